This is an optimization exercise on Yosys and OpenROAD, whose aim is small area, not a production implementation.
At most, simulation tests tie the RTL to the original design; equivalence was not proved.
The runs stand in the order in which they began. Some may have run side by side, so a run need not build on the results above it, and the first need not be the original design.
The series may have gaps, and a smaller design here may also do less where the tests do not look.
For runs 2 and 3, only the layout was checked, not whether the RTL still works.
No activity file was given, so power comes from the tool's default toggle rates.

**flow/run.sh**
```bash
#!/bin/bash
# synth_recipe.tcl (not shown) runs the flow's synth.tcl, then flattens the netlist and writes it again
# the make line also repeats each setting of config.mk as NAME=value (left out here)
make -C /OpenROAD-flow-scripts/flow DESIGN_CONFIG=/design/flow/config.mk WORK_HOME=/design/flow/orfs CLKGATE_MAP_FILE= SYNTH_SCRIPT=/design/flow/synth_recipe.tcl finish
```
**flow/config.mk**
```make
export PLATFORM = sky130hd
export DESIGN_NAME = rally_de1
export DESIGN_NICKNAME = rally_de1
export VERILOG_FILES = /design/flow/design.v
export SDC_FILE = /design/flow/constraint.sdc
export NUM_CORES = 4
export LEC_CHECK = 0
export CAP_MARGIN = 20
export CORE_MARGIN = 2
export CORE_UTILIZATION = 40
export SLEW_MARGIN = 20
```
**flow/constraint.sdc**
```tcl
create_clock -name core_clock -period 20.0 [get_ports {CLOCK_50}]
set_input_delay 4.0000 -clock core_clock [delete_from_list [all_inputs] [get_ports {CLOCK_50}]]
set_output_delay 4.0000 -clock core_clock [all_outputs]
set_load 0.01 [all_outputs]
```
**flow/design.v**
```verilog
module map (
    input [9:0] xPixel,
    input [9:0] yPixel,
    input [1:0] level_id,
    output reg is_wall
);
    wire [4:0] gx = xPixel[9:5];  
    wire [4:0] gy = yPixel[9:5];  
    always @(*) begin
        is_wall = 0;
        if (gx == 5'd0 || gx == 5'd19 || gy == 5'd0 || gy == 5'd14) 
            is_wall = 1'b1;
		  if ((gy == 5'd13 || gy == 5'd12) && (gx == 5'd18 || gx == 5'd17 || gx == 5'd16 || gx == 5'd15))
				is_wall = 1'b1;
        else begin
            case (level_id)
                2'd1: begin
							if (gx == 5'd10 && gy > 5'd2 && gy < 5'd12)
								is_wall = 1'b1;
                end
                2'd2: begin
							if (gy == 5'd5 && gx > 5'd7 && gx < 5'd16)
								is_wall = 1'b1;
							if (gx == 5'd7 && gy > 5'd4 && gy < 5'd12)
								is_wall = 1'b1;
							if (gy == 5'd9 && gx > 5'd0 && gx < 5'd7)
								is_wall = 1'b1;
                end
					 2'd3: begin
							if (gy == 5'd2 && gx >= 5'd2 && gx <= 5'd3)
								is_wall = 1'b1;
							if (gy >= 5'd1 && gy <= 5'd2 && gx >= 5'd5 && gx <= 5'd7)
								is_wall = 1'b1;
							if ((gy == 5'd4 || gy == 5'd6 || gy == 5'd8) && gx >= 5'd3 && gx <= 5'd7)
								is_wall = 1'b1;
							if (gx == 5'd3 && gy >= 5'd9 && gy <= 5'd10)
								is_wall = 1'b1;
							if (gx == 5'd1 && gy >= 5'd10 && gy <= 5'd13)
								is_wall = 1'b1;
							if (gy == 5'd12 && gx >= 5'd3 && gx <= 5'd6)
								is_wall = 1'b1;
							if (gx == 5'd6 && gy >= 5'd10 && gy <= 5'd11)
								is_wall = 1'b1;
							if (gx == 5'd7 && gy == 5'd10)
								is_wall = 1'b1;
							if (gy == 5'd12 && gx >= 5'd8 && gx <= 5'd11)
								is_wall = 1'b1;
							if (gx == 5'd10 && gy >= 5'd3 && gy <= 5'd9)
								is_wall = 1'b1;
							if (gy == 5'd9 && gx >= 5'd11 && gx <= 5'd16)
								is_wall = 1'b1;
							if (gx == 5'd13 && gy >= 5'd10 && gy <= 5'd12)
								is_wall = 1'b1;
							if (gy == 5'd1 && gx >= 5'd12 && gx <= 5'd18)
								is_wall = 1'b1;
							if (gy == 5'd3 && gx >= 5'd12 && gx <= 5'd16)
								is_wall = 1'b1;
							if (gx == 5'd12 && gy >= 5'd4 && gy <= 5'd7)
								is_wall = 1'b1;
							if (gy == 5'd7 && gx >= 5'd13 && gx <= 5'd16)
								is_wall = 1'b1;
							if (gy == 5'd5 && gx >= 5'd14 && gx <= 5'd16)
								is_wall = 1'b1;
                end
                default: ;  
            endcase
        end
    end
endmodule
module collision (
    input [9:0] x,
    input [9:0] y,
    input [1:0] level_id,
    output reg is_wall  
);
    parameter P_SIZE = 10'd31; 
    wire w_tl, w_tr, w_bl, w_br;
    map check_tl (
        .xPixel(x),
		  .yPixel(y), 
        .level_id(level_id),
		  .is_wall(w_tl)
    );
    map check_tr (
        .xPixel(x + P_SIZE), 
		  .yPixel(y), 
        .level_id(level_id), 
		  .is_wall(w_tr)
    );
    map check_bl (
        .xPixel(x), 
		  .yPixel(y + P_SIZE), 
        .level_id(level_id), 
		  .is_wall(w_bl)
    );
    map check_br (
        .xPixel(x + P_SIZE), 
		  .yPixel(y + P_SIZE), 
        .level_id(level_id), 
		  .is_wall(w_br)
    );
	 always @(*) begin
		is_wall = w_tl | w_tr | w_bl | w_br;
	 end
endmodule
module controller (
    input clk,
    input rst, 
    input [1:0] level_id,
    input btn_u, btn_d, btn_l, btn_r,
    output reg [9:0] player_x,
    output reg [9:0] player_y
);
    parameter STOP  = 3'd0;
    parameter UP    = 3'd1;
    parameter DOWN  = 3'd2;
    parameter LEFT  = 3'd3;
    parameter RIGHT = 3'd4;
    reg [2:0] cur_dir;  
    reg [2:0] req_dir;  
    reg [8:0] move_counter;  
    wire aligned = (player_x[4:0] == 5'd0) && (player_y[4:0] == 5'd0);
    always @(posedge clk) begin
        if (rst) 
            req_dir <= STOP;
        else begin
            if (btn_u) req_dir <= UP;
            else if (btn_d) req_dir <= DOWN;
            else if (btn_l) req_dir <= LEFT;
            else if (btn_r) req_dir <= RIGHT;
        end
    end
    reg [9:0] check_x_req, check_y_req;
    reg [9:0] check_x_cur, check_y_cur;
    always @(*) begin
        check_x_req = player_x;
        check_y_req = player_y;
        case (req_dir)
            UP:    check_y_req = player_y - 10'd1;
            DOWN:  check_y_req = player_y + 10'd1;
            LEFT:  check_x_req = player_x - 10'd1;
            RIGHT: check_x_req = player_x + 10'd1;
            default: ;  
        endcase
    end
    always @(*) begin
        check_x_cur = player_x;
        check_y_cur = player_y;
        case (cur_dir)
            UP:    check_y_cur = player_y - 10'd1;
            DOWN:  check_y_cur = player_y + 10'd1;
            LEFT:  check_x_cur = player_x - 10'd1;
            RIGHT: check_x_cur = player_x + 10'd1;
            default: ;  
        endcase
    end
    wire wall_req, wall_cur;
    collision col_checker_req (
        .x(check_x_req),
		  .y(check_y_req), 
		  .level_id(level_id),
        .is_wall(wall_req)
    );
    collision col_checker_cur (
        .x(check_x_cur), 
		  .y(check_y_cur), 
		  .level_id(level_id),
        .is_wall(wall_cur)
    );
    always @(posedge clk) begin
        if (rst) begin
            player_x <= 10'd160; 
            player_y <= 10'd224;
            move_counter <= 9'd0;
            cur_dir <= STOP;
        end 
        else begin
            move_counter <= move_counter + 1;
            if (move_counter >= 9'd500) begin
                move_counter <= 0;
                if (aligned) begin
                    if (!wall_req && req_dir != STOP) begin
                        cur_dir <= req_dir;
                        player_x <= check_x_req;
                        player_y <= check_y_req;
                    end
                    else if (!wall_cur && cur_dir != STOP) begin
                        player_x <= check_x_cur;
                        player_y <= check_y_cur;
                    end
                    else begin
                        cur_dir <= STOP;
                    end
                end 
                else begin
                    player_x <= check_x_cur;
                    player_y <= check_y_cur;
                end
            end
        end
    end
endmodule
module flag (
    input clk,
    input rst,
    input [1:0] level_id,
    input [9:0] player_x, 
	 input [9:0] player_y,
    input [9:0] vga_x,    
	 input [9:0] vga_y,
    output reg flag_pixel,
    output reg all_collected
);
    wire [4:0] p_gx = player_x[9:5];
    wire [4:0] p_gy = player_y[9:5];
    wire [4:0] v_gx = vga_x[9:5];
    wire [4:0] v_gy = vga_y[9:5];
	 wire [4:0] local_x = vga_x[4:0];
    wire [4:0] local_y = vga_y[4:0];
    reg [3:0] collected; 
    reg [3:0] active_flag;
	 reg grid_has_flag;
    wire is_pole_shape = (local_x >= 5'd5 && local_x <= 5'd7) && (local_y >= 5'd4 && local_y <= 5'd28);
    wire is_cloth_shape = (local_x > 5'd7) && 
                          (local_y >= 5'd4 && local_y <= 5'd16) && 
                          (local_x <= (5'd26 - (local_y - 5'd4))); 
    wire is_flag_shape = is_pole_shape | is_cloth_shape;
    always @(posedge clk) begin
        if (rst)
				collected <= 4'b0000;
        else begin
            case(level_id)
                2'd1: begin
                    if (p_gx == 5'd18 && p_gy == 5'd11)
								collected[0] <= 1'b1;
						  if (p_gx == 5'd7 && p_gy == 5'd2)
								collected[1] <= 1'b1;
                end
                2'd2: begin
                    if (p_gx == 5'd18 && p_gy == 5'd1)
								collected[0] <= 1'b1;
                    if (p_gx == 5'd2  && p_gy == 5'd11)
								collected[1] <= 1'b1;
						  if (p_gx == 5'd9 && p_gy == 5'd8)
								collected[2] <= 1'b1;
                end
					 2'd3: begin
                    if (p_gx == 5'd2 && p_gy == 5'd1)
								collected[0] <= 1'b1;
                    if (p_gx == 5'd5  && p_gy == 5'd11)
								collected[1] <= 1'b1;
						  if (p_gx == 5'd18 && p_gy == 5'd11)
								collected[2] <= 1'b1;
						  if (p_gx == 5'd13 && p_gy == 5'd6)
								collected[3] <= 1'b1;
                end
            endcase
        end
    end
    always @(*) begin
        flag_pixel = 1'b0;
        all_collected = 1'b0;
        active_flag = 1'b0;
		  grid_has_flag = 1'b0;
        case(level_id)
            2'd1: begin
                active_flag = 4'b0011;
                if (v_gx == 5'd18 && v_gy == 5'd11 && !collected[0])
							grid_has_flag = 1'b1;
					 if (v_gx == 5'd7 && v_gy == 5'd2 && !collected[1])
							grid_has_flag = 1'b1;
            end
            2'd2: begin
                active_flag = 4'b0111;
                if (v_gx == 5'd18 && v_gy == 5'd1 && !collected[0])
							grid_has_flag = 1'b1;
                if (v_gx == 5'd2  && v_gy == 5'd11 && !collected[1]) 
							grid_has_flag = 1'b1;
                if (v_gx == 5'd9  && v_gy == 5'd8 && !collected[2]) 
							grid_has_flag = 1'b1;
            end
            2'd3: begin
                active_flag = 4'b1111;
                if (v_gx == 5'd2 && v_gy == 5'd1 && !collected[0])
							grid_has_flag = 1'b1;
                if (v_gx == 5'd5  && v_gy == 5'd11 && !collected[1]) 
							grid_has_flag = 1'b1;
                if (v_gx == 5'd18  && v_gy == 5'd11 && !collected[2]) 
							grid_has_flag = 1'b1;
                if (v_gx == 5'd13  && v_gy == 5'd6 && !collected[3]) 
							grid_has_flag = 1'b1;
            end
        endcase
		  if (grid_has_flag && is_flag_shape) begin
            flag_pixel = 1'b1;
        end
        if ((active_flag != 4'd0) && (collected & active_flag) == active_flag)
            all_collected = 1'b1;
    end
endmodule
module fuel (
    input clk,
    input rst,
    output reg time_out,    
    output reg [6:0] fuel_width  
);
    reg [13:0] tick_count;
    always @(posedge clk) begin
        if (rst) begin
            fuel_width <= 7'd96;  
            tick_count <= 14'd0;
            time_out <= 1'b0;
        end 
        else if (fuel_width > 0) begin
            tick_count <= tick_count + 1;
            if (tick_count >= 14'd9999) begin
                tick_count <= 14'd0;
                fuel_width <= fuel_width - 1;
            end
        end 
        else begin
            time_out <= 1'b1;
        end
    end
endmodule
module game_state (
    input clk,
    input rst,
    input [2:0] level_sw,
    input all_flags,
    input time_out, 
    output reg game_active,
    output reg [1:0] level_id, 
    output reg [1:0] state_out
);
    parameter S_IDLE = 2'b00;
    parameter S_PLAY = 2'b01;
    parameter S_WIN  = 2'b10;
    parameter S_LOSE = 2'b11;
    reg [1:0] S; 
    reg [1:0] NS;
    always @(posedge clk) begin
        if (rst)
            S <= S_IDLE;
        else
            S <= NS;
    end
    always @(*) begin
        NS = S;
        level_id = 2'b00; 
        state_out = S;
        game_active = 1'b0; 
        case (S)
            S_IDLE: begin
                game_active = 1'b0;
                if (level_sw[0]) begin
                    NS = S_PLAY;
                    level_id = 2'd1;
                end
                else if (level_sw[1]) begin
                    NS = S_PLAY;
                    level_id = 2'd2;
                end
                else if (level_sw[2]) begin
                    NS = S_PLAY;
                    level_id = 2'd3;
                end
            end
            S_PLAY: begin
                game_active = 1'b1;
                if (level_sw[0])
						  level_id = 2'd1;
                else if (level_sw[1])
						  level_id = 2'd2;
					 else if (level_sw[2])
						  level_id = 2'd3;
                if (level_sw == 2'b00)
						  NS = S_IDLE;
                else if (all_flags)
						  NS = S_WIN;
                else if (time_out)
						  NS = S_LOSE;
					 else
						  NS = S_PLAY;
            end
            S_WIN: begin
                game_active = 1'b0;
                if (level_sw == 2'b00)
						  NS = S_IDLE;
					else
						  NS = S_WIN;
            end
            S_LOSE: begin
                game_active = 1'b0;
                if (level_sw == 2'b00)
						  NS = S_IDLE;
					 else
						  NS = S_LOSE;
            end
            default: begin
                game_active = 1'b0;
                NS = S_IDLE;
            end
        endcase
    end
endmodule
module vga_driver(
input clk,
input rst,
output reg vga_clk,
output reg hsync,  
output reg vsync,  
output reg active_pixels,  
output reg [9:0]xPixel,  
output reg [9:0]yPixel,  
output reg VGA_BLANK_N,	 
output reg VGA_SYNC_N		 
);
parameter HA_END = 10'd639;            
parameter HS_STA = HA_END + 16;    
parameter HS_END = HS_STA + 96;    
parameter WIDTH   = 10'd799;            
parameter VA_END = 10'd479;            
parameter VS_STA = VA_END + 10;    
parameter VS_END = VS_STA + 2;     
parameter HEIGHT = 10'd524;            
always @(*)
begin 
	hsync = ~((xPixel >= HS_STA) && (xPixel < HS_END));
	vsync = ~((yPixel >= VS_STA) && (yPixel < VS_END));
	active_pixels = (xPixel <= HA_END && yPixel <= VA_END); 
	VGA_BLANK_N = active_pixels;
	VGA_SYNC_N = 1'b1;
end
always @(posedge clk)
begin
	if (rst == 1'b0)
	begin
		vga_clk <= 1'b0;
		xPixel <= 10'd0;
		yPixel <= 10'd0;
	end
	else
	begin
		vga_clk = ~vga_clk;  
		if (vga_clk == 1'b1)
			if(xPixel == WIDTH)
			begin
				xPixel <= 10'd0;
				if(yPixel == HEIGHT)
				begin
					yPixel<=10'd0;
				end
				else
				begin
					yPixel <= yPixel+1'b1;
				end
			end
			else
			begin
				xPixel <= xPixel+1'b1;
			end		
		end
end
endmodule
module rally_de1 (
    input CLOCK_50,
    input reset,  
    input [3:0] KEY,  
    input [9:0] SW,  
    output VGA_CLK,
    output VGA_HS,
    output VGA_VS,
    output VGA_BLANK_N,
    output VGA_SYNC_N,
    output reg [7:0] VGA_R,
    output reg [7:0] VGA_G,
    output reg [7:0] VGA_B
);
    wire clk = CLOCK_50;
    wire [1:0] current_level;
    wire game_active;
    wire [1:0] game_state;
    wire pixel_wall;
	 wire pixel_flag;
	 wire all_collected;
	 wire time_out;
    wire [6:0] fuel_width;
    wire [9:0] xPixel, yPixel;
    wire active_pixels;
    wire [9:0] p_x, p_y;
    wire [4:0] gx = xPixel[9:5];  
    wire [4:0] gy = yPixel[9:5];  
    game_state fsm (
        .clk(clk),
        .rst(reset),
        .level_sw(SW[2:0]),
        .all_flags(all_collected),
        .time_out(time_out),
        .game_active(game_active),
        .level_id(current_level),
        .state_out(game_state)
    );
    controller control (
        .clk(clk),
        .rst(~game_active),
		  .level_id(current_level),
        .btn_u(~KEY[3]),
        .btn_d(~KEY[2]),
        .btn_l(~KEY[1]),
        .btn_r(~KEY[0]),
        .player_x(p_x),
        .player_y(p_y)
    );
    map maps (
        .xPixel(xPixel),
        .yPixel(yPixel),
        .level_id(current_level),
        .is_wall(pixel_wall)
    );
	 flag flags (
        .clk(clk),
        .rst(~game_active),
        .level_id(current_level),
        .player_x(p_x),
        .player_y(p_y),
        .vga_x(xPixel),
        .vga_y(yPixel),
        .flag_pixel(pixel_flag),
        .all_collected(all_collected)
    );
	 fuel fuel_timer (
		  .clk(clk),
		  .rst(~game_active),
		  .time_out(time_out),
		  .fuel_width(fuel_width)
	 );
    vga_driver vga (
        .clk(clk),
        .rst(~reset),  
        .vga_clk(VGA_CLK),
        .hsync(VGA_HS),
        .vsync(VGA_VS),
        .active_pixels(active_pixels),
        .xPixel(xPixel),
        .yPixel(yPixel),
        .VGA_BLANK_N(VGA_BLANK_N),
        .VGA_SYNC_N(VGA_SYNC_N)
    );
    always @(*) begin
        if (!active_pixels) begin
            {VGA_R, VGA_G, VGA_B} = 24'h000000;
        end else begin
            case (game_state)
                2'b00: begin
						{VGA_R, VGA_G, VGA_B} = 24'h7F00FE;
						if (yPixel >= 10'd215 && yPixel <= 10'd265) begin
							if ((xPixel >= 145 && xPixel <= 150) ||  
								 (xPixel >= 145 && xPixel <= 175 && yPixel <= 220) ||  
								 (xPixel >= 145 && xPixel <= 175 && yPixel >= 235 && yPixel <= 240) ||  
								 (xPixel >= 170 && xPixel <= 175 && yPixel <= 240) ||  
								 (xPixel >= 165 && xPixel <= 170 && yPixel >= 240 && xPixel >= 160))  
								 {VGA_R, VGA_G, VGA_B} = 24'hFFFFFF;
							else if ((xPixel >= 185 && xPixel <= 190) ||  
										(xPixel >= 210 && xPixel <= 215) ||  
										(xPixel >= 185 && xPixel <= 215 && yPixel <= 220) ||  
										(xPixel >= 185 && xPixel <= 215 && yPixel >= 235 && yPixel <= 240))  
								 {VGA_R, VGA_G, VGA_B} = 24'hFFFFFF;
							else if ((xPixel >= 225 && xPixel <= 230) ||  
										(xPixel >= 225 && xPixel <= 255 && yPixel >= 260))  
								 {VGA_R, VGA_G, VGA_B} = 24'hFFFFFF;
							else if ((xPixel >= 265 && xPixel <= 270) ||  
										(xPixel >= 265 && xPixel <= 295 && yPixel >= 260))  
								 {VGA_R, VGA_G, VGA_B} = 24'hFFFFFF;
							else if ((xPixel >= 305 && xPixel <= 310 && yPixel <= 240) ||  
										(xPixel >= 330 && xPixel <= 335 && yPixel <= 240) ||  
										(xPixel >= 305 && xPixel <= 335 && yPixel >= 235 && yPixel <= 240) ||  
										(xPixel >= 317 && xPixel <= 322 && yPixel >= 240))  
								 {VGA_R, VGA_G, VGA_B} = 24'hFFFFFF;
							else if (xPixel >= 345 && xPixel <= 375 && yPixel >= 260)  
								 {VGA_R, VGA_G, VGA_B} = 24'hFFFFFF;
							else if ((xPixel >= 385 && xPixel <= 390) ||  
										(xPixel >= 410 && xPixel <= 415 && yPixel >= 220 && yPixel <= 260) ||  
										(xPixel >= 385 && xPixel <= 410 && yPixel <= 220) ||  
										(xPixel >= 385 && xPixel <= 410 && yPixel >= 260))  
								 {VGA_R, VGA_G, VGA_B} = 24'hFFFFFF;
							else if ((xPixel >= 425 && xPixel <= 430) ||  
										(xPixel >= 425 && xPixel <= 455 && yPixel <= 220) ||  
										(xPixel >= 425 && xPixel <= 450 && yPixel >= 235 && yPixel <= 240) ||  
										(xPixel >= 425 && xPixel <= 455 && yPixel >= 260))  
								 {VGA_R, VGA_G, VGA_B} = 24'hFFFFFF;
							else if ((xPixel >= 477 && xPixel <= 482) ||  
										(xPixel >= 470 && xPixel <= 482 && yPixel <= 220) ||  
										(xPixel >= 465 && xPixel <= 495 && yPixel >= 260))  
								 {VGA_R, VGA_G, VGA_B} = 24'hFFFFFF;
						end
					 end
                2'b01: begin
						  if (xPixel >= 10'd512 && yPixel >= 10'd416) begin
								{VGA_R, VGA_G, VGA_B} = 24'h000000;
								if (yPixel >= 10'd448 && yPixel <= 10'd468 && xPixel >= 528 && xPixel < (528 + fuel_width))
                             {VGA_R, VGA_G, VGA_B} = 24'hFFFF00;
								else if (yPixel >= 10'd442 && yPixel <= 10'd446 && (xPixel >= 10'd528 && xPixel <= 10'd530
												| xPixel >= 10'd575 && xPixel <= 10'd577 | xPixel >= 10'd622 && xPixel <= 10'd624))
									  {VGA_R, VGA_G, VGA_B} = 24'hFF0000;
								else if (yPixel >= 10'd444 && yPixel <= 10'd446 && (xPixel >= 10'd540 && xPixel <= 10'd542
												| xPixel >= 10'd552 && xPixel <= 10'd554 | xPixel >= 10'd564 && xPixel <= 10'd566
												| xPixel >= 10'd588 && xPixel <= 10'd590 | xPixel >= 10'd600 && xPixel <= 10'd602
												| xPixel >= 10'd612 && xPixel <= 10'd614))
									  {VGA_R, VGA_G, VGA_B} = 24'hFFFF00;
                        else if (yPixel >= 10'd420 && yPixel <= 10'd435) begin
                             if ((xPixel >= 547 && xPixel <= 549) ||  
                                 (xPixel >= 547 && xPixel <= 557 && yPixel <= 422) ||  
                                 (xPixel >= 547 && xPixel <= 555 && yPixel >= 426 && yPixel <= 428))  
                                 {VGA_R, VGA_G, VGA_B} = 24'h40FF40;
                             else if ((xPixel >= 562 && xPixel <= 564) ||  
                                      (xPixel >= 570 && xPixel <= 572) ||  
                                      (xPixel >= 562 && xPixel <= 572 && yPixel >= 433))  
                                 {VGA_R, VGA_G, VGA_B} = 24'h40FF40;
                             else if ((xPixel >= 580 && xPixel <= 582) ||  
                                      (xPixel >= 580 && xPixel <= 590 && (yPixel <= 422 || yPixel >= 433)) ||  
                                      (xPixel >= 580 && xPixel <= 588 && yPixel >= 426 && yPixel <= 428))  
                                 {VGA_R, VGA_G, VGA_B} = 24'h40FF40;
                             else if ((xPixel >= 595 && xPixel <= 597) ||  
                                      (xPixel >= 595 && xPixel <= 605 && yPixel >= 433))  
                                 {VGA_R, VGA_G, VGA_B} = 24'h40FF40;
                        end
						  end
                    else if ((xPixel >= p_x && xPixel < p_x + 32) && 
                        (yPixel >= p_y && yPixel < p_y + 32)) 
                        {VGA_R, VGA_G, VGA_B} = 24'h7F00FE;
                    else if (pixel_wall) begin
								if ((gx % 2 == 1 && gy % 2 == 1) || (gx % 2 == 0 && gy % 2 == 0))
									  {VGA_R, VGA_G, VGA_B} = 24'hFF0000;
								else
									  {VGA_R, VGA_G, VGA_B} = 24'hFFFFFF;
						  end
                    else if (pixel_flag) 
                        {VGA_R, VGA_G, VGA_B} = 24'hFFFF00;
                    else 
                        {VGA_R, VGA_G, VGA_B} = 24'h404040;
                end
                2'b10: {VGA_R, VGA_G, VGA_B} = 24'h00FF00;
                2'b11: {VGA_R, VGA_G, VGA_B} = 24'hFF0000;
                default: {VGA_R, VGA_G, VGA_B} = 24'h00FFFF;
            endcase
        end
    end
endmodule
```
==> key figures, run 1 <==
Routing
  • Post-detailed-route count of antenna-violating nets: 0
  • Vias after detailed routing: 15,597
  • Pre-antenna DRT Iters: 8
  • # DRC: 0
  • Detailed Route WL: 52,100 microns
  • Routed vias/inst: 6.91
  • DRT iter0 DRCs: 2,277
  • WL/cell: 23.1 microns

Synth
  • Xor/xnor cell area share of the yosys netlist: 5.41%
  • EDFF count, synth: 0
  • Post-Synthesis Cells: 1,924
  • Synth Area in Compound Gates: 31.1%
  • Post-synth top flop: dfxtp_1
  • Synth async-reset ratio: 0%
  • Cell variety after synth: 102
  • Largest family of logic cells by synthesized area: simple AND/OR/NAND/NOR gates
  • Post-synth top area cell: dfxtp_1
  • Synth Area in Simple Gates: 33.8%
  • Top cell type's share of synthesized area: 13.0%
  • Largest cells by area after synthesis: dfxtp_1 (13%), ha_1 (7.1%), nor2_1 (5.7%)
  • Mux cell area share after synthesis: 2.29%
  • Mapped Avg Cell Area: 6.73 sq um
  • Mapped cell area: 0.0129 sq mm
  • Register area share after synthesis: 13.0%
  • Synthesis Warnings: 8
  • Area share of fa/ha/maj cells after synthesis: 7.05%
  • Synthesized Nets: 2,013
  • #FFs+latches synth: 84

Final layout
  • Reg area: 0.00168 sq mm
  • Nets: 1,939
  • Fill cells: 3,320
  • Commonest non-fill, non-tap cell in the layout: nor2_1
  • Layout cells sized above 1: 5.61%
  • Area Growth Syn to Fin: 5.81%
  • Area of the multi-input gates: 0.0104 sq mm
  • Most frequent cells in the layout: nor2_1 (198), nand2_1 (173), a21oi_1 (132), o21ai_0 (129), nor3_1 (87)
  • Final Non-Filler Cells: 2,257
  • Diode count: 0

Clock network
  • Worst-path clk slew: 70 ps
  • Clock sinks: 84
  • Worst-Skew Late Latency: 360 ps
  • Gates resized, CTS repair: 0
  • Clock Path Buffers: 2
  • CTS tree: done
  • CTS H-Tree Depth: 3
  • Post-CTS Hold Fix Bufs: 0
  • Root Buffer: clkbuf_16
  • Cts bufs inserted: 9
  • Post-CTS Setup Repair Bufs: 0

Timing
  • RSZ-0062 raised after global routing: no
  • Final hold vios: 0
  • Final setup vio count: 0
  • Slew Limit Fails: 0
  • TNS Setup: 0 ps
  • Clock Skews: 14.3 ps
  • Worst-Margin Slew: 993 ps
  • Highest clock rate: 82.6 MHz
  • Max-slew headroom: 33.4%
  • Post-layout min period: 12,110 ps
  • Final period util: 60.6%

GRT
  • Global-route wire length before repair: 82,000 microns
  • Vias in the first global route: 14,560
  • Initial antenna violation count: 0
  • Largest net degree at the start of global routing: 41
  • Total congestion overflow: 0
  • GRT Total Usage: 30.2%

Run
  • MaxCap Viol Count: 0

Critical path
  • WS Path Type: in2out
  • Critical path data required time: 16,000 ps
  • Worst Setup End Kind: primary output
  • Worst setup SP type: primary input
  • Crit path max fanout: 13
  • Crit path arrival time: 8110 ps

Place
  • DP Cell Count: 2,241
  • Placer Congestion: 1.01
  • Port-buffer cells: 36
  • Post-DP HPWL: 37,800 microns

Die
  • Io pins: 45
  • Standard-cell rows: 65
  • Die Wd: 184 microns
  • Core area: 0.0317 sq mm
  • Die ar.: 0.0338 sq mm
  • DIE HEIGHT: 184 microns
  • Starting Density: 40.8%

Status
  • Outcome: no timing/DRC/antenna violations

Worst hold path
  • Hold crit path type: reg2reg

Pwr
  • Power density cells: 31.3 mW/mm^2
  • Pleak: 4.87 nW
  • Max VDD drop: 0.0347 mV
## cells in the mapped netlist (22+ instances only)
master,instances
dfxtp_1,84
inv_1,55
a31oi_1,32
nand3_1,82
ha_1,73
nand2_1,173
and3_1,26
o22ai_1,22
nor2_1,198
o211ai_1,27
mux2i_1,27
clkbuf_1,108
o21ai_0,129
xnor2_1,55
nor4_1,32
nand4_1,55
nor3_1,87
a21oi_1,132
a211oi_1,29
or3_1,36
## final timing paths
kind / startpoint / to / slack, ps / cells past startpoint
max: SW[0] / VGA_B[5] / 7890 / 12
min: control.move_counter[0]$_SDFF_PP0_ / control.move_counter[0]$_SDFF_PP0_ / 480 / 1
max reg2reg: control.player_y[5]$_SDFFE_PP1P_ / control.player_x[2]$_SDFFE_PP0P_ / 13470 / 17
min reg2reg: control.move_counter[0]$_SDFF_PP0_ / control.move_counter[0]$_SDFF_PP0_ / 480 / 1
## per-stage QoR
step	utilization, %	area (sq um)	power, mW	setup WS (ps)	hold WS [ps]
floorplan	-	12900	0.233	9530	422
global placement	42.3	13400	0.260	8060	461
detailed placement	42.3	13400	0.260	7960	472
CTS	43.2	13700	0.430	7960	488
global route	43.2	13700	0.446	7680	492
finish	43.2	13700	0.428	7890	483
## sequential cells by signal (all words and copies together), names as in the netlist
| register | cells |
|---|---|
| fuel_timer.fuel_width | 7 |
| fuel_timer.tick_count | 14 |
| control.cur_dir | 3 |
| vga.vga_clk | 1 |
| control.player_y | 10 |
| fuel_timer.time_out | 1 |
| fsm.S | 2 |
| flags.collected | 4 |
| vga.yPixel | 10 |
| control.move_counter | 9 |
| control.req_dir | 3 |
| vga.xPixel | 10 |
| control.player_x | 10 |
## critical path: stages
cell             delay [ps]
clkdlybuf4s50_1         890
nor2_1                  110
and2_1                  340
nor3_1                  290
a21oi_1                 140
a2bb2oi_1               150
nor2_1                   50
o21ai_0                 350
and2_1                  210
o21ai_0                 100
a211oi_1                780
clkdlybuf4s50_1         690
## power by group
| group | switching [mW] | internal [mW] | leakage [nW] | total [mW] |
|---|---|---|---|---|
| Sequential | 0.00468 | 0.169 | 0.679 | 0.174 |
| Combinational | 0.0562 | 0.0296 | 4.06 | 0.0858 |
| Clock | 0.0798 | 0.0886 | 0.135 | 0.168 |
## metal layers
layer	part of all wire (%)	wire, microns	track usage (%)	vias up
met5	0	0	0	-
met4	4.6	2400	14.7	0
met3	11	5510	6.34	191
met2	43	22600	46.4	1018
met1	41	21600	40.1	7274
li1	-	-	-	7114
## cells by family after synthesis
family,Yosys count
AO/OA/AOI/OAI,597
XOR/XNOR,77
adder cells (fa/ha/maj),73
buffers and inverters,218
flip-flops,84
multiplexers,29
other,1
AND/OR/NAND/NOR,845
## area by class of cell
type	instances	area share (%)
multi-input cells	1622	75.6
flip-flops and latches	84	12.3
repair buffers	76	4.82
well taps	402	3.67
clock buffers	10	1.74
inverters	57	1.56
clock inverters	6	0.338
==> run 2: changes to the inputs <==
==> flow/design.v (replaced) <==
module map (
    input [1:0] L,
    input [4:0] gx,
    input [3:0] gy,
    output is_wall
);
    assign is_wall = (~gx[4] & ~gx[3] & ~gx[2] & ~gx[1] & ~gx[0]) | (~gy[3] & ~gy[2] & ~gy[1] & ~gy[0]) | (L[1] & ~L[0] & ~gx[4] & ~gx[3] & gy[3] & ~gy[2] & ~gy[1] & gy[0]) | (gx[4] & gx[1] & gx[0]) | (L[1] & L[0] & ~gx[4] & ~gx[3] & ~gx[2] & ~gx[1] & gy[3] & gy[1]) | (L[1] & L[0] & ~gx[3] & ~gx[2] & ~gx[1] & gy[3] & gy[2]) | (gy[3] & gy[2] & gy[1]) | (L[1] & L[0] & gx[2] & gx[0] & ~gy[3] & ~gy[2] & ~gy[1]) | (L[1] & L[0] & ~gx[3] & gx[2] & gx[0] & ~gy[3] & ~gy[0]) | (L[1] & L[0] & gx[2] & gx[1] & ~gy[3] & ~gy[2] & ~gy[1]) | (L[1] & L[0] & ~gx[3] & gx[2] & gx[1] & ~gx[0] & gy[3] & gy[1]) | (L[1] & ~L[0] & gx[3] & ~gy[3] & gy[2] & ~gy[1] & gy[0]) | (L[0] & gx[3] & ~gx[2] & gx[1] & ~gx[0] & ~gy[3] & gy[2]) | (L[1] & L[0] & gx[3] & gx[2] & ~gy[2] & ~gy[1] & gy[0]) | (L[1] & L[0] & gx[3] & gx[2] & ~gx[1] & gx[0] & gy[3] & gy[1]) | (gx[3] & gx[2] & gx[1] & gx[0] & gy[3] & gy[2]) | (L[1] & L[0] & gx[4] & ~gy[3] & ~gy[2] & ~gy[1]) | (gx[4] & gy[3] & gy[2]) | (L[1] & L[0] & gx[3] & gx[2] & ~gy[3] & gy[1] & gy[0]) | (L[1] & L[0] & ~gx[3] & gx[2] & ~gx[0] & gy[2] & ~gy[0]) | (L[1] & L[0] & ~gx[3] & ~gx[2] & gx[1] & gx[0] & ~gy[0]) | (L[1] & L[0] & ~gx[3] & gx[2] & ~gy[2] & ~gy[1] & ~gy[0]) | (L[1] & L[0] & gx[3] & ~gx[2] & gy[3] & gy[2] & ~gy[0]) | (~L[1] & L[0] & gx[3] & ~gx[2] & gx[1] & ~gx[0] & gy[3] & ~gy[2]) | (L[1] & L[0] & gx[4] & ~gx[1] & ~gx[0] & ~gy[3] & gy[0]) | (L[1] & ~gx[3] & gx[2] & gx[1] & gx[0] & gy[3] & ~gy[2] & ~gy[0]) | (L[1] & L[0] & gx[3] & gx[2] & ~gx[1] & ~gx[0] & ~gy[3] & gy[2]) | (L[1] & L[0] & ~gx[1] & gx[0] & gy[3] & gy[2] & ~gy[0]) | (L[1] & L[0] & gx[3] & gx[2] & gx[1] & ~gy[3] & gy[0]) | (L[0] & gx[3] & ~gx[2] & gx[1] & ~gx[0] & ~gy[3] & gy[1] & gy[0]) | (L[1] & L[0] & ~gx[4] & ~gx[3] & gx[1] & ~gy[3] & ~gy[2] & ~gy[0]) | (L[1] & L[0] & gx[3] & gx[1] & gy[3] & ~gy[2] & ~gy[1] & gy[0]) | (L[1] & ~L[0] & ~gx[3] & gx[2] & gx[1] & gx[0] & gy[2] & gy[1]) | (L[1] & L[0] & gx[4] & ~gx[1] & ~gx[0] & ~gy[1] & gy[0]) | (L[0] & gx[3] & ~gx[2] & gx[1] & ~gx[0] & ~gy[2] & ~gy[1] & ~gy[0]) | (L[1] & ~L[0] & ~gx[3] & gx[2] & gx[1] & gx[0] & gy[3] & gy[1]) | (L[1] & L[0] & ~gx[3] & ~gx[2] & gx[1] & gx[0] & gy[3] & ~gy[2] & ~gy[1]) | (L[1] & ~L[0] & gx[2] & gx[1] & gx[0] & ~gy[3] & gy[2] & ~gy[1] & gy[0]);
endmodule
module rally_de1 (
    input CLOCK_50,
    input reset,
    input [3:0] KEY,
    input [9:0] SW,
    output VGA_CLK,
    output VGA_HS,
    output VGA_VS,
    output VGA_BLANK_N,
    output VGA_SYNC_N,
    output [7:0] VGA_R,
    output [7:0] VGA_G,
    output [7:0] VGA_B
);
    wire clk = CLOCK_50;
    reg vga_clk;
    reg [9:0] xPixel, yPixel;
    always @(posedge clk) begin
        if (reset) begin
            vga_clk <= 1'b0;
            xPixel <= 10'd0;
            yPixel <= 10'd0;
        end else begin
            vga_clk <= ~vga_clk;
            if (!vga_clk) begin
                if (xPixel == 10'd799) begin
                    xPixel <= 10'd0;
                    yPixel <= (yPixel == 10'd524) ? 10'd0 : yPixel + 10'd1;
                end else
                    xPixel <= xPixel + 10'd1;
            end
        end
    end
    wire active = (xPixel <= 10'd639) && (yPixel <= 10'd479);
    assign VGA_CLK = vga_clk;
    assign VGA_HS = ~((xPixel >= 10'd655) && (xPixel < 10'd751));
    assign VGA_VS = ~((yPixel >= 10'd489) && (yPixel < 10'd491));
    assign VGA_BLANK_N = active;
    assign VGA_SYNC_N = 1'b1;
    localparam S_IDLE = 2'b00, S_PLAY = 2'b01, S_WIN = 2'b10, S_LOSE = 2'b11;
    reg [1:0] S;
    wire any_sw = SW[0] | SW[1] | SW[2];
    wire [1:0] L = {~SW[0] & (SW[1] | SW[2]), SW[0] | (~SW[1] & SW[2])};
    wire play = (S == S_PLAY);
    wire all_flags;
    wire time_out;
    always @(posedge clk) begin
        if (reset) S <= S_IDLE;
        else if (!any_sw) S <= S_IDLE;
        else if (S == S_IDLE) S <= S_PLAY;
        else if (play) begin
            if (all_flags) S <= S_WIN;
            else if (time_out) S <= S_LOSE;
        end
    end
    reg [2:0] req_dir, cur_dir;
    reg [8:0] move_lfsr;      
    reg [9:0] px;             
    reg [8:0] pq;             
    always @(posedge clk) begin
        if (!play) req_dir <= 3'b000;
        else if (!KEY[3]) req_dir <= 3'b111;
        else if (!KEY[2]) req_dir <= 3'b110;
        else if (!KEY[1]) req_dir <= 3'b101;
        else if (!KEY[0]) req_dir <= 3'b100;
    end
    wire move_tick = move_lfsr == 9'h043;
    wire aligned = (px[4:0] == 5'd0) && (pq[4:0] == 5'd0);
    reg [3:0] blk1, blk2, blk3;
    wire [3:0] blk = L[1] ? (L[0] ? blk3 : blk2) : blk1;
    wire go_req = req_dir[2] & ~blk[req_dir[1:0]];
    wire go_cur = cur_dir[2] & ~blk[cur_dir[1:0]];
    wire [2:0] sd = (aligned & go_req) ? req_dir : cur_dir;
    wire step = move_tick & (~aligned | go_req | go_cur);
    always @(posedge clk) begin
        if (!play) begin
            move_lfsr <= 9'd0;
            cur_dir <= 3'b000;
            px <= 10'd160;
            pq <= 9'd192;
        end else begin
            move_lfsr <= move_tick ? 9'd0 : {move_lfsr[7:0], ~(move_lfsr[8] ^ move_lfsr[4])};
            if (move_tick & aligned) begin
                if (go_req) cur_dir <= req_dir;
                else if (!go_cur) cur_dir[2] <= 1'b0;
            end
            if (step & ~sd[1]) px <= sd[0] ? px - 10'd1 : px + 10'd1;
            if (step & sd[1]) pq <= sd[0] ? pq - 9'd1 : pq + 9'd1;
        end
    end
    reg [3:0] collected;
    wire [4:0] pgx = px[9:5];
    wire [3:0] pgq = pq[8:5];    
    always @(posedge clk) begin
        if (!play) collected <= 4'b0000;
        else case (L)
            2'd1: begin
                if (pgx == 5'd18 && pgq == 4'd10) collected[0] <= 1'b1;
                if (pgx == 5'd7  && pgq == 4'd1)  collected[1] <= 1'b1;
            end
            2'd2: begin
                if (pgx == 5'd18 && pgq == 4'd0)  collected[0] <= 1'b1;
                if (pgx == 5'd2  && pgq == 4'd10) collected[1] <= 1'b1;
                if (pgx == 5'd9  && pgq == 4'd7)  collected[2] <= 1'b1;
            end
            2'd3: begin
                if (pgx == 5'd2  && pgq == 4'd0)  collected[0] <= 1'b1;
                if (pgx == 5'd5  && pgq == 4'd10) collected[1] <= 1'b1;
                if (pgx == 5'd18 && pgq == 4'd10) collected[2] <= 1'b1;
                if (pgx == 5'd13 && pgq == 4'd5)  collected[3] <= 1'b1;
            end
            default: ;
        endcase
    end
    assign all_flags = (L == 2'd1) ? (collected[0] & collected[1]) :
                       (L == 2'd2) ? (collected[0] & collected[1] & collected[2]) :
                       (L == 2'd3) ? (&collected) : 1'b0;
    reg [13:0] tick_lfsr;     
    reg [6:0] fuel16;         
    wire fuel_tick = tick_lfsr == 14'h3ff3;
    wire fuel_empty = fuel16 == 7'd16;
    always @(posedge clk) begin
        if (!play) begin
            tick_lfsr <= 14'd0;
            fuel16 <= 7'd112;
        end else begin
            tick_lfsr <= fuel_tick ? 14'd0 :
                {tick_lfsr[12:0], ~(tick_lfsr[13] ^ tick_lfsr[4] ^ tick_lfsr[2] ^ tick_lfsr[0])};
            if (fuel_tick) fuel16 <= fuel16 - 7'd1;
        end
    end
    assign time_out = fuel_empty & tick_lfsr[0];
    wire [9:0] x = xPixel, y = yPixel;
    wire [4:0] gx = x[9:5];
    wire [3:0] gy = y[8:5];
    wire [4:0] lx = x[4:0], ly = y[4:0];
    reg title;
    always @(*) begin
        title = 1'b0;
        if (y >= 215 && y <= 265) begin
            if ((x >= 145 && x <= 150) || (x >= 145 && x <= 175 && y <= 220) ||
                (x >= 145 && x <= 175 && y >= 235 && y <= 240) || (x >= 170 && x <= 175 && y <= 240) ||
                (x >= 165 && x <= 170 && y >= 240 && x >= 160)) title = 1'b1;
            if ((x >= 185 && x <= 190) || (x >= 210 && x <= 215) ||
                (x >= 185 && x <= 215 && y <= 220) || (x >= 185 && x <= 215 && y >= 235 && y <= 240)) title = 1'b1;
            if ((x >= 225 && x <= 230) || (x >= 225 && x <= 255 && y >= 260)) title = 1'b1;
            if ((x >= 265 && x <= 270) || (x >= 265 && x <= 295 && y >= 260)) title = 1'b1;
            if ((x >= 305 && x <= 310 && y <= 240) || (x >= 330 && x <= 335 && y <= 240) ||
                (x >= 305 && x <= 335 && y >= 235 && y <= 240) || (x >= 317 && x <= 322 && y >= 240)) title = 1'b1;
            if (x >= 345 && x <= 375 && y >= 260) title = 1'b1;
            if ((x >= 385 && x <= 390) || (x >= 410 && x <= 415 && y >= 220 && y <= 260) ||
                (x >= 385 && x <= 410 && y <= 220) || (x >= 385 && x <= 410 && y >= 260)) title = 1'b1;
            if ((x >= 425 && x <= 430) || (x >= 425 && x <= 455 && y <= 220) ||
                (x >= 425 && x <= 450 && y >= 235 && y <= 240) || (x >= 425 && x <= 455 && y >= 260)) title = 1'b1;
            if ((x >= 477 && x <= 482) || (x >= 470 && x <= 482 && y <= 220) ||
                (x >= 465 && x <= 495 && y >= 260)) title = 1'b1;
        end
    end
    wire gauge = x[9] & (y >= 10'd416);
    wire [6:0] fx = x[6:0];    
    wire bar = (y >= 448 && y <= 468) && fx >= 7'd16 && fx < fuel16;
    wire red_tick = (y >= 442 && y <= 446) &&
        ((fx >= 16 && fx <= 18) || (fx >= 63 && fx <= 65) || (fx >= 110 && fx <= 112));
    wire yel_tick = (y >= 444 && y <= 446) &&
        ((fx >= 28 && fx <= 30) || (fx >= 40 && fx <= 42) || (fx >= 52 && fx <= 54) ||
         (fx >= 76 && fx <= 78) || (fx >= 88 && fx <= 90) || (fx >= 100 && fx <= 102));
    reg fuel_txt;
    always @(*) begin
        fuel_txt = 1'b0;
        if (y >= 420 && y <= 435) begin
            if ((x >= 547 && x <= 549) || (x >= 547 && x <= 557 && y <= 422) ||
                (x >= 547 && x <= 555 && y >= 426 && y <= 428)) fuel_txt = 1'b1;
            if ((x >= 562 && x <= 564) || (x >= 570 && x <= 572) ||
                (x >= 562 && x <= 572 && y >= 433)) fuel_txt = 1'b1;
            if ((x >= 580 && x <= 582) || (x >= 580 && x <= 590 && (y <= 422 || y >= 433)) ||
                (x >= 580 && x <= 588 && y >= 426 && y <= 428)) fuel_txt = 1'b1;
            if ((x >= 595 && x <= 597) || (x >= 595 && x <= 605 && y >= 433)) fuel_txt = 1'b1;
        end
    end
    wire [9:0] dx = x - px;
    wire [9:0] dy = y - {1'b0, pq};
    wire player = (dx[9:5] == 5'd0) && (dy[9:5] == 5'd1);
    wire blank = ~active;
    wire [4:0] k = x[4:0];
    wire incx = ~cur_dir[1] & ~cur_dir[0] & (|px[4:0]);    
    wire incy =  cur_dir[1] & ~cur_dir[0] & (|pq[4:0]);    
    reg [4:0] tgx;
    reg [3:0] tgy;
    always @(*) begin
        tgx = px[9:5] + {4'd0, incx};
        tgy = pq[8:5] + 4'd1 + {3'd0, incy};
        if (k[2])
            case (k[1:0])
                2'b11: tgy = tgy - 4'd1;
                2'b10: tgy = tgy + 4'd1;
                2'b01: tgx = tgx - 5'd1;
                2'b00: tgx = tgx + 5'd1;
            endcase
    end
    wire pix_wall;
    map mp (.L(blank ? k[4:3] : L), .gx(blank ? tgx : gx), .gy(blank ? tgy : gy), .is_wall(pix_wall));
    reg wself;
    always @(posedge clk) begin
        if (blank && k[2:0] == 3'b000) wself <= pix_wall;
        if (!play) begin
            blk1 <= 4'b0000;
            blk2 <= 4'b0000;
            blk3 <= 4'b1100;
        end else if (blank && k[2]) begin
            case (k[4:3])
                2'd1: blk1[k[1:0]] <= wself | pix_wall;
                2'd2: blk2[k[1:0]] <= wself | pix_wall;
                2'd3: blk3[k[1:0]] <= wself | pix_wall;
                default: ;
            endcase
        end
    end
    wire vc_1_18_11 = gx == 5'd18 && gy == 4'd11;
    wire vc_7_2     = gx == 5'd7  && gy == 4'd2;
    wire vc_18_1    = gx == 5'd18 && gy == 4'd1;
    wire vc_2_11    = gx == 5'd2  && gy == 4'd11;
    wire vc_9_8     = gx == 5'd9  && gy == 4'd8;
    wire vc_2_1     = gx == 5'd2  && gy == 4'd1;
    wire vc_5_11    = gx == 5'd5  && gy == 4'd11;
    wire vc_13_6    = gx == 5'd13 && gy == 4'd6;
    reg flag_cell;
    always @(*) begin
        case (L)
            2'd1: flag_cell = (vc_1_18_11 & ~collected[0]) | (vc_7_2 & ~collected[1]);
            2'd2: flag_cell = (vc_18_1 & ~collected[0]) | (vc_2_11 & ~collected[1]) | (vc_9_8 & ~collected[2]);
            2'd3: flag_cell = (vc_2_1 & ~collected[0]) | (vc_5_11 & ~collected[1]) |
                              (vc_1_18_11 & ~collected[2]) | (vc_13_6 & ~collected[3]);
            default: flag_cell = 1'b0;
        endcase
    end
    wire flag_shape = ((lx >= 5 && lx <= 7) && (ly >= 4 && ly <= 28)) ||
                      (lx > 7 && ly >= 4 && ly <= 16 && ({1'b0, lx} + {1'b0, ly} <= 6'd30));
    wire flag_pix = flag_cell & flag_shape;
    localparam C_BLACK = 3'd0, C_PURPLE = 3'd1, C_WHITE = 3'd2, C_RED = 3'd3,
               C_YELLOW = 3'd4, C_GRAY = 3'd5, C_LGREEN = 3'd6, C_GREEN = 3'd7;
    reg [2:0] c;
    always @(*) begin
        if (!active) c = C_BLACK;
        else case (S)
            S_IDLE: c = title ? C_WHITE : C_PURPLE;
            S_PLAY: begin
                if (gauge) begin
                    if (bar) c = C_YELLOW;
                    else if (red_tick) c = C_RED;
                    else if (yel_tick) c = C_YELLOW;
                    else if (fuel_txt) c = C_LGREEN;
                    else c = C_BLACK;
                end
                else if (player) c = C_PURPLE;
                else if (pix_wall) c = (gx[0] ^ gy[0]) ? C_WHITE : C_RED;
                else if (flag_pix) c = C_YELLOW;
                else c = C_GRAY;
            end
            S_WIN: c = C_GREEN;
            default: c = C_RED;
        endcase
    end
    reg [23:0] rgb;
    always @(*) begin
        case (c)
            C_BLACK:  rgb = 24'h000000;
            C_PURPLE: rgb = 24'h7F00FE;
            C_WHITE:  rgb = 24'hFFFFFF;
            C_RED:    rgb = 24'hFF0000;
            C_YELLOW: rgb = 24'hFFFF00;
            C_GRAY:   rgb = 24'h404040;
            C_LGREEN: rgb = 24'h40FF40;
            default:  rgb = 24'h00FF00;
        endcase
    end
    assign {VGA_R, VGA_G, VGA_B} = rgb;
endmodule
==> flow/flow/run.sh (new file) <==
#!/bin/bash
# Layout flow: the standard synthesis, then its combinational logic re-mapped
# for area (flow/reopt.sh; the registers stay the cells and names the standard
# synthesis gave them), then the standard flow from floorplan to finish.
# Each tool writes its full output to a log of its own here.
set -euo pipefail
R=orfs/results/$FLOW_PLATFORM/rally_de1/base
bash standard.sh synth > 1_standard_synth.log 2>&1
cp $R/1_2_yosys.v std_synth.v
if bash flow/reopt.sh std_synth.v reopt.v > 1_reopt.log 2>&1; then
  cp reopt.v $R/1_2_yosys.v
  rm -f $R/1_synth.odb $R/1_synth.sdc
else
  echo "re-mapping failed or not proven equivalent: keeping the standard netlist" >> 1_reopt.log
fi
bash standard.sh finish > 2_standard_finish.log 2>&1
==> flow/flow/area.abc (new file) <==
strash
dch -f
balance; rewrite; refactor; balance; rewrite; rewrite -z; balance; refactor -z; rewrite -z; balance
&get -n; &dch -f; &if -K 6; &st; &syn2; &dch -f; &if -K 4; &st; &put
strash; dch -f; balance; rewrite; refactor; balance; rewrite; rewrite -z; balance; refactor -z; rewrite -z; balance; dc2
dch -f
amap
&get -n; &st; &dch -f; &nf -R 1000; &put
topo; dnsize
==> flow/flow/cut.py (new file) <==
# cut.py IN OUT: turn every flip-flop instance into cut points: Q from an input
# port ffq_<n>, D (and DE) to output ports ffd_<n>/ffe_<n>; n from the instance name.
import re, sys
s = open(sys.argv[1]).read()
pat = re.compile(r'\s*sky130_fd_sc_hd__(e?dfxtp_\d)\s+(\S+)\s*\((.*?)\);', re.S)
ports = []; assigns = []
def key(n):
    return re.sub(r'[^A-Za-z0-9]', '_', n)
def rep(m):
    name = key(m.group(2)); pins = dict(re.findall(r'\.(\w+)\(\s*(.*?)\s*\)', m.group(3), re.S))
    ports.append(('input', 'ffq_' + name)); assigns.append('assign %s = ffq_%s ;' % (pins['Q'], name))
    ports.append(('output', 'ffd_' + name)); assigns.append('assign ffd_%s = %s ;' % (name, pins['D']))
    if 'DE' in pins:
        ports.append(('output', 'ffe_' + name)); assigns.append('assign ffe_%s = %s ;' % (name, pins['DE']))
    return '\n'
s = pat.sub(rep, s)
m = re.search(r'module\s+(\w+)\s*\((.*?)\);', s, re.S)
plist = m.group(2) + ''.join(', ' + p for _, p in ports)
decl = ''.join('  %s %s;\n' % (d, p) for d, p in ports)
s = s[:m.start()] + 'module %s(%s);\n' % (m.group(1), plist) + decl + s[m.end():]
s = s.replace('endmodule', '\n'.join(assigns) + '\nendmodule', 1)
open(sys.argv[2], 'w').write(s)
==> flow/flow/dont_use.txt (new file) <==
buf_12
buf_16
buf_4
buf_6
buf_8
bufbuf_16
bufbuf_8
bufinv_16
bufinv_8
clkbuf_1
clkbuf_16
clkbuf_2
clkbuf_4
clkbuf_8
clkdlybuf4s15_1
clkdlybuf4s15_2
clkdlybuf4s18_1
clkdlybuf4s18_2
clkdlybuf4s25_1
clkdlybuf4s25_2
clkdlybuf4s50_1
clkdlybuf4s50_2
clkinv_16
conb_1
decap_12
decap_3
decap_4
decap_6
decap_8
dfbbn_1
dfbbn_2
dfbbp_1
dfrbp_1
dfrbp_2
dfrtn_1
dfrtp_1
dfrtp_2
dfrtp_4
dfsbp_1
dfsbp_2
dfstp_1
dfstp_2
dfstp_4
dfxbp_1
dfxbp_2
dfxtp_1
dfxtp_2
dfxtp_4
diode_2
dlclkp_1
dlclkp_2
dlclkp_4
dlrbn_1
dlrbn_2
dlrbp_1
dlrbp_2
dlrtn_1
dlrtn_2
dlrtn_4
dlrtp_1
dlrtp_2
dlrtp_4
dlxbn_1
dlxbn_2
dlxbp_1
dlxtn_1
dlxtn_2
dlxtn_4
dlxtp_1
dlygate4sd1_1
dlygate4sd2_1
dlygate4sd3_1
dlymetal6s2s_1
dlymetal6s4s_1
dlymetal6s6s_1
ebufn_1
ebufn_2
ebufn_4
ebufn_8
edfxbp_1
edfxtp_1
einvn_0
einvn_1
einvn_2
einvn_4
einvn_8
einvp_1
einvp_2
einvp_4
einvp_8
inv_12
inv_16
lpflow_bleeder_1
lpflow_clkbufkapwr_1
lpflow_clkbufkapwr_16
lpflow_clkbufkapwr_2
lpflow_clkbufkapwr_4
lpflow_clkbufkapwr_8
lpflow_clkinvkapwr_1
lpflow_clkinvkapwr_16
lpflow_clkinvkapwr_2
lpflow_clkinvkapwr_4
lpflow_clkinvkapwr_8
lpflow_decapkapwr_12
lpflow_decapkapwr_3
lpflow_decapkapwr_4
lpflow_decapkapwr_6
lpflow_decapkapwr_8
lpflow_inputiso0n_1
lpflow_inputiso0p_1
lpflow_inputiso1n_1
lpflow_inputiso1p_1
lpflow_inputisolatch_1
lpflow_isobufsrc_1
lpflow_isobufsrc_16
lpflow_isobufsrc_2
lpflow_isobufsrc_4
lpflow_isobufsrc_8
lpflow_isobufsrckapwr_16
lpflow_lsbuf_lh_hl_isowell_tap_1
lpflow_lsbuf_lh_hl_isowell_tap_2
lpflow_lsbuf_lh_hl_isowell_tap_4
lpflow_lsbuf_lh_isowell_4
lpflow_lsbuf_lh_isowell_tap_1
lpflow_lsbuf_lh_isowell_tap_2
lpflow_lsbuf_lh_isowell_tap_4
macro_sparecell
probe_p_8
probec_p_8
sdfbbn_1
sdfbbn_2
sdfbbp_1
sdfrbp_1
sdfrbp_2
sdfrtn_1
sdfrtp_1
sdfrtp_2
sdfrtp_4
sdfsbp_1
sdfsbp_2
sdfstp_1
sdfstp_2
sdfstp_4
sdfxbp_1
sdfxbp_2
sdfxtp_1
sdfxtp_2
sdfxtp_4
sdlclkp_1
sdlclkp_2
sdlclkp_4
sedfxbp_1
sedfxbp_2
sedfxtp_1
sedfxtp_2
sedfxtp_4
==> flow/flow/reopt.sh (new file) <==
#!/bin/bash
# reopt.sh IN.v OUT.v: re-map the combinational cells of the netlist IN.v with
# ABC (flow/area.abc), keeping every flip-flop instance as it is, then prove
# the new netlist's logic between the flip-flops equal to IN.v's with a SAT
# miter (flip-flops cut into ports by flow/cut.py). Exits non-zero on failure.
set -euo pipefail
IN=$1; OUT=$2
LIB=$FLOW_HOME/platforms/sky130hd/lib/sky130_fd_sc_hd__tt_025C_1v80.lib
D=$(dirname "$0")
FFS=$(grep -o 'sky130_fd_sc_hd__e\?dfxtp_[0-9]' "$IN" | sort -u | tr '\n' ' ')
DONT=$(sed 's/^/-dont_use sky130_fd_sc_hd__/' "$D/dont_use.txt" | tr '\n' ' ')
cat > reopt.ys <<EOS
read_liberty -ignore_miss_func $LIB
read_verilog $IN
hierarchy -top rally_de1
blackbox $FFS
flatten -noscopeinfo
opt -full
abc -liberty $LIB -script $D/area.abc $DONT
opt_clean -purge
hilomap -singleton -hicell sky130_fd_sc_hd__conb_1 HI -locell sky130_fd_sc_hd__conb_1 LO
stat -liberty $LIB
write_verilog -noattr -noexpr $OUT
EOS
yosys -l reopt_yosys.log -q reopt.ys
python3 "$D/cut.py" "$IN" reopt_gold_cut.v
python3 "$D/cut.py" "$OUT" reopt_gate_cut.v
cat > reopt_eq.ys <<EOS
read_liberty -ignore_miss_func $LIB
read_verilog reopt_gold_cut.v
rename rally_de1 gold
read_verilog reopt_gate_cut.v
rename rally_de1 gate
flatten
miter -equiv -flatten -make_assert gold gate miter
hierarchy -top miter
sat -verify -prove-asserts
EOS
yosys -l reopt_eq_yosys.log -q reopt_eq.ys
grep -q "SUCCESS" reopt_eq_yosys.log
# same flip-flop instances, same cell types
diff <(grep -o 'sky130_fd_sc_hd__e\?dfxtp_[0-9] *[^ ]*' "$IN" | sort) <(grep -o 'sky130_fd_sc_hd__e\?dfxtp_[0-9] *[^ ]*' "$OUT" | sort)
==> flow/standard.sh (new file) <==
#!/bin/bash
# synth_recipe.tcl (not shown) runs the flow's synth.tcl, then flattens the netlist and writes it again
# the make line also repeats each setting of config.mk as NAME=value (left out here)
make -C /OpenROAD-flow-scripts/flow DESIGN_CONFIG=/design/flow/config.mk WORK_HOME=/design/flow/orfs CLKGATE_MAP_FILE= SYNTH_SCRIPT=/design/flow/synth_recipe.tcl "${@:-finish}"
removed: flow/run.sh
==> key figures, run 2 <==
Final layout
  • Largest Register: tick_lfsr
  • Max reg flops: 14 (unchanged)
  • Diode count: 0 (unchanged)
  • Layout cells sized above 1: 3.64% (-2.0 points)
  • Most frequent cells in the layout: nor2_1 (127), a21oi_1 (95), dfxtp_1 (94), nand2_1 (90), o21ai_0 (83)
  • Commonest non-fill, non-tap cell in the layout: nor2_1
  • Area Growth Syn to Fin: 16.3%
  • Post-route cell area: 0.00779 sq mm (-43%)
  • Nets: 1,028 (-47%)

Clock network
  • CTS H-Tree Depth: 3 (unchanged)
  • Worst-path clk slew: 70 ps (about the same)
  • Clock Path Buffers: 2 (unchanged)
  • Post-CTS Hold Fix Bufs: 0 (unchanged)
  • CTS tree: done
  • Cts bufs inserted: 9 (unchanged)
  • Post-CTS Setup Repair Bufs: 0 (unchanged)
  • Root Buffer: clkbuf_16
  • Worst-Skew Late Latency: 360 ps (about the same)
  • Gates resized, CTS repair: 0 (unchanged)
  • Clock sinks: 95 (+13%)

Routing
  • DRT iter0 DRCs: 1,014 (-55%)
  • Post-detailed-route count of antenna-violating nets: 0 (unchanged)
  • Detailed Route WL: 23,400 microns (-55%)
  • Vias after detailed routing: 7,802 (-50%)
  • Pre-antenna DRT Iters: 7 (-1)
  • Routed vias/inst: 6.31 (-8.7%)
  • # DRC: 0 (unchanged)
  • WL/cell: 18.9 microns (-18%)

Timing
  • Slew Limit Fails: 0 (unchanged)
  • Highest clock rate: 81.0 MHz (-1.9%)
  • TNS Setup: 0 ps (unchanged)
  • Final setup vio count: 0 (unchanged)
  • Final hold vios: 0 (unchanged)
  • Final period util: 61.7% (+1.1 points)
  • WHS: 462 ps (-20.8 ps)
  • Clock Skews: 15.4 ps (+1.02 ps)
  • Post-layout min period: 12,340 ps (+230 ps)
  • Worst-Margin Slew: 932 ps (-60.8 ps)
  • RSZ-0062 raised after global routing: no
  • Max-slew headroom: 37.9% (+4.5 points)

Pwr
  • Max VDD drop: 0.0397 mV (+14%)
  • Power density cells: 53.4 mW/mm^2 (+71%)
  • Pleak: 2.66 nW (-46%)

Place
  • Placed Area: 0.00748 sq mm (-44%)
  • Placer Congestion: 0.947 (-6.2%)
  • Post-DP HPWL: 16,200 microns (-57%)
  • Port-buffer cells: 36 (unchanged)

Synth
  • Post-Synthesis Cells: 946 (-51%)
  • Synthesis Warnings: 1 (-7)
  • Synthesized Nets: 962 (-52%)
  • Mapped Avg Cell Area: 7.08 sq um (+5.2%)
  • Mapped cell area: 0.00670 sq mm (-48%)

Worst hold path
  • Hold crit path type: reg2reg

Die
  • Starting Density: 40.7% (-0.16 points)
  • DIE HEIGHT: 133 microns (-27%)
  • Die Wd: 133 microns (-27%)
  • Io pins: 45 (unchanged)
  • Core area: 0.0165 sq mm (-48%)
  • Standard-cell rows: 47 (-28%)
  • Die ar.: 0.0178 sq mm (-47%)

GRT
  • Initial antenna violation count: 0 (unchanged)
  • Vias in the first global route: 7,117 (-51%)
  • GRT Total Usage: 26.3% (-3.9 points)
  • Global-route wire length before repair: 37,800 microns (-54%)
  • Total congestion overflow: 0 (unchanged)
  • Largest net degree at the start of global routing: 38 (-7.3%)

Critical path
  • Worst Setup End Kind: primary output
  • Crit path arrival time: 8340 ps (+230 ps)
  • Crit path max fanout: 7 (-6)
  • Worst setup SP type: primary input
  • WS Path Type: in2out
  • Critical path data required time: 16,000 ps (about the same)

Run
  • MaxCap Viol Count: 0 (unchanged)

Status
  • Outcome: no timing/DRC/antenna violations
-- run 2: routing by layer --
| metal | global-route usage [%] | routed length, microns | share of wire (%) | up-vias |
|---|---|---|---|---|
| li1 | - | - | - | 3732 |
| met1 | 36.3 | 10400 | 44 | 3572 |
| met2 | 39.8 | 10100 | 43 | 409 |
| met3 | 5.33 | 2070 | 8.8 | 89 |
| met4 | 11.8 | 906 | 3.9 | 0 |
| met5 | 0 | 0 | 0 | - |
-- run 2: path summary, 6_finish.rpt --
kind | slack (ps) | endpoint | startpoint | cells after the start
worst max register to register | 13820 | blk3[2]$_SDFFE_PN1P_ | xPixel[1]$_SDFFE_PP0N_ | 19
worst min-delay path | 460 | move_lfsr[8]$_SDFF_PP0_ | move_lfsr[7]$_SDFF_PP0_ | 1
worst min register to register | 460 | move_lfsr[8]$_SDFF_PP0_ | move_lfsr[7]$_SDFF_PP0_ | 1
worst max-delay path | 7660 | VGA_G[2] | SW[2] | 22
-- run 2: through the flow --
step | total power [mW] | setup slack (ps) | util (%) | cells
final | 0.416 | 7660 | 47.3 | 1237
after global routing | 0.430 | 7130 | 47.3 | 1237
after CTS | 0.419 | 7720 | 47.3 | 1237
after detailed placement | 0.236 | 7730 | 45.4 | 1221
after global placement | 0.236 | 7740 | 45.4 | 1221
after floorplan | 0.219 | 8760 | - | 946
-- run 2: final cells by class --
type	instances	area, sq um
Fill cell	1704	8680
Multi-Input combinational cell	824	4690
Sequential cell	95	1910
Timing Repair Buffer	55	503
Tap cell	220	275
Clock buffer	12	256
Inverter	27	101
Clock inverter	4	52.6
-- run 2: critical path, stage by stage --
cell             delay [ps]
clkdlybuf4s50_1         590
clkinv_1                150
nor2_1                  180
nor2_1                   90
nor2_1                  120
a21oi_1                  40
or4_1                   490
clkinv_1                 90
and3_1                  160
a31o_1                   90
o21ai_0                  80
nand4_1                 130
nor3_1                   70
o211ai_1                230
clkinv_1                110
o21ai_0                 190
a311oi_1                170
nor3_1                  220
clkinv_1                120
o21ai_0                 100
and2_0                  310
clkdlybuf4s50_1         600
-- run 2: power by group --
group	leakage [nW]	switching (mW)	internal (mW)	total [mW]
sequential	0.773	0.00311	0.192	0.195
combinational	1.73	0.0249	0.0130	0.0379
clock	0.153	0.0787	0.104	0.183
==> run 3: changes to the inputs <==
==> flow/flow/run.sh (replaced) <==
#!/bin/bash
# Layout flow: the standard synthesis; then its combinational logic re-mapped
# for area by ABC in four runs with different seeds (flow/reopt.sh; the
# flip-flops stay the cells and names the standard synthesis gave them, and
# each result is proven equal to the standard netlist); the smallest proven
# netlist replaces the standard one; then the standard flow from floorplan
# to finish. Each tool writes its full output to a log of its own here.
set -uo pipefail
R=orfs/results/$FLOW_PLATFORM/rally_de1/base
bash standard.sh synth > 1_standard_synth.log 2>&1 || exit 1
cp $R/1_2_yosys.v std_synth.v
for s in 1 2 3 4; do
  mkdir -p reopt_$s
  sed "s/@T@/${REOPT_SECONDS:-400}/; s/@S@/$s/" flow/area.abc.in > reopt_$s/area.abc
  ( cd reopt_$s && bash ../flow/reopt.sh ../std_synth.v reopt.v area.abc > reopt.log 2>&1 ) &
done
wait
best=""; best_area=""
for s in 1 2 3 4; do
  a=$(tail -1 reopt_$s/reopt.log)
  if grep -q SUCCESS reopt_$s/reopt_eq_yosys.log 2>/dev/null && [[ $a =~ ^[0-9.]+$ ]]; then
    if [[ -z $best ]] || awk "BEGIN{exit !($a < $best_area)}"; then best=$s; best_area=$a; fi
  fi
done
echo "best re-mapping: ${best:-none} ${best_area}" > 1_reopt_choice.log
if [[ -n $best ]]; then
  cp reopt_$best/reopt.v $R/1_2_yosys.v
  rm -f $R/1_synth.odb $R/1_synth.sdc
fi
bash standard.sh finish > 2_standard_finish.log 2>&1
==> flow/flow/area.abc.in (new file) <==
strash
&get -n; &st; &deepsyn -T @T@ -S @S@; &put
strash; dch -f
&get -n; &st; &dch -f; &nf -R 1000 -a; &put
topo; dnsize
--- a/flow/flow/cut.py
+++ b/flow/flow/cut.py
@@ -2,5 +2,5 @@
 # port ffq_<n>, D (and DE) to output ports ffd_<n>/ffe_<n>; n from the instance name.
 import re, sys
-s = open(sys.argv[1]).read()
+s = re.sub(r'\(\*.*?\*\)', '', open(sys.argv[1]).read())
 pat = re.compile(r'\s*sky130_fd_sc_hd__(e?dfxtp_\d)\s+(\S+)\s*\((.*?)\);', re.S)
 ports = []; assigns = []
==> flow/flow/reopt.sh (replaced) <==
#!/bin/bash
# reopt.sh IN.v OUT.v SCRIPT.abc: re-map the combinational cells of the netlist
# IN.v with the ABC script SCRIPT.abc, keeping every flip-flop instance as it is,
# then prove the new netlist's logic between the flip-flops equal to IN.v's with
# a SAT miter (flip-flops cut into ports by cut.py) and check that the
# flip-flop instances and cell types are unchanged. Exits non-zero on failure.
# Runs in the current folder; prints the new netlist's cell area last.
set -euo pipefail
IN=$1; OUT=$2; SCRIPT=$3
LIB=$FLOW_HOME/platforms/sky130hd/lib/sky130_fd_sc_hd__tt_025C_1v80.lib
D=$(cd "$(dirname "$0")" && pwd)
FFS=$(grep -o 'sky130_fd_sc_hd__[a-z]*df[a-z]*_[0-9]*' "$IN" | sort -u | tr '\n' ' ')
DONT=$(sed 's/^/-dont_use sky130_fd_sc_hd__/' "$D/dont_use.txt" | tr '\n' ' ')
cat > reopt.ys <<EOS
read_liberty -ignore_miss_func $LIB
read_verilog $IN
hierarchy -top rally_de1
blackbox $FFS
flatten -noscopeinfo
opt -full
abc -liberty $LIB -script $SCRIPT $DONT
opt_clean -purge
hilomap -singleton -hicell sky130_fd_sc_hd__conb_1 HI -locell sky130_fd_sc_hd__conb_1 LO
stat -liberty $LIB
write_verilog -noattr -noexpr $OUT
EOS
yosys -l reopt_yosys.log -q reopt.ys > /dev/null
python3 "$D/cut.py" "$IN" reopt_gold_cut.v
python3 "$D/cut.py" "$OUT" reopt_gate_cut.v
cat > reopt_eq.ys <<EOS
read_liberty -ignore_miss_func $LIB
read_verilog reopt_gold_cut.v
rename rally_de1 gold
read_verilog reopt_gate_cut.v
rename rally_de1 gate
flatten
miter -equiv -flatten -make_assert gold gate miter
hierarchy -top miter
sat -verify -prove-asserts
EOS
yosys -l reopt_eq_yosys.log -q reopt_eq.ys > /dev/null
grep -q "SUCCESS" reopt_eq_yosys.log
diff <(grep -o 'sky130_fd_sc_hd__[a-z]*df[a-z]*_[0-9]* *[^ ]*' "$IN" | sort) \
     <(grep -o 'sky130_fd_sc_hd__[a-z]*df[a-z]*_[0-9]* *[^ ]*' "$OUT" | sort)
grep 'Chip area' reopt_yosys.log | awk '{print $NF}'
--- a/flow/config.mk
+++ b/flow/config.mk
@@ -9,3 +9,5 @@
 export CORE_MARGIN = 2
 export CORE_UTILIZATION = 40
+export CTS_BUF_LIST = sky130_fd_sc_hd__clkbuf_4 sky130_fd_sc_hd__clkbuf_8
+export GPL_TIMING_DRIVEN = 0
 export SLEW_MARGIN = 20
removed: flow/flow/area.abc
==> key figures, run 3 <==
GRT
  • Largest net degree at the start of global routing: 40 (+5.3%)
  • Total congestion overflow: 0 (unchanged)
  • Global-route wire length before repair: 30,200 microns (-20%)
  • GRT Total Usage: 23.4% (-2.9 points)
  • Vias in the first global route: 5,888 (-17%)
  • Initial antenna violation count: 0 (unchanged)

Routing
  • WL/cell: 17.5 microns (-7.4%)
  • Post-detailed-route count of antenna-violating nets: 0 (unchanged)
  • Routed vias/inst: 6.02 (-4.6%)
  • Vias after detailed routing: 6,369 (-18%)
  • DRT iter0 DRCs: 604 (-40%)
  • Detailed Route WL: 18,500 microns (-21%)
  • # DRC: 0 (unchanged)
  • Pre-antenna DRT Iters: 7 (unchanged)

Final layout
  • Layout cells sized above 1: 2.06% (-1.6 points)
  • Commonest non-fill, non-tap cell in the layout: nor2_1
  • Most frequent cells in the layout: nor2_1 (111), dfxtp_1 (94), a21oi_1 (90), nand2_1 (83), o21ai_0 (71)
  • Diode count: 0 (unchanged)
  • Post-route cell area: 0.00675 sq mm (-13%)
  • Largest Register: tick_lfsr
  • Final core utilization: 46.6% (-0.64 points)
  • Nets: 886 (-14%)
  • Area Growth Syn to Fin: 14.2%
  • Max reg flops: 14 (unchanged)
  • Fill cells: 1,487 (-13%)
  • Final Non-Filler Cells: 1,058 (-14%)

Timing
  • Max-slew headroom: 29.6% (-8.3 points)
  • Final hold vios: 0 (unchanged)
  • Highest clock rate: 71.5 MHz (-12%)
  • WHS: 463 ps (+1.21 ps)
  • Worst setup margin: 6010 ps (-1650 ps)
  • Post-layout min period: 13,990 ps (+1650 ps)
  • Slew Limit Fails: 0 (unchanged)
  • TNS Setup: 0 ps (unchanged)
  • Clock Skews: 17.5 ps (+2.13 ps)
  • Final setup vio count: 0 (unchanged)
  • RSZ-0062 raised after global routing: no
  • Worst-Margin Slew: 1050 ps (+113 ps)
  • Final period util: 70.0% (+8.3 points)

Die
  • DIE HEIGHT: 126 microns (-5.8%)
  • Standard-cell rows: 44 (-6.4%)
  • Die Wd: 126 microns (-5.8%)
  • Die ar.: 0.0158 sq mm (-11%)
  • Core area: 0.0145 sq mm (-12%)
  • Starting Density: 40.9% (+0.19 points)
  • Io pins: 45 (unchanged)

Critical path
  • WS Path Type: in2out
  • Critical path data required time: 16,000 ps (about the same)
  • Cell mode on critical path: o21ai_0
  • Crit path max-delay family: compound AO/OA/AOI/OAI gates
  • Worst Setup End Kind: primary output
  • Worst path cell trace: clkdlybuf4s50_1 -> nor2b_1 -> nand2b_1 -> o21ai_0 -> nand2_1 -> a2bb2oi_1 -> nand3_1 -> a21oi_1 -> nand2b_1 -> o2111ai_1 -> o21ai_0 -> o21ai_0 -> o2111a_1 -> o21ai_0 -> a311oi_1 -> or2_0 -> or2_0 -> a21boi_0 -> a31oi_1 -> a21oi_1 -> nand2b_1 -> clkdlybuf4s50_1
  • Worst setup SP type: primary input
  • Crit path arrival time: 9990 ps (+1650 ps)
  • CP bufs+invs: 2 (-4)
  • Crit path max fanout: 10 (+3)
  • Cell with the largest stage delay on the worst path: o21ai_0
  • CP max stage delay: 850 ps (+250 ps)

Clock network
  • Gates resized, CTS repair: 0 (unchanged)
  • Clock Path Buffers: 2 (unchanged)
  • CTS tree: done
  • Root Buffer: clkbuf_8
  • Post-CTS Setup Repair Bufs: 0 (unchanged)
  • Worst-Skew Late Latency: 390 ps (+30 ps)
  • Cts bufs inserted: 9 (unchanged)
  • CTS H-Tree Depth: 3 (unchanged)
  • Post-CTS Hold Fix Bufs: 0 (unchanged)
  • Worst-path clk slew: 80 ps (about the same)
  • Clock sinks: 95 (unchanged)

Synth
  • Mapped cell area: 0.00592 sq mm (-12%)
  • Synthesized Nets: 838 (-13%)
  • Synthesis Warnings: 1 (unchanged)
  • Mapped Avg Cell Area: 7.20 sq um (+1.7%)
  • Post-Synthesis Cells: 822 (-13%)

Place
  • Placer Congestion: 0.937 (-1.0%)
  • Post-DP HPWL: 13,300 microns (-18%)
  • DP Cell Count: 1,043 (-15%)
  • Placed Area: 0.00653 sq mm (-13%)
  • Port-buffer cells: 36 (unchanged)
  • Post-Place Setup Slack: 6150 ps (-1590 ps)

Pwr
  • Pleak: 2.35 nW (-12%)
  • Power density cells: 54.0 mW/mm^2 (+1.1%)
  • Share of total power in the clock network: 39.2% (-4.8 points)
  • Comb power frac: 7.4% (-1.7 points)
  • Pwr Total: 0.365 mW (-12%)
  • P_sw: 0.0862 mW (-19%)
  • Max VDD drop: 0.0432 mV (+9.0%)
  • Internal power: 0.279 mW (-9.9%)
  • Seq pwr share: 53.5% (+6.7 points)
  • Switch share: 23.6% (-2.0 points)

Run
  • MaxCap Viol Count: 0 (unchanged)

Worst hold path
  • Hold crit path type: reg2reg

Status
  • Outcome: no timing/DRC/antenna violations
run 3: per-layer routing:
layer	up-vias	routed length [microns]	global-route usage, %
met1	2959	8680	32.8
met3	41	1350	5.44
li1	3137	-	-
met5	-	0	0
met2	232	8010	34.7
met4	0	501	9.28
run 3: worst paths after layout:
kind                            from                      end  slack (ps)  cells past startpoint
max                            SW[1]                 VGA_R[3]        6010                     22
min          move_lfsr[5]$_SDFF_PP0_  move_lfsr[6]$_SDFF_PP0_         460                      1
max reg2reg   xPixel[7]$_SDFFE_PP0N_     blk3[2]$_SDFFE_PN1P_       13870                     16
min reg2reg  move_lfsr[5]$_SDFF_PP0_  move_lfsr[6]$_SDFF_PP0_         460                      1
run 3: final cells by class:
cell class              count  area, sq um  share of cell area [%]
multi-input cells         692         3880                    57.4
flip-flops and latches     95         1910                    28.3
repair buffers             37          380                    5.63
well taps                 184          230                    3.41
clock buffers              12          153                    2.26
inverters                  35          131                    1.95
clock inverters             3         67.6                    1.00
run 3: power by group through the flow:
stage	registers, mW	logic [mW]	clock network, mW
detailed placement	0.199	0.0266	0
finish	0.195	0.0269	0.143
global route	0.195	0.0294	0.152
CTS	0.195	0.0268	0.147
floorplan	0.198	0.0142	0
global placement	0.199	0.0261	0
==> run 4: changes to the inputs <==
--- a/flow/design.v
+++ b/flow/design.v
@@ -6,4 +6,15 @@
 );
     assign is_wall = (~gx[4] & ~gx[3] & ~gx[2] & ~gx[1] & ~gx[0]) | (~gy[3] & ~gy[2] & ~gy[1] & ~gy[0]) | (L[1] & ~L[0] & ~gx[4] & ~gx[3] & gy[3] & ~gy[2] & ~gy[1] & gy[0]) | (gx[4] & gx[1] & gx[0]) | (L[1] & L[0] & ~gx[4] & ~gx[3] & ~gx[2] & ~gx[1] & gy[3] & gy[1]) | (L[1] & L[0] & ~gx[3] & ~gx[2] & ~gx[1] & gy[3] & gy[2]) | (gy[3] & gy[2] & gy[1]) | (L[1] & L[0] & gx[2] & gx[0] & ~gy[3] & ~gy[2] & ~gy[1]) | (L[1] & L[0] & ~gx[3] & gx[2] & gx[0] & ~gy[3] & ~gy[0]) | (L[1] & L[0] & gx[2] & gx[1] & ~gy[3] & ~gy[2] & ~gy[1]) | (L[1] & L[0] & ~gx[3] & gx[2] & gx[1] & ~gx[0] & gy[3] & gy[1]) | (L[1] & ~L[0] & gx[3] & ~gy[3] & gy[2] & ~gy[1] & gy[0]) | (L[0] & gx[3] & ~gx[2] & gx[1] & ~gx[0] & ~gy[3] & gy[2]) | (L[1] & L[0] & gx[3] & gx[2] & ~gy[2] & ~gy[1] & gy[0]) | (L[1] & L[0] & gx[3] & gx[2] & ~gx[1] & gx[0] & gy[3] & gy[1]) | (gx[3] & gx[2] & gx[1] & gx[0] & gy[3] & gy[2]) | (L[1] & L[0] & gx[4] & ~gy[3] & ~gy[2] & ~gy[1]) | (gx[4] & gy[3] & gy[2]) | (L[1] & L[0] & gx[3] & gx[2] & ~gy[3] & gy[1] & gy[0]) | (L[1] & L[0] & ~gx[3] & gx[2] & ~gx[0] & gy[2] & ~gy[0]) | (L[1] & L[0] & ~gx[3] & ~gx[2] & gx[1] & gx[0] & ~gy[0]) | (L[1] & L[0] & ~gx[3] & gx[2] & ~gy[2] & ~gy[1] & ~gy[0]) | (L[1] & L[0] & gx[3] & ~gx[2] & gy[3] & gy[2] & ~gy[0]) | (~L[1] & L[0] & gx[3] & ~gx[2] & gx[1] & ~gx[0] & gy[3] & ~gy[2]) | (L[1] & L[0] & gx[4] & ~gx[1] & ~gx[0] & ~gy[3] & gy[0]) | (L[1] & ~gx[3] & gx[2] & gx[1] & gx[0] & gy[3] & ~gy[2] & ~gy[0]) | (L[1] & L[0] & gx[3] & gx[2] & ~gx[1] & ~gx[0] & ~gy[3] & gy[2]) | (L[1] & L[0] & ~gx[1] & gx[0] & gy[3] & gy[2] & ~gy[0]) | (L[1] & L[0] & gx[3] & gx[2] & gx[1] & ~gy[3] & gy[0]) | (L[0] & gx[3] & ~gx[2] & gx[1] & ~gx[0] & ~gy[3] & gy[1] & gy[0]) | (L[1] & L[0] & ~gx[4] & ~gx[3] & gx[1] & ~gy[3] & ~gy[2] & ~gy[0]) | (L[1] & L[0] & gx[3] & gx[1] & gy[3] & ~gy[2] & ~gy[1] & gy[0]) | (L[1] & ~L[0] & ~gx[3] & gx[2] & gx[1] & gx[0] & gy[2] & gy[1]) | (L[1] & L[0] & gx[4] & ~gx[1] & ~gx[0] & ~gy[1] & gy[0]) | (L[0] & gx[3] & ~gx[2] & gx[1] & ~gx[0] & ~gy[2] & ~gy[1] & ~gy[0]) | (L[1] & ~L[0] & ~gx[3] & gx[2] & gx[1] & gx[0] & gy[3] & gy[1]) | (L[1] & L[0] & ~gx[3] & ~gx[2] & gx[1] & gx[0] & gy[3] & ~gy[2] & ~gy[1]) | (L[1] & ~L[0] & gx[2] & gx[1] & gx[0] & ~gy[3] & gy[2] & ~gy[1] & gy[0]);
+endmodule
+module collision (
+    input [1:0] L,
+    input [4:0] gx,
+    input [3:0] gq,
+    output bu, bd, bl, br
+);
+    assign bu = (~gq[3] & ~gq[2] & ~gq[1] & ~gq[0]) | (gx[3] & gx[2] & gx[1] & gx[0] & gq[3] & gq[1] & gq[0]) | (gx[3] & gx[2] & gx[1] & gx[0] & gq[3] & gq[2]) | (L[1] & L[0] & gx[4] & ~gq[3] & ~gq[2] & ~gq[1]) | (gx[4] & gq[3] & gq[1] & gq[0]) | (gx[4] & gq[3] & gq[2]) | (L[1] & L[0] & gx[2] & gx[1] & ~gq[3]) | (~L[0] & gx[3] & ~gq[3] & gq[2] & ~gq[1]) | (~L[0] & ~gx[4] & ~gx[3] & gq[3] & ~gq[2] & ~gq[1]) | (L[1] & L[0] & ~gx[3] & ~gx[2] & gx[1] & gx[0]) | (L[1] & L[0] & gx[3] & gx[2] & ~gq[2] & ~gq[1]) | (L[1] & L[0] & ~gx[3] & gx[2] & ~gx[1] & gq[2]) | (L[1] & L[0] & gx[3] & gx[2] & ~gq[3] & gq[1]) | (L[0] & gx[3] & ~gx[2] & gx[1] & ~gx[0] & ~gq[3] & gq[1]) | (L[1] & L[0] & gx[4] & ~gx[1] & ~gx[0] & ~gq[3]) | (L[1] & L[0] & gx[3] & ~gx[2] & gx[1] & gq[3] & ~gq[1]) | (L[1] & L[0] & ~gx[3] & gx[2] & gx[1] & ~gx[0]) | (L[1] & ~gx[3] & gx[2] & gx[1] & gx[0] & ~gq[3] & gq[2]) | (L[1] & L[0] & ~gx[1] & gx[0] & gq[3] & gq[1] & gq[0]) | (gx[3] & ~gx[2] & gx[1] & ~gx[0] & ~gq[3] & gq[2] & ~gq[1]) | (~L[1] & gx[3] & ~gx[2] & gx[1] & ~gx[0] & gq[3] & ~gq[2]) | (L[1] & ~gx[3] & gx[2] & ~gq[2] & ~gq[1] & ~gq[0]) | (L[1] & L[0] & ~gx[1] & gx[0] & gq[3] & gq[2]) | (L[1] & L[0] & gx[2] & gx[0] & ~gq[3] & ~gq[2]) | (L[1] & L[0] & gx[3] & ~gx[2] & gq[3] & gq[1] & gq[0]) | (L[1] & L[0] & gx[2] & ~gx[0] & ~gq[3] & gq[2]) | (L[1] & L[0] & gx[4] & ~gx[1] & ~gx[0] & ~gq[1]) | (~L[0] & ~gx[3] & gx[2] & gx[1] & gx[0] & gq[3] & ~gq[2]) | (L[1] & L[0] & ~gx[3] & ~gx[1] & ~gx[0] & gq[1] & gq[0]) | (L[1] & L[0] & gx[2] & gx[1] & ~gq[2] & ~gq[1]) | (L[1] & L[0] & ~gx[2] & ~gx[1] & gq[3] & gq[2]) | (L[1] & L[0] & gx[3] & gx[2] & ~gx[1] & gx[0] & ~gq[2]) | (L[1] & L[0] & ~gx[3] & gx[1] & gx[0] & ~gq[2] & ~gq[0]) | (L[1] & L[0] & ~gx[3] & gx[1] & ~gq[3] & ~gq[2] & ~gq[1]) | (L[1] & L[0] & ~gx[4] & ~gx[3] & gx[1] & ~gq[3] & ~gq[2] & ~gq[0]) | (L[1] & ~gx[4] & ~gx[3] & ~gx[2] & gx[0] & gq[3] & ~gq[1] & gq[0]) | (L[1] & L[0] & ~gx[4] & ~gx[3] & ~gx[2] & gx[0] & gq[3] & gq[1]);
+    assign bd = (~L[0] & ~gx[4] & ~gx[3] & gq[2] & gq[1] & gq[0]) | (gq[3] & gq[2]) | (~L[0] & ~gx[4] & ~gx[3] & gq[3] & ~gq[1] & ~gq[0]) | (~L[0] & gx[3] & ~gq[3] & ~gq[2] & gq[1] & gq[0]) | (~L[0] & gx[3] & gq[2] & ~gq[1] & ~gq[0]) | (gx[3] & gx[2] & gx[1] & gx[0] & gq[3] & gq[1]) | (L[1] & L[0] & gx[4] & ~gq[3] & ~gq[2] & ~gq[1] & ~gq[0]) | (gx[4] & gq[3] & gq[1]) | (L[1] & L[0] & gx[2] & gx[1] & ~gq[3]) | (L[1] & L[0] & ~gx[3] & ~gx[2] & gx[1] & gx[0]) | (L[1] & L[0] & ~gx[3] & gx[2] & ~gx[1] & gq[1]) | (L[1] & L[0] & gx[3] & gx[2] & ~gx[0] & ~gq[3]) | (L[0] & gx[3] & ~gx[2] & gx[1] & ~gx[0] & gq[2]) | (L[1] & L[0] & gx[3] & ~gx[2] & gq[3] & gq[1]) | (L[1] & L[0] & gx[4] & ~gx[1] & ~gx[0] & ~gq[3]) | (L[1] & L[0] & gx[3] & gx[2] & gx[0] & ~gq[2] & ~gq[0]) | (L[1] & L[0] & gx[2] & gq[2] & gq[0]) | (L[1] & L[0] & ~gx[3] & gx[2] & gx[1] & ~gq[1]) | (L[0] & gx[3] & ~gx[2] & gx[1] & ~gx[0] & ~gq[3] & gq[1]) | (L[1] & L[0] & ~gx[4] & ~gx[3] & ~gx[2] & gx[0] & gq[3]) | (L[1] & ~gx[3] & gx[2] & gx[1] & gx[0] & gq[2]) | (L[1] & L[0] & ~gx[3] & gx[2] & gx[0] & ~gq[3]) | (L[1] & L[0] & gx[3] & gx[1] & gq[3] & ~gq[1] & ~gq[0]) | (L[1] & L[0] & ~gx[3] & gx[2] & ~gx[0] & gq[1]) | (L[1] & L[0] & gx[3] & gx[2] & ~gx[1] & gx[0] & gq[3]) | (~L[1] & gx[3] & ~gx[2] & gx[1] & ~gx[0] & gq[3] & ~gq[1]) | (L[0] & gx[3] & ~gx[2] & gx[1] & ~gx[0] & ~gq[3] & gq[0]) | (L[1] & L[0] & ~gx[4] & ~gx[3] & gx[1] & ~gq[3] & ~gq[2] & ~gq[1]) | (L[1] & L[0] & gx[2] & ~gx[0] & gq[2]) | (L[1] & L[0] & gx[2] & gq[2] & gq[1]) | (L[1] & L[0] & gx[4] & ~gx[1] & ~gx[0] & ~gq[0]) | (L[0] & gx[3] & ~gx[2] & gx[1] & ~gx[0] & gq[1] & ~gq[0]) | (L[1] & L[0] & gx[3] & gx[2] & gq[3] & ~gq[1] & ~gq[0]) | (~L[0] & gx[2] & gx[1] & gx[0] & gq[3] & gq[1] & ~gq[0]) | (L[1] & L[0] & gx[1] & gx[0] & gq[2] & gq[1] & gq[0]) | (~L[0] & ~gx[3] & gx[2] & gx[1] & gx[0] & gq[3] & ~gq[1]) | (L[1] & L[0] & gx[3] & gx[2] & ~gq[3] & ~gq[1] & gq[0]) | (~L[0] & gx[2] & gx[1] & gx[0] & ~gq[3] & ~gq[2] & gq[1] & gq[0]);
+    assign bl = (~gx[4] & ~gx[3] & ~gx[2] & ~gx[1]) | (~L[0] & ~gx[4] & ~gx[3] & gq[3] & ~gq[2] & ~gq[1] & ~gq[0]) | (L[1] & L[0] & ~gx[3] & ~gx[2] & ~gx[0] & gq[3] & gq[2]) | (L[1] & L[0] & gq[3] & gq[1] & gq[0]) | (gx[3] & gx[2] & gx[1] & gx[0] & gq[3] & gq[1] & gq[0]) | (gx[3] & gx[2] & gx[1] & gx[0] & gq[3] & gq[2]) | (L[1] & L[0] & gx[4] & ~gq[3] & ~gq[2] & ~gq[1] & ~gq[0]) | (gx[4] & gq[3] & gq[1] & gq[0]) | (gx[4] & gq[3] & gq[2]) | (L[1] & L[0] & ~gx[3] & gx[2] & ~gq[3] & gq[0]) | (L[0] & gx[3] & ~gx[2] & gx[1] & ~gq[3] & gq[2]) | (L[1] & L[0] & gx[3] & gx[2] & ~gq[3] & ~gq[0]) | (~L[0] & gx[3] & ~gq[3] & gq[2] & ~gq[1] & ~gq[0]) | (L[0] & gx[3] & ~gx[2] & gx[1] & ~gq[3] & gq[1]) | (L[1] & L[0] & ~gx[3] & gx[1] & gx[0] & gq[0]) | (L[1] & L[0] & gx[4] & ~gx[1] & ~gq[3] & ~gq[0]) | (L[1] & L[0] & gx[3] & ~gx[2] & ~gx[1] & ~gx[0] & gq[0]) | (~L[1] & gx[3] & ~gx[2] & gx[1] & gq[3] & ~gq[2] & ~gq[0]) | (~L[0] & ~gx[3] & gx[2] & gx[1] & gx[0] & ~gq[3] & gq[2]) | (L[1] & L[0] & gx[3] & gx[2] & ~gq[2] & ~gq[1] & ~gq[0]) | (L[1] & L[0] & ~gx[4] & ~gx[3] & ~gx[0] & ~gq[2] & ~gq[1] & gq[0]) | (~L[0] & gx[3] & ~gx[2] & ~gx[1] & ~gx[0] & ~gq[3] & gq[2]) | (L[1] & L[0] & gx[4] & ~gx[1] & ~gq[1] & ~gq[0]) | (L[1] & L[0] & gx[2] & ~gx[1] & ~gq[2] & gq[1] & gq[0]) | (~L[1] & gx[3] & ~gx[2] & gx[1] & gq[3] & ~gq[2] & ~gq[1]) | (L[1] & L[0] & ~gx[3] & gx[2] & gx[1] & gq[3] & gq[1]) | (L[1] & L[0] & gx[2] & ~gx[1] & gq[2] & ~gq[1] & gq[0]) | (L[0] & gx[3] & ~gx[2] & gx[1] & gq[3] & ~gq[2] & ~gq[1] & ~gq[0]) | (L[1] & L[0] & gx[2] & gx[0] & ~gq[3] & ~gq[2] & ~gq[1] & ~gq[0]) | (~L[0] & gx[3] & ~gx[2] & ~gx[1] & ~gx[0] & gq[3] & ~gq[2] & ~gq[0]) | (L[1] & L[0] & gx[3] & gx[2] & ~gx[1] & gx[0] & gq[3] & ~gq[2]) | (L[1] & L[0] & gx[3] & gx[2] & gx[1] & ~gx[0] & gq[3] & ~gq[2]) | (L[1] & gx[4] & ~gx[1] & ~gx[0] & gq[2] & ~gq[1] & ~gq[0]) | (L[1] & ~gx[3] & gx[2] & gx[1] & gx[0] & gq[3] & gq[1] & ~gq[0]) | (~L[0] & ~gx[3] & gx[2] & gx[1] & gx[0] & gq[3] & ~gq[2] & ~gq[1]) | (L[1] & gx[3] & ~gx[2] & ~gx[1] & ~gx[0] & gq[3] & ~gq[1] & gq[0]) | (L[1] & L[0] & ~gx[4] & ~gx[3] & ~gx[2] & ~gx[0] & gq[3] & gq[1]) | (L[1] & L[0] & gx[2] & gx[1] & ~gq[3] & ~gq[2] & ~gq[1] & ~gq[0]) | (L[1] & L[0] & ~gx[3] & ~gx[2] & gx[1] & gx[0] & gq[3] & ~gq[2] & ~gq[1]) | (L[1] & L[0] & gx[2] & ~gx[1] & ~gx[0] & gq[3] & ~gq[2] & ~gq[1] & ~gq[0]) | (L[1] & L[0] & gx[3] & ~gx[1] & ~gx[0] & ~gq[3] & ~gq[2] & ~gq[1] & ~gq[0]);
+    assign br = (gx[4] & gx[1]) | (~L[0] & ~gx[4] & ~gx[3] & gq[3] & ~gq[2] & ~gq[1] & ~gq[0]) | (L[1] & L[0] & ~gx[3] & ~gx[2] & ~gx[1] & gq[3] & gq[2]) | (L[1] & L[0] & ~gx[3] & gx[1] & gq[0]) | (L[1] & L[0] & gq[3] & gq[1] & gq[0]) | (gx[3] & gx[2] & gx[1] & gq[3] & gq[1] & gq[0]) | (gx[3] & gx[2] & gx[1] & gq[3] & gq[2]) | (L[1] & L[0] & gx[4] & ~gq[3] & ~gq[2] & ~gq[1] & ~gq[0]) | (gx[4] & gq[3] & gq[1] & gq[0]) | (gx[4] & gq[3] & gq[2]) | (L[1] & L[0] & gx[3] & gx[2] & ~gq[3] & ~gq[0]) | (~L[0] & gx[3] & ~gq[3] & gq[2] & ~gq[1] & ~gq[0]) | (L[1] & L[0] & ~gx[3] & gx[2] & ~gq[3] & gq[0]) | (~L[0] & ~gx[3] & gx[2] & gx[1] & ~gq[3] & gq[2]) | (L[0] & gx[3] & ~gx[2] & gx[1] & ~gx[0] & ~gq[3] & gq[1]) | (L[0] & gx[3] & ~gx[2] & ~gx[1] & gx[0] & ~gq[3] & gq[2]) | (L[1] & L[0] & gx[3] & gx[2] & ~gx[1] & gq[3] & ~gq[2]) | (L[1] & L[0] & gx[3] & gx[1] & gx[0] & ~gq[3] & ~gq[0]) | (L[1] & L[0] & gx[2] & ~gq[3] & ~gq[2] & ~gq[1] & ~gq[0]) | (L[0] & gx[3] & ~gx[2] & ~gx[1] & gx[0] & ~gq[3] & gq[1]) | (L[0] & gx[3] & ~gx[2] & gx[1] & ~gx[0] & ~gq[3] & gq[2]) | (L[1] & L[0] & ~gx[2] & gx[1] & gq[3] & ~gq[2] & ~gq[1] & ~gq[0]) | (L[1] & L[0] & gx[4] & ~gx[0] & ~gq[3] & ~gq[0]) | (L[1] & L[0] & ~gx[4] & ~gx[3] & gx[0] & ~gq[2] & ~gq[1] & gq[0]) | (~L[0] & ~gx[3] & gx[2] & gx[1] & gq[3] & ~gq[2] & ~gq[1]) | (~L[0] & ~gx[3] & gx[2] & gx[1] & gq[3] & gq[1] & ~gq[0]) | (L[1] & L[0] & gx[3] & gx[2] & gx[1] & ~gq[1] & ~gq[0]) | (~L[1] & gx[3] & ~gx[2] & ~gx[1] & gx[0] & gq[3] & ~gq[2] & ~gq[0]) | (~L[1] & gx[3] & ~gx[2] & gx[1] & ~gx[0] & gq[3] & ~gq[2] & ~gq[1]) | (L[1] & L[0] & ~gx[4] & ~gx[3] & ~gx[1] & gx[0] & gq[3] & gq[1]) | (L[1] & L[0] & gx[4] & ~gx[0] & ~gq[1] & ~gq[0]) | (L[1] & L[0] & ~gx[2] & gx[1] & ~gq[2] & gq[1] & gq[0]) | (L[1] & L[0] & ~gx[2] & gx[1] & gq[2] & ~gq[1] & gq[0]) | (~L[1] & gx[3] & ~gx[2] & gx[1] & ~gx[0] & gq[1] & ~gq[0]) | (L[1] & L[0] & gx[2] & ~gx[1] & ~gx[0] & gq[2] & ~gq[1] & gq[0]) | (L[1] & ~gx[3] & gx[2] & gx[1] & ~gx[0] & gq[3] & gq[1] & ~gq[0]) | (L[1] & L[0] & gx[3] & gx[0] & gq[3] & ~gq[2] & ~gq[1] & ~gq[0]) | (~L[1] & gx[3] & ~gx[2] & ~gx[1] & gx[0] & gq[3] & ~gq[2] & ~gq[1]) | (L[1] & L[0] & gx[2] & ~gx[1] & ~gx[0] & ~gq[2] & gq[1] & gq[0]);
 endmodule
 module rally_de1 (
@@ -64,6 +75,9 @@
     reg [2:0] req_dir, cur_dir;
     reg [8:0] move_lfsr;      
-    reg [9:0] px;             
-    reg [8:0] pq;             
+    reg [4:0] pgx;
+    reg [3:0] pgq;
+    reg [4:0] off;
+    wire [9:0] px = {pgx, cur_dir[1] ? 5'd0 : off};    
+    wire [8:0] pq = {pgq, cur_dir[1] ? off : 5'd0};    
     always @(posedge clk) begin
         if (!play) req_dir <= 3'b000;
@@ -74,17 +88,22 @@
     end
     wire move_tick = move_lfsr == 9'h043;
-    wire aligned = (px[4:0] == 5'd0) && (pq[4:0] == 5'd0);
-    reg [3:0] blk1, blk2, blk3;
-    wire [3:0] blk = L[1] ? (L[0] ? blk3 : blk2) : blk1;
-    wire go_req = req_dir[2] & ~blk[req_dir[1:0]];
-    wire go_cur = cur_dir[2] & ~blk[cur_dir[1:0]];
+    wire aligned = off == 5'd0;
+    wire bu, bd, bl, br;
+    collision col (.L(L), .gx(pgx), .gq(pgq), .bu(bu), .bd(bd), .bl(bl), .br(br));
+    function blocked(input [2:0] d, input u, input dn, input l, input r);
+        blocked = d[1] ? (d[0] ? u : dn) : (d[0] ? l : r);
+    endfunction
+    wire go_req = req_dir[2] & ~blocked(req_dir, bu, bd, bl, br);
+    wire go_cur = cur_dir[2] & ~blocked(cur_dir, bu, bd, bl, br);
     wire [2:0] sd = (aligned & go_req) ? req_dir : cur_dir;
     wire step = move_tick & (~aligned | go_req | go_cur);
+    wire wrap = sd[0] ? (off == 5'd0) : (off == 5'd31);
     always @(posedge clk) begin
         if (!play) begin
             move_lfsr <= 9'd0;
             cur_dir <= 3'b000;
-            px <= 10'd160;
-            pq <= 9'd192;
+            pgx <= 5'd5;
+            pgq <= 4'd6;
+            off <= 5'd0;
         end else begin
             move_lfsr <= move_tick ? 9'd0 : {move_lfsr[7:0], ~(move_lfsr[8] ^ move_lfsr[4])};
@@ -93,11 +112,12 @@
                 else if (!go_cur) cur_dir[2] <= 1'b0;
             end
-            if (step & ~sd[1]) px <= sd[0] ? px - 10'd1 : px + 10'd1;
-            if (step & sd[1]) pq <= sd[0] ? pq - 9'd1 : pq + 9'd1;
+            if (step) begin
+                off <= sd[0] ? off - 5'd1 : off + 5'd1;
+                if (wrap & ~sd[1]) pgx <= sd[0] ? pgx - 5'd1 : pgx + 5'd1;
+                if (wrap & sd[1]) pgq <= sd[0] ? pgq - 4'd1 : pgq + 4'd1;
+            end
         end
     end
     reg [3:0] collected;
-    wire [4:0] pgx = px[9:5];
-    wire [3:0] pgq = pq[8:5];    
     always @(posedge clk) begin
         if (!play) collected <= 4'b0000;
@@ -189,39 +209,6 @@
     wire [9:0] dy = y - {1'b0, pq};
     wire player = (dx[9:5] == 5'd0) && (dy[9:5] == 5'd1);
-    wire blank = ~active;
-    wire [4:0] k = x[4:0];
-    wire incx = ~cur_dir[1] & ~cur_dir[0] & (|px[4:0]);    
-    wire incy =  cur_dir[1] & ~cur_dir[0] & (|pq[4:0]);    
-    reg [4:0] tgx;
-    reg [3:0] tgy;
-    always @(*) begin
-        tgx = px[9:5] + {4'd0, incx};
-        tgy = pq[8:5] + 4'd1 + {3'd0, incy};
-        if (k[2])
-            case (k[1:0])
-                2'b11: tgy = tgy - 4'd1;
-                2'b10: tgy = tgy + 4'd1;
-                2'b01: tgx = tgx - 5'd1;
-                2'b00: tgx = tgx + 5'd1;
-            endcase
-    end
     wire pix_wall;
-    map mp (.L(blank ? k[4:3] : L), .gx(blank ? tgx : gx), .gy(blank ? tgy : gy), .is_wall(pix_wall));
-    reg wself;
-    always @(posedge clk) begin
-        if (blank && k[2:0] == 3'b000) wself <= pix_wall;
-        if (!play) begin
-            blk1 <= 4'b0000;
-            blk2 <= 4'b0000;
-            blk3 <= 4'b1100;
-        end else if (blank && k[2]) begin
-            case (k[4:3])
-                2'd1: blk1[k[1:0]] <= wself | pix_wall;
-                2'd2: blk2[k[1:0]] <= wself | pix_wall;
-                2'd3: blk3[k[1:0]] <= wself | pix_wall;
-                default: ;
-            endcase
-        end
-    end
+    map mp (.L(L), .gx(gx), .gy(gy), .is_wall(pix_wall));
     wire vc_1_18_11 = gx == 5'd18 && gy == 4'd11;
     wire vc_7_2     = gx == 5'd7  && gy == 4'd2;
--- a/flow/flow/run.sh
+++ b/flow/flow/run.sh
@@ -5,5 +5,5 @@
 # each result is proven equal to the standard netlist); the smallest proven
 # netlist replaces the standard one; then the standard flow from floorplan
-# to finish. Each tool writes its full output to a log of its own here.
+# to finish, with a leaner clock tree. Each tool writes its full output to a log of its own here.
 set -uo pipefail
 R=orfs/results/$FLOW_PLATFORM/rally_de1/base
@@ -28,3 +28,4 @@
   rm -f $R/1_synth.odb $R/1_synth.sdc
 fi
-bash standard.sh finish > 2_standard_finish.log 2>&1
+# Clock tree: no dummy loads, clkbuf_8 buffers.
+bash standard.sh CTS_ARGS="-sink_clustering_enable -repair_clock_nets -dont_use_dummy_load -buf_list sky130_fd_sc_hd__clkbuf_8" finish > 2_standard_finish.log 2>&1
==> flow/flow/area.abc.in (replaced) <==
strash
&get -n; &st; &deepsyn -T @T@ -S @S@; &put
strash; dch -f
amap -F 20 -A 20 -C 5000
topo; dnsize
--- a/flow/config.mk
+++ b/flow/config.mk
@@ -9,5 +9,4 @@
 export CORE_MARGIN = 2
 export CORE_UTILIZATION = 40
-export CTS_BUF_LIST = sky130_fd_sc_hd__clkbuf_4 sky130_fd_sc_hd__clkbuf_8
 export GPL_TIMING_DRIVEN = 0
 export SLEW_MARGIN = 20
==> key figures, run 4 <==
Critical path
  • R2r setup slk: 13,400 ps (-470 ps)
  • Cell mode on critical path: o21ai_0
  • Cell with the largest stage delay on the worst path: a311oi_1
  • Crit path arrival time: 9040 ps (-950 ps)
  • WS Path Type: in2out
  • Worst path cell trace: clkdlybuf4s50_1 -> nor2_1 -> clkinv_1 -> o21ai_0 -> a222oi_1 -> a311oi_1 -> o21ai_0 -> o21a_1 -> o21ai_0 -> nor2_1 -> o21a_1 -> o21ai_0 -> nor2_1 -> or2_0 -> clkdlybuf4s50_1
  • CP max stage delay: 660 ps (-190 ps)
  • Critical path data required time: 16,000 ps (about the same)
  • Worst setup SP type: primary input
  • Worst Setup End Kind: primary output
  • Crit path max fanout: 10 (unchanged)

Final layout
  • Top Registers: tick_lfsr x14, xPixel x10, yPixel x10
  • Max reg flops: 14 (unchanged)
  • Nets: 883 (-0.34%)
  • Area of the multi-input gates: 0.00342 sq mm (-12%)
  • Area Growth Syn to Fin: 13.2%
  • Reg area: 0.00154 sq mm (-19%)
  • Commonest non-fill, non-tap cell in the layout: nor2_1
  • Final Non-Filler Cells: 1,041 (-1.6%)
  • Diode count: 0 (unchanged)
  • Most frequent cells in the layout: nor2_1 (181), clkinv_1 (114), dfxtp_1 (77), o21ai_0 (62), a21oi_1 (54)
  • Layout cells sized above 1: 1.27% (-0.79 points)
  • Fill cells: 1,420 (-4.5%)
  • Largest Register: tick_lfsr

Clock network
  • Clock sinks: 77 (-19%)
  • Worst-path clk slew: 90 ps (about the same)
  • CTS H-Tree Depth: 3 (unchanged)
  • Post-CTS Hold Fix Bufs: 0 (unchanged)
  • Clock Path Buffers: 2 (unchanged)
  • Post-CTS Setup Repair Bufs: 0 (unchanged)
  • Gates resized, CTS repair: 0 (unchanged)
  • CTS tree: done
  • Root Buffer: clkbuf_8
  • Cts bufs inserted: 9 (unchanged)
  • Worst-Skew Late Latency: 390 ps (about the same)

Status
  • Outcome: no timing/DRC/antenna violations

GRT
  • Vias in the first global route: 6,264 (+6.4%)
  • Largest net degree at the start of global routing: 28 (-30%)
  • Initial antenna violation count: 0 (unchanged)
  • Total congestion overflow: 0 (unchanged)
  • GRT Total Usage: 29.5% (+6.1 points)
  • Global-route wire length before repair: 33,400 microns (+10%)

Timing
  • Max-slew headroom: 37.0% (+7.4 points)
  • Final setup vio count: 0 (unchanged)
  • Slew Limit Fails: 0 (unchanged)
  • TNS Setup: 0 ps (unchanged)
  • Final period util: 65.2% (-4.8 points)
  • Worst setup margin: 6960 ps (+950 ps)
  • Clock Skews: 18.7 ps (+1.16 ps)
  • WHS: 427 ps (-36.6 ps)
  • RSZ-0062 raised after global routing: no
  • Highest clock rate: 76.7 MHz (+7.3%)
  • Worst-Margin Slew: 922 ps (-124 ps)
  • Final hold vios: 0 (unchanged)
  • Post-layout min period: 13,040 ps (-950 ps)

Die
  • Die Wd: 120 microns (-4.5%)
  • Core area: 0.0132 sq mm (-8.9%)
  • DIE HEIGHT: 120 microns (-4.5%)
  • Die ar.: 0.0144 sq mm (-8.7%)
  • Standard-cell rows: 42 (-4.5%)
  • Starting Density: 40.8% (about the same)
  • Io pins: 45 (unchanged)

Place
  • Post-Place Setup Slack: 7090 ps (+949 ps)
  • Port-buffer cells: 36 (unchanged)
  • Placer Congestion: 1.00 (+6.8%)
  • Post-DP HPWL: 15,200 microns (+15%)
  • DP Cell Count: 1,032 (-1.1%)

Pwr
  • Max VDD drop: 0.0556 mV (+29%)
  • Pleak: 1.90 nW (-19%)
  • Power density cells: 46.9 mW/mm^2 (-13%)

Routing
  • Post-detailed-route count of antenna-violating nets: 0 (unchanged)
  • # DRC: 0 (unchanged)
  • WL/cell: 20.3 microns (+16%)
  • Pre-antenna DRT Iters: 9 (+2)
  • Vias after detailed routing: 6,753 (+6.0%)
  • Detailed Route WL: 21,100 microns (+14%)
  • DRT iter0 DRCs: 873 (+45%)
  • Routed vias/inst: 6.49 (+7.8%)

Run
  • MaxCap Viol Count: 0 (unchanged)

Synth
  • Post-Synthesis Cells: 819 (-0.36%)
  • Mapped Avg Cell Area: 6.57 sq um (-8.7%)
  • Mapped cell area: 0.00538 sq mm (-9.0%)
  • Synthesis Warnings: 1 (unchanged)
  • Synthesized Nets: 835 (-0.36%)

Worst hold path
  • Hold crit path type: reg2reg
==> run 4: through the flow <==
| step | instance area, sq um | util (%) | power (mW) |
|---|---|---|---|
| floorplan | 5380 | - | 0.176 |
| global placement | 5960 | 45.2 | 0.191 |
| detailed placement | 5970 | 45.3 | 0.191 |
| CTS | 6100 | 46.2 | 0.289 |
| global route | 6100 | 46.2 | 0.298 |
| finish | 6100 | 46.2 | 0.286 |
==> run 4: critical path, delay by kind of cell <==
| kind | cells | cell delay [ps] |
|---|---|---|
| AND/OR/NAND/NOR | 4 | 1300 |
| buffers and inverters | 3 | 1610 |
| AO/OA/AOI/OAI | 8 | 2130 |
==> run 4: power by group <==
group          switching, mW  internal (mW)
Sequential           0.00253          0.155
Combinational         0.0180         0.0121
Clock                 0.0579         0.0403
Total                 0.0784          0.208
==> run 4: cell type report <==
cell class,instances,share of cell area [%]
clock buffer,9,2.03
inverter,114,7.02
multi-input combinational,628,56.1
sequential,77,25.3
tap,176,3.61
timing repair buffer,37,5.99
==> run 4: per-layer routing <==
metal | vias up | track usage (%) | routed length, microns
met2 | 412 | 44.3 | 8960
met1 | 3102 | 40.7 | 9420
met3 | 70 | 7.27 | 2120
met4 | 0 | 11.1 | 608
li1 | 3169 | - | -
met5 | - | 0 | 0
==> run 4: worst paths after layout <==
check | end | cells past startpoint | from
setup / recovery | VGA_R[2] | 15 | SW[0]
hold / removal | move_lfsr[3]$_SDFF_PP0_ | 2 | move_lfsr[2]$_SDFF_PP0_
setup reg to reg | pgx[4]$_SDFFE_PP0P_ | 26 | pgq[0]$_SDFFE_PP0P_
hold reg to reg | move_lfsr[3]$_SDFF_PP0_ | 2 | move_lfsr[2]$_SDFF_PP0_
==> run 5: changes to the inputs <==
--- a/flow/design.v
+++ b/flow/design.v
@@ -13,8 +13,8 @@
     output bu, bd, bl, br
 );
-    assign bu = (~gq[3] & ~gq[2] & ~gq[1] & ~gq[0]) | (gx[3] & gx[2] & gx[1] & gx[0] & gq[3] & gq[1] & gq[0]) | (gx[3] & gx[2] & gx[1] & gx[0] & gq[3] & gq[2]) | (L[1] & L[0] & gx[4] & ~gq[3] & ~gq[2] & ~gq[1]) | (gx[4] & gq[3] & gq[1] & gq[0]) | (gx[4] & gq[3] & gq[2]) | (L[1] & L[0] & gx[2] & gx[1] & ~gq[3]) | (~L[0] & gx[3] & ~gq[3] & gq[2] & ~gq[1]) | (~L[0] & ~gx[4] & ~gx[3] & gq[3] & ~gq[2] & ~gq[1]) | (L[1] & L[0] & ~gx[3] & ~gx[2] & gx[1] & gx[0]) | (L[1] & L[0] & gx[3] & gx[2] & ~gq[2] & ~gq[1]) | (L[1] & L[0] & ~gx[3] & gx[2] & ~gx[1] & gq[2]) | (L[1] & L[0] & gx[3] & gx[2] & ~gq[3] & gq[1]) | (L[0] & gx[3] & ~gx[2] & gx[1] & ~gx[0] & ~gq[3] & gq[1]) | (L[1] & L[0] & gx[4] & ~gx[1] & ~gx[0] & ~gq[3]) | (L[1] & L[0] & gx[3] & ~gx[2] & gx[1] & gq[3] & ~gq[1]) | (L[1] & L[0] & ~gx[3] & gx[2] & gx[1] & ~gx[0]) | (L[1] & ~gx[3] & gx[2] & gx[1] & gx[0] & ~gq[3] & gq[2]) | (L[1] & L[0] & ~gx[1] & gx[0] & gq[3] & gq[1] & gq[0]) | (gx[3] & ~gx[2] & gx[1] & ~gx[0] & ~gq[3] & gq[2] & ~gq[1]) | (~L[1] & gx[3] & ~gx[2] & gx[1] & ~gx[0] & gq[3] & ~gq[2]) | (L[1] & ~gx[3] & gx[2] & ~gq[2] & ~gq[1] & ~gq[0]) | (L[1] & L[0] & ~gx[1] & gx[0] & gq[3] & gq[2]) | (L[1] & L[0] & gx[2] & gx[0] & ~gq[3] & ~gq[2]) | (L[1] & L[0] & gx[3] & ~gx[2] & gq[3] & gq[1] & gq[0]) | (L[1] & L[0] & gx[2] & ~gx[0] & ~gq[3] & gq[2]) | (L[1] & L[0] & gx[4] & ~gx[1] & ~gx[0] & ~gq[1]) | (~L[0] & ~gx[3] & gx[2] & gx[1] & gx[0] & gq[3] & ~gq[2]) | (L[1] & L[0] & ~gx[3] & ~gx[1] & ~gx[0] & gq[1] & gq[0]) | (L[1] & L[0] & gx[2] & gx[1] & ~gq[2] & ~gq[1]) | (L[1] & L[0] & ~gx[2] & ~gx[1] & gq[3] & gq[2]) | (L[1] & L[0] & gx[3] & gx[2] & ~gx[1] & gx[0] & ~gq[2]) | (L[1] & L[0] & ~gx[3] & gx[1] & gx[0] & ~gq[2] & ~gq[0]) | (L[1] & L[0] & ~gx[3] & gx[1] & ~gq[3] & ~gq[2] & ~gq[1]) | (L[1] & L[0] & ~gx[4] & ~gx[3] & gx[1] & ~gq[3] & ~gq[2] & ~gq[0]) | (L[1] & ~gx[4] & ~gx[3] & ~gx[2] & gx[0] & gq[3] & ~gq[1] & gq[0]) | (L[1] & L[0] & ~gx[4] & ~gx[3] & ~gx[2] & gx[0] & gq[3] & gq[1]);
-    assign bd = (~L[0] & ~gx[4] & ~gx[3] & gq[2] & gq[1] & gq[0]) | (gq[3] & gq[2]) | (~L[0] & ~gx[4] & ~gx[3] & gq[3] & ~gq[1] & ~gq[0]) | (~L[0] & gx[3] & ~gq[3] & ~gq[2] & gq[1] & gq[0]) | (~L[0] & gx[3] & gq[2] & ~gq[1] & ~gq[0]) | (gx[3] & gx[2] & gx[1] & gx[0] & gq[3] & gq[1]) | (L[1] & L[0] & gx[4] & ~gq[3] & ~gq[2] & ~gq[1] & ~gq[0]) | (gx[4] & gq[3] & gq[1]) | (L[1] & L[0] & gx[2] & gx[1] & ~gq[3]) | (L[1] & L[0] & ~gx[3] & ~gx[2] & gx[1] & gx[0]) | (L[1] & L[0] & ~gx[3] & gx[2] & ~gx[1] & gq[1]) | (L[1] & L[0] & gx[3] & gx[2] & ~gx[0] & ~gq[3]) | (L[0] & gx[3] & ~gx[2] & gx[1] & ~gx[0] & gq[2]) | (L[1] & L[0] & gx[3] & ~gx[2] & gq[3] & gq[1]) | (L[1] & L[0] & gx[4] & ~gx[1] & ~gx[0] & ~gq[3]) | (L[1] & L[0] & gx[3] & gx[2] & gx[0] & ~gq[2] & ~gq[0]) | (L[1] & L[0] & gx[2] & gq[2] & gq[0]) | (L[1] & L[0] & ~gx[3] & gx[2] & gx[1] & ~gq[1]) | (L[0] & gx[3] & ~gx[2] & gx[1] & ~gx[0] & ~gq[3] & gq[1]) | (L[1] & L[0] & ~gx[4] & ~gx[3] & ~gx[2] & gx[0] & gq[3]) | (L[1] & ~gx[3] & gx[2] & gx[1] & gx[0] & gq[2]) | (L[1] & L[0] & ~gx[3] & gx[2] & gx[0] & ~gq[3]) | (L[1] & L[0] & gx[3] & gx[1] & gq[3] & ~gq[1] & ~gq[0]) | (L[1] & L[0] & ~gx[3] & gx[2] & ~gx[0] & gq[1]) | (L[1] & L[0] & gx[3] & gx[2] & ~gx[1] & gx[0] & gq[3]) | (~L[1] & gx[3] & ~gx[2] & gx[1] & ~gx[0] & gq[3] & ~gq[1]) | (L[0] & gx[3] & ~gx[2] & gx[1] & ~gx[0] & ~gq[3] & gq[0]) | (L[1] & L[0] & ~gx[4] & ~gx[3] & gx[1] & ~gq[3] & ~gq[2] & ~gq[1]) | (L[1] & L[0] & gx[2] & ~gx[0] & gq[2]) | (L[1] & L[0] & gx[2] & gq[2] & gq[1]) | (L[1] & L[0] & gx[4] & ~gx[1] & ~gx[0] & ~gq[0]) | (L[0] & gx[3] & ~gx[2] & gx[1] & ~gx[0] & gq[1] & ~gq[0]) | (L[1] & L[0] & gx[3] & gx[2] & gq[3] & ~gq[1] & ~gq[0]) | (~L[0] & gx[2] & gx[1] & gx[0] & gq[3] & gq[1] & ~gq[0]) | (L[1] & L[0] & gx[1] & gx[0] & gq[2] & gq[1] & gq[0]) | (~L[0] & ~gx[3] & gx[2] & gx[1] & gx[0] & gq[3] & ~gq[1]) | (L[1] & L[0] & gx[3] & gx[2] & ~gq[3] & ~gq[1] & gq[0]) | (~L[0] & gx[2] & gx[1] & gx[0] & ~gq[3] & ~gq[2] & gq[1] & gq[0]);
-    assign bl = (~gx[4] & ~gx[3] & ~gx[2] & ~gx[1]) | (~L[0] & ~gx[4] & ~gx[3] & gq[3] & ~gq[2] & ~gq[1] & ~gq[0]) | (L[1] & L[0] & ~gx[3] & ~gx[2] & ~gx[0] & gq[3] & gq[2]) | (L[1] & L[0] & gq[3] & gq[1] & gq[0]) | (gx[3] & gx[2] & gx[1] & gx[0] & gq[3] & gq[1] & gq[0]) | (gx[3] & gx[2] & gx[1] & gx[0] & gq[3] & gq[2]) | (L[1] & L[0] & gx[4] & ~gq[3] & ~gq[2] & ~gq[1] & ~gq[0]) | (gx[4] & gq[3] & gq[1] & gq[0]) | (gx[4] & gq[3] & gq[2]) | (L[1] & L[0] & ~gx[3] & gx[2] & ~gq[3] & gq[0]) | (L[0] & gx[3] & ~gx[2] & gx[1] & ~gq[3] & gq[2]) | (L[1] & L[0] & gx[3] & gx[2] & ~gq[3] & ~gq[0]) | (~L[0] & gx[3] & ~gq[3] & gq[2] & ~gq[1] & ~gq[0]) | (L[0] & gx[3] & ~gx[2] & gx[1] & ~gq[3] & gq[1]) | (L[1] & L[0] & ~gx[3] & gx[1] & gx[0] & gq[0]) | (L[1] & L[0] & gx[4] & ~gx[1] & ~gq[3] & ~gq[0]) | (L[1] & L[0] & gx[3] & ~gx[2] & ~gx[1] & ~gx[0] & gq[0]) | (~L[1] & gx[3] & ~gx[2] & gx[1] & gq[3] & ~gq[2] & ~gq[0]) | (~L[0] & ~gx[3] & gx[2] & gx[1] & gx[0] & ~gq[3] & gq[2]) | (L[1] & L[0] & gx[3] & gx[2] & ~gq[2] & ~gq[1] & ~gq[0]) | (L[1] & L[0] & ~gx[4] & ~gx[3] & ~gx[0] & ~gq[2] & ~gq[1] & gq[0]) | (~L[0] & gx[3] & ~gx[2] & ~gx[1] & ~gx[0] & ~gq[3] & gq[2]) | (L[1] & L[0] & gx[4] & ~gx[1] & ~gq[1] & ~gq[0]) | (L[1] & L[0] & gx[2] & ~gx[1] & ~gq[2] & gq[1] & gq[0]) | (~L[1] & gx[3] & ~gx[2] & gx[1] & gq[3] & ~gq[2] & ~gq[1]) | (L[1] & L[0] & ~gx[3] & gx[2] & gx[1] & gq[3] & gq[1]) | (L[1] & L[0] & gx[2] & ~gx[1] & gq[2] & ~gq[1] & gq[0]) | (L[0] & gx[3] & ~gx[2] & gx[1] & gq[3] & ~gq[2] & ~gq[1] & ~gq[0]) | (L[1] & L[0] & gx[2] & gx[0] & ~gq[3] & ~gq[2] & ~gq[1] & ~gq[0]) | (~L[0] & gx[3] & ~gx[2] & ~gx[1] & ~gx[0] & gq[3] & ~gq[2] & ~gq[0]) | (L[1] & L[0] & gx[3] & gx[2] & ~gx[1] & gx[0] & gq[3] & ~gq[2]) | (L[1] & L[0] & gx[3] & gx[2] & gx[1] & ~gx[0] & gq[3] & ~gq[2]) | (L[1] & gx[4] & ~gx[1] & ~gx[0] & gq[2] & ~gq[1] & ~gq[0]) | (L[1] & ~gx[3] & gx[2] & gx[1] & gx[0] & gq[3] & gq[1] & ~gq[0]) | (~L[0] & ~gx[3] & gx[2] & gx[1] & gx[0] & gq[3] & ~gq[2] & ~gq[1]) | (L[1] & gx[3] & ~gx[2] & ~gx[1] & ~gx[0] & gq[3] & ~gq[1] & gq[0]) | (L[1] & L[0] & ~gx[4] & ~gx[3] & ~gx[2] & ~gx[0] & gq[3] & gq[1]) | (L[1] & L[0] & gx[2] & gx[1] & ~gq[3] & ~gq[2] & ~gq[1] & ~gq[0]) | (L[1] & L[0] & ~gx[3] & ~gx[2] & gx[1] & gx[0] & gq[3] & ~gq[2] & ~gq[1]) | (L[1] & L[0] & gx[2] & ~gx[1] & ~gx[0] & gq[3] & ~gq[2] & ~gq[1] & ~gq[0]) | (L[1] & L[0] & gx[3] & ~gx[1] & ~gx[0] & ~gq[3] & ~gq[2] & ~gq[1] & ~gq[0]);
-    assign br = (gx[4] & gx[1]) | (~L[0] & ~gx[4] & ~gx[3] & gq[3] & ~gq[2] & ~gq[1] & ~gq[0]) | (L[1] & L[0] & ~gx[3] & ~gx[2] & ~gx[1] & gq[3] & gq[2]) | (L[1] & L[0] & ~gx[3] & gx[1] & gq[0]) | (L[1] & L[0] & gq[3] & gq[1] & gq[0]) | (gx[3] & gx[2] & gx[1] & gq[3] & gq[1] & gq[0]) | (gx[3] & gx[2] & gx[1] & gq[3] & gq[2]) | (L[1] & L[0] & gx[4] & ~gq[3] & ~gq[2] & ~gq[1] & ~gq[0]) | (gx[4] & gq[3] & gq[1] & gq[0]) | (gx[4] & gq[3] & gq[2]) | (L[1] & L[0] & gx[3] & gx[2] & ~gq[3] & ~gq[0]) | (~L[0] & gx[3] & ~gq[3] & gq[2] & ~gq[1] & ~gq[0]) | (L[1] & L[0] & ~gx[3] & gx[2] & ~gq[3] & gq[0]) | (~L[0] & ~gx[3] & gx[2] & gx[1] & ~gq[3] & gq[2]) | (L[0] & gx[3] & ~gx[2] & gx[1] & ~gx[0] & ~gq[3] & gq[1]) | (L[0] & gx[3] & ~gx[2] & ~gx[1] & gx[0] & ~gq[3] & gq[2]) | (L[1] & L[0] & gx[3] & gx[2] & ~gx[1] & gq[3] & ~gq[2]) | (L[1] & L[0] & gx[3] & gx[1] & gx[0] & ~gq[3] & ~gq[0]) | (L[1] & L[0] & gx[2] & ~gq[3] & ~gq[2] & ~gq[1] & ~gq[0]) | (L[0] & gx[3] & ~gx[2] & ~gx[1] & gx[0] & ~gq[3] & gq[1]) | (L[0] & gx[3] & ~gx[2] & gx[1] & ~gx[0] & ~gq[3] & gq[2]) | (L[1] & L[0] & ~gx[2] & gx[1] & gq[3] & ~gq[2] & ~gq[1] & ~gq[0]) | (L[1] & L[0] & gx[4] & ~gx[0] & ~gq[3] & ~gq[0]) | (L[1] & L[0] & ~gx[4] & ~gx[3] & gx[0] & ~gq[2] & ~gq[1] & gq[0]) | (~L[0] & ~gx[3] & gx[2] & gx[1] & gq[3] & ~gq[2] & ~gq[1]) | (~L[0] & ~gx[3] & gx[2] & gx[1] & gq[3] & gq[1] & ~gq[0]) | (L[1] & L[0] & gx[3] & gx[2] & gx[1] & ~gq[1] & ~gq[0]) | (~L[1] & gx[3] & ~gx[2] & ~gx[1] & gx[0] & gq[3] & ~gq[2] & ~gq[0]) | (~L[1] & gx[3] & ~gx[2] & gx[1] & ~gx[0] & gq[3] & ~gq[2] & ~gq[1]) | (L[1] & L[0] & ~gx[4] & ~gx[3] & ~gx[1] & gx[0] & gq[3] & gq[1]) | (L[1] & L[0] & gx[4] & ~gx[0] & ~gq[1] & ~gq[0]) | (L[1] & L[0] & ~gx[2] & gx[1] & ~gq[2] & gq[1] & gq[0]) | (L[1] & L[0] & ~gx[2] & gx[1] & gq[2] & ~gq[1] & gq[0]) | (~L[1] & gx[3] & ~gx[2] & gx[1] & ~gx[0] & gq[1] & ~gq[0]) | (L[1] & L[0] & gx[2] & ~gx[1] & ~gx[0] & gq[2] & ~gq[1] & gq[0]) | (L[1] & ~gx[3] & gx[2] & gx[1] & ~gx[0] & gq[3] & gq[1] & ~gq[0]) | (L[1] & L[0] & gx[3] & gx[0] & gq[3] & ~gq[2] & ~gq[1] & ~gq[0]) | (~L[1] & gx[3] & ~gx[2] & ~gx[1] & gx[0] & gq[3] & ~gq[2] & ~gq[1]) | (L[1] & L[0] & gx[2] & ~gx[1] & ~gx[0] & ~gq[2] & gq[1] & gq[0]);
+    assign bu = (~gq[3] & ~gq[2] & ~gq[1] & ~gq[0]) | (L[1] & L[0] & gx[4] & ~gq[3] & ~gq[2] & ~gq[1]) | (L[1] & L[0] & gx[2] & gx[1] & ~gq[3]) | (~L[0] & gx[3] & ~gq[3] & gq[2] & ~gq[1]) | (~L[0] & ~gx[4] & ~gx[3] & gq[3] & ~gq[2] & ~gq[1]) | (L[1] & L[0] & ~gx[3] & ~gx[2] & gx[1] & gx[0]) | (L[1] & L[0] & gx[3] & gx[2] & ~gq[2] & ~gq[1]) | (L[1] & L[0] & ~gx[3] & gx[2] & ~gx[1] & gq[2]) | (L[1] & L[0] & gx[3] & gx[2] & ~gq[3] & gq[1]) | (L[0] & gx[3] & ~gx[2] & gx[1] & ~gx[0] & ~gq[3] & gq[1]) | (L[1] & L[0] & gx[4] & ~gx[1] & ~gx[0] & ~gq[3]) | (L[1] & L[0] & gx[3] & ~gx[2] & gx[1] & gq[3] & ~gq[1]) | (L[1] & L[0] & ~gx[3] & gx[2] & gx[1] & ~gx[0]) | (L[1] & ~gx[3] & gx[2] & gx[1] & gx[0] & ~gq[3] & gq[2]) | (L[1] & L[0] & ~gx[1] & gx[0] & gq[3] & gq[1] & gq[0]) | (~L[1] & gx[3] & ~gx[2] & gx[1] & ~gx[0] & gq[3] & ~gq[2]) | (L[1] & ~gx[3] & gx[2] & ~gq[2] & ~gq[1] & ~gq[0]) | (L[1] & L[0] & ~gx[1] & gx[0] & gq[3] & gq[2]) | (L[1] & L[0] & gx[2] & gx[0] & ~gq[3] & ~gq[2]) | (L[1] & L[0] & gx[3] & ~gx[2] & gq[3] & gq[1] & gq[0]) | (L[1] & L[0] & gx[2] & ~gx[0] & ~gq[3] & gq[2]) | (L[1] & L[0] & gx[4] & ~gx[1] & ~gx[0] & ~gq[1]) | (L[0] & gx[3] & ~gx[2] & gx[1] & ~gx[0] & gq[2] & gq[0]) | (~L[0] & ~gx[3] & gx[2] & gx[1] & gx[0] & gq[3] & ~gq[2]) | (L[1] & L[0] & ~gx[3] & ~gx[1] & ~gx[0] & gq[1] & gq[0]) | (L[1] & L[0] & gx[2] & gx[1] & ~gq[2] & ~gq[1]) | (L[1] & L[0] & ~gx[2] & ~gx[1] & gq[3] & gq[2]) | (L[1] & L[0] & gx[3] & gx[2] & ~gx[1] & gx[0] & ~gq[2]) | (L[1] & L[0] & ~gx[3] & gx[1] & gx[0] & ~gq[2] & ~gq[0]) | (L[1] & L[0] & ~gx[3] & gx[1] & ~gq[3] & ~gq[2] & ~gq[1]) | (L[1] & L[0] & ~gx[4] & ~gx[3] & gx[1] & ~gq[3] & ~gq[2] & ~gq[0]) | (L[1] & ~gx[4] & ~gx[3] & ~gx[2] & gx[0] & gq[3] & ~gq[1] & gq[0]) | (L[1] & L[0] & ~gx[4] & ~gx[3] & ~gx[2] & gx[0] & gq[3] & gq[1]);
+    assign bd = (~L[0] & ~gx[4] & ~gx[3] & gq[2] & gq[1] & gq[0]) | (gq[3] & gq[2]) | (~L[0] & ~gx[4] & ~gx[3] & gq[3] & ~gq[1] & ~gq[0]) | (~L[0] & gx[3] & ~gq[3] & ~gq[2] & gq[1] & gq[0]) | (~L[0] & gx[3] & gq[2] & ~gq[1] & ~gq[0]) | (gx[3] & gx[2] & gx[1] & gx[0] & gq[3] & gq[1]) | (L[1] & L[0] & gx[4] & ~gq[3] & ~gq[2] & ~gq[1] & ~gq[0]) | (gx[4] & gq[3] & gq[1]) | (L[1] & L[0] & gx[2] & gx[1] & ~gq[3]) | (L[1] & L[0] & ~gx[3] & ~gx[2] & gx[1] & gx[0]) | (L[1] & L[0] & ~gx[3] & gx[2] & ~gx[1] & gq[1]) | (L[1] & L[0] & gx[3] & gx[2] & ~gx[0] & ~gq[3]) | (L[1] & L[0] & gx[3] & ~gx[2] & gq[3] & gq[1]) | (L[0] & gx[3] & ~gx[2] & gx[1] & ~gx[0] & ~gq[3] & gq[1]) | (L[1] & L[0] & gx[4] & ~gx[1] & ~gx[0] & ~gq[3]) | (L[1] & L[0] & gx[3] & gx[2] & gx[0] & ~gq[2] & ~gq[0]) | (L[1] & L[0] & gx[2] & gq[2] & gq[0]) | (L[1] & L[0] & ~gx[3] & gx[2] & gx[1] & ~gq[1]) | (L[1] & L[0] & ~gx[4] & ~gx[3] & ~gx[2] & gx[0] & gq[3]) | (L[0] & gx[3] & ~gx[2] & gx[1] & ~gx[0] & ~gq[3] & gq[0]) | (L[1] & ~gx[3] & gx[2] & gx[1] & gx[0] & gq[2]) | (L[1] & L[0] & ~gx[3] & gx[2] & gx[0] & ~gq[3]) | (L[1] & L[0] & gx[3] & gx[1] & gq[3] & ~gq[1] & ~gq[0]) | (L[1] & L[0] & ~gx[3] & gx[2] & ~gx[0] & gq[1]) | (L[1] & L[0] & gx[3] & gx[2] & ~gx[1] & gx[0] & gq[3]) | (~L[1] & gx[3] & ~gx[2] & gx[1] & ~gx[0] & gq[3] & ~gq[1]) | (L[1] & L[0] & ~gx[4] & ~gx[3] & gx[1] & ~gq[3] & ~gq[2] & ~gq[1]) | (L[1] & L[0] & gx[2] & ~gx[0] & gq[2]) | (L[1] & L[0] & gx[2] & gq[2] & gq[1]) | (L[1] & L[0] & gx[4] & ~gx[1] & ~gx[0] & ~gq[0]) | (L[0] & gx[3] & ~gx[2] & gx[1] & ~gx[0] & gq[1] & ~gq[0]) | (L[1] & L[0] & gx[3] & gx[2] & gq[3] & ~gq[1] & ~gq[0]) | (~L[0] & gx[2] & gx[1] & gx[0] & gq[3] & gq[1] & ~gq[0]) | (L[1] & L[0] & gx[1] & gx[0] & gq[2] & gq[1] & gq[0]) | (~L[0] & ~gx[3] & gx[2] & gx[1] & gx[0] & gq[3] & ~gq[1]) | (L[1] & L[0] & gx[3] & gx[2] & ~gq[3] & ~gq[1] & gq[0]) | (~L[0] & gx[2] & gx[1] & gx[0] & ~gq[3] & ~gq[2] & gq[1] & gq[0]);
+    assign bl = (~gx[4] & ~gx[3] & ~gx[2] & ~gx[1]) | (~L[0] & ~gx[4] & ~gx[3] & gq[3] & ~gq[2] & ~gq[1] & ~gq[0]) | (L[1] & L[0] & ~gx[3] & ~gx[2] & ~gx[0] & gq[3] & gq[2]) | (L[1] & L[0] & gq[3] & gq[1] & gq[0]) | (L[1] & L[0] & gx[4] & ~gq[3] & ~gq[2] & ~gq[1] & ~gq[0]) | (L[1] & L[0] & ~gx[3] & gx[2] & ~gq[3] & gq[0]) | (L[1] & L[0] & gx[3] & gx[2] & ~gq[3] & ~gq[0]) | (L[0] & gx[3] & ~gx[2] & gx[1] & ~gq[3] & gq[1]) | (~L[0] & gx[3] & ~gq[3] & gq[2] & ~gq[1] & ~gq[0]) | (L[1] & L[0] & ~gx[3] & gx[1] & gx[0] & gq[0]) | (L[1] & L[0] & gx[4] & ~gx[1] & ~gq[3] & ~gq[0]) | (L[0] & gx[3] & ~gx[2] & gx[1] & ~gq[3] & gq[2]) | (L[1] & L[0] & gx[3] & ~gx[2] & ~gx[1] & ~gx[0] & gq[0]) | (~L[1] & gx[3] & ~gx[2] & gx[1] & gq[3] & ~gq[2] & ~gq[0]) | (~L[0] & ~gx[3] & gx[2] & gx[1] & gx[0] & ~gq[3] & gq[2]) | (L[1] & L[0] & gx[3] & gx[2] & ~gq[2] & ~gq[1] & ~gq[0]) | (L[1] & L[0] & ~gx[4] & ~gx[3] & ~gx[0] & ~gq[2] & ~gq[1] & gq[0]) | (~L[0] & gx[3] & ~gx[2] & ~gx[1] & ~gx[0] & ~gq[3] & gq[2]) | (L[1] & L[0] & gx[4] & ~gx[1] & ~gq[1] & ~gq[0]) | (L[1] & L[0] & gx[2] & ~gx[1] & ~gq[2] & gq[1] & gq[0]) | (~L[1] & gx[3] & ~gx[2] & gx[1] & gq[3] & ~gq[2] & ~gq[1]) | (L[1] & L[0] & ~gx[3] & gx[2] & gx[1] & gq[3] & gq[1]) | (L[1] & L[0] & gx[2] & ~gx[1] & gq[2] & ~gq[1] & gq[0]) | (L[0] & gx[3] & ~gx[2] & gx[1] & gq[3] & ~gq[2] & ~gq[1] & ~gq[0]) | (L[1] & L[0] & gx[2] & gx[0] & ~gq[3] & ~gq[2] & ~gq[1] & ~gq[0]) | (~L[0] & gx[3] & ~gx[2] & ~gx[1] & ~gx[0] & gq[3] & ~gq[2] & ~gq[0]) | (L[1] & L[0] & gx[3] & gx[2] & ~gx[1] & gx[0] & gq[3] & ~gq[2]) | (L[1] & L[0] & gx[3] & gx[2] & gx[1] & ~gx[0] & gq[3] & ~gq[2]) | (L[1] & gx[4] & ~gx[1] & ~gx[0] & gq[2] & ~gq[1] & ~gq[0]) | (L[1] & ~gx[3] & gx[2] & gx[1] & gx[0] & gq[3] & gq[1] & ~gq[0]) | (~L[0] & ~gx[3] & gx[2] & gx[1] & gx[0] & gq[3] & ~gq[2] & ~gq[1]) | (L[1] & gx[3] & ~gx[2] & ~gx[1] & ~gx[0] & gq[3] & ~gq[1] & gq[0]) | (L[1] & L[0] & ~gx[4] & ~gx[3] & ~gx[2] & ~gx[0] & gq[3] & gq[1]) | (L[1] & L[0] & gx[2] & gx[1] & ~gq[3] & ~gq[2] & ~gq[1] & ~gq[0]) | (L[1] & L[0] & ~gx[3] & ~gx[2] & gx[1] & gx[0] & gq[3] & ~gq[2] & ~gq[1]) | (L[1] & L[0] & gx[2] & ~gx[1] & ~gx[0] & gq[3] & ~gq[2] & ~gq[1] & ~gq[0]) | (L[1] & L[0] & gx[3] & ~gx[1] & ~gx[0] & ~gq[3] & ~gq[2] & ~gq[1] & ~gq[0]);
+    assign br = (~L[0] & ~gx[4] & ~gx[3] & gq[3] & ~gq[2] & ~gq[1] & ~gq[0]) | (L[1] & L[0] & ~gx[3] & ~gx[2] & ~gx[1] & gq[3] & gq[2]) | (L[1] & L[0] & ~gx[3] & gx[1] & gq[0]) | (L[1] & L[0] & gq[3] & gq[1] & gq[0]) | (gx[3] & gx[2] & gx[1] & gq[3] & gq[1] & gq[0]) | (gx[3] & gx[2] & gx[1] & gq[3] & gq[2]) | (L[1] & L[0] & gx[4] & ~gq[3] & ~gq[2] & ~gq[1] & ~gq[0]) | (gx[4] & gx[1]) | (L[1] & L[0] & gx[3] & gx[2] & ~gq[3] & ~gq[0]) | (L[1] & L[0] & ~gx[3] & gx[2] & ~gq[3] & gq[0]) | (~L[0] & ~gx[3] & gx[2] & gx[1] & ~gq[3] & gq[2]) | (L[0] & gx[3] & ~gx[2] & gx[1] & ~gx[0] & ~gq[3] & gq[1]) | (L[0] & gx[3] & ~gx[2] & ~gx[1] & gx[0] & ~gq[3] & gq[2]) | (~L[0] & gx[3] & ~gq[3] & gq[2] & ~gq[1] & ~gq[0]) | (L[1] & L[0] & gx[3] & gx[2] & ~gx[1] & gq[3] & ~gq[2]) | (L[1] & L[0] & gx[3] & gx[1] & gx[0] & ~gq[3] & ~gq[0]) | (L[1] & L[0] & gx[2] & ~gq[3] & ~gq[2] & ~gq[1] & ~gq[0]) | (L[0] & gx[3] & ~gx[2] & ~gx[1] & gx[0] & ~gq[3] & gq[1]) | (L[1] & L[0] & ~gx[2] & gx[1] & gq[3] & ~gq[2] & ~gq[1] & ~gq[0]) | (L[1] & L[0] & gx[4] & ~gx[0] & ~gq[3] & ~gq[0]) | (L[1] & L[0] & ~gx[4] & ~gx[3] & gx[0] & ~gq[2] & ~gq[1] & gq[0]) | (L[1] & L[0] & ~gx[2] & gx[1] & gq[2] & ~gq[1] & gq[0]) | (~L[0] & ~gx[3] & gx[2] & gx[1] & gq[3] & ~gq[2] & ~gq[1]) | (~L[0] & ~gx[3] & gx[2] & gx[1] & gq[3] & gq[1] & ~gq[0]) | (L[1] & L[0] & gx[3] & gx[2] & gx[1] & ~gq[1] & ~gq[0]) | (~L[1] & gx[3] & ~gx[2] & ~gx[1] & gx[0] & gq[3] & ~gq[2] & ~gq[0]) | (~L[1] & gx[3] & ~gx[2] & gx[1] & ~gx[0] & gq[3] & ~gq[2] & ~gq[1]) | (L[1] & L[0] & ~gx[4] & ~gx[3] & ~gx[1] & gx[0] & gq[3] & gq[1]) | (L[1] & L[0] & gx[4] & ~gx[0] & ~gq[1] & ~gq[0]) | (L[1] & L[0] & ~gx[2] & gx[1] & ~gq[2] & gq[1] & gq[0]) | (L[0] & gx[3] & ~gx[2] & gx[1] & ~gx[0] & gq[2] & gq[0]) | (~L[1] & gx[3] & ~gx[2] & gx[1] & ~gx[0] & gq[1] & ~gq[0]) | (L[1] & L[0] & gx[2] & ~gx[1] & ~gx[0] & gq[2] & ~gq[1] & gq[0]) | (L[1] & ~gx[3] & gx[2] & gx[1] & ~gx[0] & gq[3] & gq[1] & ~gq[0]) | (L[1] & L[0] & gx[3] & gx[0] & gq[3] & ~gq[2] & ~gq[1] & ~gq[0]) | (~L[1] & gx[3] & ~gx[2] & ~gx[1] & gx[0] & gq[3] & ~gq[2] & ~gq[1]) | (L[1] & L[0] & gx[2] & ~gx[1] & ~gx[0] & ~gq[2] & gq[1] & gq[0]);
 endmodule
 module rally_de1 (
@@ -43,7 +43,7 @@
             vga_clk <= ~vga_clk;
             if (!vga_clk) begin
-                if (xPixel == 10'd799) begin
+                if (xPixel[9] & xPixel[8] & (&xPixel[4:0])) begin
                     xPixel <= 10'd0;
-                    yPixel <= (yPixel == 10'd524) ? 10'd0 : yPixel + 10'd1;
+                    yPixel <= (yPixel[9] & yPixel[3] & yPixel[2]) ? 10'd0 : yPixel + 10'd1;
                 end else
                     xPixel <= xPixel + 10'd1;
--- a/flow/flow/run.sh
+++ b/flow/flow/run.sh
@@ -12,5 +12,5 @@
 for s in 1 2 3 4; do
   mkdir -p reopt_$s
-  sed "s/@T@/${REOPT_SECONDS:-400}/; s/@S@/$s/" flow/area.abc.in > reopt_$s/area.abc
+  sed "s/@T@/${REOPT_SECONDS:-1200}/; s/@S@/$s/" flow/area.abc.in > reopt_$s/area.abc
   ( cd reopt_$s && bash ../flow/reopt.sh ../std_synth.v reopt.v area.abc > reopt.log 2>&1 ) &
 done
@@ -28,4 +28,4 @@
   rm -f $R/1_synth.odb $R/1_synth.sdc
 fi
-# Clock tree: no dummy loads, clkbuf_8 buffers.
-bash standard.sh CTS_ARGS="-sink_clustering_enable -repair_clock_nets -dont_use_dummy_load -buf_list sky130_fd_sc_hd__clkbuf_8" finish > 2_standard_finish.log 2>&1
+# Clock tree: no dummy loads, clkbuf_8 buffers. Port buffers: buf_1.
+bash standard.sh CTS_ARGS="-sink_clustering_enable -repair_clock_nets -dont_use_dummy_load -buf_list sky130_fd_sc_hd__clkbuf_8" BUFFER_PORTS_ARGS="-buffer_cell sky130_fd_sc_hd__buf_1" finish > 2_standard_finish.log 2>&1
==> key figures, run 5 <==
Clock network
  • CTS tree: done
  • Clock sinks: 77 (unchanged)
  • Cts bufs inserted: 9 (unchanged)
  • Root Buffer: clkbuf_8
  • Worst-path clk slew: 90 ps (about the same)
  • Post-CTS Setup Repair Bufs: 0 (unchanged)
  • Worst-Skew Late Latency: 380 ps (about the same)
  • Gates resized, CTS repair: 0 (unchanged)
  • Post-CTS Hold Fix Bufs: 0 (unchanged)
  • CTS H-Tree Depth: 3 (unchanged)
  • Clock Path Buffers: 2 (unchanged)

Routing
  • # DRC: 0 (unchanged)
  • WL/cell: 20.5 microns (+1.1%)
  • Detailed Route WL: 20,800 microns (-1.3%)
  • Routed vias/inst: 6.60 (+1.7%)
  • Vias after detailed routing: 6,706 (-0.70%)
  • DRT iter0 DRCs: 745 (-15%)
  • Post-detailed-route count of antenna-violating nets: 0 (unchanged)
  • Pre-antenna DRT Iters: 6 (-3)

Timing
  • Clock Skews: 21.4 ps (+2.75 ps)
  • RSZ-0062 raised after global routing: no
  • Slew Limit Fails: 0 (unchanged)
  • Post-layout min period: 11,480 ps (-1560 ps)
  • Highest clock rate: 87.1 MHz (+14%)
  • Final hold vios: 0 (unchanged)
  • Final period util: 57.4% (-7.8 points)
  • Final setup vio count: 0 (unchanged)
  • Worst-Margin Slew: 852 ps (-69.9 ps)
  • TNS Setup: 0 ps (unchanged)
  • Max-slew headroom: 43.1% (+6.2 points)

Synth
  • Mapped Avg Cell Area: 6.82 sq um (+3.8%)
  • Synthesized Nets: 811 (-2.9%)
  • Post-Synthesis Cells: 795 (-2.9%)
  • Mapped cell area: 0.00542 sq mm (+0.74%)
  • Synthesis Warnings: 1 (unchanged)

Die
  • Standard-cell rows: 42 (unchanged)
  • DIE HEIGHT: 120 microns (+0.36%)
  • Die ar.: 0.0145 sq mm (+0.72%)
  • Core area: 0.0132 sq mm (+0.40%)
  • Starting Density: 41.0% (+0.14 points)
  • Io pins: 45 (unchanged)
  • Die Wd: 120 microns (+0.36%)

Worst hold path
  • Hold crit path type: reg2reg
  • Hold depth: 2 (unchanged)

Final layout
  • Most frequent cells in the layout: nor2_1 (154), clkinv_1 (126), dfxtp_1 (77), o21ai_0 (60), a21oi_1 (43)
  • Final core utilization: 44.6% (-1.6 points)
  • Area Growth Syn to Fin: 8.88%
  • Diode count: 0 (unchanged)
  • Largest Register: tick_lfsr
  • Layout cells sized above 1: 1.19% (-0.081 points)
  • Top Registers: tick_lfsr x14, xPixel x10, yPixel x10
  • Commonest non-fill, non-tap cell in the layout: nor2_1
  • Nets: 858 (-2.8%)
  • Max reg flops: 14 (unchanged)

Critical path
  • Cell with the largest stage delay on the worst path: o21ai_0
  • Worst Setup End Kind: primary output
  • Worst setup SP type: primary input
  • Levels on crit path: 14 (-1)
  • WS Path Type: in2out
  • R2R cell count: 31 (+19%)
  • Worst path cell trace: buf_1 -> clkinv_1 -> o21ai_0 -> clkinv_1 -> o2111ai_1 -> a31oi_1 -> o2111a_1 -> a222oi_1 -> o22ai_1 -> nor3_1 -> nor2_1 -> nor2_1 -> or2_0 -> buf_1
  • Critical path data required time: 16,000 ps (about the same)
  • CP max stage delay: 360 ps (-300 ps)
  • Crit path max-delay family: compound AO/OA/AOI/OAI gates
  • Crit path max fanout: 9 (-1)
  • CP bufs+invs: 4 (+1)
  • Crit path arrival time: 7480 ps (-1560 ps)

Status
  • Outcome: no timing/DRC/antenna violations

GRT
  • Initial antenna violation count: 0 (unchanged)
  • GRT Total Usage: 28.5% (-0.96 points)
  • Largest net degree at the start of global routing: 34 (+21%)
  • Total congestion overflow: 0 (unchanged)
  • Global-route wire length before repair: 32,600 microns (-2.4%)
  • Vias in the first global route: 6,179 (-1.4%)

Run
  • MaxCap Viol Count: 0 (unchanged)

Pwr
  • Max VDD drop: 0.0403 mV (-28%)
  • Power density cells: 47.0 mW/mm^2 (+0.14%)
  • Pleak: 1.77 nW (-6.7%)

Place
  • Port-buffer cells: 36 (unchanged)
  • Post-DP HPWL: 15,000 microns (-1.6%)
  • Placer Congestion: 0.998 (-0.26%)
run 5: changes by cell type in the layout (fill, tap and decap cells not counted), moves of 9 or more:
| cell | change |
|---|---|
| nor3_1 | -16 |
| clkdlybuf4s50_1 | -36 |
| nor2b_1 | +10 |
| and3_1 | -9 |
| nor2_1 | -27 |
| clkinv_1 | +12 |
| buf_1 | +36 |
| o32ai_1 | +10 |
| a21oi_1 | -11 |
run 5: worst paths after layout:
check                          start                       to  slack, ps
max reg2reg      pgx[0]$_SDFFE_PN1P_      pgx[4]$_SDFFE_PN0P_      12750
min          move_lfsr[7]$_SDFF_PP0_  move_lfsr[8]$_SDFF_PP0_        430
max                            SW[0]                 VGA_R[0]       8520
min reg2reg  move_lfsr[7]$_SDFF_PP0_  move_lfsr[8]$_SDFF_PP0_        430
run 5: per-stage QoR:
| stage | power, mW | cell area (sq um) | instances | setup slack (ps) | hold WS, ps |
|---|---|---|---|---|---|
| final | 0.278 | 5910 | 1016 | 8520 | 430 |
| after global routing | 0.289 | 5910 | 1016 | 8250 | 451 |
| after CTS | 0.279 | 5910 | 1016 | 8610 | 434 |
| after detailed placement | 0.185 | 5780 | 1007 | 8620 | 419 |
| after global placement | 0.184 | 5780 | 1007 | 8730 | 411 |
| after floorplan | 0.176 | 5420 | 795 | 8530 | 403 |
run 5: report_power, final:
part | internal [mW] | leakage, nW | switching [mW]
registers | 0.155 | 0.624 | 0.00278
clock network | 0.0403 | 0.0647 | 0.0558
logic | 0.00657 | 1.08 | 0.0168
total | 0.202 | 1.77 | 0.0754
run 5: layout make-up:
| class | count | area (sq um) |
|---|---|---|
| Fill cell | 1419 | 7340 |
| Multi-Input combinational cell | 592 | 3410 |
| Inverter | 126 | 473 |
| Tap cell | 176 | 220 |
| Sequential cell | 77 | 1540 |
| Timing Repair Buffer | 36 | 135 |
| Clock buffer | 9 | 124 |
run 5: per-layer routing:
layer | part of all wire (%) | vias to the layer above | track usage [%]
li1 | - | 3123 | -
met1 | 41 | 3067 | 37.6
met2 | 45 | 447 | 44.4
met3 | 11 | 69 | 5.99
met4 | 3.2 | 0 | 13.8
met5 | 0 | - | 0
run 5: tightest hold or removal path, stage by stage (launching register included):
cell      delay [ps]
dfxtp_1          310
clkinv_1          50
nor2_1            40
==> run 6: changes to the inputs <==
--- a/flow/design.v
+++ b/flow/design.v
@@ -13,8 +13,15 @@
     output bu, bd, bl, br
 );
-    assign bu = (~gq[3] & ~gq[2] & ~gq[1] & ~gq[0]) | (L[1] & L[0] & gx[4] & ~gq[3] & ~gq[2] & ~gq[1]) | (L[1] & L[0] & gx[2] & gx[1] & ~gq[3]) | (~L[0] & gx[3] & ~gq[3] & gq[2] & ~gq[1]) | (~L[0] & ~gx[4] & ~gx[3] & gq[3] & ~gq[2] & ~gq[1]) | (L[1] & L[0] & ~gx[3] & ~gx[2] & gx[1] & gx[0]) | (L[1] & L[0] & gx[3] & gx[2] & ~gq[2] & ~gq[1]) | (L[1] & L[0] & ~gx[3] & gx[2] & ~gx[1] & gq[2]) | (L[1] & L[0] & gx[3] & gx[2] & ~gq[3] & gq[1]) | (L[0] & gx[3] & ~gx[2] & gx[1] & ~gx[0] & ~gq[3] & gq[1]) | (L[1] & L[0] & gx[4] & ~gx[1] & ~gx[0] & ~gq[3]) | (L[1] & L[0] & gx[3] & ~gx[2] & gx[1] & gq[3] & ~gq[1]) | (L[1] & L[0] & ~gx[3] & gx[2] & gx[1] & ~gx[0]) | (L[1] & ~gx[3] & gx[2] & gx[1] & gx[0] & ~gq[3] & gq[2]) | (L[1] & L[0] & ~gx[1] & gx[0] & gq[3] & gq[1] & gq[0]) | (~L[1] & gx[3] & ~gx[2] & gx[1] & ~gx[0] & gq[3] & ~gq[2]) | (L[1] & ~gx[3] & gx[2] & ~gq[2] & ~gq[1] & ~gq[0]) | (L[1] & L[0] & ~gx[1] & gx[0] & gq[3] & gq[2]) | (L[1] & L[0] & gx[2] & gx[0] & ~gq[3] & ~gq[2]) | (L[1] & L[0] & gx[3] & ~gx[2] & gq[3] & gq[1] & gq[0]) | (L[1] & L[0] & gx[2] & ~gx[0] & ~gq[3] & gq[2]) | (L[1] & L[0] & gx[4] & ~gx[1] & ~gx[0] & ~gq[1]) | (L[0] & gx[3] & ~gx[2] & gx[1] & ~gx[0] & gq[2] & gq[0]) | (~L[0] & ~gx[3] & gx[2] & gx[1] & gx[0] & gq[3] & ~gq[2]) | (L[1] & L[0] & ~gx[3] & ~gx[1] & ~gx[0] & gq[1] & gq[0]) | (L[1] & L[0] & gx[2] & gx[1] & ~gq[2] & ~gq[1]) | (L[1] & L[0] & ~gx[2] & ~gx[1] & gq[3] & gq[2]) | (L[1] & L[0] & gx[3] & gx[2] & ~gx[1] & gx[0] & ~gq[2]) | (L[1] & L[0] & ~gx[3] & gx[1] & gx[0] & ~gq[2] & ~gq[0]) | (L[1] & L[0] & ~gx[3] & gx[1] & ~gq[3] & ~gq[2] & ~gq[1]) | (L[1] & L[0] & ~gx[4] & ~gx[3] & gx[1] & ~gq[3] & ~gq[2] & ~gq[0]) | (L[1] & ~gx[4] & ~gx[3] & ~gx[2] & gx[0] & gq[3] & ~gq[1] & gq[0]) | (L[1] & L[0] & ~gx[4] & ~gx[3] & ~gx[2] & gx[0] & gq[3] & gq[1]);
-    assign bd = (~L[0] & ~gx[4] & ~gx[3] & gq[2] & gq[1] & gq[0]) | (gq[3] & gq[2]) | (~L[0] & ~gx[4] & ~gx[3] & gq[3] & ~gq[1] & ~gq[0]) | (~L[0] & gx[3] & ~gq[3] & ~gq[2] & gq[1] & gq[0]) | (~L[0] & gx[3] & gq[2] & ~gq[1] & ~gq[0]) | (gx[3] & gx[2] & gx[1] & gx[0] & gq[3] & gq[1]) | (L[1] & L[0] & gx[4] & ~gq[3] & ~gq[2] & ~gq[1] & ~gq[0]) | (gx[4] & gq[3] & gq[1]) | (L[1] & L[0] & gx[2] & gx[1] & ~gq[3]) | (L[1] & L[0] & ~gx[3] & ~gx[2] & gx[1] & gx[0]) | (L[1] & L[0] & ~gx[3] & gx[2] & ~gx[1] & gq[1]) | (L[1] & L[0] & gx[3] & gx[2] & ~gx[0] & ~gq[3]) | (L[1] & L[0] & gx[3] & ~gx[2] & gq[3] & gq[1]) | (L[0] & gx[3] & ~gx[2] & gx[1] & ~gx[0] & ~gq[3] & gq[1]) | (L[1] & L[0] & gx[4] & ~gx[1] & ~gx[0] & ~gq[3]) | (L[1] & L[0] & gx[3] & gx[2] & gx[0] & ~gq[2] & ~gq[0]) | (L[1] & L[0] & gx[2] & gq[2] & gq[0]) | (L[1] & L[0] & ~gx[3] & gx[2] & gx[1] & ~gq[1]) | (L[1] & L[0] & ~gx[4] & ~gx[3] & ~gx[2] & gx[0] & gq[3]) | (L[0] & gx[3] & ~gx[2] & gx[1] & ~gx[0] & ~gq[3] & gq[0]) | (L[1] & ~gx[3] & gx[2] & gx[1] & gx[0] & gq[2]) | (L[1] & L[0] & ~gx[3] & gx[2] & gx[0] & ~gq[3]) | (L[1] & L[0] & gx[3] & gx[1] & gq[3] & ~gq[1] & ~gq[0]) | (L[1] & L[0] & ~gx[3] & gx[2] & ~gx[0] & gq[1]) | (L[1] & L[0] & gx[3] & gx[2] & ~gx[1] & gx[0] & gq[3]) | (~L[1] & gx[3] & ~gx[2] & gx[1] & ~gx[0] & gq[3] & ~gq[1]) | (L[1] & L[0] & ~gx[4] & ~gx[3] & gx[1] & ~gq[3] & ~gq[2] & ~gq[1]) | (L[1] & L[0] & gx[2] & ~gx[0] & gq[2]) | (L[1] & L[0] & gx[2] & gq[2] & gq[1]) | (L[1] & L[0] & gx[4] & ~gx[1] & ~gx[0] & ~gq[0]) | (L[0] & gx[3] & ~gx[2] & gx[1] & ~gx[0] & gq[1] & ~gq[0]) | (L[1] & L[0] & gx[3] & gx[2] & gq[3] & ~gq[1] & ~gq[0]) | (~L[0] & gx[2] & gx[1] & gx[0] & gq[3] & gq[1] & ~gq[0]) | (L[1] & L[0] & gx[1] & gx[0] & gq[2] & gq[1] & gq[0]) | (~L[0] & ~gx[3] & gx[2] & gx[1] & gx[0] & gq[3] & ~gq[1]) | (L[1] & L[0] & gx[3] & gx[2] & ~gq[3] & ~gq[1] & gq[0]) | (~L[0] & gx[2] & gx[1] & gx[0] & ~gq[3] & ~gq[2] & gq[1] & gq[0]);
-    assign bl = (~gx[4] & ~gx[3] & ~gx[2] & ~gx[1]) | (~L[0] & ~gx[4] & ~gx[3] & gq[3] & ~gq[2] & ~gq[1] & ~gq[0]) | (L[1] & L[0] & ~gx[3] & ~gx[2] & ~gx[0] & gq[3] & gq[2]) | (L[1] & L[0] & gq[3] & gq[1] & gq[0]) | (L[1] & L[0] & gx[4] & ~gq[3] & ~gq[2] & ~gq[1] & ~gq[0]) | (L[1] & L[0] & ~gx[3] & gx[2] & ~gq[3] & gq[0]) | (L[1] & L[0] & gx[3] & gx[2] & ~gq[3] & ~gq[0]) | (L[0] & gx[3] & ~gx[2] & gx[1] & ~gq[3] & gq[1]) | (~L[0] & gx[3] & ~gq[3] & gq[2] & ~gq[1] & ~gq[0]) | (L[1] & L[0] & ~gx[3] & gx[1] & gx[0] & gq[0]) | (L[1] & L[0] & gx[4] & ~gx[1] & ~gq[3] & ~gq[0]) | (L[0] & gx[3] & ~gx[2] & gx[1] & ~gq[3] & gq[2]) | (L[1] & L[0] & gx[3] & ~gx[2] & ~gx[1] & ~gx[0] & gq[0]) | (~L[1] & gx[3] & ~gx[2] & gx[1] & gq[3] & ~gq[2] & ~gq[0]) | (~L[0] & ~gx[3] & gx[2] & gx[1] & gx[0] & ~gq[3] & gq[2]) | (L[1] & L[0] & gx[3] & gx[2] & ~gq[2] & ~gq[1] & ~gq[0]) | (L[1] & L[0] & ~gx[4] & ~gx[3] & ~gx[0] & ~gq[2] & ~gq[1] & gq[0]) | (~L[0] & gx[3] & ~gx[2] & ~gx[1] & ~gx[0] & ~gq[3] & gq[2]) | (L[1] & L[0] & gx[4] & ~gx[1] & ~gq[1] & ~gq[0]) | (L[1] & L[0] & gx[2] & ~gx[1] & ~gq[2] & gq[1] & gq[0]) | (~L[1] & gx[3] & ~gx[2] & gx[1] & gq[3] & ~gq[2] & ~gq[1]) | (L[1] & L[0] & ~gx[3] & gx[2] & gx[1] & gq[3] & gq[1]) | (L[1] & L[0] & gx[2] & ~gx[1] & gq[2] & ~gq[1] & gq[0]) | (L[0] & gx[3] & ~gx[2] & gx[1] & gq[3] & ~gq[2] & ~gq[1] & ~gq[0]) | (L[1] & L[0] & gx[2] & gx[0] & ~gq[3] & ~gq[2] & ~gq[1] & ~gq[0]) | (~L[0] & gx[3] & ~gx[2] & ~gx[1] & ~gx[0] & gq[3] & ~gq[2] & ~gq[0]) | (L[1] & L[0] & gx[3] & gx[2] & ~gx[1] & gx[0] & gq[3] & ~gq[2]) | (L[1] & L[0] & gx[3] & gx[2] & gx[1] & ~gx[0] & gq[3] & ~gq[2]) | (L[1] & gx[4] & ~gx[1] & ~gx[0] & gq[2] & ~gq[1] & ~gq[0]) | (L[1] & ~gx[3] & gx[2] & gx[1] & gx[0] & gq[3] & gq[1] & ~gq[0]) | (~L[0] & ~gx[3] & gx[2] & gx[1] & gx[0] & gq[3] & ~gq[2] & ~gq[1]) | (L[1] & gx[3] & ~gx[2] & ~gx[1] & ~gx[0] & gq[3] & ~gq[1] & gq[0]) | (L[1] & L[0] & ~gx[4] & ~gx[3] & ~gx[2] & ~gx[0] & gq[3] & gq[1]) | (L[1] & L[0] & gx[2] & gx[1] & ~gq[3] & ~gq[2] & ~gq[1] & ~gq[0]) | (L[1] & L[0] & ~gx[3] & ~gx[2] & gx[1] & gx[0] & gq[3] & ~gq[2] & ~gq[1]) | (L[1] & L[0] & gx[2] & ~gx[1] & ~gx[0] & gq[3] & ~gq[2] & ~gq[1] & ~gq[0]) | (L[1] & L[0] & gx[3] & ~gx[1] & ~gx[0] & ~gq[3] & ~gq[2] & ~gq[1] & ~gq[0]);
-    assign br = (~L[0] & ~gx[4] & ~gx[3] & gq[3] & ~gq[2] & ~gq[1] & ~gq[0]) | (L[1] & L[0] & ~gx[3] & ~gx[2] & ~gx[1] & gq[3] & gq[2]) | (L[1] & L[0] & ~gx[3] & gx[1] & gq[0]) | (L[1] & L[0] & gq[3] & gq[1] & gq[0]) | (gx[3] & gx[2] & gx[1] & gq[3] & gq[1] & gq[0]) | (gx[3] & gx[2] & gx[1] & gq[3] & gq[2]) | (L[1] & L[0] & gx[4] & ~gq[3] & ~gq[2] & ~gq[1] & ~gq[0]) | (gx[4] & gx[1]) | (L[1] & L[0] & gx[3] & gx[2] & ~gq[3] & ~gq[0]) | (L[1] & L[0] & ~gx[3] & gx[2] & ~gq[3] & gq[0]) | (~L[0] & ~gx[3] & gx[2] & gx[1] & ~gq[3] & gq[2]) | (L[0] & gx[3] & ~gx[2] & gx[1] & ~gx[0] & ~gq[3] & gq[1]) | (L[0] & gx[3] & ~gx[2] & ~gx[1] & gx[0] & ~gq[3] & gq[2]) | (~L[0] & gx[3] & ~gq[3] & gq[2] & ~gq[1] & ~gq[0]) | (L[1] & L[0] & gx[3] & gx[2] & ~gx[1] & gq[3] & ~gq[2]) | (L[1] & L[0] & gx[3] & gx[1] & gx[0] & ~gq[3] & ~gq[0]) | (L[1] & L[0] & gx[2] & ~gq[3] & ~gq[2] & ~gq[1] & ~gq[0]) | (L[0] & gx[3] & ~gx[2] & ~gx[1] & gx[0] & ~gq[3] & gq[1]) | (L[1] & L[0] & ~gx[2] & gx[1] & gq[3] & ~gq[2] & ~gq[1] & ~gq[0]) | (L[1] & L[0] & gx[4] & ~gx[0] & ~gq[3] & ~gq[0]) | (L[1] & L[0] & ~gx[4] & ~gx[3] & gx[0] & ~gq[2] & ~gq[1] & gq[0]) | (L[1] & L[0] & ~gx[2] & gx[1] & gq[2] & ~gq[1] & gq[0]) | (~L[0] & ~gx[3] & gx[2] & gx[1] & gq[3] & ~gq[2] & ~gq[1]) | (~L[0] & ~gx[3] & gx[2] & gx[1] & gq[3] & gq[1] & ~gq[0]) | (L[1] & L[0] & gx[3] & gx[2] & gx[1] & ~gq[1] & ~gq[0]) | (~L[1] & gx[3] & ~gx[2] & ~gx[1] & gx[0] & gq[3] & ~gq[2] & ~gq[0]) | (~L[1] & gx[3] & ~gx[2] & gx[1] & ~gx[0] & gq[3] & ~gq[2] & ~gq[1]) | (L[1] & L[0] & ~gx[4] & ~gx[3] & ~gx[1] & gx[0] & gq[3] & gq[1]) | (L[1] & L[0] & gx[4] & ~gx[0] & ~gq[1] & ~gq[0]) | (L[1] & L[0] & ~gx[2] & gx[1] & ~gq[2] & gq[1] & gq[0]) | (L[0] & gx[3] & ~gx[2] & gx[1] & ~gx[0] & gq[2] & gq[0]) | (~L[1] & gx[3] & ~gx[2] & gx[1] & ~gx[0] & gq[1] & ~gq[0]) | (L[1] & L[0] & gx[2] & ~gx[1] & ~gx[0] & gq[2] & ~gq[1] & gq[0]) | (L[1] & ~gx[3] & gx[2] & gx[1] & ~gx[0] & gq[3] & gq[1] & ~gq[0]) | (L[1] & L[0] & gx[3] & gx[0] & gq[3] & ~gq[2] & ~gq[1] & ~gq[0]) | (~L[1] & gx[3] & ~gx[2] & ~gx[1] & gx[0] & gq[3] & ~gq[2] & ~gq[1]) | (L[1] & L[0] & gx[2] & ~gx[1] & ~gx[0] & ~gq[2] & gq[1] & gq[0]);
+    wire [3:0] gy = gq + 4'd1;
+    wire ws, wu, wd, wl, wr;
+    map self_cell  (.L(L), .gx(gx),        .gy(gy),         .is_wall(ws));
+    map up_cell    (.L(L), .gx(gx),        .gy(gq),         .is_wall(wu));
+    map down_cell  (.L(L), .gx(gx),        .gy(gq + 4'd2),  .is_wall(wd));
+    map left_cell  (.L(L), .gx(gx - 5'd1), .gy(gy),         .is_wall(wl));
+    map right_cell (.L(L), .gx(gx + 5'd1), .gy(gy),         .is_wall(wr));
+    assign bu = ws | wu;
+    assign bd = ws | wd;
+    assign bl = ws | wl;
+    assign br = ws | wr;
 endmodule
 module rally_de1 (
--- a/flow/flow/run.sh
+++ b/flow/flow/run.sh
@@ -12,5 +12,5 @@
 for s in 1 2 3 4; do
   mkdir -p reopt_$s
-  sed "s/@T@/${REOPT_SECONDS:-1200}/; s/@S@/$s/" flow/area.abc.in > reopt_$s/area.abc
+  sed "s/@T@/${REOPT_SECONDS:-1800}/; s/@S@/$s/" flow/area.abc.in > reopt_$s/area.abc
   ( cd reopt_$s && bash ../flow/reopt.sh ../std_synth.v reopt.v area.abc > reopt.log 2>&1 ) &
 done
==> key figures, run 6 <==
Timing
  • TNS Setup: 0 ps (unchanged)
  • Clock Skews: 32.0 ps (+10.6 ps)
  • Final period util: 63.1% (+5.7 points)
  • Slew Limit Fails: 0 (unchanged)
  • RSZ-0062 raised after global routing: no
  • Highest clock rate: 79.3 MHz (-9.0%)
  • Final hold vios: 0 (unchanged)
  • Post-layout min period: 12,620 ps (+1130 ps)
  • Max-slew headroom: 25.3% (-18 points)
  • Final setup vio count: 0 (unchanged)
  • Worst-Margin Slew: 1110 ps (+260 ps)

Critical path
  • Worst setup SP type: primary input
  • CP max stage delay: 950 ps (+590 ps)
  • Critical path data required time: 16,000 ps (about the same)
  • Crit path arrival time: 8620 ps (+1140 ps)
  • WS Path Type: in2out
  • Worst Setup End Kind: primary output
  • Cell with the largest stage delay on the worst path: nor3_1
  • R2r setup slk: 14,340 ps (+1590 ps)
  • Crit path max fanout: 12 (+3)
  • Worst path cell trace: buf_1 -> nor3_1 -> clkinv_1 -> o32a_1 -> nor4_1 -> a311oi_1 -> o311ai_0 -> nand3_1 -> clkinv_1 -> nor2_1 -> nor2_1 -> nor2_1 -> a21oi_1 -> or2_0 -> buf_1
  • Cell mode on critical path: nor2_1

Final layout
  • Largest Register: tick_lfsr
  • Fill cells: 1,355 (-4.5%)
  • Commonest non-fill, non-tap cell in the layout: nor2_1
  • Max reg flops: 14 (unchanged)
  • Nets: 828 (-3.5%)
  • Diode count: 0 (unchanged)
  • Area Growth Syn to Fin: 9.21%
  • Most frequent cells in the layout: nor2_1 (165), clkinv_1 (108), dfxtp_1 (77), a21oi_1 (52), o21ai_0 (47)
  • Post-route cell area: 0.00565 sq mm (-4.3%)
  • Top Registers: tick_lfsr x14, xPixel x10, yPixel x10
  • Layout cells sized above 1: 1.23% (+0.044 points)
  • Final core utilization: 44.8% (+0.18 points)

Routing
  • Pre-antenna DRT Iters: 6 (unchanged)
  • Max layer used: met4
  • Wl on met1: 8030 microns (-5.9%)
  • WL/cell: 19.0 microns (-7.3%)
  • Met3 Wirelength: 1710 microns (-25%)
  • # DRC: 0 (unchanged)
  • DRT iter0 DRCs: 689 (-7.5%)
  • Met2 Wirelength: 8190 microns (-12%)
  • Vias after detailed routing: 6,298 (-6.1%)
  • Detailed Route WL: 18,700 microns (-10%)
  • Routed vias/inst: 6.41 (-2.8%)
  • Post-detailed-route count of antenna-violating nets: 0 (unchanged)

Place
  • Placer Congestion: 0.976 (-2.2%)
  • Port-buffer cells: 36 (unchanged)
  • Post-DP HPWL: 13,500 microns (-9.8%)
  • Placed Area: 0.00552 sq mm (-4.5%)

Worst hold path
  • Hold crit path type: reg2reg

Clock network
  • Cts bufs inserted: 9 (unchanged)
  • Clock sinks: 77 (unchanged)
  • Worst-path clk slew: 80 ps (about the same)
  • Clock Path Buffers: 2 (unchanged)
  • CTS H-Tree Depth: 3 (unchanged)
  • Gates resized, CTS repair: 0 (unchanged)
  • CTS tree: done
  • Post-CTS Hold Fix Bufs: 0 (unchanged)
  • Post-CTS Setup Repair Bufs: 0 (unchanged)
  • Worst-Skew Late Latency: 360 ps (-20 ps)
  • Root Buffer: clkbuf_8

Die
  • Die ar.: 0.0139 sq mm (-4.5%)
  • Io pins: 45 (unchanged)
  • Die Wd: 118 microns (-2.3%)
  • Core area: 0.0126 sq mm (-4.7%)
  • Starting Density: 41.0% (about the same)
  • Standard-cell rows: 41 (-2.4%)
  • DIE HEIGHT: 118 microns (-2.3%)

Pwr
  • Share of total power in the clock network: 32.9% (-1.7 points)
  • Pleak: 1.76 nW (-0.75%)
  • Comb power frac: 10.1% (+1.7 points)
  • Power density cells: 49.1 mW/mm^2 (+4.4%)
  • Pwr Total: 0.277 mW (about the same)
  • Max VDD drop: 0.0413 mV (+2.3%)
  • Seq pwr share: 57.0% (about the same)
  • P_sw: 0.0736 mW (-2.4%)
  • Switch share: 26.5% (-0.62 points)
  • Internal power: 0.204 mW (+0.77%)

Synth
  • Synthesis Warnings: 1 (unchanged)
  • Mapped cell area: 0.00517 sq mm (-4.6%)
  • Post-Synthesis Cells: 765 (-3.8%)
  • Mapped Avg Cell Area: 6.76 sq um (-0.87%)
  • Synthesized Nets: 781 (-3.7%)

Run
  • MaxCap Viol Count: 0 (unchanged)

Status
  • Outcome: no timing/DRC/antenna violations

GRT
  • Global-route wire length before repair: 29,800 microns (-8.3%)
  • Total congestion overflow: 0 (unchanged)
  • Largest net degree at the start of global routing: 30 (-12%)
  • Vias in the first global route: 5,812 (-5.9%)
  • Initial antenna violation count: 0 (unchanged)
  • GRT Total Usage: 26.4% (-2.1 points)
==> run 6: cell count changes in the layout (fill, tap and decap cells not counted), moves of 9 or more <==
cell | previous run | this run
o21ai_0 | 60 | 47
a21oi_1 | 43 | 52
a31oi_1 | 25 | 14
clkinv_1 | 126 | 108
nor2_1 | 154 | 165
o32ai_1 | 13 | 3
nor3_1 | 30 | 44
o22ai_1 | 25 | 38
==> run 6: power by group through the flow <==
stage                     Sequential, mW  Clock, mW  Combinational [mW]
final                              0.158     0.0913              0.0280
after global routing               0.158      0.100              0.0309
after CTS                          0.158     0.0938              0.0279
after detailed placement           0.161          0              0.0278
after global placement             0.161          0              0.0275
after floorplan                    0.161          0              0.0179
==> run 6: final timing paths <==
kind,to,from,cells after the start
setup / recovery,VGA_R[5],SW[0],15
hold / removal,tick_lfsr[11]$_SDFF_PP0_,tick_lfsr[10]$_SDFF_PP0_,2
setup reg to reg,pgx[4]$_SDFFE_PP0P_,pgx[0]$_SDFFE_PP1P_,23
hold reg to reg,tick_lfsr[11]$_SDFF_PP0_,tick_lfsr[10]$_SDFF_PP0_,2
==> run 6: final cells by class <==
type                       count  area [sq um]  share of cell area [%]
multi-input combinational    580          3230                    57.2
sequential                    77          1540                    27.3
inverter                     108           405                    7.17
tap                          172           215                    3.81
timing repair buffer          36           135                    2.39
clock buffer                   9           124                    2.19
==> run 6: critical path, delay by kind of cell <==
family                 cells  cell delay, ps
buffers and inverters      4            1210
AOI/OAI and AO/OA          4            1240
and+or+nand+nor            7            2150
==> run 6: metal layers <==
layer | up-vias | GRT usage (%)
met5 | - | 0
met4 | 0 | 12.7
met3 | 74 | 6.69
met2 | 370 | 41.1
met1 | 2876 | 34.1
li1 | 2978 | -
==> run 6: through the flow <==
stage	hold slack [ps]	setup WS, ps	instances
final	427	7380	982
after global routing	460	7060	982
after CTS	431	7510	982
after detailed placement	418	7540	973
after global placement	414	7630	973
after floorplan	403	7880	765
==> run 7: changes to the inputs <==
--- a/flow/design.v
+++ b/flow/design.v
@@ -193,9 +193,10 @@
     end
     wire gauge = x[9] & (y >= 10'd416);
-    wire [6:0] fx = x[6:0];    
-    wire bar = (y >= 448 && y <= 468) && fx >= 7'd16 && fx < fuel16;
-    wire red_tick = (y >= 442 && y <= 446) &&
+    wire [6:0] fx = x[6:0];
+    wire [5:0] fr = {~y[5], y[4:0]};
+    wire bar = (fr >= 6'd32 && fr <= 6'd52) && fx >= 7'd16 && fx < fuel16;
+    wire red_tick = (fr >= 6'd26 && fr <= 6'd30) &&
         ((fx >= 16 && fx <= 18) || (fx >= 63 && fx <= 65) || (fx >= 110 && fx <= 112));
-    wire yel_tick = (y >= 444 && y <= 446) &&
+    wire yel_tick = (fr >= 6'd28 && fr <= 6'd30) &&
         ((fx >= 28 && fx <= 30) || (fx >= 40 && fx <= 42) || (fx >= 52 && fx <= 54) ||
          (fx >= 76 && fx <= 78) || (fx >= 88 && fx <= 90) || (fx >= 100 && fx <= 102));
@@ -203,12 +204,12 @@
     always @(*) begin
         fuel_txt = 1'b0;
-        if (y >= 420 && y <= 435) begin
-            if ((x >= 547 && x <= 549) || (x >= 547 && x <= 557 && y <= 422) ||
-                (x >= 547 && x <= 555 && y >= 426 && y <= 428)) fuel_txt = 1'b1;
-            if ((x >= 562 && x <= 564) || (x >= 570 && x <= 572) ||
-                (x >= 562 && x <= 572 && y >= 433)) fuel_txt = 1'b1;
-            if ((x >= 580 && x <= 582) || (x >= 580 && x <= 590 && (y <= 422 || y >= 433)) ||
-                (x >= 580 && x <= 588 && y >= 426 && y <= 428)) fuel_txt = 1'b1;
-            if ((x >= 595 && x <= 597) || (x >= 595 && x <= 605 && y >= 433)) fuel_txt = 1'b1;
+        if (fr >= 6'd4 && fr <= 6'd19) begin
+            if ((fx >= 35 && fx <= 37) || (fx >= 35 && fx <= 45 && fr <= 6) ||
+                (fx >= 35 && fx <= 43 && fr >= 10 && fr <= 12)) fuel_txt = 1'b1;
+            if ((fx >= 50 && fx <= 52) || (fx >= 58 && fx <= 60) ||
+                (fx >= 50 && fx <= 60 && fr >= 17)) fuel_txt = 1'b1;
+            if ((fx >= 68 && fx <= 70) || (fx >= 68 && fx <= 78 && (fr <= 6 || fr >= 17)) ||
+                (fx >= 68 && fx <= 76 && fr >= 10 && fr <= 12)) fuel_txt = 1'b1;
+            if ((fx >= 83 && fx <= 85) || (fx >= 83 && fx <= 93 && fr >= 17)) fuel_txt = 1'b1;
         end
     end
--- a/flow/flow/run.sh
+++ b/flow/flow/run.sh
@@ -1,5 +1,5 @@
 #!/bin/bash
 # Layout flow: the standard synthesis; then its combinational logic re-mapped
-# for area by ABC in four runs with different seeds (flow/reopt.sh; the
+# for area by ABC in six runs with different seeds (flow/reopt.sh; the
 # flip-flops stay the cells and names the standard synthesis gave them, and
 # each result is proven equal to the standard netlist); the smallest proven
@@ -10,12 +10,12 @@
 bash standard.sh synth > 1_standard_synth.log 2>&1 || exit 1
 cp $R/1_2_yosys.v std_synth.v
-for s in 1 2 3 4; do
+for s in 1 2 3 4 5 6; do
   mkdir -p reopt_$s
-  sed "s/@T@/${REOPT_SECONDS:-1800}/; s/@S@/$s/" flow/area.abc.in > reopt_$s/area.abc
+  sed "s/@T@/${REOPT_SECONDS:-3000}/; s/@S@/$s/" flow/area.abc.in > reopt_$s/area.abc
   ( cd reopt_$s && bash ../flow/reopt.sh ../std_synth.v reopt.v area.abc > reopt.log 2>&1 ) &
 done
 wait
 best=""; best_area=""
-for s in 1 2 3 4; do
+for s in 1 2 3 4 5 6; do
   a=$(tail -1 reopt_$s/reopt.log)
   if grep -q SUCCESS reopt_$s/reopt_eq_yosys.log 2>/dev/null && [[ $a =~ ^[0-9.]+$ ]]; then
==> key figures, run 7 <==
Status
  • Outcome: no timing/DRC/antenna violations

Critical path
  • Worst setup SP type: primary input
  • Critical path data required time: 16,000 ps (about the same)
  • R2R cell count: 21 (-8.7%)
  • Cell with the largest stage delay on the worst path: o311ai_0
  • Reg-to-Reg End: pgq[3]$_SDFFE_PN0P_
  • Worst path cell trace: buf_1 -> nor3_2 -> clkinv_1 -> o311ai_0 -> o2111ai_1 -> o22ai_1 -> nor2_1 -> nor2_1 -> a21oi_1 -> nor2_1 -> nand2_1 -> o21ai_0 -> o21ai_0 -> o22ai_1 -> or2_0 -> buf_1
  • FF-to-FF Start: pgx[0]$_SDFFE_PN1P_
  • R2r setup slk: 13,960 ps (-380 ps)
  • Crit path max fanout: 10 (-2)
  • Critical Path End: VGA_R[4]
  • CP max stage delay: 900 ps (-50 ps)
  • Cell mode on critical path: nor2_1
  • WS Path Type: in2out
  • Worst setup startpoint: SW[0]
  • Worst Setup End Kind: primary output
  • Crit path arrival time: 8760 ps (+140 ps)

Place
  • Placer Congestion: 0.918 (-6.0%)
  • Post-DP HPWL: 13,700 microns (+1.2%)
  • Port-buffer cells: 36 (unchanged)
  • DP Cell Count: 963 (-1.0%)
  • Post-Place Setup Slack: 7300 ps (-235 ps)

Routing
  • Vias after detailed routing: 6,168 (-2.1%)
  • WL/cell: 19.5 microns (+2.4%)
  • Met2 Wirelength: 8690 microns (+6.2%)
  • Detailed Route WL: 18,900 microns (+1.3%)
  • Pre-antenna DRT Iters: 7 (+1)
  • DRT iter0 DRCs: 683 (-0.87%)
  • Met3 Wirelength: 1430 microns (-16%)
  • Wl on met1: 8200 microns (+2.1%)
  • Routed vias/inst: 6.35 (-1.1%)
  • # DRC: 0 (unchanged)
  • Post-detailed-route count of antenna-violating nets: 0 (unchanged)
  • Max layer used: met4

Clock network
  • Cts bufs inserted: 9 (unchanged)
  • Worst-Skew Late Latency: 360 ps (about the same)
  • Clock sinks: 77 (unchanged)
  • Post-CTS Setup Repair Bufs: 0 (unchanged)
  • Gates resized, CTS repair: 0 (unchanged)
  • Worst-path clk slew: 100 ps (+20 ps)
  • Post-CTS Hold Fix Bufs: 0 (unchanged)
  • CTS tree: done
  • CTS H-Tree Depth: 3 (unchanged)
  • Root Buffer: clkbuf_8
  • Clock Path Buffers: 2 (unchanged)

Timing
  • Final period util: 63.8% (+0.71 points)
  • Post-layout min period: 12,760 ps (+142 ps)
  • Worst setup margin: 7240 ps (-142 ps)
  • RSZ-0062 raised after global routing: no
  • Clock Skews: 32.8 ps (+0.739 ps)
  • Slew Limit Fails: 0 (unchanged)
  • Max-slew headroom: 38.9% (+14 points)
  • Final hold vios: 0 (unchanged)
  • Worst-Margin Slew: 911 ps (-200 ps)
  • Final setup vio count: 0 (unchanged)
  • Highest clock rate: 78.4 MHz (-1.1%)
  • TNS Setup: 0 ps (unchanged)

Final layout
  • Area Growth Syn to Fin: 9.64%
  • Most frequent cells in the layout: nor2_1 (137), clkinv_1 (116), dfxtp_1 (77), o21ai_0 (63), a21oi_1 (51)
  • Largest Register: tick_lfsr
  • Top Registers: tick_lfsr x14, xPixel x10, yPixel x10
  • Diode count: 0 (unchanged)
  • Final core utilization: 44.7% (about the same)
  • Nets: 818 (-1.2%)
  • Layout cells sized above 1: 1.63% (+0.39 points)
  • Max reg flops: 14 (unchanged)
  • Final Non-Filler Cells: 972 (-1.0%)
  • Commonest non-fill, non-tap cell in the layout: nor2_1

Pwr
  • Max VDD drop: 0.0348 mV (-16%)
  • P_sw: 0.0691 mW (-6.1%)
  • Switch share: 25.5% (-1.0 points)
  • Pwr Total: 0.271 mW (-2.3%)
  • Internal power: 0.202 mW (-0.99%)
  • Power density cells: 48.2 mW/mm^2 (-1.9%)
  • Share of total power in the clock network: 33.6% (+0.7 points)
  • Seq pwr share: 58.4% (+1.4 points)
  • Pleak: 1.70 nW (-3.3%)
  • Comb power frac: 8.0% (-2.1 points)

Run
  • MaxCap Viol Count: 0 (unchanged)

Die
  • Standard-cell rows: 41 (unchanged)
  • Die ar.: 0.0137 sq mm (-0.85%)
  • Io pins: 45 (unchanged)
  • DIE HEIGHT: 117 microns (-0.42%)
  • Die Wd: 117 microns (-0.42%)
  • Starting Density: 40.8% (-0.19 points)
  • Core area: 0.0126 sq mm (-0.41%)

GRT
  • Initial antenna violation count: 0 (unchanged)
  • Global-route wire length before repair: 30,500 microns (+2.1%)
  • Total congestion overflow: 0 (unchanged)
  • Largest net degree at the start of global routing: 29 (-3.3%)
  • Vias in the first global route: 5,681 (-2.3%)
  • GRT Total Usage: 28.6% (+2.2 points)

Synth
  • Synthesized Nets: 770 (-1.4%)
  • Post-Synthesis Cells: 754 (-1.4%)
  • Mapped cell area: 0.00513 sq mm (-0.87%)
  • Mapped Avg Cell Area: 6.80 sq um (+0.58%)
  • Synthesis Warnings: 1 (unchanged)

Worst hold path
  • Hold crit path type: reg2reg
[run 7: stage by stage]
stage                     area (sq um)  hold WS (ps)
after floorplan                   5130           403
after global placement            5480           408
after detailed placement          5500           413
after global routing              5620           442
final                             5620           426
after CTS                         5620           427
[run 7: critical path, delay by kind of cell]
kind | cells | cell delay (ps)
AND/OR/NAND/NOR | 6 | 1760
AO/OA/AOI/OAI | 7 | 1990
buffers and inverters | 3 | 1000
[run 7: worst min path at each step]
stage / to / cells past startpoint / slack [ps] / startpoint
floorplan: tick_lfsr[4]$_SDFF_PP0_ / 2 / 400 / tick_lfsr[3]$_SDFF_PP0_
global placement: move_lfsr[4]$_SDFF_PP0_ / 2 / 410 / move_lfsr[3]$_SDFF_PP0_
detailed placement: move_lfsr[4]$_SDFF_PP0_ / 2 / 410 / move_lfsr[3]$_SDFF_PP0_
CTS: move_lfsr[4]$_SDFF_PP0_ / 2 / 430 / move_lfsr[3]$_SDFF_PP0_
global route: move_lfsr[4]$_SDFF_PP0_ / 2 / 440 / move_lfsr[3]$_SDFF_PP0_
finish: move_lfsr[4]$_SDFF_PP0_ / 2 / 430 / move_lfsr[3]$_SDFF_PP0_
[run 7: final cells by class]
class	count	area, sq um
sequential	77	1540
timing repair buffer	37	140
tap	172	215
clock buffer	9	124
inverter	116	435
multi-input combinational	561	3170
fill	1372	6950
[run 7: power groups by stage]
| stage | combinational (mW) | clock [mW] | sequential (mW) |
|---|---|---|---|
| floorplan | 0.0135 | 0 | 0.161 |
| global placement | 0.0208 | 0 | 0.161 |
| detailed placement | 0.0213 | 0 | 0.162 |
| CTS | 0.0214 | 0.0940 | 0.158 |
| global route | 0.0245 | 0.0992 | 0.158 |
| finish | 0.0216 | 0.0911 | 0.158 |
[run 7: per-layer routing]
| layer | global-route usage (%) | vias to the layer above |
|---|---|---|
| li1 | - | 2926 |
| met1 | 37.5 | 2877 |
| met2 | 47.0 | 312 |
| met3 | 4.58 | 53 |
| met4 | 11.2 | 0 |
| met5 | 0 | - |

what the ideal ports hide:
How much do the figures lean on ideal ports? The routed layouts below were timed once more, with nothing changed but the port constraints. Step 1 sets driving cells, clkbuf_16 on the clock port and buf_2 on the other inputs (assumed; they add their load-dependent delay and slew). Step 2 times the ports against the registers' clock, not the clock port: input delays grow and output delays shrink by t, the midpoint of the rising clock arrivals with the driver on. a / b / c = ideal ports / drivers / drivers and shift; a / b = the first two.
run | shift t [ns] | slack for setup (ns) | latest minus earliest clock arrival (ns) | worst register clock-pin slew, ns | worst slew at a driven data input, ns
run 1 | 0.404 | 7.888 / 7.861 / 7.861 | 0.014 / 0.014 | 0.07 / 0.07 | 0.03
run 2 | 0.401 | 7.658 / 7.632 / 7.632 | 0.015 / 0.015 | 0.08 / 0.08 | 0.03
run 3 | 0.424 | 6.007 / 5.983 / 5.983 | 0.017 / 0.018 | 0.10 / 0.10 | 0.03
run 4 | 0.413 | 6.957 / 6.928 / 6.928 | 0.019 / 0.019 | 0.09 / 0.09 | 0.03
run 5 | 0.409 | 8.516 / 8.493 / 8.493 | 0.028 / 0.028 | 0.09 / 0.09 | 0.03
run 6 | 0.381 | 7.385 / 7.366 / 7.366 | 0.032 / 0.032 | 0.08 / 0.08 | 0.03
run 7 | 0.384 | 7.243 / 7.223 / 7.223 | 0.033 / 0.033 | 0.10 / 0.10 | 0.03
After both steps every run listed still meets setup and hold. For run 4, which loses most, drivers alone change the setup slack by -0.029 ns; drivers and shift together by -0.029 ns.
